This is an optimization exercise on Yosys and OpenROAD, whose aim is small area, not a production implementation.
The RTL was checked by simulation tests, not by an equivalence proof against the original design.
The runs stand in the order in which they began. Some may have run side by side, so a run need not build on the results above it, and the first need not be the original design.
The series may have gaps, and a smaller design here may also do less where the tests do not look.

--- flow/config.mk ---
export PLATFORM = sky130hd
export DESIGN_NAME = top
export DESIGN_NICKNAME = top
export VERILOG_FILES = /design/flow/design.v
export SDC_FILE = /design/flow/constraint.sdc
export NUM_CORES = 4
export LEC_CHECK = 0
export CAP_MARGIN = 20
export CORE_MARGIN = 2
export CORE_UTILIZATION = 40
export PLACE_DENSITY = 0.6
export SLEW_MARGIN = 20
--- flow/constraint.sdc ---
create_clock -name core_clock -period 10.0 [get_ports {clk}]
set_input_delay 2.0000 -clock core_clock [delete_from_list [all_inputs] [get_ports {clk}]]
set_output_delay 2.0000 -clock core_clock [all_outputs]
set_load 0.01 [all_outputs]
--- flow/design.v ---
module clk_div_4 (
  input     wire clk,
  input     wire rst,
  output    wire clk_div_4,      
  output    wire mclk_rise,      
  output    wire mclk_fall       
);
  reg [1:0] div_cnt;
  always @(posedge clk, posedge rst) begin
    if (rst) begin
      div_cnt <= 2'b00;
    end else begin
      div_cnt <= div_cnt + 2'b01;
    end
  end
  assign clk_div_4 = div_cnt[1];
  assign mclk_rise = (div_cnt == 2'b01);
  assign mclk_fall = (div_cnt == 2'b11);
endmodule
module word_clk #( 
  parameter DIVCLK = 256
) (
  input         clk,
  input         rst,
  input         mclk_rise,
  output reg    word_clk,
  output wire   word_rise        
);
  localparam bit_width = $clog2(DIVCLK);  
  reg [bit_width :0] word_count;
  assign word_rise = mclk_rise && (word_count == DIVCLK/2-1);
  always @(posedge clk, posedge rst) begin
    if (rst) begin
      word_count <= 0;
      word_clk   <= 1'b0;
    end else if (mclk_rise) begin
      word_count <= word_count + 1'b1;
      if (word_count == DIVCLK-1) begin 
        word_count <= 0;
        word_clk <= 1'b0;
      end else if (word_count == DIVCLK/2-1) begin 
        word_clk <= 1'b1;
      end
    end
  end
endmodule
module data_adc (
  input     wire     clk,
  input     wire     rst,
  input     wire     mclk_rise,
  input     wire     data_in_i1,   
  input     wire     data_in_u1,
  input     wire     data_in_i2,   
  input     wire     data_in_u2,
  input     wire     data_in_i3,   
  input     wire     data_in_u3,
  output    reg      mdat_i1,       
  output    reg      mdat_u1,
  output    reg      mdat_i2,       
  output    reg      mdat_u2, 
  output    reg      mdat_i3,       
  output    reg      mdat_u3     
);
  always @(posedge clk, posedge rst) begin
    if(rst) begin
      mdat_i1 <= 0;
      mdat_u1 <= 0;  
      mdat_i2 <= 0;
      mdat_u2 <= 0;
      mdat_i3 <= 0;
      mdat_u3 <= 0;
    end else if (mclk_rise) begin  
      mdat_i1 <= data_in_i1;
      mdat_u1 <= data_in_u1;  
      mdat_i2 <= data_in_i2;
      mdat_u2 <= data_in_u2;
      mdat_i3 <= data_in_i3;
      mdat_u3 <= data_in_u3;  
    end
  end
endmodule
module filter_sinc3 #(
  parameter WIDTH = 16,
  parameter dec_rate = 256,
  parameter REG_BIT_WIDTH = 37                        
) (
  input                       clk,
  input                       rst,
  input                       mclk_fall,              
  input                       word_rise,              
  input                       mdata1,                 
  output reg [WIDTH - 1: 0]   DATA                    
);
   reg [REG_BIT_WIDTH - 1:0] ip_data1;
   reg [REG_BIT_WIDTH - 1:0] acc1;
   reg [REG_BIT_WIDTH - 1:0] acc2;
   reg [REG_BIT_WIDTH - 1:0] acc3;
   reg [REG_BIT_WIDTH - 1:0] acc3_d2;
   reg [REG_BIT_WIDTH - 1:0] diff1;
   reg [REG_BIT_WIDTH - 1:0] diff2;
   reg [REG_BIT_WIDTH - 1:0] diff3;
   reg [REG_BIT_WIDTH - 1:0] diff1_d;
   reg [REG_BIT_WIDTH - 1:0] diff2_d;
  always @( mdata1 ) begin
    if (mdata1 == 0) begin
	    ip_data1 = 37'd0;
	 end else begin
	    ip_data1 = 37'd1;
    end
  end
  always @( posedge clk, posedge  rst) begin
    if (rst) begin
       acc1    <= 0;
       acc2    <= 0;
       acc3    <= 0;
    end else if (mclk_fall) begin
      acc1 <= acc1 + ip_data1;
      acc2 <= acc2 + acc1;
      acc3 <= acc3 + acc2;
    end
  end
  always @( posedge clk, posedge rst ) begin
    if (rst) begin
       acc3_d2 <= 0;
       diff1   <= 0;
       diff2   <= 0;
       diff3   <= 0;
       diff1_d <= 0;
       diff2_d <= 0;
    end else if (word_rise) begin
      diff1 <= acc3 - acc3_d2;
	    diff2 <= diff1 - diff1_d;
	    diff3 <= diff2 - diff2_d;
	    acc3_d2 <= acc3; 
	    diff1_d <= diff1;
	    diff2_d <= diff2;
    end
  end
  always @ ( posedge clk, posedge rst ) begin
    if (rst) begin
      DATA <= 0;
    end else if (word_rise) begin
    case ( dec_rate )
      16'd32:   DATA <= (diff3[15:0]  == 16'h8000)  ? 16'hFFFF : {diff3[14:0], 1'b0};
      16'd64:   DATA <= (diff3[18:2]  == 17'h10000) ? 16'hFFFF : diff3[17:2];
      16'd128:  DATA <= (diff3[21:5]  == 17'h10000) ? 16'hFFFF : diff3[20:5];
      16'd256:  DATA <= (diff3[24:8]  == 17'h10000) ? 16'hFFFF : diff3[23:8];
      16'd512:  DATA <= (diff3[27:11] == 17'h10000) ? 16'hFFFF : diff3[26:11];
      16'd1024: DATA <= (diff3[30:14] == 17'h10000) ? 16'hFFFF : diff3[29:14];
      16'd2048: DATA <= (diff3[33:17] == 17'h10000) ? 16'hFFFF : diff3[32:17];
      16'd4096: DATA <= (diff3[36:20] == 17'h10000) ? 16'hFFFF : diff3[35:20];
      default:  DATA <= (diff3[24:8]  == 17'h10000) ? 16'hFFFF : diff3[23:8];
    endcase
    end
  end
endmodule
module top #(
  parameter WIDTH = 16 
  ) (
    input    clk,                
    input    rst,
    input    data_in_i1,         
    input    data_in_u1,         
    input    data_in_i2,         
    input    data_in_u2,         
    input    data_in_i3,         
    input    data_in_u3,         
    output   mclkin,             
    output   word_clk,           
    output   [WIDTH - 1 :0]  data_i1,
    output   [WIDTH - 1 :0]  data_u1,
    output   [WIDTH - 1 :0]  data_i2,
    output   [WIDTH - 1 :0]  data_u2,
    output   [WIDTH - 1 :0]  data_i3,
    output   [WIDTH - 1 :0]  data_u3
);
  wire      mdat_i1;
  wire      mdat_u1;
  wire      mdat_i2;
  wire      mdat_u2;
  wire      mdat_i3;
  wire      mdat_u3;
  wire      mclk_rise;
  wire      mclk_fall;
  wire      word_rise;
  clk_div_4 gen_mclkin (
    .clk(clk),
    .rst(rst),
    .clk_div_4(mclkin),
    .mclk_rise(mclk_rise),
    .mclk_fall(mclk_fall)
  );
  word_clk gen_word_clk (
  .clk(clk),
  .rst(rst),
  .mclk_rise(mclk_rise),
  .word_clk(word_clk),
  .word_rise(word_rise)
  );
  data_adc SIGMA_DELTA_DATA (
  .clk(clk),
  .rst(rst),
  .mclk_rise(mclk_rise),
  .data_in_i1(data_in_i1),
  .data_in_u1(data_in_u1),
  .data_in_i2(data_in_i2),
  .data_in_u2(data_in_u2),
  .data_in_i3(data_in_i3),
  .data_in_u3(data_in_u3),
  .mdat_i1(mdat_i1),
  .mdat_u1(mdat_u1),
  .mdat_i2(mdat_i2),
  .mdat_u2(mdat_u2),
  .mdat_i3(mdat_i3),
  .mdat_u3(mdat_u3)
  );
  filter_sinc3 data_filter_I1 (
  .clk(clk),
  .rst(rst),
  .mclk_fall(mclk_fall),
  .word_rise(word_rise),
  .mdata1(mdat_i1),
  .DATA(data_i1)
  );
  filter_sinc3 data_filter_U1 (
  .clk(clk),
  .rst(rst),
  .mclk_fall(mclk_fall),
  .word_rise(word_rise),
  .mdata1(mdat_u1),
  .DATA(data_u1)
  );
  filter_sinc3 data_filter_I2 (
  .clk(clk),
  .rst(rst),
  .mclk_fall(mclk_fall),
  .word_rise(word_rise),
  .mdata1(mdat_i2),
  .DATA(data_i2)
  );
  filter_sinc3 data_filter_U2 (
  .clk(clk),
  .rst(rst),
  .mclk_fall(mclk_fall),
  .word_rise(word_rise),
  .mdata1(mdat_u2),
  .DATA(data_u2)
  );
  filter_sinc3 data_filter_I3 (
  .clk(clk),
  .rst(rst),
  .mclk_fall(mclk_fall),
  .word_rise(word_rise),
  .mdata1(mdat_i3),
  .DATA(data_i3)
  );
  filter_sinc3 data_filter_U3 (
  .clk(clk),
  .rst(rst),
  .mclk_fall(mclk_fall),
  .word_rise(word_rise),
  .mdata1(mdat_u3),
  .DATA(data_u3)
  );
endmodule
--- flow/run.sh ---
#!/bin/bash
# synth_recipe.tcl (not shown) runs the flow's synth.tcl, then flattens the netlist and writes it again
# the make line also repeats each setting of config.mk as NAME=value (left out here)
make -C /OpenROAD-flow-scripts/flow DESIGN_CONFIG=/design/flow/config.mk WORK_HOME=/design/flow/orfs CLKGATE_MAP_FILE= SYNTH_SCRIPT=/design/flow/synth_recipe.tcl finish
==> run_results.csv, run 1 <==
group,metric,value,unit
global_route,overflow,0,
status,status,"finished clean",
detailed_routing,dr.pass1.iters,8,
cts,clockRootBuffer,"clkbuf_16",
detailed_routing,via_count,60300,
yosys,ys_warn_count,4,
detailed_routing,detail_route.iter0.violations,3098,
yosys,syn_area_per_cell,9.44,um^2
sta,slew_headroom,29.8,%
worst_setup_path,startpoint_type,"flip-flop",
sta,fmax,0.243,GHz
global_route,grt_max_degree,236,
cts,clock_path_buffers,3,
floorplanning,rows,167,
worst_setup_path,crit_type,"flip-flop to output port",
cts,ctsResizeCount,0,
layout,seq_area,35400,um^2
floorplanning,initial_utilization,40.2,%
detailed_routing,wirelength,163000,um
worst_setup_path,crit_path_max_incr_delay,0.80,ns
worst_setup_path,critPathBufInv,1,
floorplanning,ios,106,
sta,fin_skew,0.0423,ns
worst_hold_path,hold_path_depth,2,
worst_hold_path,min-delay-start,"data_filter_U1.diff2_d[0]",
floorplanning,dieArea,211000,um^2
yosys,synth.ff_latch_count,1416,
global_route,grt_pass1_wl,285000,um
global_route,antenna_found_initial,6,
detailed_routing,post_drt_via_cell_ratio,5.17,
floorplanning,dieHeight,460,um
placement,numPortBuffers,105,
worst_setup_path,r2r_start,"data_filter_I2.acc3[0]",
global_route,grtUsageTotal,15.6,%
layout,multiInputGateArea,44500,um^2
global_route,grt_pass1_vias,59600,
sta,worst_slew_pin_slew,1.05,ns
worst_setup_path,cp_slowest_cell,"clkdlybuf4s50_1",
worst_hold_path,worstHoldEndpoint,"data_filter_U1.diff2_d[0]",
layout,drive_gt1_share,7.08,%
yosys,synth_cell_type_count,86,
sta,grt_setup_unrepaired,"no",
worst_setup_path,rrSetupSlack,6.10,ns
cts,clock_sinks,1416,
yosys,syn_inst,8800,
run,maxCapViolCount,0,
worst_setup_path,r2r_cells,15,
sta,setup_viol,0,
yosys,async_flop_share,100,%
cts,clk-insertion-delay-late,0.82,ns
detailed_routing,drcViolationCount,0,
yosys,dominantRegCellSynth,"dfrtp_1",
worst_setup_path,end_kind,"output port",
yosys,synth_edf_count,0,
floorplanning,core,207000,um^2
cts,postCtsHoldBufs,0,
sta,fin_crit,4.12,ns
worst_setup_path,path_max_fanout,2,
sta,tns,0,ns
detailed_routing,postRouteAntennaNets,0,
floorplanning,die_w,460,um
sta,final_max_slew_viol_count,0,
sta,final.period_utilization,41.2,%
worst_setup_path,cp_cell_sequence,"clkdlybuf4s50_1",
layout,finalNetCount,9602,
worst_setup_path,critPathTopFamily,"buffers and inverters",
cts,clkTransAtPathRegs,0.06,ns
detailed_routing,wl_per_cell,14.0,um
worst_hold_path,min_path_type,"flip-flop to flip-flop",
cts,ctsHtreeMaxLevel,4,
worst_setup_path,worstReg2RegEnd,"data_filter_I2.diff1[24]",
placement,place.detailed.hpwl,116000,um
yosys,syn-cell-area,83100,um^2
sta,hold_violations,0,
yosys,synth_seq_area_share,42.6,%
layout,area_delta_synth_final,11.4,%
placement,finalWeightedCongestion,0.843,
worst_setup_path,required,8.00,ns
cts,cts_tree,"yes",
cts,post_cts_buffers,0,
worst_setup_path,arrival,2.12,ns
layout,fill_cells,19700,
cts,cts_made_buffers,162,
[area by class of cell]
cell class              count  share of cell area, %
well taps                2704                   3.65
diodes                      1                0.00270
inverters                 600                   2.44
clock buffers             235                   5.21
repair buffers            146                   1.64
multi-input cells        6515                   48.0
flip-flops and latches   1416                   38.3
clock inverters            60                  0.745
[kinds of logic (layout without fill, tap and decap cells)]
family                   Yosys count  after routing  synth area share, %
buffers and inverters            869           1041                 3.93
XOR/XNOR                         724            724                 7.63
multiplexers                     259            259                 3.50
flip-flops                      1416           1416                 42.6
AO/OA/AOI/OAI                   2421           2421                 18.0
AND/OR/NAND/NOR                 2358           2358                 12.7
other                              0              1                    0
adder cells (fa/ha/maj)          753            753                 11.6
[cell usage in the layout (no fill, tap or decap), types with 22 or more instances in the layout]
cell type        Yosys  routed
dfrtp_1           1416    1416
nand2_1           1222    1222
o21ai_0           1008    1008
ha_1               729     727
inv_1              599     598
a21oi_1            464     464
xnor2_1            459     459
nor2_1             369     369
xor2_1             265     265
mux2_2             251     251
a21o_1             244     244
clkbuf_16            0     168
nand3_1            152     152
nor3_1             118     118
clkdlybuf4s50_1      0     105
o22a_1              98      98
nor2b_1             86      86
nand4_1             85      85
nand2b_1            78      78
and3_1              76      76
o21a_1              73      73
o31ai_1             71      71
o21bai_1            68      68
a31oi_1             59      59
a211oi_1            49      49
clkbuf_8             0      37
clkinv_2             0      36
o211ai_1            35      35
or3_1               32      32
clkbuf_1           250      30
buf_4                0      27
and2_1              25      25
fa_1                24      24
a211o_1             23      23
nor4_1              23      22
[stage by stage]
step	cells	area, um^2	util, %	hold slack [ns]	setup slack [ns]
finish	11700	92600	44.8	0.466	5.88
global route	11700	92600	44.8	0.492	5.74
CTS	11700	92600	44.7	0.471	5.68
detailed placement	11400	87000	42.1	0.456	5.57
global placement	11400	87000	42.1	0.450	5.59
floorplan	8800	83100	-	0.423	-11.60
[synth_stat cells (all sizes together) (24+ instances only)]
cell / n / share of area (%)
a21o: 244 / 2.2
o22a: 98 / 1.0
o41ai: 27 / 0.31
a211oi: 50 / 0.46
and2: 25 / 0.19
xnor2: 459 / 4.8
mux2: 251 / 3.4
o21ai: 1019 / 6.1
nor2: 369 / 1.7
nand4: 85 / 0.64
nand2: 1222 / 5.5
o21bai: 68 / 0.61
a21oi: 466 / 2.8
xor2: 265 / 2.8
fa: 24 / 0.58
a21boi: 24 / 0.22
clkbuf: 250 / 1.1
ha: 729 / 11
nand3: 152 / 0.92
or3: 32 / 0.24
nand2b: 78 / 0.59
o31ai: 71 / 0.64
o21a: 73 / 0.66
o211ai: 36 / 0.33
dfrtp: 1416 / 43
nor3: 118 / 0.71
a31oi: 60 / 0.46
inv: 600 / 2.7
nor2b: 86 / 0.65
and3: 76 / 0.57
[per-layer routing]
layer	GRT usage [%]	vias to the layer above	wire length (um)
met5	0	-	0
met4	4.58	0	3920
met3	2.15	262	4670
met2	26.3	673	75900
met1	20.7	28400	78800
li1	-	31000	-
[how the worst max path moves through the flow]
stage	from	end	slack [ns]	depth (start not counted)
finish	data_filter_U2.DATA[0]	data_u2[0]	5.88	1
global route	data_filter_I2.acc3[0]	data_filter_I2.diff1[24]	5.74	15
CTS	data_filter_U2.DATA[0]	data_u2[0]	5.68	1
detailed placement	rst	data_filter_I3.DATA[3]	5.57	4
global placement	rst	data_filter_I3.DATA[5]	5.59	4
floorplan	rst	SIGMA_DELTA_DATA.mdat_i1	-11.60	1
Power of run 1 is not shown: the default activity estimate is doubtful for this run.
==> inputs of run 2 (changes only) <==
==> flow/design.v (replaced) <==
module clk_div_4 (
  input  wire       clk,
  input  wire       rst,
  output wire       clk_div_4,   
  output wire       word_clk,
  output wire [1:0] phase,       
  output wire [1:0] role,        
  output wire [7:0] p0,          
  output wire       cap,         
  output wire       word_rise,   
  output wire       clr,         
  output wire       ext,         
  output wire       pshift,      
  output wire       wzero        
);
  reg [1:0] div_cnt;
  reg [9:0] cnt;
  reg       init;                
  reg       init2;               
  always @(posedge clk, posedge rst) begin
    if (rst) begin
      div_cnt <= 2'b00;
      cnt     <= 10'd128;
      init    <= 1'b1;
      init2   <= 1'b1;
    end else begin
      div_cnt <= div_cnt + 2'b01;
      if (div_cnt == 2'b01)
        cnt <= cnt + 10'd1;
      if (div_cnt == 2'b11) begin
        init  <= 1'b0;
        init2 <= init;
      end
    end
  end
  assign clk_div_4 = div_cnt[1];
  assign word_clk  = ~cnt[7];
  assign phase     = div_cnt;
  assign role      = div_cnt - cnt[9:8];
  assign p0        = ~cnt[7:0];
  assign cap       = (div_cnt == 2'b01);
  assign word_rise = cap && (cnt[7:0] == 8'hFF);
  wire start = (role == 2'd3) && (cnt[7:0] == 8'd0);
  assign clr    = init | start;
  wire   zinit  = init2 & ~init;
  assign ext    = start | (zinit && div_cnt == 2'b00);
  assign pshift = word_rise | (zinit && div_cnt == 2'b01);
  assign wzero  = init && !div_cnt[1];
endmodule
module word_clk (
  input  wire [1:0]  role,
  input  wire [7:0]  p0,
  input  wire        wzero,
  output wire [15:0] w
);
  wire [16:0] sq = p0 * p0;
  wire [16:0] w1 = (sq - p0) >> 1;
  wire [16:0] w2 = 17'd32640 + {p0, 8'd0} + p0 - sq;
  wire [16:0] w3 = 17'd65536 - w1 - w2;
  reg [16:0] wr;
  always @(*) begin
    case (role)
      2'd1:    wr = w1;
      2'd2:    wr = w2;
      2'd3:    wr = w3;
      default: wr = 17'd0;
    endcase
  end
  assign w = wzero ? 16'd0 : wr[15:0];
endmodule
module data_adc (
  input  wire       clk,
  input  wire       cap,
  input  wire [5:0] din,
  output reg  [5:0] mdat
);
  always @(posedge clk) begin
    if (cap)
      mdat <= din;
  end
endmodule
module filter_sinc3 (
  input  wire        clk,
  input  wire        rst,
  input  wire        x,           
  input  wire [15:0] w,           
  input  wire        clr,
  input  wire        ext,
  input  wire        pshift,
  input  wire        word_rise,
  output reg  [15:0] DATA
);
  reg  [24:0] r0, r1, r2, r3;    
  reg  [15:0] pn, po;            
  wire [24:0] a = clr ? 25'd0 : r3;
  always @(posedge clk) begin
    r0 <= a + (x ? w : 16'd0);
    r1 <= r0;
    r2 <= r1;
    r3 <= r2;
    if (ext)
      pn <= r3[23:8] | {16{r3[24]}};
    if (pshift)
      po <= pn;
  end
  always @(posedge clk, posedge rst) begin
    if (rst)
      DATA <= 16'd0;
    else if (word_rise)
      DATA <= po;
  end
endmodule
module top #(
  parameter WIDTH = 16
  ) (
    input    clk,
    input    rst,
    input    data_in_i1,         
    input    data_in_u1,
    input    data_in_i2,
    input    data_in_u2,
    input    data_in_i3,
    input    data_in_u3,
    output   mclkin,             
    output   word_clk,           
    output   [WIDTH - 1 :0]  data_i1,
    output   [WIDTH - 1 :0]  data_u1,
    output   [WIDTH - 1 :0]  data_i2,
    output   [WIDTH - 1 :0]  data_u2,
    output   [WIDTH - 1 :0]  data_i3,
    output   [WIDTH - 1 :0]  data_u3
);
  wire [1:0]  phase, role;
  wire [7:0]  p0;
  wire        cap, word_rise, clr, ext, pshift, wzero;
  wire [15:0] w;
  wire [5:0]  mdat;
  clk_div_4 ctrl (
    .clk(clk), .rst(rst),
    .clk_div_4(mclkin), .word_clk(word_clk),
    .phase(phase), .role(role), .p0(p0),
    .cap(cap), .word_rise(word_rise),
    .clr(clr), .ext(ext), .pshift(pshift), .wzero(wzero)
  );
  word_clk kernel (
    .role(role), .p0(p0), .wzero(wzero), .w(w)
  );
  data_adc SIGMA_DELTA_DATA (
    .clk(clk), .cap(cap),
    .din({data_in_u3, data_in_i3, data_in_u2, data_in_i2, data_in_u1, data_in_i1}),
    .mdat(mdat)
  );
  wire [15:0] dout [0:5];
  genvar g;
  generate
    for (g = 0; g < 6; g = g + 1) begin : ch
      filter_sinc3 f (
        .clk(clk), .rst(rst),
        .x(mdat[g]), .w(w),
        .clr(clr), .ext(ext), .pshift(pshift), .word_rise(word_rise),
        .DATA(dout[g])
      );
    end
  endgenerate
  assign data_i1 = dout[0];
  assign data_u1 = dout[1];
  assign data_i2 = dout[2];
  assign data_u2 = dout[3];
  assign data_i3 = dout[4];
  assign data_u3 = dout[5];
endmodule
==> run 2 against run 1 <==
Against the previous run: synthesized cell count is 70% lower; maximum frequency down 56%; non-clock buffer count is 6 higher; wire length is 60% lower; sequential share of layout area is 15 points higher; final cell count decreased by 66%; cell area shrank 58%; register-to-register slack lost 5.5 ns; area after synthesis decreased by 60%; largest cell class is now registers.
==> run_results.csv, run 2 <==
group,metric,value,unit
yosys,synth-compound-area-share,6.79,%
worst_hold_path,min-delay-start,"ch[5].f.r2[9]",
sta,grt_setup_unrepaired,"no",
cts,postCtsHoldBufs,0,
floorplanning,core,82100,um^2
sta,tns,0,ns
worst_setup_path,r2r_cells,39,
worst_hold_path,min_path_type,"flip-flop to flip-flop",
placement,placed_area,35800,um^2
sta,setup_viol,0,
worst_setup_path,path_max_fanout,8,
layout,mostFrequentLayoutCells,"dfxtp_1, nor2_1, edfxtp_1",
detailed_routing,wirelength,65300,um
yosys,synth.most_common_cell,"dfxtp_1",
yosys,synth.ff_latch_count,908,
floorplanning,rows,105,
placement,dp.cells,3843,
global_route,grt_pass1_wl,107000,um
detailed_routing,wl_met3,2280,um
worst_setup_path,crit_type,"flip-flop to flip-flop",
worst_setup_path,rrSetupSlack,0.62,ns
detailed_routing,drcViolationCount,0,
global_route,grt_pass1_vias,19800,
worst_setup_path,cp_slowest_cell,"fa_1",
layout,drive_gt1_share,14.6,%
worst_hold_path,hold_path_depth,0,
worst_hold_path,worstHoldEndpoint,"ch[5].f.r3[9]",
yosys,synth_largest_area_cell,"dfxtp_1",
layout,final_cells,4012,
sta,hold_violations,0,
floorplanning,initial_utilization,40.4,%
worst_setup_path,startpoint_type,"flip-flop",
yosys,synth_cell_type_count,71,
cts,cts_tree,"yes",
floorplanning,dieHeight,292,um
layout,stdcell_area,38900,um^2
run,maxCapViolCount,0,
detailed_routing,via_count,19100,
worst_setup_path,worstReg2RegEnd,"ch[0].f.r0[23]",
yosys,synthMuxAreaShare,3.41,%
yosys,dominantRegCellSynth,"dfxtp_1",
sta,fin_skew,0.0488,ns
worst_setup_path,arrival,9.90,ns
sta,worst_slew_pin_slew,1.06,ns
sta,fin_ws,0.622,ns
yosys,synth_top_family_by_area,"simple AND/OR/NAND/NOR gates",
layout,final_common_cell,"dfxtp_1",
yosys,syn_area_per_cell,12.4,um^2
global_route,overflow,0,
placement,place.detailed.hpwl,45300,um
cts,cts_made_buffers,90,
sta,slew_headroom,29.3,%
global_route,grt_max_degree,59,
detailed_routing,post_drt_via_cell_ratio,4.77,
detailed_routing,dr.pass1.iters,5,
detailed_routing,met1_length,31100,um
yosys,syn-cell-area,33200,um^2
status,status,"finished clean",
yosys,synth_xor_area_share,4.89,%
cts,clock_sinks,908,
global_route,antenna_found_initial,2,
layout,diodes,0,
yosys,synth_edf_count,198,
cts,ctsHtreeMaxLevel,3,
cts,post_cts_buffers,0,
cts,clkTransAtPathRegs,0.07,ns
floorplanning,die_w,292,um
worst_setup_path,worst_path_most_repeated_cell,"ha_1",
sta,final_max_slew_viol_count,0,
yosys,synth_seq_area_share,62.5,%
detailed_routing,postRouteAntennaNets,0,
worst_setup_path,required,10.53,ns
floorplanning,ios,106,
detailed_routing,wl_per_cell,16.3,um
worst_setup_path,end_kind,"flip-flop",
layout,finalNetCount,3093,
detailed_routing,dr_wl_met2,30300,um
cts,clk-insertion-delay-late,0.65,ns
yosys,synth_common_cells,"dfxtp_1, nor2_1, edfxtp_1, ha_1, xnor2_1",
sta,final.period_utilization,93.8,%
yosys,synth_simple_gate_area_share,11.5,%
placement,numPortBuffers,105,
yosys,syn_inst,2670,
yosys,synth_top_area_share,36.2,%
sta,fin_crit,9.38,ns
worst_setup_path,crit_path_max_incr_delay,0.51,ns
layout,area_delta_synth_final,17.3,%
detailed_routing,top_layer_used,"met5",
sta,fmax,0.107,GHz
worst_setup_path,r2r_start,"ctrl.cnt[1]",
cts,clock_path_buffers,3,
placement,finalWeightedCongestion,0.856,
cts,clockRootBuffer,"clkbuf_16",
detailed_routing,detail_route.iter0.violations,891,
placement,pre_cts_ws,0.485,ns
floorplanning,dieArea,85200,um^2
yosys,ys_warn_count,5,
yosys,synth-adder-area-share,8.98,%
global_route,grtUsageTotal,15.7,%
yosys,synthTopCellsByArea,"dfxtp_1, edfxtp_1, dfrtp_1",
yosys,async_flop_share,12.1,%
-- run 2: per-stage QoR --
| stage | hold slack [ns] | utilization, % |
|---|---|---|
| detailed placement | 0.312 | 43.6 |
| CTS | 0.293 | 47.4 |
| global placement | 0.310 | 43.5 |
| global route | 0.302 | 47.4 |
| finish | 0.292 | 47.4 |
| floorplan | 0.310 | - |
-- run 2: final cells by class --
class / instances / area, um^2
fillers: 7231 / 43200
flip-flops and latches: 908 / 20700
multi-input cells: 1592 / 11900
clock buffers: 122 / 2590
repair buffers: 152 / 1420
well taps: 1070 / 1340
clock inverters: 47 / 520
inverters: 121 / 457
-- run 2: logic make-up after synthesis --
group,count (synthesis)
other,1
DFF,908
AOI/OAI and AO/OA,349
buffers and inverters,171
muxes,101
adders and majority gates,220
and+or+nand+nor,735
xor gates and xnor gates,185
-- run 2: per-layer routing --
metal  up-vias  GRT usage [%]
li1       9496              -
met4         2           5.24
met2       297           25.7
met5         -              0
met3       109           2.42
met1      9224           21.2
-- run 2: how the worst max path moves through the flow --
| stage | start | endpoint | slack, ns |
|---|---|---|---|
| floorplan | ctrl.cnt[1] | ch[4].f.r0[18] | 1.15 |
| finish | ctrl.cnt[1] | ch[0].f.r0[23] | 0.62 |
| global placement | ctrl.cnt[5] | ch[3].f.r0[24] | 0.52 |
| detailed placement | ctrl.cnt[5] | ch[2].f.r0[17] | 0.48 |
| global route | ctrl.cnt[7] | ch[0].f.r0[21] | 0.01 |
| CTS | ctrl.cnt[1] | ch[2].f.r0[17] | 0.44 |
-- run 2: critical path, delay by kind of cell, from the launching register on --
| kind | cells | cell delay, ns |
|---|---|---|
| fa+ha+maj | 10 | 3.48 |
| compound gates | 11 | 2.76 |
| simple gates | 8 | 1.32 |
| buf+inv | 7 | 0.74 |
| xor+xnor | 3 | 0.56 |
| flops | 1 | 0.37 |
-- run 2: what timing repair did --
action / 4_1_cts / 5_1_grt
hold endpoints to repair: 0 / 0
gates resized for setup: 0 / 6
setup endpoints to repair: 0 / 38
Power of run 2 is not shown: the default activity estimate is doubtful for this run.
==> inputs of run 3 (changes only) <==
--- a/flow/design.v
+++ b/flow/design.v
@@ -5,3 +5,2 @@
   output wire       word_clk,
-  output wire [1:0] phase,       
   output wire [1:0] role,        
@@ -37,3 +36,2 @@
   assign word_clk  = ~cnt[7];
-  assign phase     = div_cnt;
   assign role      = div_cnt - cnt[9:8];
@@ -42,5 +40,5 @@
   assign word_rise = cap && (cnt[7:0] == 8'hFF);
-  wire start = (role == 2'd3) && (cnt[7:0] == 8'd0);
+  wire   start  = (role == 2'd3) && (cnt[7:0] == 8'd0);
+  wire   zinit  = init2 & ~init;
   assign clr    = init | start;
-  wire   zinit  = init2 & ~init;
   assign ext    = start | (zinit && div_cnt == 2'b00);
@@ -50,2 +48,5 @@
 module word_clk (
+  input  wire        clk,
+  input  wire        rst,
+  input  wire        cap,
   input  wire [1:0]  role,
@@ -55,16 +56,42 @@
 );
-  wire [16:0] sq = p0 * p0;
-  wire [16:0] w1 = (sq - p0) >> 1;
-  wire [16:0] w2 = 17'd32640 + {p0, 8'd0} + p0 - sq;
-  wire [16:0] w3 = 17'd65536 - w1 - w2;
-  reg [16:0] wr;
+  reg  [14:0] t;
+  wire [14:0] tdec;
+  ripple_add #(15) step (.a(t), .b(~{7'd0, p0 - 8'd1}), .ci(1'b1), .s(tdec));
+  always @(posedge clk, posedge rst) begin
+    if (rst)
+      t <= 15'd8001;              
+    else if (cap)
+      t <= (p0 == 8'd0) ? 15'd32385 : tdec;
+  end
+  reg  [15:0] base, op;
+  reg         ci;
   always @(*) begin
     case (role)
-      2'd1:    wr = w1;
-      2'd2:    wr = w2;
-      2'd3:    wr = w3;
-      default: wr = 17'd0;
+      2'd1:    begin base = 16'd0;                       op = {1'b0, t};  ci = 1'b0; end
+      2'd2:    begin base = {8'h7F + p0, 8'h80};         op = ~{t, 1'b0}; ci = 1'b1; end
+      2'd3:    begin base = {8'h80 - p0, 8'h80};         op = {1'b0, t};  ci = 1'b0; end
+      default: begin base = 16'd0;                       op = 16'd0;      ci = 1'b0; end
     endcase
   end
-  assign w = wzero ? 16'd0 : wr[15:0];
+  wire [15:0] wsum;
+  ripple_add #(16) sum (.a(base), .b(op), .ci(ci), .s(wsum));
+  assign w = wzero ? 16'd0 : wsum;
+endmodule
+module ripple_add #(
+  parameter N = 16
+) (
+  input  wire [N-1:0] a,
+  input  wire [N-1:0] b,
+  input  wire         ci,
+  output wire [N-1:0] s
+);
+  wire [N:0] c;
+  assign c[0] = ci;
+  genvar i;
+  generate
+    for (i = 0; i < N; i = i + 1) begin : bit_
+      assign s[i]   = a[i] ^ b[i] ^ c[i];
+      assign c[i+1] = (a[i] & b[i]) | (a[i] & c[i]) | (b[i] & c[i]);
+    end
+  endgenerate
 endmodule
@@ -95,4 +122,7 @@
   wire [24:0] a = clr ? 25'd0 : r3;
+  wire [24:0] b = {9'd0, x ? w : 16'd0};
+  wire [24:0] s;
+  ripple_add #(25) add (.a(a), .b(b), .ci(1'b0), .s(s));
   always @(posedge clk) begin
-    r0 <= a + (x ? w : 16'd0);
+    r0 <= s;
     r1 <= r0;
@@ -132,3 +162,3 @@
 );
-  wire [1:0]  phase, role;
+  wire [1:0]  role;
   wire [7:0]  p0;
@@ -140,3 +170,3 @@
     .clk_div_4(mclkin), .word_clk(word_clk),
-    .phase(phase), .role(role), .p0(p0),
+    .role(role), .p0(p0),
     .cap(cap), .word_rise(word_rise),
@@ -145,2 +175,3 @@
   word_clk kernel (
+    .clk(clk), .rst(rst), .cap(cap),
     .role(role), .p0(p0), .wzero(wzero), .w(w)
==> run 3 against run 2 <==
Against the previous run: sequential share of layout area grew 8.7 points; first-iteration DRC count shrank 25%; still clean on timing, DRC and antenna; area after synthesis shrank 13%; global-route usage shrank 2.2 points; flip-flop and latch count grew 15; non-clock buffer count shrank 27; worst hold slack gained 0.016 ns.
==> run_results.csv, run 3 <==
group,metric,value,unit
cts,clk-insertion-delay-late,0.64,ns
detailed_routing,wirelength,48200,um
sta,fmax,0.106,GHz
floorplanning,ios,106,
worst_setup_path,required,10.52,ns
sta,fin_crit,9.46,ns
cts,clockRootBuffer,"clkbuf_16",
sta,fin_skew,0.0280,ns
placement,numPortBuffers,105,
sta,fin_hold_ws,0.308,ns
yosys,synth_largest_area_cell,"dfxtp_1",
detailed_routing,post_drt_via_cell_ratio,4.38,
layout,final_cells,3172,
sta,tns,0,ns
worst_setup_path,path_max_fanout,11,
yosys,dominantRegCellSynth,"dfxtp_1",
floorplanning,rows,98,
yosys,synth_top_area_share,41.6,%
detailed_routing,via_count,13900,
layout,mostFrequentLayoutCells,"dfxtp_1, nand2_1, edfxtp_1",
sta,hold_violations,0,
global_route,antenna_found_initial,1,
detailed_routing,detail_route.iter0.violations,670,
worst_setup_path,cp_slowest_cell,"ha_1",
layout,final_common_cell,"dfxtp_1",
cts,clock_path_buffers,3,
global_route,grt_max_degree,73,
layout,multiInputGateArea,7170,um^2
yosys,synth.ff_latch_count,923,
yosys,syn-cell-area,28900,um^2
cts,clkTransAtPathRegs,0.06,ns
global_route,grt_pass1_wl,79000,um
cts,ctsHtreeMaxLevel,3,
status,status,"finished clean",
worst_setup_path,startpoint_type,"flip-flop",
floorplanning,initial_utilization,40.4,%
placement,placed_area,30900,um^2
layout,fill_cells,6101,
yosys,syn_area_per_cell,14.5,um^2
yosys,synth.most_common_cell,"dfxtp_1",
layout,diodes,0,
floorplanning,core,71500,um^2
floorplanning,dieArea,74400,um^2
layout,area_delta_synth_final,17.8,%
sta,worst_slew_pin_slew,1.21,ns
yosys,synthTopCellsByArea,"dfxtp_1, edfxtp_1, dfrtp_1",
yosys,synth_seq_area_share,73.0,%
worst_setup_path,worst_path_most_repeated_cell,"fa_1",
worst_setup_path,end_kind,"flip-flop",
placement,place.detailed.hpwl,31000,um
detailed_routing,drcViolationCount,0,
cts,cts_made_buffers,88,
yosys,ys_warn_count,5,
detailed_routing,postRouteAntennaNets,0,
yosys,synth_edf_count,198,
yosys,synth_cell_type_count,44,
run,maxCapViolCount,0,
layout,drive_gt1_share,13.0,%
yosys,syn_inst,1999,
layout,seq_area,21100,um^2
global_route,grtUsageTotal,13.5,%
global_route,overflow,0,
cts,cts_tree,"yes",
placement,finalWeightedCongestion,0.789,
worst_hold_path,min_path_type,"flip-flop to flip-flop",
floorplanning,die_w,273,um
sta,final.period_utilization,94.6,%
layout,finalNetCount,2332,
yosys,async_flop_share,13.5,%
sta,slew_headroom,19.3,%
sta,setup_viol,0,
global_route,grt_pass1_vias,14800,
detailed_routing,wl_per_cell,15.2,um
cts,ctsResizeCount,0,
worst_setup_path,crit_type,"flip-flop to flip-flop",
floorplanning,dieHeight,273,um
layout,stdcell_area,34000,um^2
sta,final_max_slew_viol_count,0,
worst_setup_path,crit_path_max_incr_delay,0.61,ns
yosys,synth_common_cells,"dfxtp_1, nand2_1, edfxtp_1, and2_1, dfrtp_1",
worst_setup_path,arrival,9.98,ns
cts,postCtsHoldBufs,0,
cts,clock_sinks,923,
placement,dp.cells,3006,
cts,post_cts_buffers,0,
sta,grt_setup_unrepaired,"no",
detailed_routing,dr.pass1.iters,5,
run 3: changes by cell type in the layout (fill, tap and decap cells not counted), moves of 61 or more:
cell / change
ha_1: -117
nand2_1: +233
xnor2_1: -123
o21ai_0: -61
fa_1: +75
mux2_2: -96
nor2_1: -180
a21oi_1: -108
run 3: final timing paths:
path,depth (start not counted),startpoint,slack (ns),endpoint
worst min register to register,0,ch[0].f.r1[5],0.31,ch[0].f.r2[5]
worst min-delay path,0,ch[0].f.r1[5],0.31,ch[0].f.r2[5]
max in group asynchronous,3,rst,6.92,ch[3].f.DATA[3]
worst max-delay path,34,ctrl.div_cnt[0],0.54,ch[5].f.r0[24]
worst max register to register,34,ctrl.div_cnt[0],0.54,ch[5].f.r0[24]
min in group asynchronous,2,rst,1.85,ch[0].f.DATA[2]
run 3: cells by family (layout without fill, tap and decap cells):
| kind of cell | count (synthesis) | in the layout | share of synthesized area (%) |
|---|---|---|---|
| compound gates | 35 | 35 | 0.827 |
| xor+xnor | 24 | 24 | 0.844 |
| fa+ha+maj | 178 | 178 | 10.4 |
| buf+inv | 130 | 353 | 2.29 |
| flops | 923 | 923 | 73.0 |
| mux | 13 | 13 | 0.498 |
| simple gates | 696 | 696 | 12.1 |
run 3: critical path, delay by kind of cell, from the launching register on:
kind	cells	cell delay (ns)
buf+inv	4	0.27
simple gates	3	0.57
fa+ha+maj	25	7.80
flops	1	0.39
compound gates	1	0.18
xor+xnor	1	0.12
run 3: through the flow:
stage	utilization (%)	worst slack, ns
after CTS	47.6	0.538
after floorplan	-	0.882
final	47.6	0.543
after detailed placement	43.2	0.567
after global placement	43.2	0.723
after global routing	47.6	0.0744
run 3: final cells by class:
type                            instances  area share, %
Clock buffer                          127           7.74
Clock inverter                         39           1.50
Inverter                               62          0.698
Multi-Input combinational cell        946           21.1
Sequential cell                       923           62.0
Tap cell                              950           3.49
Timing Repair Buffer                  125           3.53
run 3: layer usage:
| metal | track usage [%] | part of all wire, % |
|---|---|---|
| met1 | 18.4 | 47 |
| met2 | 21.5 | 46 |
| met3 | 2.64 | 4.3 |
| met4 | 5.12 | 2.8 |
| met5 | 0 | 0 |
Power of run 3 is not shown: the default activity estimate is doubtful for this run.
==> inputs of run 4 (changes only) <==
--- a/flow/config.mk
+++ b/flow/config.mk
@@ -9,4 +9,7 @@
 export CORE_MARGIN = 2
-export CORE_UTILIZATION = 40
-export PLACE_DENSITY = 0.6
+export CORE_UTILIZATION = 60
+export CTS_BUF_LIST = sky130_fd_sc_hd__clkbuf_8
+export CTS_CLUSTER_DIAMETER = 50
+export CTS_CLUSTER_SIZE = 20
+export PLACE_DENSITY = 0.75
 export SLEW_MARGIN = 20
==> run 4 against run 3 <==
Against the previous run: still clean on timing, DRC and antenna; wire length fell by 7.3%; worst hold slack got worse by 0.0017 ns; first-iteration DRC count rose by 14%; worst setup slack lost 0.0034 ns; register-to-register slack hardly changed; global-route usage rose by 5.3 points; flip-flop and latch count unchanged; core utilization is 19 points higher; clock skew rose by 0.0044 ns; synthesized cell count did not move; non-clock buffer count fell by 3; critical endpoint is now ch[0].f.r0[24]; largest cell class unchanged.
==> run_results.csv, run 4 <==
group,metric,value,unit
sta,fin_skew,0.0324,ns
status,status,"finished clean",
placement,finalWeightedCongestion,0.828,
yosys,syn_area_per_cell,14.5,um^2
yosys,synth_common_cells,"dfxtp_1, nand2_1, edfxtp_1, and2_1, dfrtp_1",
floorplanning,die_w,223,um
global_route,grt_pass1_vias,13900,
detailed_routing,postRouteAntennaNets,0,
yosys,dominantRegCellSynth,"dfxtp_1",
detailed_routing,wirelength,44700,um
layout,fill_cells,3305,
cts,clock_sinks,923,
cts,cts_made_buffers,59,
run,maxCapViolCount,0,
cts,clkTransAtPathRegs,0.12,ns
yosys,synth-adder-area-share,10.4,%
worst_setup_path,critPathTopFamily,"adder cells",
global_route,grt_most_used_layer,"met2",
yosys,async_flop_share,13.5,%
yosys,synth_largest_area_cell,"dfxtp_1",
cts,post_cts_buffers,0,
yosys,synth_edf_count,198,
detailed_routing,dr.pass1.iters,5,
worst_setup_path,worst_path_most_repeated_cell,"fa_1",
yosys,syn-cell-area,28900,um^2
floorplanning,dieHeight,223,um
yosys,synth_xor_area_share,0.844,%
floorplanning,ios,106,
global_route,antenna_found_initial,5,
cts,postCtsHoldBufs,0,
layout,area_delta_synth_final,9.78,%
worst_setup_path,path_max_fanout,11,
global_route,use_met1,26.6,%
sta,final_max_slew_viol_count,0,
worst_setup_path,required,10.59,ns
detailed_routing,drcViolationCount,0,
yosys,synth.most_common_cell,"dfxtp_1",
worst_setup_path,critPathBufInv,4,
layout,drive_gt1_share,10.3,%
cts,ctsResizeCount,0,
sta,setup_viol,0,
global_route,overflow,0,
yosys,syn_inst,1999,
yosys,synth_top_area_share,41.6,%
detailed_routing,via_count,13600,
yosys,synth-compound-area-share,0.827,%
placement,numPortBuffers,105,
worst_setup_path,crit_type,"flip-flop to flip-flop",
sta,tns,0,ns
yosys,synth.ff_latch_count,923,
worst_setup_path,arrival,10.05,ns
worst_setup_path,cp_slowest_cell,"ha_1",
worst_setup_path,startpoint_type,"flip-flop",
yosys,synth_simple_gate_area_share,12.1,%
layout,final_common_cell,"dfxtp_1",
yosys,ys_warn_count,5,
placement,place.detailed.hpwl,28600,um
floorplanning,initial_utilization,60.7,%
yosys,synth_seq_area_share,73.0,%
cts,clock_path_buffers,3,
cts,clk-insertion-delay-late,0.70,ns
sta,slew_headroom,23.4,%
floorplanning,core,47600,um^2
detailed_routing,wl_per_cell,16.1,um
layout,finalNetCount,2300,
worst_setup_path,crit_path_max_incr_delay,0.61,ns
sta,final.period_utilization,94.6,%
sta,worst_slew_pin_slew,1.14,ns
yosys,synthTopCellsByArea,"dfxtp_1, edfxtp_1, dfrtp_1",
sta,hold_violations,0,
detailed_routing,detail_route.iter0.violations,765,
global_route,grtUsageTotal,18.8,%
yosys,synthMuxAreaShare,0.498,%
cts,cts_tree,"yes",
yosys,synth_cell_type_count,44,
cts,clockRootBuffer,"clkbuf_8",
layout,mostFrequentLayoutCells,"dfxtp_1, nand2_1, edfxtp_1",
worst_hold_path,min_path_type,"flip-flop to flip-flop",
yosys,synth_top_family_by_area,"simple AND/OR/NAND/NOR gates",
cts,ctsHtreeMaxLevel,2,
floorplanning,rows,80,
floorplanning,dieArea,49900,um^2
sta,fin_crit,9.46,ns
global_route,grt_max_degree,99,
detailed_routing,post_drt_via_cell_ratio,4.91,
global_route,grt_pass1_wl,73300,um
sta,grt_setup_unrepaired,"no",
global_route,use_met3,3.74,%
worst_setup_path,end_kind,"flip-flop",
sta,fmax,0.106,GHz
global_route,met2_usage,30.1,%
[run 4: metal layers]
metal | vias up | part of all wire [%] | wire length (um)
met5 | - | 0 | 0
met3 | 80 | 4.6 | 2060
met2 | 241 | 46 | 20700
li1 | 6585 | - | -
met1 | 6704 | 47 | 20900
met4 | 0 | 2.3 | 1020
[run 4: cells by family (layout without fill, tap and decap cells)]
| family | Yosys count | in the layout |
|---|---|---|
| AO/OA/AOI/OAI | 35 | 35 |
| XOR/XNOR | 24 | 24 |
| adder cells (fa/ha/maj) | 178 | 178 |
| buffers and inverters | 130 | 289 |
| flip-flops | 923 | 923 |
| multiplexers | 13 | 13 |
| other | 0 | 1 |
| AND/OR/NAND/NOR | 696 | 696 |
[run 4: final timing paths]
check	endpoint	slack, ns	from	cells after the start
worst max-delay path	ch[0].f.r0[24]	0.54	ctrl.div_cnt[0]	34
worst min-delay path	ch[3].f.r3[14]	0.31	ch[3].f.r2[14]	0
worst max register to register	ch[0].f.r0[24]	0.54	ctrl.div_cnt[0]	34
worst min register to register	ch[3].f.r3[14]	0.31	ch[3].f.r2[14]	0
max in group asynchronous	ch[1].f.DATA[5]	6.82	rst	3
min in group asynchronous	ch[0].f.DATA[12]	1.79	rst	2
[run 4: cell type report]
cell class / instances / area (um^2) / area share (%)
timing repair buffer: 122 / 1190 / 3.75
antenna: 1 / 2.50 / 0.00789
clock buffer: 63 / 867 / 2.73
tap: 615 / 769 / 2.43
clock inverter: 42 / 387 / 1.22
multi-input combinational: 946 / 7180 / 22.6
sequential: 923 / 21100 / 66.5
inverter: 62 / 235 / 0.741
[run 4: per-stage QoR]
step                utilization [%]  setup slack (ns)  instance area [um^2]  hold WS (ns)  std cells
floorplan                         -             0.882                 28900         0.310       1999
global placement               63.9             0.813                 30400         0.310       2667
detailed placement             63.9             0.629                 30400         0.312       2667
CTS                            66.5             0.595                 31700         0.308       2772
global route                   66.6             0.125                 31700         0.300       2774
finish                         66.6             0.539                 31700         0.306       2774
[run 4: worst reg2reg max path: cells and delay by family (launching register included)]
kind / cells / cell delay (ns)
adder cells (fa/ha/maj): 25 / 7.79
AND/OR/NAND/NOR: 3 / 0.59
flip-flops: 1 / 0.40
buffers and inverters: 4 / 0.27
AO/OA/AOI/OAI: 1 / 0.18
XOR/XNOR: 1 / 0.12
Power of run 4 is not shown: the default activity estimate is doubtful for this run.
==> inputs of run 5 (changes only) <==
--- a/flow/design.v
+++ b/flow/design.v
@@ -58,3 +58,3 @@
   wire [14:0] tdec;
-  ripple_add #(15) step (.a(t), .b(~{7'd0, p0 - 8'd1}), .ci(1'b1), .s(tdec));
+  ripple_add #(15) step (.a(t), .b(~{7'd0, p0 - 8'd1}), .ci(1'b1), .s(tdec), .co());
   always @(posedge clk, posedge rst) begin
@@ -76,3 +76,3 @@
   wire [15:0] wsum;
-  ripple_add #(16) sum (.a(base), .b(op), .ci(ci), .s(wsum));
+  ripple_add #(16) sum (.a(base), .b(op), .ci(ci), .s(wsum), .co());
   assign w = wzero ? 16'd0 : wsum;
@@ -85,3 +85,4 @@
   input  wire         ci,
-  output wire [N-1:0] s
+  output wire [N-1:0] s,
+  output wire         co
 );
@@ -89,2 +90,3 @@
   assign c[0] = ci;
+  assign co   = c[N];
   genvar i;
@@ -119,10 +121,11 @@
 );
-  reg  [24:0] r0, r1, r2, r3;    
+  reg  [23:0] r0, r1, r2, r3;    
   reg  [15:0] pn, po;            
-  wire [24:0] a = clr ? 25'd0 : r3;
-  wire [24:0] b = {9'd0, x ? w : 16'd0};
-  wire [24:0] s;
-  ripple_add #(25) add (.a(a), .b(b), .ci(1'b0), .s(s));
+  wire [23:0] a = clr ? 24'd0 : r3;
+  wire [23:0] b = {8'd0, x ? w : 16'd0};
+  wire [23:0] s;
+  wire        co;
+  ripple_add #(24) add (.a(a), .b(b), .ci(1'b0), .s(s), .co(co));
   always @(posedge clk) begin
-    r0 <= s;
+    r0 <= {s[23:8] | {16{co}}, s[7:0]};
     r1 <= r0;
@@ -131,3 +134,3 @@
     if (ext)
-      pn <= r3[23:8] | {16{r3[24]}};
+      pn <= r3[23:8];
     if (pshift)
==> run 5 against run 4 <==
Against the previous run: critical path depth is 3 higher; still clean; critical path type unchanged; area after synthesis is 2.0% lower; clock skew hardly changed; die area is 2.0% lower; worst setup slack worse by 0.24 ns.
==> run_results.csv, run 5 <==
group,metric,value,unit
global_route,grt_max_degree,104,
global_route,antenna_found_initial,0,
cts,clockRootBuffer,"clkbuf_8",
worst_setup_path,cp_slowest_cell,"or4b_4",
worst_setup_path,required,10.59,ns
sta,setup_viol,0,
worst_setup_path,arrival,10.28,ns
detailed_routing,via_count,13600,
yosys,synthTopCellsByArea,"dfxtp_1, edfxtp_1, dfrtp_1",
layout,fill_cells,3190,
worst_setup_path,rrSetupSlack,0.30,ns
worst_setup_path,worst_path_most_repeated_cell,"fa_1",
yosys,ys_warn_count,5,
layout,mostFrequentLayoutCells,"dfxtp_1, nand2_1, edfxtp_1",
worst_setup_path,r2r_cells,37,
floorplanning,dieArea,48900,um^2
yosys,dominantRegCellSynth,"dfxtp_1",
global_route,overflow,0,
detailed_routing,postRouteAntennaNets,0,
yosys,syn-cell-area,28300,um^2
yosys,synth_edf_count,198,
worst_setup_path,setup.worst_path.start,"ctrl.cnt[1]",
yosys,synth_common_cells,"dfxtp_1, nand2_1, edfxtp_1, and2_1, dfrtp_1",
detailed_routing,wirelength,46600,um
placement,place.detailed.hpwl,30200,um
global_route,grt_pass1_wl,74800,um
worst_setup_path,end_kind,"flip-flop",
yosys,synth.most_common_cell,"dfxtp_1",
yosys,synth_cell_type_count,40,
sta,final_max_slew_viol_count,0,
cts,cts_tree,"yes",
yosys,synth.ff_latch_count,899,
placement,numPortBuffers,105,
sta,final.period_utilization,97.0,%
placement,finalWeightedCongestion,0.840,
worst_hold_path,min-delay-start,"ch[4].f.r2[16]",
floorplanning,ios,106,
worst_setup_path,crit_end,"ch[1].f.r0[15]",
layout,finalNetCount,2310,
sta,fin_skew,0.0321,ns
worst_setup_path,crit_path_max_incr_delay,0.46,ns
detailed_routing,dr.pass1.iters,5,
sta,fmax,0.103,GHz
floorplanning,die_w,221,um
sta,fin_crit,9.70,ns
yosys,synth_largest_area_cell,"dfxtp_1",
yosys,syn_inst,2002,
yosys,synth_xor_area_share,0.526,%
yosys,synthMuxAreaShare,0.371,%
sta,worst_slew_pin_slew,1.22,ns
layout,drive_gt1_share,7.21,%
status,status,"finished clean",
yosys,synth_top_area_share,40.7,%
cts,ctsHtreeMaxLevel,2,
worst_setup_path,crit_type,"flip-flop to flip-flop",
cts,clock_path_buffers,3,
yosys,synth-compound-area-share,1.32,%
floorplanning,initial_utilization,60.8,%
floorplanning,rows,79,
layout,final_common_cell,"dfxtp_1",
cts,cts_made_buffers,59,
run,maxCapViolCount,0,
worst_setup_path,path_max_fanout,7,
detailed_routing,detail_route.iter0.violations,869,
floorplanning,core,46600,um^2
yosys,async_flop_share,13.9,%
cts,clock_sinks,899,
worst_setup_path,r2r_start,"ctrl.cnt[1]",
layout,area_delta_synth_final,10.8,%
detailed_routing,wl_per_cell,16.7,um
worst_setup_path,startpoint_type,"flip-flop",
global_route,grt_pass1_vias,14000,
global_route,grtUsageTotal,19.4,%
sta,fin_hold_ws,0.320,ns
cts,clkTransAtPathRegs,0.12,ns
worst_setup_path,worstReg2RegEnd,"ch[1].f.r0[15]",
sta,hold_violations,0,
yosys,synth_seq_area_share,72.8,%
sta,slew_headroom,18.6,%
detailed_routing,post_drt_via_cell_ratio,4.90,
yosys,synth_simple_gate_area_share,12.4,%
yosys,syn_area_per_cell,14.1,um^2
cts,clk-insertion-delay-late,0.71,ns
yosys,synth_top_family_by_area,"simple AND/OR/NAND/NOR gates",
yosys,synth-adder-area-share,10.4,%
floorplanning,dieHeight,221,um
worst_hold_path,min_path_type,"flip-flop to flip-flop",
detailed_routing,drcViolationCount,0,
[run 5: cell types whose count changed in the layout (fill, tap and decap cells not counted), sizes merged, moves of 11 or more]
cell / before / now
dfxtp: 600 / 576
or2: 96 / 1
o21ai: 2 / 13
nor2: 26 / 42
buf: 17 / 36
nand2b: 1 / 93
[run 5: how the worst min path moves through the flow]
stage,end,slack (ns),cells past startpoint
2_1_floorplan,ch[0].f.r1[0],0.31,0
3_3_place_gp,ch[1].f.r1[17],0.31,0
3_5_place_dp,ch[3].f.r1[9],0.31,0
4_1_cts,ch[2].f.r1[6],0.32,0
5_1_grt,ch[3].f.r3[12],0.32,0
6_report,ch[4].f.r3[16],0.32,0
[run 5: stage by stage]
stage / TNS [ns] / area, um^2 / cells / util (%) / setup slack [ns]
detailed placement: 0 / 30000 / 2666 / 64.5 / 0.0902
global placement: 0 / 30000 / 2666 / 64.5 / 0.374
floorplan: 0 / 28300 / 2002 / - / 0.487
finish: 0 / 31400 / 2786 / 67.4 / 0.304
CTS: 0 / 31200 / 2774 / 67.1 / 0.0875
global route: -0.0374 / 31400 / 2784 / 67.4 / -0.0112
[run 5: final cells by class]
| type | instances | area [um^2] | area share [%] |
|---|---|---|---|
| sequential | 899 | 20600 | 65.7 |
| multi-input combinational | 964 | 7150 | 22.8 |
| timing repair buffer | 142 | 1390 | 4.42 |
| clock buffer | 62 | 853 | 2.72 |
| tap | 607 | 759 | 2.42 |
| clock inverter | 46 | 355 | 1.13 |
| inverter | 64 | 243 | 0.774 |
| antenna | 2 | 5.00 | 0.0160 |
[run 5: logic make-up after synthesis]
| family | count (synthesis) |
|---|---|
| flops | 899 |
| mux | 10 |
| compound gates | 57 |
| buf+inv | 139 |
| simple gates | 708 |
| fa+ha+maj | 172 |
| xor+xnor | 17 |
[run 5: what timing repair did]
| item | 4_1_cts | 5_1_grt |
|---|---|---|
| hold buffers | 0 | 0 |
| resized for setup | 0 | 21 |
| setup endpoints to repair | 0 | 60 |
| setup buffers | 0 | 6 |
[run 5: routing by layer]
metal | wire, um | GRT usage (%)
met3 | 1900 | 3.47
met1 | 22400 | 28.3
met5 | 0 | 0
met2 | 21000 | 29.6
met4 | 1340 | 6.82
[run 5: critical path: cells and delay by family (launching register included)]
family / cells / cell delay, ns
buffers and inverters: 7 / 0.70
flip-flops: 1 / 0.42
AO/OA/AOI/OAI: 1 / 0.24
AND/OR/NAND/NOR: 5 / 1.18
adder cells (fa/ha/maj): 24 / 7.03
Power of run 5 is not shown: the default activity estimate is doubtful for this run.
==> inputs of run 6 (changes only) <==
==> flow/flow/run.sh (new file) <==
#!/bin/bash
# Standard layout with three changes: port buffers use the smallest buffer,
# the clock tree uses clkbuf_8 with clusters of up to 20 sinks, and CTS adds
# no dummy loads.  Each tool's output goes to the ORFS logs under orfs/logs/;
# this script's own output goes to flow.log.
set -euo pipefail
export BUFFER_PORTS_ARGS="-buffer_cell sky130_fd_sc_hd__buf_1"
export CTS_ARGS="-sink_clustering_enable -repair_clock_nets -dont_use_dummy_load -buf_list sky130_fd_sc_hd__clkbuf_8 -sink_clustering_size 20 -sink_clustering_max_diameter 50"
bash standard.sh > flow.log 2>&1
==> flow/standard.sh (new file) <==
#!/bin/bash
# synth_recipe.tcl (not shown) runs the flow's synth.tcl, then flattens the netlist and writes it again
# the make line also repeats each setting of config.mk as NAME=value (left out here)
make -C /OpenROAD-flow-scripts/flow DESIGN_CONFIG=/design/flow/config.mk WORK_HOME=/design/flow/orfs CLKGATE_MAP_FILE= SYNTH_SCRIPT=/design/flow/synth_recipe.tcl "${@:-finish}"
--- a/flow/config.mk
+++ b/flow/config.mk
@@ -10,5 +10,2 @@
 export CORE_UTILIZATION = 60
-export CTS_BUF_LIST = sky130_fd_sc_hd__clkbuf_8
-export CTS_CLUSTER_DIAMETER = 50
-export CTS_CLUSTER_SIZE = 20
 export PLACE_DENSITY = 0.75
removed: flow/run.sh
==> run 6 against run 5 <==
Against the previous run: flip-flop and latch count did not move; worst hold slack got worse by 0.041 ns; non-clock buffer count fell by 7; core utilization fell by 2.6 points; cell area fell by 3.8%; critical path type unchanged; critical endpoint is now ch[3].f.r0[9]; largest cell class unchanged.
==> run_results.csv, run 6 <==
group,metric,value,unit
yosys,syn-cell-area,28300,um^2
detailed_routing,post_drt_via_cell_ratio,4.97,
status,status,"finished clean",
worst_setup_path,arrival,10.15,ns
yosys,ys_warn_count,5,
worst_setup_path,path_max_fanout,15,
cts,clkTransAtPathRegs,0.11,ns
cts,clk-insertion-delay-late,0.67,ns
global_route,grtUsageTotal,19.4,%
layout,area_delta_synth_final,6.60,%
yosys,synth_largest_area_cell,"dfxtp_1",
placement,pre_cts_ws,0.190,ns
layout,fill_cells,3321,
detailed_routing,via_count,13500,
layout,drive_gt1_share,5.38,%
layout,seq_area,20600,um^2
sta,fmax,0.104,GHz
layout,finalNetCount,2301,
yosys,dominantRegCellSynth,"dfxtp_1",
cts,cts_tree,"yes",
placement,placed_area,29400,um^2
sta,fin_hold_ws,0.280,ns
cts,cts_made_buffers,57,
floorplanning,initial_utilization,60.8,%
cts,postCtsHoldBufs,0,
yosys,synth_common_cells,"dfxtp_1, nand2_1, edfxtp_1, and2_1, dfrtp_1",
worst_setup_path,required,10.57,ns
floorplanning,dieHeight,221,um
detailed_routing,wirelength,45800,um
yosys,synthTopCellsByArea,"dfxtp_1, edfxtp_1, dfrtp_1",
worst_setup_path,cp_slowest_cell,"or4b_4",
yosys,syn_area_per_cell,14.1,um^2
sta,grt_setup_unrepaired,"no",
worst_setup_path,end_kind,"flip-flop",
sta,tns,0,ns
worst_setup_path,crit_type,"flip-flop to flip-flop",
run,maxCapViolCount,0,
yosys,synth_top_area_share,40.7,%
layout,diodes,0,
floorplanning,ios,106,
sta,slew_headroom,25.1,%
floorplanning,die_w,221,um
yosys,synth_cell_type_count,40,
sta,hold_violations,0,
global_route,grt_max_degree,65,
layout,multiInputGateArea,7130,um^2
global_route,overflow,0,
detailed_routing,dr.pass1.iters,5,
sta,fin_crit,9.58,ns
sta,fin_ws,0.421,ns
sta,worst_slew_pin_slew,1.12,ns
placement,place.detailed.hpwl,30100,um
worst_setup_path,worst_path_most_repeated_cell,"fa_1",
layout,stdcell_area,30200,um^2
yosys,synth_edf_count,198,
worst_setup_path,crit_path_max_incr_delay,0.46,ns
cts,clock_sinks,899,
worst_hold_path,min-delay-start,"ch[5].f.r1[1]",
global_route,antenna_found_initial,0,
floorplanning,dieArea,48900,um^2
cts,ctsHtreeMaxLevel,2,
detailed_routing,wl_per_cell,16.8,um
yosys,synth_seq_area_share,72.8,%
cts,clockRootBuffer,"clkbuf_8",
placement,finalWeightedCongestion,0.840,
detailed_routing,postRouteAntennaNets,0,
yosys,async_flop_share,13.9,%
yosys,synth.most_common_cell,"dfxtp_1",
sta,fin_skew,0.0825,ns
detailed_routing,detail_route.iter0.violations,764,
placement,numPortBuffers,105,
worst_setup_path,r2r_start,"ctrl.cnt[1]",
floorplanning,core,46600,um^2
detailed_routing,drcViolationCount,0,
yosys,synth.ff_latch_count,899,
worst_hold_path,min_path_type,"flip-flop to flip-flop",
global_route,grt_pass1_vias,13900,
global_route,grt_pass1_wl,74800,um
yosys,syn_inst,2002,
worst_setup_path,startpoint_type,"flip-flop",
cts,clock_path_buffers,3,
layout,mostFrequentLayoutCells,"dfxtp_1, nand2_1, edfxtp_1",
layout,final_common_cell,"dfxtp_1",
worst_setup_path,setup.worst_path.start,"ctrl.cnt[1]",
sta,setup_viol,0,
sta,final.period_utilization,95.8,%
sta,final_max_slew_viol_count,0,
floorplanning,rows,79,
[run 6: logic make-up (layout without fill, tap and decap cells)]
kind of cell / Yosys count / count (layout) / synth area share [%]
AOI/OAI and AO/OA: 57 / 57 / 1.32
xor gates and xnor gates: 17 / 17 / 0.526
adders and majority gates: 172 / 172 / 10.4
buffers and inverters: 139 / 256 / 2.14
DFF: 899 / 899 / 72.8
muxes: 10 / 10 / 0.371
and+or+nand+nor: 708 / 708 / 12.4
[run 6: routing by layer]
layer	share of wire, %	wire (um)	up-vias	track usage [%]
met1	47	21700	6643	28.6
met2	46	21000	261	30.3
li1	-	-	6570	-
met3	4.5	2060	70	2.84
met4	2.3	1060	0	5.91
met5	0	0	-	0
[run 6: timing repair]
| item | CTS | global route |
|---|---|---|
| endpoints found under the setup margin | 0 | 45 |
| gates resized for setup | 0 | 5 |
| hold endpoints to repair | 0 | 0 |
| setup buffers | 0 | 3 |
[run 6: final cells by class]
type / instances / area share (%)
Tap cell: 607 / 2.52
Multi-Input combinational cell: 964 / 23.6
Inverter: 64 / 0.804
Timing Repair Buffer: 135 / 2.13
Clock buffer: 57 / 2.60
Sequential cell: 899 / 68.3
[run 6: worst max-delay path, delay by kind of cell, from the launching register on]
kind,cells,cell delay (ns)
buffers and inverters,7,0.76
and+or+nand+nor,5,1.10
adders and majority gates,24,7.03
DFF,1,0.43
AOI/OAI and AO/OA,1,0.21
[run 6: path summary, 6_finish.rpt]
path | end | slack [ns] | cells past startpoint
setup / recovery | ch[3].f.r0[9] | 0.42 | 37
hold / removal | ch[5].f.r2[1] | 0.28 | 0
setup reg to reg | ch[3].f.r0[9] | 0.42 | 37
hold reg to reg | ch[5].f.r2[1] | 0.28 | 0
max in group asynchronous | ch[1].f.DATA[5] | 7.15 | 3
min in group asynchronous | ch[0].f.DATA[3] | 1.48 | 2
[run 6: through the flow]
step           cells  util [%]
3_3_place_gp    2665      63.0
2_1_floorplan   2002         -
4_1_cts         2723      64.7
6_report        2726      64.8
3_5_place_dp    2666      63.1
5_1_grt         2726      64.8
Power of run 6 is not shown: the default activity estimate is doubtful for this run.
==> inputs of run 7 (changes only) <==
--- a/flow/config.mk
+++ b/flow/config.mk
@@ -9,4 +9,4 @@
 export CORE_MARGIN = 2
-export CORE_UTILIZATION = 60
-export PLACE_DENSITY = 0.75
+export CORE_UTILIZATION = 75
+export PLACE_DENSITY = 0.88
 export SLEW_MARGIN = 20
==> run 7 against run 6 <==
Against the previous run: via count is 4.3% higher; non-clock buffer count grew 4; critical path depth fell by 1; first-iteration DRC count up 30%; worst setup slack lost 0.20 ns; cell area decreased by 0.19%; synthesized cell count is the same; die area decreased by 20%; final cell count down 3.5%; maximum frequency down 2.1%; highest routed layer unchanged.
==> run_results.csv, run 7 <==
group,metric,value,unit
detailed_routing,post_drt_via_cell_ratio,5.37,
detailed_routing,wirelength,49100,um
worst_setup_path,path_max_fanout,15,
yosys,synth_edf_count,198,
worst_setup_path,setup.worst_path.start,"ctrl.cnt[1]",
worst_setup_path,cp_slowest_cell,"or4b_4",
yosys,synth-compound-area-share,1.32,%
global_route,grt_max_degree,104,
yosys,synth_common_cells,"dfxtp_1, nand2_1, edfxtp_1, and2_1, dfrtp_1",
worst_setup_path,crit_type,"flip-flop to flip-flop",
worst_setup_path,r2r_cells,36,
worst_setup_path,end_kind,"flip-flop",
yosys,synth.ff_latch_count,899,
global_route,antenna_found_initial,3,
yosys,async_flop_share,13.9,%
worst_setup_path,startpoint_type,"flip-flop",
yosys,synth_top_area_share,40.7,%
sta,final.period_utilization,97.8,%
yosys,synth_simple_gate_area_share,12.4,%
yosys,dominantRegCellSynth,"dfxtp_1",
run,maxCapViolCount,0,
placement,dp.cells,2568,
floorplanning,dieArea,39300,um^2
sta,hold_violations,0,
worst_setup_path,arrival,10.34,ns
yosys,synthMuxAreaShare,0.371,%
layout,mostFrequentLayoutCells,"dfxtp_1, nand2_1, edfxtp_1",
yosys,synth_cell_type_count,40,
global_route,grtUsageTotal,25.7,%
worst_setup_path,crit_path_max_incr_delay,0.47,ns
worst_setup_path,rrSetupSlack,0.22,ns
yosys,syn_inst,2002,
cts,clock_path_buffers,3,
worst_setup_path,worstReg2RegEnd,"ch[5].f.r0[16]",
yosys,synth_largest_area_cell,"dfxtp_1",
yosys,synthTopCellsByArea,"dfxtp_1, edfxtp_1, dfrtp_1",
layout,area_delta_synth_final,6.40,%
sta,fin_skew,0.0458,ns
floorplanning,core,37400,um^2
sta,fin_crit,9.78,ns
yosys,synth_xor_area_share,0.526,%
yosys,syn_area_per_cell,14.1,um^2
yosys,synth_top_family_by_area,"simple AND/OR/NAND/NOR gates",
global_route,overflow,0,
sta,worst_slew_pin_slew,1.22,ns
detailed_routing,detail_route.iter0.violations,994,
worst_setup_path,worst_path_most_repeated_cell,"fa_1",
yosys,syn-cell-area,28300,um^2
sta,final_max_slew_viol_count,0,
floorplanning,ios,106,
cts,clk-insertion-delay-late,0.66,ns
cts,clock_sinks,899,
yosys,synth-adder-area-share,10.4,%
worst_setup_path,critPathTopFamily,"adder cells",
status,status,"finished clean",
yosys,synth_seq_area_share,72.8,%
worst_hold_path,min-delay-start,"ch[2].f.r0[0]",
sta,setup_viol,0,
floorplanning,dieHeight,198,um
layout,finalNetCount,2301,
cts,clockRootBuffer,"clkbuf_8",
placement,finalWeightedCongestion,0.844,
floorplanning,rows,71,
cts,clkTransAtPathRegs,0.11,ns
yosys,ys_warn_count,5,
detailed_routing,wl_per_cell,18.7,um
sta,slew_headroom,18.5,%
worst_hold_path,min_path_type,"flip-flop to flip-flop",
cts,cts_tree,"yes",
detailed_routing,drcViolationCount,0,
floorplanning,initial_utilization,75.7,%
worst_setup_path,cp.depth,36,
layout,drive_gt1_share,6.04,%
layout,final_cells,2631,
worst_setup_path,r2r_start,"ctrl.cnt[1]",
placement,numPortBuffers,105,
worst_setup_path,required,10.56,ns
cts,postCtsHoldBufs,0,
global_route,grt_pass1_vias,14300,
worst_setup_path,crit_end,"ch[5].f.r0[16]",
layout,final_common_cell,"dfxtp_1",
cts,cts_made_buffers,53,
worst_setup_path,critPathBufInv,6,
floorplanning,die_w,198,um
detailed_routing,postRouteAntennaNets,0,
sta,fmax,0.102,GHz
cts,ctsHtreeMaxLevel,2,
detailed_routing,via_count,14100,
global_route,grt_pass1_wl,76400,um
yosys,synth.most_common_cell,"dfxtp_1",
placement,place.detailed.hpwl,30900,um
detailed_routing,dr.pass1.iters,8,
==> run 7: cell counts after synthesis <==
Identical to the previous run, type by type.
==> run 7: per-stage QoR <==
stage | cell area, um^2 | hold slack, ns | worst slack, ns | TNS (ns) | util (%)
after floorplan | 28300 | 0.310 | 0.487 | 0 | -
after global placement | 29200 | 0.310 | 0.467 | 0 | 78.1
after detailed placement | 29200 | 0.312 | 0.150 | 0 | 78.1
after CTS | 30000 | 0.291 | 0.137 | 0 | 80.1
after global routing | 30100 | 0.299 | -0.0980 | -1.33 | 80.5
final | 30100 | 0.295 | 0.217 | 0 | 80.5
==> run 7: how the worst min path moves through the flow <==
stage	to	slack, ns	cells past startpoint
after detailed placement	ch[1].f.r3[6]	0.31	0
after global routing	ch[1].f.r2[1]	0.30	0
final	ch[2].f.r1[0]	0.30	0
after global placement	ch[5].f.r1[12]	0.31	0
after floorplan	ch[0].f.r1[0]	0.31	0
after CTS	ch[2].f.r1[0]	0.29	0
==> run 7: what timing repair did <==
item | in CTS | in global routing
buffers inserted | 2 | 3
endpoints found under the setup margin | 15 | 90
resized for setup | 0 | 26
pin swaps | 1 | 2
cloned | 0 | 3
==> run 7: kinds of logic (layout without fill, tap and decap cells) <==
family,Yosys count,in the layout
flip-flops,899,899
AND/OR/NAND/NOR,708,708
adder cells (fa/ha/maj),172,172
buffers and inverters,139,256
AO/OA/AOI/OAI,57,57
XOR/XNOR,17,17
multiplexers,10,10
other,0,1
==> run 7: final cells by class <==
cell class	instances	area, um^2
antenna	1	2.50
clock buffer	53	729
fill	1912	7280
multi-input combinational	964	7180
tap	511	639
timing repair buffer	139	706
sequential	899	20600
inverter	64	243
==> run 7: metal layers <==
layer  GRT usage [%]  share of wire, %  up-vias
met4            9.36               3.4        0
met1            35.7                43     6975
met2            41.7                49      444
met5               0                 0        -
met3            4.41               5.3      130
li1                -                 -     6571
Power of run 7 is not shown: the default activity estimate is doubtful for this run.
==> inputs of run 8 (changes only) <==
--- a/flow/design.v
+++ b/flow/design.v
@@ -6,3 +6,4 @@
   output wire [1:0] role,        
-  output wire [7:0] p0,          
+  output wire [7:0] m,           
+  output wire [7:0] m1,          
   output wire       cap,         
@@ -16,2 +17,3 @@
   reg [9:0] cnt;
+  wire [9:0] cnt1 = cnt + 10'd1;
   reg       init;                
@@ -27,3 +29,3 @@
       if (div_cnt == 2'b01)
-        cnt <= cnt + 10'd1;
+        cnt <= cnt1;
       if (div_cnt == 2'b11) begin
@@ -37,3 +39,4 @@
   assign role      = div_cnt - cnt[9:8];
-  assign p0        = ~cnt[7:0];
+  assign m         = cnt[7:0];
+  assign m1        = cnt1[7:0];
   assign cap       = (div_cnt == 2'b01);
@@ -52,5 +55,6 @@
   input  wire [1:0]  role,
-  input  wire [7:0]  p0,
+  input  wire [7:0]  m,           
+  input  wire [7:0]  m1,          
   input  wire        wzero,
-  output wire [15:0] w
+  output wire [15:0] nw           
 );
@@ -58,3 +62,3 @@
   wire [14:0] tdec;
-  ripple_add #(15) step (.a(t), .b(~{7'd0, p0 - 8'd1}), .ci(1'b1), .s(tdec), .co());
+  ripple_add #(15) step (.a(t), .b({7'h7F, m1}), .ci(1'b1), .s(tdec), .co());
   always @(posedge clk, posedge rst) begin
@@ -63,4 +67,6 @@
     else if (cap)
-      t <= (p0 == 8'd0) ? 15'd32385 : tdec;
-  end
+      t <= (m == 8'hFF) ? 15'd32385 : tdec;
+  end
+  wire [7:0] hb = m + 8'h81;
+  wire [1:0] r  = wzero ? 2'd0 : role;
   reg  [15:0] base, op;
@@ -68,12 +74,10 @@
   always @(*) begin
-    case (role)
-      2'd1:    begin base = 16'd0;                       op = {1'b0, t};  ci = 1'b0; end
-      2'd2:    begin base = {8'h7F + p0, 8'h80};         op = ~{t, 1'b0}; ci = 1'b1; end
-      2'd3:    begin base = {8'h80 - p0, 8'h80};         op = {1'b0, t};  ci = 1'b0; end
-      default: begin base = 16'd0;                       op = 16'd0;      ci = 1'b0; end
+    case (r)
+      2'd1:    begin base = 16'd0;          op = {1'b0, t};  ci = 1'b0; end
+      2'd2:    begin base = {~hb, 8'h80};   op = ~{t, 1'b0}; ci = 1'b1; end
+      2'd3:    begin base = {hb, 8'h80};    op = {1'b0, t};  ci = 1'b0; end
+      default: begin base = 16'd0;          op = 16'd0;      ci = 1'b0; end
     endcase
   end
-  wire [15:0] wsum;
-  ripple_add #(16) sum (.a(base), .b(op), .ci(ci), .s(wsum), .co());
-  assign w = wzero ? 16'd0 : wsum;
+  ripple_add #(16) sum (.a(~base), .b(~op), .ci(~ci), .s(nw), .co());
 endmodule
@@ -103,3 +107,3 @@
   input  wire [5:0] din,
-  output reg  [5:0] mdat
+  output reg  [5:0] nmdat
 );
@@ -107,3 +111,3 @@
     if (cap)
-      mdat <= din;
+      nmdat <= ~din;
   end
@@ -113,4 +117,4 @@
   input  wire        rst,
-  input  wire        x,           
-  input  wire [15:0] w,           
+  input  wire        nx,          
+  input  wire [15:0] nw,          
   input  wire        clr,
@@ -124,3 +128,3 @@
   wire [23:0] a = clr ? 24'd0 : r3;
-  wire [23:0] b = {8'd0, x ? w : 16'd0};
+  wire [23:0] b = {8'd0, ~({16{nx}} | nw)};
   wire [23:0] s;
@@ -166,6 +170,6 @@
   wire [1:0]  role;
-  wire [7:0]  p0;
+  wire [7:0]  m, m1;
   wire        cap, word_rise, clr, ext, pshift, wzero;
-  wire [15:0] w;
-  wire [5:0]  mdat;
+  wire [15:0] nw;
+  wire [5:0]  nmdat;
   clk_div_4 ctrl (
@@ -173,3 +177,3 @@
     .clk_div_4(mclkin), .word_clk(word_clk),
-    .role(role), .p0(p0),
+    .role(role), .m(m), .m1(m1),
     .cap(cap), .word_rise(word_rise),
@@ -179,3 +183,3 @@
     .clk(clk), .rst(rst), .cap(cap),
-    .role(role), .p0(p0), .wzero(wzero), .w(w)
+    .role(role), .m(m), .m1(m1), .wzero(wzero), .nw(nw)
   );
@@ -184,3 +188,3 @@
     .din({data_in_u3, data_in_i3, data_in_u2, data_in_i2, data_in_u1, data_in_i1}),
-    .mdat(mdat)
+    .nmdat(nmdat)
   );
@@ -192,3 +196,3 @@
         .clk(clk), .rst(rst),
-        .x(mdat[g]), .w(w),
+        .nx(nmdat[g]), .nw(nw),
         .clr(clr), .ext(ext), .pshift(pshift), .word_rise(word_rise),
--- a/flow/config.mk
+++ b/flow/config.mk
@@ -9,4 +9,4 @@
 export CORE_MARGIN = 2
-export CORE_UTILIZATION = 75
-export PLACE_DENSITY = 0.88
+export CORE_UTILIZATION = 60
+export PLACE_DENSITY = 0.75
 export SLEW_MARGIN = 20
==> run 8 against run 7 <==
Against the previous run: worst hold slack gained 0.0020 ns; critical endpoint is now ch[0].f.r0[11]; flip-flop and latch count is the same; clock skew grew 0.049 ns; largest cell class unchanged; non-clock buffer count shrank 8; global-route usage shrank 7.4 points; cell area shrank 0.14%; final cell count shrank 5.5%; worst setup slack gained 0.19 ns; clock-buffer cell count grew 5; critical path depth is the same; sequential share of layout area grew 0.090 points.
==> run_results.csv, run 8 <==
group,metric,value,unit
cts,ctsHtreeMaxLevel,2,
worst_setup_path,startpoint_type,"flip-flop",
floorplanning,die_w,220,um
placement,place.detailed.hpwl,27500,um
layout,finalNetCount,2061,
yosys,synth_cell_type_count,47,
detailed_routing,detail_route.iter0.violations,602,
global_route,grt_pass1_wl,68700,um
global_route,grt_pass1_vias,13000,
worst_setup_path,worst_path_most_repeated_cell,"fa_1",
sta,hold_violations,0,
yosys,syn-cell-area,28100,um^2
cts,clock_sinks,899,
floorplanning,initial_utilization,60.6,%
cts,clock_path_buffers,3,
detailed_routing,dr.pass1.iters,4,
worst_setup_path,r2r_start,"ctrl.div_cnt[0]",
detailed_routing,postRouteAntennaNets,0,
worst_setup_path,cp_slowest_cell,"fa_1",
worst_setup_path,path_max_fanout,15,
sta,final.period_utilization,95.9,%
yosys,synth.most_common_cell,"dfxtp_1",
global_route,overflow,0,
detailed_routing,wl_per_cell,16.9,um
sta,slew_headroom,43.2,%
yosys,synth_seq_area_share,73.4,%
layout,final_common_cell,"dfxtp_1",
sta,final_max_slew_viol_count,0,
cts,clkTransAtPathRegs,0.11,ns
layout,final_util,64.9,%
worst_hold_path,min-delay-start,"ch[5].f.r2[0]",
yosys,syn_inst,1741,
cts,cts_tree,"yes",
yosys,ys_warn_count,5,
layout,final_cells,2486,
detailed_routing,wirelength,42000,um
cts,clk-insertion-delay-late,0.69,ns
cts,postCtsHoldBufs,0,
floorplanning,dieArea,48500,um^2
sta,fin_crit,9.59,ns
status,status,"finished clean",
layout,fill_cells,3295,
global_route,grt_max_degree,72,
worst_setup_path,r2r_cells,36,
worst_setup_path,required,10.54,ns
sta,setup_viol,0,
global_route,grtUsageTotal,18.4,%
floorplanning,ios,106,
detailed_routing,via_count,12300,
yosys,synth_edf_count,198,
yosys,synth_top_area_share,41.1,%
yosys,synth.ff_latch_count,899,
sta,fmax,0.104,GHz
global_route,antenna_found_initial,1,
sta,fin_skew,0.0947,ns
yosys,synth_largest_area_cell,"dfxtp_1",
yosys,dominantRegCellSynth,"dfxtp_1",
detailed_routing,drcViolationCount,0,
layout,area_delta_synth_final,7.13,%
floorplanning,core,46400,um^2
worst_setup_path,rrSetupSlack,0.41,ns
worst_setup_path,setup.worst_path.start,"ctrl.div_cnt[0]",
cts,cts_made_buffers,58,
yosys,synthTopCellsByArea,"dfxtp_1, edfxtp_1, dfrtp_1",
floorplanning,rows,79,
worst_setup_path,crit_path_max_incr_delay,0.42,ns
placement,finalWeightedCongestion,0.817,
layout,drive_gt1_share,15.5,%
worst_setup_path,crit_type,"flip-flop to flip-flop",
yosys,synth_common_cells,"dfxtp_1, edfxtp_1, and2_1, dfrtp_1, fa_1",
worst_hold_path,worstHoldEndpoint,"ch[5].f.r3[0]",
placement,dp.cells,2426,
placement,numPortBuffers,105,
worst_setup_path,arrival,10.13,ns
layout,mostFrequentLayoutCells,"dfxtp_1, edfxtp_1, and2_1",
layout,multiInputGateArea,7060,um^2
worst_setup_path,worstReg2RegEnd,"ch[0].f.r0[11]",
layout,seq_area,20600,um^2
run,maxCapViolCount,0,
layout,diodes,0,
floorplanning,dieHeight,220,um
detailed_routing,post_drt_via_cell_ratio,4.96,
worst_hold_path,min_path_type,"flip-flop to flip-flop",
yosys,syn_area_per_cell,16.1,um^2
worst_hold_path,hold_path_depth,0,
worst_setup_path,end_kind,"flip-flop",
sta,worst_slew_pin_slew,0.852,ns
yosys,async_flop_share,13.9,%
cts,clockRootBuffer,"clkbuf_8",
-- run 8: cell types whose count changed after synthesis, moves of 10 or more --
| cell | delta |
|---|---|
| clkbuf_1 | -23 |
| or2_1 | +10 |
| nor2_1 | -18 |
| and3_1 | -29 |
| mux2_2 | +63 |
| and2_1 | -48 |
| nand2b_1 | -80 |
| nor2b_1 | +71 |
| or2_2 | +79 |
| mux2_4 | +30 |
| nand2_1 | -289 |
| a21oi_1 | -10 |
-- run 8: through the flow --
step	TNS, ns	cell area, um^2	hold WS (ns)	setup slack [ns]
final	0	30100	0.297	0.411
after global routing	-0.00901	30100	0.299	-0.00901
after CTS	0	30000	0.290	0.0478
after detailed placement	-1.42	29200	0.312	-0.102
after global placement	0	29200	0.310	0.124
after floorplan	0	28100	0.310	0.392
-- run 8: how the worst max path moves through the flow --
stage / to / slack (ns) / cells past startpoint
global route: ch[3].f.r0[19] / -0.009 / 36
global placement: ch[3].f.r0[16] / 0.12 / 36
detailed placement: ch[1].f.r0[15] / -0.10 / 36
floorplan: ch[0].f.r0[13] / 0.39 / 37
finish: ch[0].f.r0[11] / 0.41 / 36
CTS: ch[1].f.r0[10] / 0.05 / 36
-- run 8: routing by layer --
| layer | global-route usage (%) | wire length, um | share of wire [%] |
|---|---|---|---|
| met4 | 5.84 | 1070 | 2.5 |
| met1 | 26.3 | 19700 | 47 |
| met2 | 28.9 | 19300 | 46 |
| met5 | 0 | 0 | 0 |
| met3 | 3.27 | 1880 | 4.5 |
-- run 8: critical path: cells and delay by family, from the launching register on --
family	cells	cell delay, ns
and+or+nand+nor	4	0.75
buffers and inverters	5	0.49
AOI/OAI and AO/OA	1	0.10
adders and majority gates	24	7.29
xor gates and xnor gates	1	0.20
DFF	1	0.40
muxes	1	0.28
-- run 8: final cells by class --
class / count / share of cell area [%]
Multi-Input combinational cell: 728 / 23.5
Tap cell: 607 / 2.52
Inverter: 63 / 0.794
Timing Repair Buffer: 131 / 2.01
Clock buffer: 58 / 2.65
Sequential cell: 899 / 68.5
-- run 8: what timing repair did --
| action | CTS | global route |
|---|---|---|
| gates resized for setup | 0 | 18 |
| endpoints found under the setup margin | 0 | 90 |
| buffers inserted | 0 | 2 |
-- run 8: kinds of logic (layout without fill, tap and decap cells) --
logic type      Yosys count  in the layout  synth area share, %
compound gates           46             46                 1.08
xor+xnor                 24             24                0.749
fa+ha+maj               172            172                 10.5
buf+inv                 114            252                 1.76
flops                   899            899                 73.4
mux                      98             98                 4.33
simple gates            388            388                 8.19
Power of run 8 is not shown: the default activity estimate is doubtful for this run.
==> inputs of run 9 (changes only) <==
--- a/flow/flow/run.sh
+++ b/flow/flow/run.sh
@@ -7,3 +7,3 @@
 export BUFFER_PORTS_ARGS="-buffer_cell sky130_fd_sc_hd__buf_1"
-export CTS_ARGS="-sink_clustering_enable -repair_clock_nets -dont_use_dummy_load -buf_list sky130_fd_sc_hd__clkbuf_8 -sink_clustering_size 20 -sink_clustering_max_diameter 50"
+export CTS_ARGS="-sink_clustering_enable -repair_clock_nets -dont_use_dummy_load -buf_list sky130_fd_sc_hd__clkbuf_4 -sink_clustering_size 12 -sink_clustering_max_diameter 40"
 bash standard.sh > flow.log 2>&1
==> run 9 against run 8 <==
Against the previous run: worst setup slack better by 0.012 ns; worst hold slack worse by 0.024 ns; via count up 2.4%; clock-buffer cell count up 43; final cell count up 1.9%; wire length up 0.66%; global-route usage up 0.32 points; critical path type unchanged.
==> run_results.csv, run 9 <==
group,metric,value,unit
yosys,synth.most_common_cell,"dfxtp_1",
cts,ctsHtreeMaxLevel,3,
yosys,synth.ff_latch_count,899,
worst_setup_path,rrSetupSlack,0.42,ns
sta,fin_skew,0.0888,ns
layout,mostFrequentLayoutCells,"dfxtp_1, edfxtp_1, and2_1",
detailed_routing,via_count,12600,
cts,clkTransAtPathRegs,0.11,ns
sta,fmax,0.104,GHz
layout,fill_cells,3318,
worst_setup_path,crit_type,"flip-flop to flip-flop",
cts,clock_sinks,899,
sta,final_max_slew_viol_count,0,
detailed_routing,wl_per_cell,16.7,um
worst_setup_path,startpoint_type,"flip-flop",
floorplanning,rows,79,
sta,hold_violations,0,
global_route,grt_pass1_vias,13400,
sta,fin_hold_ws,0.274,ns
floorplanning,dieArea,48500,um^2
detailed_routing,met1_length,19600,um
yosys,syn-cell-area,28100,um^2
detailed_routing,detail_route.iter0.violations,511,
yosys,async_flop_share,13.9,%
layout,area_delta_synth_final,7.04,%
yosys,synth_seq_area_share,73.4,%
yosys,synth-adder-area-share,10.5,%
yosys,synth_largest_area_cell,"dfxtp_1",
global_route,overflow,0,
layout,final_cells,2534,
yosys,dominantRegCellSynth,"dfxtp_1",
global_route,grt_pass1_wl,69500,um
yosys,synth_cell_type_count,47,
yosys,synth_top_family_by_area,"adder cells",
sta,slew_headroom,43.1,%
yosys,synth_common_cells,"dfxtp_1, edfxtp_1, and2_1, dfrtp_1, fa_1",
cts,cts_tree,"yes",
worst_hold_path,min_path_type,"flip-flop to flip-flop",
yosys,synthMuxAreaShare,4.33,%
floorplanning,initial_utilization,60.6,%
yosys,synthTopCellsByArea,"dfxtp_1, edfxtp_1, dfrtp_1",
detailed_routing,wl_met3,1860,um
global_route,grt_max_degree,72,
yosys,syn_area_per_cell,16.1,um^2
sta,fin_crit,9.58,ns
worst_setup_path,path_max_fanout,15,
detailed_routing,drcViolationCount,0,
status,status,"finished clean",
worst_setup_path,worst_path_most_repeated_cell,"fa_1",
run,maxCapViolCount,0,
sta,setup_viol,0,
placement,dp.cells,2426,
yosys,ys_warn_count,5,
floorplanning,ios,106,
yosys,synth-compound-area-share,1.08,%
cts,postCtsHoldBufs,0,
yosys,synth_xor_area_share,0.749,%
cts,clock_path_buffers,3,
worst_setup_path,end_kind,"flip-flop",
floorplanning,dieHeight,220,um
sta,grt_setup_unrepaired,"no",
worst_setup_path,crit_path_max_incr_delay,0.41,ns
yosys,syn_inst,1741,
detailed_routing,dr.pass1.iters,5,
worst_setup_path,arrival,10.24,ns
worst_setup_path,required,10.66,ns
placement,place.detailed.hpwl,27500,um
placement,numPortBuffers,105,
detailed_routing,dr_wl_met2,19700,um
global_route,grtUsageTotal,18.7,%
detailed_routing,top_layer_used,"met4",
layout,drive_gt1_share,17.5,%
yosys,synth_edf_count,198,
layout,finalNetCount,2104,
worst_setup_path,cp_slowest_cell,"dfrtp_1",
global_route,antenna_found_initial,3,
placement,finalWeightedCongestion,0.817,
cts,cts_made_buffers,101,
cts,clockRootBuffer,"clkbuf_4",
yosys,synth_simple_gate_area_share,8.19,%
floorplanning,core,46400,um^2
floorplanning,die_w,220,um
yosys,synth_top_area_share,41.1,%
detailed_routing,post_drt_via_cell_ratio,4.98,
sta,final.period_utilization,95.8,%
detailed_routing,wirelength,42200,um
detailed_routing,postRouteAntennaNets,0,
layout,final_common_cell,"dfxtp_1",
sta,worst_slew_pin_slew,0.854,ns
cts,clk-insertion-delay-late,0.86,ns
-- run 9: repair_timing --
item	in CTS	in global routing
cloned	0	0
setup buffers	0	2
pin swaps	0	1
resized for setup	1	19
setup endpoints to repair	3	82
-- run 9: per-layer routing --
metal	vias to the layer above	global-route usage, %
met5	-	0
met4	0	6.60
met3	94	4.56
met2	224	28.9
met1	6294	26.1
li1	6011	-
-- run 9: through the flow --
stage | worst slack [ns] | setup TNS [ns] | utilization [%] | instance area [um^2]
3_3_place_gp | 0.124 | 0 | 63.0 | 29200
4_1_cts | 0.0756 | 0 | 64.6 | 30000
2_1_floorplan | 0.392 | 0 | - | 28100
6_report | 0.423 | 0 | 64.8 | 30100
5_1_grt | 0.00813 | 0 | 64.8 | 30100
3_5_place_dp | -0.102 | -1.42 | 63.0 | 29200
-- run 9: final timing paths --
path | from | end | depth (start not counted)
max | ctrl.div_cnt[0] | ch[0].f.r0[11] | 36
min | ch[1].f.r1[1] | ch[1].f.r2[1] | 0
max reg2reg | ctrl.div_cnt[0] | ch[0].f.r0[11] | 36
min reg2reg | ch[1].f.r1[1] | ch[1].f.r2[1] | 0
max in group asynchronous | rst | ctrl.cnt[4] | 3
min in group asynchronous | rst | ch[3].f.DATA[8] | 2
-- run 9: cells by family after synthesis --
group | Yosys count
AND/OR/NAND/NOR | 388
multiplexers | 98
adder cells (fa/ha/maj) | 172
flip-flops | 899
XOR/XNOR | 24
buffers and inverters | 114
AO/OA/AOI/OAI | 46
-- run 9: critical path: cells and delay by family, from the launching register on --
kind / cells / cell delay (ns)
XOR/XNOR: 1 / 0.20
AND/OR/NAND/NOR: 4 / 0.76
AO/OA/AOI/OAI: 1 / 0.10
multiplexers: 1 / 0.28
adder cells (fa/ha/maj): 24 / 7.21
buffers and inverters: 5 / 0.46
flip-flops: 1 / 0.41
-- run 9: area by class of cell --
cell class | instances | area, um^2 | area share [%]
Sequential cell | 899 | 20600 | 68.6
Multi-Input combinational cell | 728 | 7060 | 23.5
Tap cell | 607 | 759 | 2.53
Clock buffer | 101 | 758 | 2.52
Timing Repair Buffer | 131 | 606 | 2.01
Inverter | 63 | 239 | 0.795
Antenna cell | 5 | 12.5 | 0.0416
Power of run 9 is not shown: the default activity estimate is doubtful for this run.
==> inputs of run 10 (changes only) <==
--- a/flow/flow/run.sh
+++ b/flow/flow/run.sh
@@ -7,3 +7,3 @@
 export BUFFER_PORTS_ARGS="-buffer_cell sky130_fd_sc_hd__buf_1"
-export CTS_ARGS="-sink_clustering_enable -repair_clock_nets -dont_use_dummy_load -buf_list sky130_fd_sc_hd__clkbuf_4 -sink_clustering_size 12 -sink_clustering_max_diameter 40"
+export CTS_ARGS="-sink_clustering_enable -repair_clock_nets -dont_use_dummy_load -buf_list sky130_fd_sc_hd__clkbuf_16 -sink_clustering_size 32 -sink_clustering_max_diameter 60"
 bash standard.sh > flow.log 2>&1
==> run 10 against run 9 <==
Against the previous run: clock-buffer cell count down 58; worst hold slack better by 0.017 ns; via count down 2.9%; critical path type unchanged; critical endpoint is now ch[0].f.r0[10].
==> run_results.csv, run 10 <==
group,metric,value,unit
placement,numPortBuffers,105,
status,status,"finished clean",
detailed_routing,wl_per_cell,17.0,um
worst_setup_path,arrival,10.07,ns
placement,pre_cts_ws,-0.102,ns
global_route,grt_pass1_vias,12900,
yosys,syn_inst,1741,
yosys,async_flop_share,13.9,%
cts,clk-insertion-delay-late,0.61,ns
cts,cts_made_buffers,43,
sta,fin_crit,9.60,ns
yosys,syn-cell-area,28100,um^2
cts,postCtsHoldBufs,0,
yosys,dominantRegCellSynth,"dfxtp_1",
global_route,antenna_found_initial,1,
sta,final.period_utilization,96.0,%
layout,mostFrequentLayoutCells,"dfxtp_1, edfxtp_1, and2_1",
cts,clock_path_buffers,3,
yosys,synthTopCellsByArea,"dfxtp_1, edfxtp_1, dfrtp_1",
floorplanning,core,46400,um^2
cts,clkTransAtPathRegs,0.10,ns
layout,stdcell_area,30400,um^2
sta,hold_violations,0,
detailed_routing,detail_route.iter0.violations,594,
cts,clock_sinks,899,
yosys,synth.most_common_cell,"dfxtp_1",
floorplanning,dieArea,48500,um^2
yosys,synth_cell_type_count,47,
global_route,grtUsageTotal,18.5,%
detailed_routing,via_count,12300,
worst_setup_path,required,10.46,ns
sta,slew_headroom,41.9,%
global_route,overflow,0,
worst_hold_path,min_path_type,"flip-flop to flip-flop",
layout,final_common_cell,"dfxtp_1",
worst_setup_path,startpoint_type,"flip-flop",
cts,ctsHtreeMaxLevel,2,
layout,fill_cells,3247,
worst_setup_path,cp_slowest_cell,"fa_1",
yosys,syn_area_per_cell,16.1,um^2
worst_setup_path,critPathBufInv,5,
yosys,synth_largest_area_cell,"dfxtp_1",
layout,diodes,0,
worst_setup_path,worst_path_most_repeated_cell,"fa_1",
detailed_routing,post_drt_via_cell_ratio,4.96,
cts,clockRootBuffer,"clkbuf_16",
worst_setup_path,crit_path_max_incr_delay,0.42,ns
placement,finalWeightedCongestion,0.817,
detailed_routing,wirelength,42100,um
yosys,synth.ff_latch_count,899,
floorplanning,rows,79,
yosys,synth_common_cells,"dfxtp_1, edfxtp_1, and2_1, dfrtp_1, fa_1",
yosys,synth_seq_area_share,73.4,%
cts,cts_tree,"yes",
worst_setup_path,crit_type,"flip-flop to flip-flop",
yosys,synth_top_area_share,41.1,%
worst_setup_path,end_kind,"flip-flop",
layout,finalNetCount,2047,
sta,setup_viol,0,
global_route,grt_max_degree,72,
detailed_routing,drcViolationCount,0,
detailed_routing,dr.pass1.iters,4,
layout,area_delta_synth_final,8.17,%
global_route,grt_pass1_wl,69200,um
floorplanning,ios,106,
run,maxCapViolCount,0,
sta,fin_ws,0.398,ns
detailed_routing,postRouteAntennaNets,0,
sta,fin_skew,0.0774,ns
layout,drive_gt1_share,15.0,%
floorplanning,initial_utilization,60.6,%
worst_setup_path,rrSetupSlack,0.40,ns
sta,final_max_slew_viol_count,0,
yosys,synth_edf_count,198,
yosys,ys_warn_count,5,
placement,place.detailed.hpwl,27500,um
worst_setup_path,critPathTopFamily,"adder cells",
floorplanning,die_w,220,um
floorplanning,dieHeight,220,um
worst_setup_path,path_max_fanout,15,
sta,fmax,0.104,GHz
sta,fin_hold_ws,0.291,ns
sta,worst_slew_pin_slew,0.871,ns
placement,placed_area,29200,um^2
==> run 10: cell counts after synthesis <==
No cell type changed its count.
==> run 10: metrics by stage <==
| stage | instances | TNS, ns | utilization, % |
|---|---|---|---|
| 6_report | 2472 | 0 | 65.5 |
| 5_1_grt | 2472 | -0.00527 | 65.5 |
| 4_1_cts | 2469 | 0 | 65.3 |
| 3_5_place_dp | 2426 | -1.42 | 63.0 |
| 3_3_place_gp | 2426 | 0 | 63.0 |
| 2_1_floorplan | 1741 | 0 | - |
==> run 10: layout make-up <==
type	instances	area, um^2	area share, %
timing repair buffer	132	613	2.02
multi-input combinational	728	7070	23.3
clock buffer	43	1080	3.54
tap	607	759	2.50
sequential	899	20600	67.9
inverter	63	239	0.787
==> run 10: per-layer routing <==
metal	GRT usage [%]	vias up	routed length, um
met1	26.3	6172	19700
met3	3.20	58	1720
li1	-	5860	-
met5	0	-	0
met4	5.57	0	1010
met2	29.5	169	19700
==> run 10: path summary, 6_finish.rpt <==
path	start	endpoint	depth (start not counted)
worst max-delay path	ctrl.div_cnt[0]	ch[0].f.r0[10]	36
worst min-delay path	ch[1].f.r0[9]	ch[1].f.r1[9]	0
worst max register to register	ctrl.div_cnt[0]	ch[0].f.r0[10]	36
worst min register to register	ch[1].f.r0[9]	ch[1].f.r1[9]	0
max in group asynchronous	rst	ctrl.cnt[4]	3
min in group asynchronous	rst	ch[3].f.DATA[8]	2
==> run 10: cells by family (layout without fill, tap and decap cells) <==
group / Yosys count / count (layout) / share of synthesized area (%)
DFF: 899 / 899 / 73.4
xor gates and xnor gates: 24 / 24 / 0.749
AOI/OAI and AO/OA: 46 / 46 / 1.08
buffers and inverters: 114 / 238 / 1.76
adders and majority gates: 172 / 172 / 10.5
and+or+nand+nor: 388 / 388 / 8.19
muxes: 98 / 98 / 4.33
==> run 10: what timing repair did <==
action | 4_1_cts | 5_1_grt
setup buffers | 0 | 3
gates resized for setup | 0 | 21
setup endpoints to repair | 0 | 91
==> run 10: worst register-to-register path: cells and delay by family, from the launching register on <==
kind | cells | cell delay (ns)
flip-flops | 1 | 0.41
adder cells (fa/ha/maj) | 24 | 7.28
AND/OR/NAND/NOR | 4 | 0.75
buffers and inverters | 5 | 0.46
multiplexers | 1 | 0.28
XOR/XNOR | 1 | 0.20
AO/OA/AOI/OAI | 1 | 0.11
Power of run 10 is not shown: the default activity estimate is doubtful for this run.
==> inputs of run 11 (changes only) <==
--- a/flow/design.v
+++ b/flow/design.v
@@ -62,3 +62,13 @@
   wire [14:0] tdec;
-  ripple_add #(15) step (.a(t), .b({7'h7F, m1}), .ci(1'b1), .s(tdec), .co());
+  wire [14:0] sa = t;
+  wire [14:0] sb = {7'h7F, m1};
+  wire [15:0] sc;
+  assign sc[0] = 1'b1;
+  genvar i;
+  generate
+    for (i = 0; i < 15; i = i + 1) begin : step
+      assign tdec[i]  = sa[i] ^ sb[i] ^ sc[i];
+      assign sc[i+1]  = (sa[i] & sb[i]) | (sa[i] & sc[i]) | (sb[i] & sc[i]);
+    end
+  endgenerate
   always @(posedge clk, posedge rst) begin
@@ -81,21 +91,10 @@
   end
-  ripple_add #(16) sum (.a(~base), .b(~op), .ci(~ci), .s(nw), .co());
-endmodule
-module ripple_add #(
-  parameter N = 16
-) (
-  input  wire [N-1:0] a,
-  input  wire [N-1:0] b,
-  input  wire         ci,
-  output wire [N-1:0] s,
-  output wire         co
-);
-  wire [N:0] c;
-  assign c[0] = ci;
-  assign co   = c[N];
-  genvar i;
-  generate
-    for (i = 0; i < N; i = i + 1) begin : bit_
-      assign s[i]   = a[i] ^ b[i] ^ c[i];
-      assign c[i+1] = (a[i] & b[i]) | (a[i] & c[i]) | (b[i] & c[i]);
+  wire [15:0] wa = ~base;
+  wire [15:0] wb = ~op;
+  wire [16:0] wc;
+  assign wc[0] = ~ci;
+  generate
+    for (i = 0; i < 16; i = i + 1) begin : sum
+      assign nw[i]    = wa[i] ^ wb[i] ^ wc[i];
+      assign wc[i+1]  = (wa[i] & wb[i]) | (wa[i] & wc[i]) | (wb[i] & wc[i]);
     end
@@ -130,4 +129,12 @@
   wire [23:0] s;
-  wire        co;
-  ripple_add #(24) add (.a(a), .b(b), .ci(1'b0), .s(s), .co(co));
+  wire [24:0] c;
+  assign c[0] = 1'b0;
+  genvar i;
+  generate
+    for (i = 0; i < 24; i = i + 1) begin : add
+      assign s[i]   = a[i] ^ b[i] ^ c[i];
+      assign c[i+1] = (a[i] & b[i]) | (a[i] & c[i]) | (b[i] & c[i]);
+    end
+  endgenerate
+  wire        co = c[24];
   always @(posedge clk) begin
--- a/flow/flow/run.sh
+++ b/flow/flow/run.sh
@@ -7,3 +7,3 @@
 export BUFFER_PORTS_ARGS="-buffer_cell sky130_fd_sc_hd__buf_1"
-export CTS_ARGS="-sink_clustering_enable -repair_clock_nets -dont_use_dummy_load -buf_list sky130_fd_sc_hd__clkbuf_16 -sink_clustering_size 32 -sink_clustering_max_diameter 60"
+export CTS_ARGS="-sink_clustering_enable -repair_clock_nets -dont_use_dummy_load -buf_list sky130_fd_sc_hd__clkbuf_4 -sink_clustering_size 10 -sink_clustering_max_diameter 40"
 bash standard.sh > flow.log 2>&1
==> run 11 against run 10 <==
Against the previous run: still clean; clock skew rose by 0.067 ns; critical path depth decreased by 1; maximum frequency is 0.57% lower; first-iteration DRC count is 8.6% lower; critical path type unchanged; largest cell class unchanged; highest routed layer unchanged.
==> run_results.csv, run 11 <==
group,metric,value,unit
status,status,"finished clean",
floorplanning,rows,79,
floorplanning,die_w,220,um
worst_setup_path,end_kind,"flip-flop",
detailed_routing,postRouteAntennaNets,0,
detailed_routing,detail_route.iter0.violations,543,
floorplanning,initial_utilization,60.4,%
layout,drive_gt1_share,17.4,%
sta,final.period_utilization,96.6,%
worst_setup_path,crit_path_max_incr_delay,0.50,ns
yosys,syn_area_per_cell,15.9,um^2
yosys,synth_largest_area_cell,"dfxtp_1",
detailed_routing,drcViolationCount,0,
detailed_routing,post_drt_via_cell_ratio,4.93,
sta,final_max_slew_viol_count,0,
worst_hold_path,worstHoldEndpoint,"ch[1].f.r3[1]",
cts,clockRootBuffer,"clkbuf_4",
yosys,synth_common_cells,"dfxtp_1, edfxtp_1, and2_1, dfrtp_1, fa_1",
worst_setup_path,required,10.70,ns
global_route,grtUsageTotal,18.6,%
worst_hold_path,hold_path_depth,0,
sta,hold_violations,0,
sta,fmax,0.104,GHz
worst_setup_path,path_max_fanout,15,
yosys,syn-cell-area,28000,um^2
placement,finalWeightedCongestion,0.812,
floorplanning,core,46300,um^2
cts,clock_path_buffers,3,
run,maxCapViolCount,0,
cts,clk-insertion-delay-late,0.87,ns
sta,grt_setup_unrepaired,"no",
layout,final_common_cell,"dfxtp_1",
detailed_routing,wl_per_cell,16.5,um
worst_setup_path,r2r_start,"ctrl.div_cnt[0]",
yosys,synth_cell_type_count,44,
worst_setup_path,startpoint_type,"flip-flop",
sta,slew_headroom,27.6,%
worst_setup_path,arrival,10.36,ns
placement,place.detailed.hpwl,27100,um
cts,clock_sinks,899,
worst_setup_path,rrSetupSlack,0.34,ns
worst_setup_path,worstReg2RegEnd,"ch[2].f.r0[19]",
global_route,grt_pass1_vias,13100,
sta,fin_skew,0.145,ns
yosys,synth.most_common_cell,"dfxtp_1",
yosys,syn_inst,1759,
sta,fin_crit,9.66,ns
worst_setup_path,crit_type,"flip-flop to flip-flop",
cts,cts_tree,"yes",
yosys,synth.ff_latch_count,899,
yosys,synthTopCellsByArea,"dfxtp_1, edfxtp_1, dfrtp_1",
yosys,synth_top_area_share,41.2,%
layout,finalNetCount,2114,
yosys,synth_edf_count,198,
global_route,antenna_found_initial,3,
floorplanning,dieHeight,220,um
worst_hold_path,min_path_type,"flip-flop to flip-flop",
worst_setup_path,worst_path_most_repeated_cell,"fa_1",
worst_setup_path,r2r_cells,35,
global_route,grt_max_degree,77,
cts,clkTransAtPathRegs,0.10,ns
placement,numPortBuffers,105,
yosys,async_flop_share,13.9,%
floorplanning,dieArea,48300,um^2
layout,mostFrequentLayoutCells,"dfxtp_1, edfxtp_1, and2_1",
yosys,synth_seq_area_share,73.7,%
worst_setup_path,critPathTopFamily,"adder cells",
yosys,ys_warn_count,5,
global_route,overflow,0,
detailed_routing,via_count,12500,
layout,final_cells,2541,
sta,setup_viol,0,
worst_setup_path,cp_slowest_cell,"or4b_4",
yosys,dominantRegCellSynth,"dfxtp_1",
detailed_routing,dr.pass1.iters,5,
cts,ctsHtreeMaxLevel,3,
layout,area_delta_synth_final,6.86,%
worst_setup_path,critPathBufInv,5,
placement,dp.cells,2433,
floorplanning,ios,106,
cts,cts_made_buffers,105,
detailed_routing,wirelength,42000,um
global_route,grt_pass1_wl,68700,um
worst_hold_path,min-delay-start,"ch[1].f.r2[1]",
sta,worst_slew_pin_slew,1.09,ns
-- run 11: how the worst max path moves through the flow --
stage                          from              to  slack [ns]  depth (start not counted)
finish              ctrl.div_cnt[0]  ch[2].f.r0[19]        0.34                         35
floorplan           ctrl.div_cnt[0]  ch[0].f.r0[13]        0.61                         38
global route        ctrl.div_cnt[0]  ch[2].f.r0[18]       0.001                         35
global placement    ctrl.div_cnt[0]  ch[2].f.r0[19]        0.14                         36
CTS                 ctrl.div_cnt[0]  ch[4].f.r0[13]        0.04                         36
detailed placement  ctrl.div_cnt[0]  ch[4].f.r0[21]      -0.009                         36
-- run 11: cell type report --
cell class                 count  area (um^2)
multi-input combinational    739         6930
antenna                        2         5.00
fill                        3310        16400
tap                          607          759
inverter                      69          264
timing repair buffer         120          514
clock buffer                 105          788
sequential                   899        20600
-- run 11: layer usage --
metal,part of all wire (%),GRT usage (%),up-vias,wire length [um]
li1,-,-,6070,-
met1,47,26.1,6149,19800
met2,46,28.5,246,19200
met3,4.8,4.17,70,2000
met4,2.6,7.40,0,1090
met5,0,0,-,0
-- run 11: what timing repair did --
| action | CTS | global route |
|---|---|---|
| pin swaps | 0 | 2 |
| hold buffers | 0 | 0 |
| endpoints found under the setup margin | 9 | 85 |
| endpoints found under the hold margin | 0 | 0 |
| gates resized for setup | 2 | 18 |
| setup buffers | 0 | 1 |
-- run 11: through the flow --
stage                     hold WS [ns]  setup slack, ns  TNS (ns)  area [um^2]  utilization, %
after floorplan                  0.310            0.611         0        28000               -
after global placement           0.310            0.140         0        29000            62.7
after detailed placement         0.312         -0.00935   -0.0234        29000            62.7
after CTS                        0.228           0.0396         0        29800            64.4
after global routing             0.226         0.000953         0        29900            64.6
final                            0.244            0.344         0        29900            64.6
-- run 11: cells by family after synthesis --
| kind of cell | after synthesis | synth area share (%) |
|---|---|---|
| AND/OR/NAND/NOR | 401 | 8.31 |
| XOR/XNOR | 20 | 0.680 |
| AO/OA/AOI/OAI | 48 | 1.02 |
| adder cells (fa/ha/maj) | 172 | 10.5 |
| flip-flops | 899 | 73.7 |
| buffers and inverters | 121 | 1.79 |
| multiplexers | 98 | 3.95 |
Power of run 11 is not shown: the default activity estimate is doubtful for this run.
==> inputs of run 12 (changes only) <==
--- a/flow/flow/run.sh
+++ b/flow/flow/run.sh
@@ -7,3 +7,3 @@
 export BUFFER_PORTS_ARGS="-buffer_cell sky130_fd_sc_hd__buf_1"
-export CTS_ARGS="-sink_clustering_enable -repair_clock_nets -dont_use_dummy_load -buf_list sky130_fd_sc_hd__clkbuf_4 -sink_clustering_size 10 -sink_clustering_max_diameter 40"
+export CTS_ARGS="-sink_clustering_enable -repair_clock_nets -dont_use_dummy_load -buf_list sky130_fd_sc_hd__clkbuf_8 -sink_clustering_size 20 -sink_clustering_max_diameter 50"
 bash standard.sh > flow.log 2>&1
==> run 12 against run 11 <==
Against the previous run: still clean on timing, DRC and antenna; flip-flop and latch count is the same; global-route usage shrank 0.42 points; maximum frequency grew 0.28%; synthesized cell count is the same; cell area is essentially flat; first-iteration DRC count grew 15%; clock-buffer cell count shrank 49; wire length shrank 0.99%; die area is the same; area after synthesis is the same; register-to-register slack gained 0.03 ns; largest cell class unchanged.
==> run_results.csv, run 12 <==
group,metric,value,unit
sta,fin_hold_ws,0.289,ns
placement,place.detailed.hpwl,27100,um
sta,setup_viol,0,
floorplanning,die_w,220,um
sta,final_max_slew_viol_count,0,
placement,pre_cts_ws,-0.00935,ns
worst_setup_path,r2r_start,"ctrl.div_cnt[0]",
yosys,synth_cell_type_count,44,
worst_hold_path,worstHoldEndpoint,"ch[1].f.r2[20]",
cts,postCtsHoldBufs,0,
sta,grt_setup_unrepaired,"no",
cts,clock_path_buffers,3,
yosys,synth_top_area_share,41.2,%
worst_setup_path,arrival,10.15,ns
layout,drive_gt1_share,15.1,%
worst_setup_path,worst_path_most_repeated_cell,"fa_1",
yosys,synth_largest_area_cell,"dfxtp_1",
layout,mostFrequentLayoutCells,"dfxtp_1, edfxtp_1, and2_1",
sta,fin_crit,9.63,ns
global_route,overflow,0,
floorplanning,dieHeight,220,um
floorplanning,core,46300,um^2
yosys,synth.ff_latch_count,899,
worst_hold_path,min_path_type,"flip-flop to flip-flop",
sta,fmax,0.104,GHz
cts,clkTransAtPathRegs,0.08,ns
sta,fin_skew,0.0804,ns
worst_setup_path,worstReg2RegEnd,"ch[1].f.r0[20]",
worst_setup_path,rrSetupSlack,0.37,ns
worst_setup_path,r2r_cells,35,
worst_setup_path,crit_path_max_incr_delay,0.53,ns
worst_setup_path,crit_type,"flip-flop to flip-flop",
layout,finalNetCount,2065,
yosys,async_flop_share,13.9,%
layout,fill_cells,3277,
yosys,syn-cell-area,28000,um^2
sta,fin_ws,0.371,ns
cts,clockRootBuffer,"clkbuf_8",
worst_setup_path,startpoint_type,"flip-flop",
global_route,grt_pass1_vias,12700,
worst_hold_path,min-delay-start,"ch[1].f.r1[20]",
detailed_routing,via_count,12300,
worst_setup_path,end_kind,"flip-flop",
global_route,grtUsageTotal,18.2,%
layout,multiInputGateArea,6930,um^2
cts,cts_made_buffers,56,
yosys,synthTopCellsByArea,"dfxtp_1, edfxtp_1, dfrtp_1",
cts,clock_sinks,899,
yosys,syn_area_per_cell,15.9,um^2
sta,slew_headroom,27.7,%
yosys,synth_edf_count,198,
detailed_routing,postRouteAntennaNets,0,
sta,hold_violations,0,
global_route,grt_pass1_wl,67500,um
worst_hold_path,hold_path_depth,0,
run,maxCapViolCount,0,
floorplanning,ios,106,
layout,seq_area,20600,um^2
floorplanning,initial_utilization,60.4,%
placement,numPortBuffers,105,
detailed_routing,post_drt_via_cell_ratio,4.93,
yosys,synth_seq_area_share,73.7,%
yosys,dominantRegCellSynth,"dfxtp_1",
worst_setup_path,cp_slowest_cell,"or4b_1",
global_route,grt_max_degree,77,
yosys,synth_common_cells,"dfxtp_1, edfxtp_1, and2_1, dfrtp_1, fa_1",
status,status,"finished clean",
yosys,synth.most_common_cell,"dfxtp_1",
sta,worst_slew_pin_slew,1.09,ns
detailed_routing,wirelength,41600,um
sta,final.period_utilization,96.3,%
layout,final_common_cell,"dfxtp_1",
worst_setup_path,path_max_fanout,15,
placement,finalWeightedCongestion,0.812,
detailed_routing,drcViolationCount,0,
cts,clk-insertion-delay-late,0.69,ns
layout,area_delta_synth_final,6.78,%
floorplanning,dieArea,48300,um^2
global_route,antenna_found_initial,1,
worst_setup_path,setup.worst_path.start,"ctrl.div_cnt[0]",
yosys,syn_inst,1759,
detailed_routing,dr.pass1.iters,5,
cts,cts_tree,"yes",
detailed_routing,wl_per_cell,16.7,um
detailed_routing,detail_route.iter0.violations,626,
floorplanning,rows,79,
yosys,ys_warn_count,5,
worst_setup_path,required,10.52,ns
cts,ctsHtreeMaxLevel,2,
## run 12: worst max-delay path by stage
stage,end,cells after the start,slack [ns]
after floorplan,ch[0].f.r0[13],38,0.61
after global placement,ch[2].f.r0[19],36,0.14
after detailed placement,ch[4].f.r0[21],36,-0.009
after CTS,ch[4].f.r0[13],36,0.02
after global routing,ch[4].f.r0[8],35,0.003
final,ch[1].f.r0[20],35,0.37
## run 12: cell families after synthesis
kind of cell | Yosys count | synth area share, %
flops | 899 | 73.7
simple gates | 401 | 8.31
fa+ha+maj | 172 | 10.5
buf+inv | 121 | 1.79
mux | 98 | 3.95
compound gates | 48 | 1.02
xor+xnor | 20 | 0.680
## run 12: critical path, delay by kind of cell, from the launching register on
| kind | cells | cell delay [ns] |
|---|---|---|
| simple gates | 6 | 1.58 |
| buf+inv | 5 | 0.32 |
| fa+ha+maj | 24 | 7.19 |
| flops | 1 | 0.41 |
## run 12: through the flow
step	utilization, %	cells	TNS [ns]	cell area, um^2
after floorplan	-	1759	0	28000
after global placement	62.7	2433	0	29000
after detailed placement	62.7	2433	-0.0234	29000
after CTS	64.4	2489	0	29800
after global routing	64.5	2490	0	29900
final	64.5	2491	0	29900
## run 12: repair_timing
item / 4_1_cts / 5_1_grt
pin swaps: 0 / 1
resized for setup: 1 / 18
hold endpoints to repair: 0 / 0
setup buffers: 0 / 1
endpoints found under the setup margin: 9 / 90
## run 12: layer usage
layer / track usage, % / part of all wire (%)
met4: 4.99 / 2.3
met2: 28.4 / 46
met5: 0 / 0
met3: 3.56 / 3.9
met1: 26.3 / 48
## run 12: final cells by class
class,instances,share of cell area (%)
timing repair buffer,120,1.72
multi-input combinational,739,23.2
inverter,69,0.884
clock buffer,56,2.58
antenna,1,0.00838
sequential,899,69.1
tap,607,2.54
Power of run 12 is not shown: the default activity estimate is doubtful for this run.
==> inputs of run 13 (changes only) <==
--- a/flow/config.mk
+++ b/flow/config.mk
@@ -10,2 +10,3 @@
 export CORE_UTILIZATION = 60
+export GPL_TIMING_DRIVEN = 0
 export PLACE_DENSITY = 0.75
==> run 13 against run 12 <==
Against the previous run: non-clock buffer count is 44 higher; clock skew is 0.046 ns higher; global-route usage is 1.8 points higher; critical path depth is 2 higher; core utilization is 0.97 points higher; critical endpoint is now ch[5].f.r0[18].
==> run_results.csv, run 13 <==
group,metric,value,unit
worst_setup_path,path_max_fanout,10,
detailed_routing,dr.pass1.iters,5,
detailed_routing,via_count,12500,
layout,stdcell_area,30300,um^2
placement,finalWeightedCongestion,0.830,
cts,cts_made_buffers,56,
floorplanning,die_w,220,um
global_route,grtUsageTotal,19.9,%
detailed_routing,wl_per_cell,18.0,um
detailed_routing,detail_route.iter0.violations,687,
yosys,synth_cell_type_count,44,
sta,final.period_utilization,97.3,%
detailed_routing,postRouteAntennaNets,0,
worst_setup_path,worst_path_most_repeated_cell,"fa_1",
yosys,dominantRegCellSynth,"dfxtp_1",
detailed_routing,drcViolationCount,0,
yosys,syn_inst,1759,
yosys,syn-cell-area,28000,um^2
worst_setup_path,end_kind,"flip-flop",
layout,area_delta_synth_final,8.38,%
yosys,synth_top_area_share,41.2,%
layout,diodes,0,
detailed_routing,post_drt_via_cell_ratio,4.95,
cts,clockRootBuffer,"clkbuf_8",
yosys,synthTopCellsByArea,"dfxtp_1, edfxtp_1, dfrtp_1",
global_route,grt_max_degree,76,
worst_setup_path,arrival,10.32,ns
global_route,antenna_found_initial,3,
yosys,synth_seq_area_share,73.7,%
sta,fmax,0.103,GHz
yosys,ys_warn_count,5,
layout,finalNetCount,2109,
worst_setup_path,required,10.59,ns
placement,placed_area,29300,um^2
yosys,synth.most_common_cell,"dfxtp_1",
layout,mostFrequentLayoutCells,"dfxtp_1, edfxtp_1, and2_1",
cts,ctsHtreeMaxLevel,2,
cts,clk-insertion-delay-late,0.70,ns
worst_setup_path,crit_type,"flip-flop to flip-flop",
floorplanning,core,46300,um^2
status,status,"finished clean",
worst_setup_path,startpoint_type,"flip-flop",
global_route,overflow,0,
sta,worst_slew_pin_slew,1.00,ns
placement,numPortBuffers,105,
placement,place.detailed.hpwl,30600,um
yosys,async_flop_share,13.9,%
floorplanning,ios,106,
cts,clock_path_buffers,3,
worst_setup_path,cp_slowest_cell,"or4b_4",
sta,setup_viol,0,
sta,fin_crit,9.73,ns
yosys,synth_edf_count,198,
sta,fin_skew,0.127,ns
sta,slew_headroom,33.0,%
global_route,grt_pass1_wl,72600,um
floorplanning,dieHeight,220,um
yosys,syn_area_per_cell,15.9,um^2
sta,final_max_slew_viol_count,0,
yosys,synth.ff_latch_count,899,
yosys,synth_largest_area_cell,"dfxtp_1",
worst_setup_path,crit_path_max_incr_delay,0.50,ns
cts,cts_tree,"yes",
yosys,synth_common_cells,"dfxtp_1, edfxtp_1, and2_1, dfrtp_1, fa_1",
layout,drive_gt1_share,17.7,%
floorplanning,rows,79,
floorplanning,dieArea,48300,um^2
cts,clock_sinks,899,
worst_hold_path,min_path_type,"flip-flop to flip-flop",
global_route,grt_pass1_vias,13100,
detailed_routing,wirelength,45600,um
run,maxCapViolCount,0,
floorplanning,initial_utilization,60.4,%
sta,hold_violations,0,
cts,clkTransAtPathRegs,0.11,ns
layout,final_common_cell,"dfxtp_1",
## run 13: cell counts after synthesis
Identical to the previous run, type by type.
## run 13: stage by stage
step	hold WS, ns	cells	setup TNS [ns]	util [%]	setup WS [ns]
2_1_floorplan	0.310	1759	0	-	0.611
4_1_cts	0.260	2534	0	65.3	0.00549
3_5_place_dp	0.312	2477	-58.68	63.3	-0.916
3_3_place_gp	0.310	2471	-41.99	62.9	-0.709
6_report	0.260	2534	0	65.5	0.268
5_1_grt	0.250	2534	-0.00336	65.5	-0.00330
## run 13: final timing paths
path	cells past startpoint	to	startpoint	slack, ns
max in group asynchronous	3	ctrl.cnt[7]	rst	7.77
max reg2reg	37	ch[5].f.r0[18]	ctrl.cnt[8]	0.27
min reg2reg	0	ch[2].f.r3[5]	ch[2].f.r2[5]	0.26
min in group asynchronous	2	ch[1].f.DATA[5]	rst	1.33
max	37	ch[5].f.r0[18]	ctrl.cnt[8]	0.27
min	0	ch[2].f.r3[5]	ch[2].f.r2[5]	0.26
## run 13: critical path, delay by kind of cell (launching register included)
| kind | cells | cell delay [ns] |
|---|---|---|
| flops | 1 | 0.43 |
| simple gates | 6 | 1.38 |
| buf+inv | 7 | 0.74 |
| fa+ha+maj | 24 | 7.05 |
## run 13: final cells by class
type / count / area, um^2
timing repair buffer: 114 / 558
inverter: 69 / 267
tap: 607 / 759
fill: 3214 / 16000
multi-input combinational: 739 / 7030
clock buffer: 56 / 771
buffer: 50 / 298
sequential: 899 / 20600
## run 13: routing by layer
metal | up-vias | track usage [%] | wire, um
met3 | 61 | 3.75 | 2080
met1 | 6269 | 28.3 | 21000
met5 | - | 0 | 0
met4 | 0 | 5.57 | 1090
li1 | 6012 | - | -
met2 | 204 | 31.9 | 21400
## run 13: logic make-up after synthesis
family,count (synthesis),synth area share (%)
AOI/OAI and AO/OA,48,1.02
xor gates and xnor gates,20,0.680
adders and majority gates,172,10.5
buffers and inverters,121,1.79
DFF,899,73.7
muxes,98,3.95
and+or+nand+nor,401,8.31
## run 13: timing repair
action | 4_1_cts | 5_1_grt
endpoints found under the setup margin | 96 | 88
hold buffers | 0 | 0
gates resized for setup | 52 | 27
buffers inserted | 2 | 1
pin swaps | 4 | 3
Power of run 13 is not shown: the default activity estimate is doubtful for this run.
==> inputs of run 14 (changes only) <==
--- a/flow/config.mk
+++ b/flow/config.mk
@@ -9,5 +9,4 @@
 export CORE_MARGIN = 2
-export CORE_UTILIZATION = 60
-export GPL_TIMING_DRIVEN = 0
-export PLACE_DENSITY = 0.75
+export CORE_UTILIZATION = 65
+export PLACE_DENSITY = 0.7
 export SLEW_MARGIN = 20
==> run 14 against run 13 <==
Against the previous run: clock skew decreased by 0.068 ns; register-to-register slack improved by 0.09 ns; critical endpoint is now ch[1].f.r0[8]; still clean; non-clock buffer count decreased by 37; cell area decreased by 1.6%; flip-flop and latch count unchanged; first-iteration DRC count decreased by 14%; global-route usage increased by 0.33 points; highest routed layer is now met5.
==> run_results.csv, run 14 <==
group,metric,value,unit
status,status,"finished clean",
cts,clock_path_buffers,3,
detailed_routing,via_count,12300,
sta,fmax,0.104,GHz
global_route,antenna_found_initial,4,
yosys,syn_area_per_cell,15.9,um^2
cts,ctsHtreeMaxLevel,2,
detailed_routing,dr.pass1.iters,4,
sta,setup_viol,0,
floorplanning,die_w,211,um
worst_setup_path,cp_slowest_cell,"or4b_4",
yosys,synth.ff_latch_count,899,
cts,clockRootBuffer,"clkbuf_8",
worst_setup_path,worst_path_most_repeated_cell,"fa_1",
floorplanning,rows,75,
floorplanning,ios,106,
cts,cts_tree,"yes",
yosys,synth_cell_type_count,44,
global_route,grtUsageTotal,20.3,%
detailed_routing,detail_route.iter0.violations,590,
layout,finalNetCount,2072,
floorplanning,initial_utilization,66.2,%
sta,final.period_utilization,96.4,%
yosys,synth_top_area_share,41.2,%
detailed_routing,wl_per_cell,17.4,um
layout,stdcell_area,29800,um^2
worst_setup_path,setup.worst_path.start,"ctrl.cnt[8]",
worst_setup_path,startpoint_type,"flip-flop",
sta,worst_slew_pin_slew,1.02,ns
global_route,overflow,0,
yosys,synth_edf_count,198,
floorplanning,dieArea,44700,um^2
worst_setup_path,end_kind,"flip-flop",
yosys,synth.most_common_cell,"dfxtp_1",
cts,cts_made_buffers,56,
worst_setup_path,crit_type,"flip-flop to flip-flop",
layout,fill_cells,2884,
yosys,syn-cell-area,28000,um^2
yosys,synth_seq_area_share,73.7,%
floorplanning,dieHeight,211,um
placement,place.detailed.hpwl,26900,um
sta,slew_headroom,31.8,%
layout,drive_gt1_share,15.3,%
worst_setup_path,r2r_start,"ctrl.cnt[8]",
yosys,ys_warn_count,5,
global_route,grt_pass1_wl,69700,um
layout,final_util,70.6,%
cts,clock_sinks,899,
cts,clk-insertion-delay-late,0.68,ns
global_route,grt_pass1_vias,12900,
sta,fin_crit,9.64,ns
placement,placed_area,29000,um^2
placement,numPortBuffers,105,
sta,fin_skew,0.0584,ns
global_route,grt_max_degree,112,
detailed_routing,post_drt_via_cell_ratio,5.07,
placement,finalWeightedCongestion,0.814,
detailed_routing,postRouteAntennaNets,0,
yosys,dominantRegCellSynth,"dfxtp_1",
worst_setup_path,arrival,10.19,ns
detailed_routing,wirelength,42200,um
layout,final_common_cell,"dfxtp_1",
worst_setup_path,required,10.55,ns
run,maxCapViolCount,0,
sta,tns,0,ns
yosys,async_flop_share,13.9,%
worst_hold_path,min_path_type,"flip-flop to flip-flop",
yosys,synthTopCellsByArea,"dfxtp_1, edfxtp_1, dfrtp_1",
layout,mostFrequentLayoutCells,"dfxtp_1, edfxtp_1, and2_1",
detailed_routing,drcViolationCount,0,
floorplanning,core,42200,um^2
sta,hold_violations,0,
yosys,synth_largest_area_cell,"dfxtp_1",
worst_setup_path,path_max_fanout,15,
layout,area_delta_synth_final,6.69,%
cts,clkTransAtPathRegs,0.11,ns
worst_setup_path,crit_path_max_incr_delay,0.50,ns
yosys,syn_inst,1759,
worst_hold_path,min-delay-start,"ch[5].f.r2[5]",
yosys,synth_common_cells,"dfxtp_1, edfxtp_1, and2_1, dfrtp_1, fa_1",
sta,final_max_slew_viol_count,0,
## run 14: per-layer routing
| metal | routed length (um) | vias up | track usage (%) |
|---|---|---|---|
| met3 | 1970 | 82 | 3.43 |
| met1 | 19600 | 6120 | 29.4 |
| met2 | 19300 | 186 | 31.5 |
| met4 | 1320 | 4 | 7.14 |
| li1 | - | 5936 | - |
| met5 | 32 | - | 0 |
## run 14: cells by family (layout without fill, tap and decap cells)
group	count (synthesis)	after routing	synth area share [%]
AND/OR/NAND/NOR	401	401	8.31
flip-flops	899	899	73.7
XOR/XNOR	20	20	0.680
multiplexers	98	98	3.95
AO/OA/AOI/OAI	48	48	1.02
buffers and inverters	121	252	1.79
adder cells (fa/ha/maj)	172	172	10.5
other	0	2	0
## run 14: path summary, 6_finish.rpt
check | cells after the start | slack (ns) | endpoint
setup reg to reg | 34 | 0.36 | ch[1].f.r0[8]
setup / recovery | 34 | 0.36 | ch[1].f.r0[8]
hold / removal | 0 | 0.30 | ch[5].f.r3[5]
min in group asynchronous | 2 | 1.48 | ch[1].f.DATA[12]
max in group asynchronous | 3 | 7.09 | ctrl.cnt[5]
hold reg to reg | 0 | 0.30 | ch[5].f.r3[5]
## run 14: area by class of cell
class / instances / area (um^2) / share of cell area, %
diodes: 2 / 5.00 / 0.0168
clock buffers: 56 / 771 / 2.58
inverters: 69 / 262 / 0.877
multi-input cells: 739 / 6940 / 23.3
flip-flops and latches: 899 / 20600 / 69.1
well taps: 539 / 674 / 2.26
repair buffers: 127 / 559 / 1.87
## run 14: critical path, delay by kind of cell, from the launching register on
family / cells / cell delay [ns]
buffers and inverters: 4 / 0.25
flip-flops: 1 / 0.42
adder cells (fa/ha/maj): 24 / 7.31
AND/OR/NAND/NOR: 6 / 1.52
## run 14: timing repair
| action | in CTS | in global routing |
|---|---|---|
| setup buffers | 0 | 2 |
| setup endpoints to repair | 15 | 90 |
| gates resized for setup | 1 | 15 |
| hold buffers | 0 | 0 |
| pin swaps | 0 | 2 |
## run 14: stage by stage
stage               instances  setup slack (ns)  hold WS, ns
floorplan                1759             0.611        0.310
detailed placement       2371           -0.0490        0.312
finish                   2431             0.359        0.301
global placement         2371             0.165        0.310
CTS                      2427            0.0140        0.293
global route             2429          -0.00782        0.302
Power of run 14 is not shown: the default activity estimate is doubtful for this run.
==> inputs of run 15 (changes only) <==
--- a/flow/design.v
+++ b/flow/design.v
@@ -12,3 +12,3 @@
   output wire       ext,         
-  output wire       pshift,      
+  output wire       lo_wr,       
   output wire       wzero        
@@ -20,2 +20,3 @@
   reg       init2;               
+  reg       init3;               
   always @(posedge clk, posedge rst) begin
@@ -26,2 +27,3 @@
       init2   <= 1'b1;
+      init3   <= 1'b1;
     end else begin
@@ -33,2 +35,3 @@
         init2 <= init;
+        init3 <= init2;
       end
@@ -44,6 +47,6 @@
   wire   start  = (role == 2'd3) && (cnt[7:0] == 8'd0);
-  wire   zinit  = init2 & ~init;
+  wire   zinit  = init3 & ~init;
   assign clr    = init | start;
   assign ext    = start | (zinit && div_cnt == 2'b00);
-  assign pshift = word_rise | (zinit && div_cnt == 2'b01);
+  assign lo_wr  = start;
   assign wzero  = init && !div_cnt[1];
@@ -118,5 +121,5 @@
   input  wire [15:0] nw,          
-  input  wire        clr,
-  input  wire        ext,
-  input  wire        pshift,
+  input  wire        clr,         
+  input  wire        ext,         
+  input  wire        lo_wr,       
   input  wire        word_rise,
@@ -125,3 +128,4 @@
   reg  [23:0] r0, r1, r2, r3;    
-  reg  [15:0] pn, po;            
+  reg  [7:0]  pn;                
+  reg  [15:0] po;                
   wire [23:0] a = clr ? 24'd0 : r3;
@@ -143,7 +147,7 @@
     r2 <= r1;
-    r3 <= r2;
-    if (ext)
-      pn <= r3[23:8];
-    if (pshift)
-      po <= pn;
+    r3 <= {r2[23:8], lo_wr ? r3[15:8] : r2[7:0]};
+    if (ext) begin
+      pn <= r3[23:16];
+      po <= {pn, r3[7:0]};
+    end
   end
@@ -178,3 +182,3 @@
   wire [7:0]  m, m1;
-  wire        cap, word_rise, clr, ext, pshift, wzero;
+  wire        cap, word_rise, clr, ext, lo_wr, wzero;
   wire [15:0] nw;
@@ -186,3 +190,3 @@
     .cap(cap), .word_rise(word_rise),
-    .clr(clr), .ext(ext), .pshift(pshift), .wzero(wzero)
+    .clr(clr), .ext(ext), .lo_wr(lo_wr), .wzero(wzero)
   );
@@ -204,3 +208,3 @@
         .nx(nmdat[g]), .nw(nw),
-        .clr(clr), .ext(ext), .pshift(pshift), .word_rise(word_rise),
+        .clr(clr), .ext(ext), .lo_wr(lo_wr), .word_rise(word_rise),
         .DATA(dout[g])
--- a/flow/config.mk
+++ b/flow/config.mk
@@ -9,4 +9,4 @@
 export CORE_MARGIN = 2
-export CORE_UTILIZATION = 65
-export PLACE_DENSITY = 0.7
+export CORE_UTILIZATION = 60
+export PLACE_DENSITY = 0.75
 export SLEW_MARGIN = 20
==> run 15 against run 14 <==
Against the previous run: global-route usage down 0.088 points; clock-buffer cell count down 1; largest cell class unchanged; wire length up 6.1%; final cell count up 5.6%; maximum frequency about the same; still clean; flip-flop and latch count down 47.
==> run_results.csv, run 15 <==
group,metric,value,unit
status,status,"finished clean",
worst_hold_path,min-delay-start,"ch[2].f.r1[20]",
yosys,synth_simple_gate_area_share,10.4,%
sta,slew_headroom,39.2,%
layout,finalNetCount,2157,
worst_setup_path,worst_path_most_repeated_cell,"fa_1",
yosys,synth-compound-area-share,0.849,%
worst_setup_path,end_kind,"flip-flop",
cts,clock_sinks,852,
yosys,synth_edf_count,150,
detailed_routing,postRouteAntennaNets,0,
layout,area_delta_synth_final,7.03,%
detailed_routing,via_count,12800,
placement,finalWeightedCongestion,0.813,
worst_setup_path,critPathBufInv,4,
worst_setup_path,setup.worst_path.start,"ctrl.div_cnt[0]",
yosys,synth_top_family_by_area,"adder cells",
sta,fin_crit,9.65,ns
yosys,syn_area_per_cell,14.7,um^2
placement,place.detailed.hpwl,28700,um
global_route,grtUsageTotal,20.2,%
worst_setup_path,critPathTopFamily,"adder cells",
layout,drive_gt1_share,15.0,%
global_route,grt_pass1_vias,13700,
yosys,synth.ff_latch_count,852,
detailed_routing,dr.pass1.iters,5,
cts,post_cts_buffers,0,
placement,numPortBuffers,105,
worst_setup_path,arrival,10.21,ns
worst_setup_path,crit_path_max_incr_delay,0.43,ns
yosys,synth_common_cells,"dfxtp_1, nand2_1, edfxtp_1, and2_1, dfrtp_1",
worst_hold_path,min_path_type,"flip-flop to flip-flop",
sta,setup_viol,0,
sta,final.period_utilization,96.5,%
cts,postCtsHoldBufs,0,
yosys,synth_largest_area_cell,"dfxtp_1",
floorplanning,ios,106,
worst_setup_path,required,10.56,ns
yosys,syn-cell-area,27100,um^2
detailed_routing,wirelength,44800,um
yosys,syn_inst,1849,
sta,fmax,0.104,GHz
cts,clk-insertion-delay-late,0.68,ns
layout,fill_cells,3241,
sta,grt_setup_unrepaired,"no",
floorplanning,rows,77,
layout,mostFrequentLayoutCells,"dfxtp_1, nand2_1, edfxtp_1",
global_route,grt_max_degree,65,
yosys,synth.most_common_cell,"dfxtp_1",
detailed_routing,wl_per_cell,17.5,um
floorplanning,dieArea,46900,um^2
sta,worst_slew_pin_slew,0.910,ns
layout,final_common_cell,"dfxtp_1",
yosys,async_flop_share,14.8,%
sta,tns,0,ns
floorplanning,die_w,217,um
cts,cts_made_buffers,55,
cts,ctsHtreeMaxLevel,2,
global_route,antenna_found_initial,0,
floorplanning,initial_utilization,61.1,%
yosys,synth-adder-area-share,10.8,%
run,maxCapViolCount,0,
cts,clkTransAtPathRegs,0.11,ns
detailed_routing,post_drt_via_cell_ratio,4.98,
global_route,grt_pass1_wl,73100,um
detailed_routing,detail_route.iter0.violations,646,
yosys,synth_top_area_share,42.5,%
worst_setup_path,r2r_start,"ctrl.div_cnt[0]",
cts,cts_tree,"yes",
worst_setup_path,crit_type,"flip-flop to flip-flop",
yosys,synth_seq_area_share,70.8,%
cts,clockRootBuffer,"clkbuf_8",
floorplanning,dieHeight,217,um
sta,final_max_slew_viol_count,0,
worst_setup_path,path_max_fanout,15,
yosys,synthTopCellsByArea,"dfxtp_1, edfxtp_1, dfrtp_1",
yosys,synthMuxAreaShare,4.38,%
sta,fin_skew,0.0826,ns
yosys,synth_xor_area_share,0.830,%
floorplanning,core,44400,um^2
worst_setup_path,cp_slowest_cell,"fa_1",
yosys,dominantRegCellSynth,"dfxtp_1",
cts,ctsResizeCount,0,
yosys,ys_warn_count,5,
global_route,overflow,0,
detailed_routing,drcViolationCount,0,
worst_setup_path,startpoint_type,"flip-flop",
yosys,synth_cell_type_count,46,
cts,clock_path_buffers,3,
sta,hold_violations,0,
run 15: changes by cell type in the layout (fill, tap and decap cells not counted), moves of 7 or more:
cell,before,now
nand3_1,15,4
or2_1,10,0
nor2_1,33,40
o21ai_0,25,13
mux2_2,98,91
nor3_1,8,1
nand2_1,36,181
or2_2,80,90
edfxtp_1,198,150
mux2i_1,0,7
run 15: cell type report:
class                           count  area, um^2  share of cell area [%]
Sequential cell                   852       19200                    66.1
Multi-Input combinational cell    874        7500                    25.8
Clock buffer                       55         757                    2.61
Tap cell                          592         741                    2.55
Timing Repair Buffer              131         597                    2.06
Inverter                           63         241                   0.832
Antenna cell                        1        2.50                 0.00862
run 15: final timing paths:
| path | cells after the start | slack, ns | endpoint |
|---|---|---|---|
| worst max-delay path | 35 | 0.35 | ch[1].f.r0[14] |
| worst min-delay path | 0 | 0.26 | ch[2].f.r2[20] |
| worst max register to register | 35 | 0.35 | ch[1].f.r0[14] |
| worst min register to register | 0 | 0.26 | ch[2].f.r2[20] |
| max in group asynchronous | 3 | 7.20 | ctrl.cnt[3] |
| min in group asynchronous | 2 | 1.40 | ch[5].f.DATA[2] |
run 15: kinds of logic (layout without fill, tap and decap cells):
kind of cell             after synthesis  count (layout)
AO/OA/AOI/OAI                         36              36
flip-flops                           852             852
multiplexers                         105             105
AND/OR/NAND/NOR                      537             537
adder cells (fa/ha/maj)              172             172
buffers and inverters                123             249
other                                  0               1
XOR/XNOR                              24              24
run 15: through the flow:
stage	instances	instance area, um^2	hold WS (ns)	util, %	setup WS, ns
finish	2568	29000	0.258	65.4	0.351
global route	2567	29000	0.255	65.4	0.0128
CTS	2567	29000	0.256	65.2	0.0651
detailed placement	2512	28200	0.312	63.5	0.0698
global placement	2512	28200	0.310	63.5	0.217
floorplan	1849	27100	0.310	-	0.388
run 15: per-layer routing:
metal	GRT usage, %	up-vias	part of all wire [%]
met1	26.7	6345	44
met2	33.7	227	48
met5	0	-	0
li1	-	6131	-
met3	4.29	74	4.6
met4	6.23	0	2.8
Power of run 15 is not shown: the default activity estimate is doubtful for this run.
==> inputs of run 16 (changes only) <==
--- a/flow/flow/run.sh
+++ b/flow/flow/run.sh
@@ -7,3 +7,3 @@
 export BUFFER_PORTS_ARGS="-buffer_cell sky130_fd_sc_hd__buf_1"
-export CTS_ARGS="-sink_clustering_enable -repair_clock_nets -dont_use_dummy_load -buf_list sky130_fd_sc_hd__clkbuf_8 -sink_clustering_size 20 -sink_clustering_max_diameter 50"
+export CTS_ARGS="-sink_clustering_enable -repair_clock_nets -dont_use_dummy_load -buf_list sky130_fd_sc_hd__clkbuf_4 -sink_clustering_size 10 -sink_clustering_max_diameter 40"
 bash standard.sh > flow.log 2>&1
==> run 16 against run 15 <==
Against the previous run: non-clock buffer count is the same; first-iteration DRC count is 6.7% higher; synthesized cell count stayed put; sequential share of layout area decreased by 0.083 points; flip-flop and latch count did not move; wire length increased by 0.26%; die area unchanged; clock skew grew 0.028 ns; maximum frequency shrank 0.15%; worst hold slack got worse by 0.013 ns; register-to-register slack hardly changed.
==> run_results.csv, run 16 <==
group,metric,value,unit
worst_setup_path,crit_path_max_incr_delay,0.43,ns
global_route,antenna_found_initial,2,
yosys,synth_common_cells,"dfxtp_1, nand2_1, edfxtp_1, and2_1, dfrtp_1",
sta,tns,0,ns
yosys,synth.most_common_cell,"dfxtp_1",
sta,hold_violations,0,
layout,fill_cells,3267,
floorplanning,ios,106,
cts,ctsHtreeMaxLevel,3,
worst_setup_path,end_kind,"flip-flop",
yosys,synth_cell_type_count,46,
layout,area_delta_synth_final,7.16,%
worst_setup_path,startpoint_type,"flip-flop",
yosys,async_flop_share,14.8,%
cts,postCtsHoldBufs,0,
yosys,synthTopCellsByArea,"dfxtp_1, edfxtp_1, dfrtp_1",
worst_setup_path,cp_slowest_cell,"dfrtp_1",
yosys,ys_warn_count,5,
cts,clkTransAtPathRegs,0.11,ns
global_route,grt_pass1_vias,14200,
layout,stdcell_area,29100,um^2
detailed_routing,wirelength,44900,um
placement,numPortBuffers,105,
cts,clk-insertion-delay-late,0.88,ns
floorplanning,initial_utilization,61.1,%
yosys,syn_area_per_cell,14.7,um^2
global_route,grt_pass1_wl,74300,um
yosys,synth_edf_count,150,
floorplanning,dieArea,46900,um^2
layout,drive_gt1_share,17.1,%
layout,mostFrequentLayoutCells,"dfxtp_1, nand2_1, edfxtp_1",
sta,fin_skew,0.111,ns
detailed_routing,post_drt_via_cell_ratio,4.97,
yosys,synth_seq_area_share,70.8,%
placement,finalWeightedCongestion,0.813,
sta,final.period_utilization,96.6,%
detailed_routing,top_layer_used,"met4",
worst_hold_path,hold_path_depth,0,
worst_setup_path,r2r_start,"ctrl.div_cnt[0]",
global_route,overflow,0,
detailed_routing,wl_met3,2400,um
detailed_routing,met1_length,19700,um
detailed_routing,dr_wl_met2,21400,um
floorplanning,die_w,217,um
floorplanning,core,44400,um^2
sta,setup_viol,0,
floorplanning,rows,77,
floorplanning,dieHeight,217,um
worst_setup_path,path_max_fanout,15,
worst_setup_path,crit_type,"flip-flop to flip-flop",
detailed_routing,wl_per_cell,17.2,um
detailed_routing,dr.pass1.iters,5,
sta,worst_slew_pin_slew,0.949,ns
sta,fin_hold_ws,0.245,ns
worst_setup_path,required,10.76,ns
yosys,synth_largest_area_cell,"dfxtp_1",
detailed_routing,drcViolationCount,0,
worst_setup_path,rrSetupSlack,0.34,ns
yosys,syn_inst,1849,
yosys,synth_top_area_share,42.5,%
cts,post_cts_buffers,0,
sta,final_max_slew_viol_count,0,
worst_setup_path,arrival,10.43,ns
yosys,syn-cell-area,27100,um^2
worst_hold_path,worstHoldEndpoint,"ch[1].f.r3[9]",
run,maxCapViolCount,0,
worst_hold_path,min-delay-start,"ch[1].f.r2[9]",
worst_setup_path,worst_path_most_repeated_cell,"fa_1",
layout,finalNetCount,2206,
global_route,grt_max_degree,65,
global_route,grtUsageTotal,20.6,%
sta,fin_crit,9.66,ns
sta,grt_setup_unrepaired,"no",
status,status,"finished clean",
sta,slew_headroom,36.5,%
detailed_routing,via_count,13000,
detailed_routing,detail_route.iter0.violations,689,
layout,final_common_cell,"dfxtp_1",
cts,cts_made_buffers,104,
detailed_routing,postRouteAntennaNets,0,
cts,cts_tree,"yes",
cts,clock_path_buffers,3,
yosys,synth.ff_latch_count,852,
worst_setup_path,r2r_cells,35,
cts,clockRootBuffer,"clkbuf_4",
yosys,dominantRegCellSynth,"dfxtp_1",
worst_setup_path,worstReg2RegEnd,"ch[4].f.r0[10]",
worst_hold_path,min_path_type,"flip-flop to flip-flop",
sta,fmax,0.103,GHz
cts,clock_sinks,852,
placement,place.detailed.hpwl,28700,um
placement,placed_area,28200,um^2
run 16: cell type report:
cell class | count | area, um^2 | area share (%)
sequential | 852 | 19200 | 66.0
multi-input combinational | 874 | 7510 | 25.8
clock buffer | 104 | 781 | 2.69
tap | 592 | 741 | 2.55
timing repair buffer | 131 | 597 | 2.05
inverter | 63 | 241 | 0.831
antenna | 2 | 5.00 | 0.0172
run 16: timing repair:
item / in CTS / in global routing
setup endpoints to repair: 0 / 90
endpoints found under the hold margin: 0 / 0
resized for setup: 0 / 20
run 16: worst max-delay path: cells and delay by family (launching register included):
kind	cells	cell delay, ns
AOI/OAI and AO/OA	1	0.14
xor gates and xnor gates	1	0.17
adders and majority gates	24	7.35
buffers and inverters	4	0.38
DFF	1	0.43
muxes	1	0.28
and+or+nand+nor	4	0.87
run 16: how the worst max path moves through the flow:
stage | from | slack, ns | endpoint | depth (start not counted)
global placement | ctrl.div_cnt[0] | 0.22 | ch[3].f.r0[20] | 36
CTS | ctrl.div_cnt[0] | 0.06 | ch[1].f.r0[14] | 35
finish | ctrl.div_cnt[0] | 0.34 | ch[4].f.r0[10] | 35
detailed placement | ctrl.div_cnt[0] | 0.07 | ch[3].f.r0[22] | 36
floorplan | ctrl.div_cnt[0] | 0.39 | ch[4].f.r0[13] | 37
global route | ctrl.div_cnt[0] | 0.005 | ch[2].f.r0[20] | 35
run 16: kinds of logic (layout without fill, tap and decap cells):
family / count (synthesis) / after routing / share of synthesized area [%]
DFF: 852 / 852 / 70.8
adders and majority gates: 172 / 172 / 10.8
other: 0 / 2 / 0
xor gates and xnor gates: 24 / 24 / 0.830
AOI/OAI and AO/OA: 36 / 36 / 0.849
muxes: 105 / 105 / 4.38
and+or+nand+nor: 537 / 537 / 10.4
buffers and inverters: 123 / 298 / 1.89
run 16: per-layer routing:
layer | up-vias | GRT usage [%]
met5 | - | 0
li1 | 6260 | -
met1 | 6365 | 26.7
met2 | 283 | 33.7
met4 | 0 | 8.56
met3 | 114 | 4.58
run 16: stage by stage:
| step | util, % | setup slack [ns] | instances |
|---|---|---|---|
| floorplan | - | 0.388 | 1849 |
| global placement | 63.5 | 0.217 | 2512 |
| detailed placement | 63.5 | 0.0698 | 2512 |
| CTS | 65.3 | 0.0554 | 2616 |
| global route | 65.5 | 0.00543 | 2618 |
| finish | 65.5 | 0.336 | 2618 |
Power of run 16 is not shown: the default activity estimate is doubtful for this run.
==> inputs of run 17 (changes only) <==
--- a/flow/flow/run.sh
+++ b/flow/flow/run.sh
@@ -7,3 +7,3 @@
 export BUFFER_PORTS_ARGS="-buffer_cell sky130_fd_sc_hd__buf_1"
-export CTS_ARGS="-sink_clustering_enable -repair_clock_nets -dont_use_dummy_load -buf_list sky130_fd_sc_hd__clkbuf_4 -sink_clustering_size 10 -sink_clustering_max_diameter 40"
+export CTS_ARGS="-sink_clustering_enable -repair_clock_nets -dont_use_dummy_load -buf_list sky130_fd_sc_hd__clkbuf_8 -sink_clustering_size 20 -sink_clustering_max_diameter 50"
 bash standard.sh > flow.log 2>&1
--- a/flow/config.mk
+++ b/flow/config.mk
@@ -9,4 +9,4 @@
 export CORE_MARGIN = 2
-export CORE_UTILIZATION = 60
-export PLACE_DENSITY = 0.75
+export CORE_UTILIZATION = 55
+export PLACE_DENSITY = 0.7
 export SLEW_MARGIN = 20
==> run 17 against run 16 <==
Against the previous run: largest cell class unchanged; area after synthesis is the same; first-iteration DRC count fell by 21%; final cell count increased by 1.0%; highest routed layer is now met5; critical path type unchanged; cell area increased by 0.34%; clock skew decreased by 0.033 ns; core utilization fell by 5.7 points; register-to-register slack gained 0.08 ns.
==> run_results.csv, run 17 <==
group,metric,value,unit
cts,cts_tree,"yes",
run,maxCapViolCount,0,
yosys,synth_edf_count,150,
sta,fmax,0.104,GHz
sta,slew_headroom,37.1,%
yosys,synth_common_cells,"dfxtp_1, nand2_1, edfxtp_1, and2_1, dfrtp_1",
layout,stdcell_area,29200,um^2
floorplanning,core,48800,um^2
worst_setup_path,worstReg2RegEnd,"ch[1].f.r0[8]",
layout,diodes,0,
floorplanning,dieArea,51100,um^2
yosys,synth_cell_type_count,46,
worst_hold_path,min-delay-start,"ch[5].f.r1[20]",
global_route,overflow,0,
worst_setup_path,critPathBufInv,4,
placement,placed_area,28300,um^2
detailed_routing,detail_route.iter0.violations,542,
yosys,ys_warn_count,5,
worst_setup_path,required,10.55,ns
global_route,grtUsageTotal,18.4,%
worst_hold_path,min_path_type,"flip-flop to flip-flop",
floorplanning,die_w,226,um
worst_setup_path,rrSetupSlack,0.41,ns
cts,clock_sinks,852,
yosys,syn_inst,1849,
sta,worst_slew_pin_slew,0.944,ns
sta,final.period_utilization,95.9,%
detailed_routing,wirelength,44700,um
detailed_routing,wl_per_cell,16.9,um
global_route,antenna_found_initial,1,
worst_setup_path,crit_type,"flip-flop to flip-flop",
detailed_routing,via_count,12800,
cts,clockRootBuffer,"clkbuf_8",
cts,clkTransAtPathRegs,0.11,ns
placement,place.detailed.hpwl,29200,um
placement,finalWeightedCongestion,0.815,
cts,clock_path_buffers,3,
sta,fin_skew,0.0777,ns
sta,setup_viol,0,
worst_setup_path,crit_path_max_incr_delay,0.42,ns
layout,drive_gt1_share,15.2,%
floorplanning,rows,81,
yosys,syn_area_per_cell,14.7,um^2
yosys,synth.most_common_cell,"dfxtp_1",
layout,final_util,59.7,%
worst_setup_path,critPathTopFamily,"adder cells",
global_route,grt_max_degree,71,
worst_hold_path,hold_path_depth,0,
worst_hold_path,worstHoldEndpoint,"ch[5].f.r2[20]",
detailed_routing,dr.pass1.iters,4,
detailed_routing,postRouteAntennaNets,0,
detailed_routing,drcViolationCount,0,
yosys,synth_seq_area_share,70.8,%
yosys,dominantRegCellSynth,"dfxtp_1",
sta,fin_crit,9.59,ns
global_route,grt_pass1_wl,71400,um
worst_setup_path,setup.worst_path.start,"ctrl.div_cnt[0]",
status,status,"finished clean",
worst_setup_path,cp_slowest_cell,"fa_1",
cts,ctsHtreeMaxLevel,2,
yosys,synthTopCellsByArea,"dfxtp_1, edfxtp_1, dfrtp_1",
worst_setup_path,r2r_cells,35,
layout,area_delta_synth_final,7.52,%
sta,tns,0,ns
yosys,async_flop_share,14.8,%
worst_setup_path,worst_path_most_repeated_cell,"fa_1",
sta,final_max_slew_viol_count,0,
sta,hold_violations,0,
yosys,synth.ff_latch_count,852,
detailed_routing,post_drt_via_cell_ratio,4.82,
yosys,syn-cell-area,27100,um^2
floorplanning,initial_utilization,55.5,%
layout,mostFrequentLayoutCells,"dfxtp_1, nand2_1, edfxtp_1",
sta,grt_setup_unrepaired,"no",
global_route,grt_pass1_vias,13300,
layout,multiInputGateArea,7490,um^2
layout,finalNetCount,2163,
yosys,synth_largest_area_cell,"dfxtp_1",
worst_setup_path,startpoint_type,"flip-flop",
floorplanning,dieHeight,226,um
worst_setup_path,r2r_start,"ctrl.div_cnt[0]",
layout,seq_area,19200,um^2
worst_setup_path,end_kind,"flip-flop",
cts,cts_made_buffers,58,
placement,numPortBuffers,105,
worst_setup_path,path_max_fanout,15,
layout,final_common_cell,"dfxtp_1",
layout,fill_cells,3843,
cts,clk-insertion-delay-late,0.70,ns
worst_setup_path,arrival,10.14,ns
yosys,synth_top_area_share,42.5,%
floorplanning,ios,106,
-- run 17: cell counts after synthesis --
Identical to the previous run, type by type.
-- run 17: repair_timing --
item,4_1_cts,5_1_grt
endpoints found under the setup margin,0,90
resized for setup,0,14
hold buffers,0,0
hold endpoints to repair,0,0
buffers inserted,0,2
-- run 17: per-layer routing --
layer	global-route usage, %	share of wire (%)	up-vias
met5	0	0.027	-
met4	6.18	3.1	2
met3	4.32	4.7	94
met2	29.9	47	191
met1	24.4	45	6337
li1	-	-	6131
-- run 17: final cells by class --
class                   instances  share of cell area [%]
flip-flops and latches        852                    65.8
multi-input cells             874                    25.7
well taps                     664                    2.85
clock buffers                  58                    2.74
repair buffers                134                    2.10
inverters                      63                   0.828
-- run 17: kinds of logic after synthesis --
logic type	count (synthesis)	synth area share [%]
flip-flops	852	70.8
multiplexers	105	4.38
adder cells (fa/ha/maj)	172	10.8
AND/OR/NAND/NOR	537	10.4
XOR/XNOR	24	0.830
AO/OA/AOI/OAI	36	0.849
buffers and inverters	123	1.89
-- run 17: how the worst max path moves through the flow --
stage	end	cells after the start	slack, ns
floorplan	ch[4].f.r0[13]	37	0.39
global placement	ch[3].f.r0[19]	35	0.32
detailed placement	ch[1].f.r0[17]	35	0.15
CTS	ch[1].f.r0[8]	35	0.13
global route	ch[2].f.r0[13]	35	0.03
finish	ch[1].f.r0[8]	35	0.41
-- run 17: metrics by stage --
step / std cells / setup slack (ns) / hold WS (ns)
5_1_grt: 2645 / 0.0327 / 0.269
3_5_place_dp: 2585 / 0.154 / 0.312
3_3_place_gp: 2585 / 0.320 / 0.309
4_1_cts: 2643 / 0.131 / 0.277
6_report: 2645 / 0.414 / 0.285
2_1_floorplan: 1849 / 0.388 / 0.310
-- run 17: worst register-to-register path, delay by kind of cell, from the launching register on --
family,cells,cell delay [ns]
adder cells (fa/ha/maj),24,7.42
AND/OR/NAND/NOR,4,0.81
flip-flops,1,0.40
buffers and inverters,4,0.36
multiplexers,1,0.24
XOR/XNOR,1,0.16
AO/OA/AOI/OAI,1,0.10
Power of run 17 is not shown: the default activity estimate is doubtful for this run.
==> inputs of run 18 (changes only) <==
==> flow/flow/run.sh (replaced) <==
#!/bin/bash
# Standard layout with these changes: after the standard synthesis, its
# combinational logic is mapped again for area (flow/resynth.tcl; registers
# and adder cells are kept as they are); port buffers use the smallest
# buffer; the clock tree uses clkbuf_8 with clusters of up to 20 sinks and
# no dummy loads.  Each tool's output goes to a log file in this folder
# (synth.log, resynth.log, flow.log) and to ORFS's own logs under orfs/logs/.
set -euo pipefail
export BUFFER_PORTS_ARGS="-buffer_cell sky130_fd_sc_hd__buf_1"
export CTS_ARGS="-sink_clustering_enable -repair_clock_nets -dont_use_dummy_load -buf_list sky130_fd_sc_hd__clkbuf_8 -sink_clustering_size 20 -sink_clustering_max_diameter 50"

R=orfs/results/$FLOW_PLATFORM/top/base
bash standard.sh synth > synth.log 2>&1
cp $R/1_2_yosys.v $R/1_2_yosys_standard.v

PLAT=$FLOW_HOME/platforms/$FLOW_PLATFORM
export LIB=$PLAT/lib/sky130_fd_sc_hd__tt_025C_1v80.lib
export DONT_USE_ARGS="$(sed -n '/DONT_USE_CELLS += /,/^#/p' $PLAT/config.mk | grep -o 'sky130_fd_sc_hd__[A-Za-z0-9_]*' | sed 's/^/-dont_use /' | tr '\n' ' ')"
export STD_NETLIST=$R/1_2_yosys_standard.v
export OUT_NETLIST=$R/1_2_yosys.v
export ABC_SCRIPT=$PWD/flow/area.abc
yosys -c flow/resynth.tcl > resynth.log 2>&1
rm -f $R/1_synth.odb $R/1_synth.sdc
bash standard.sh > flow.log 2>&1
==> flow/flow/area.abc (new file) <==
&get -n
&st
&syn2
&dch -f
&nf -a -R 1000
&put
==> flow/flow/resynth.tcl (new file) <==
# Re-map the combinational logic of the standard synthesis for area.  The
# registers, full/half adders and tie cells stay the cell instances the
# standard synthesis made, with their names; every other cell is read as its
# liberty function and mapped again by ABC with an area-oriented script.
yosys read_liberty -ignore_miss_func $::env(LIB)
yosys read_verilog $::env(STD_NETLIST)
yosys hierarchy -top $::env(FLOW_TOP)
yosys setattr -mod -set keep_hierarchy 1 sky130_fd_sc_hd__df* sky130_fd_sc_hd__edf* sky130_fd_sc_hd__fa_* sky130_fd_sc_hd__ha_* sky130_fd_sc_hd__conb_*
yosys flatten
yosys opt_clean
yosys techmap
yosys opt -fast
yosys abc -liberty $::env(LIB) {*}$::env(DONT_USE_ARGS) -script $::env(ABC_SCRIPT)
yosys opt_clean -purge
yosys select $::env(FLOW_TOP)
yosys write_verilog -noattr -nohex -nodec -selected $::env(OUT_NETLIST)
--- a/flow/config.mk
+++ b/flow/config.mk
@@ -9,4 +9,4 @@
 export CORE_MARGIN = 2
-export CORE_UTILIZATION = 55
-export PLACE_DENSITY = 0.7
+export CORE_UTILIZATION = 60
+export PLACE_DENSITY = 0.75
 export SLEW_MARGIN = 20
==> run 18 against run 17 <==
Against the previous run: die area shrank 9.5%; cell area grew 0.95%; clock skew is 0.011 ns higher; wire length about the same; first-iteration DRC count rose by 45%; global-route usage grew 1.6 points; sequential share of layout area is 0.62 points lower; core utilization is 7.0 points higher; synthesized cell count is 8.1% lower; via count decreased by 0.80%; flip-flop and latch count stayed put; area after synthesis shrank 1.5%.
==> run_results.csv, run 18 <==
group,metric,value,unit
worst_setup_path,worst_path_most_repeated_cell,"fa_2",
sta,final.period_utilization,94.9,%
status,status,"finished clean",
global_route,overflow,0,
floorplanning,dieHeight,215,um
worst_setup_path,crit_type,"flip-flop to flip-flop",
worst_setup_path,critPathBufInv,6,
layout,area_delta_synth_final,10.2,%
cts,ctsHtreeMaxLevel,2,
placement,placed_area,28700,um^2
floorplanning,initial_utilization,60.6,%
placement,finalWeightedCongestion,0.812,
placement,dp.cells,2412,
global_route,grt_pass1_vias,13300,
layout,final_common_cell,"dfxtp_1",
cts,clkTransAtPathRegs,0.11,ns
worst_hold_path,min_path_type,"flip-flop to flip-flop",
yosys,syn-cell-area,26700,um^2
layout,final_util,66.7,%
layout,drive_gt1_share,13.1,%
layout,final_cells,2466,
detailed_routing,postRouteAntennaNets,0,
worst_setup_path,required,10.54,ns
placement,numPortBuffers,105,
cts,clk-insertion-delay-late,0.70,ns
yosys,syn_area_per_cell,15.7,um^2
worst_setup_path,startpoint_type,"flip-flop",
worst_setup_path,cp_slowest_cell,"ha_1",
worst_setup_path,path_max_fanout,15,
sta,final_max_slew_viol_count,0,
sta,setup_viol,0,
floorplanning,rows,77,
layout,fill_cells,3172,
floorplanning,core,44100,um^2
floorplanning,die_w,215,um
sta,fmax,0.105,GHz
detailed_routing,post_drt_via_cell_ratio,5.13,
cts,postCtsHoldBufs,0,
detailed_routing,drcViolationCount,0,
global_route,antenna_found_initial,0,
detailed_routing,dr.pass1.iters,4,
layout,diodes,0,
cts,cts_tree,"yes",
cts,clock_path_buffers,3,
run,maxCapViolCount,0,
yosys,ys_warn_count,5,
sta,fin_crit,9.49,ns
sta,worst_slew_pin_slew,1.01,ns
floorplanning,ios,106,
detailed_routing,via_count,12700,
placement,place.detailed.hpwl,29100,um
layout,stdcell_area,29400,um^2
floorplanning,dieArea,46200,um^2
yosys,syn_inst,1699,
worst_setup_path,end_kind,"flip-flop",
worst_setup_path,critPathTopFamily,"adder cells",
global_route,grt_pass1_wl,71800,um
cts,clockRootBuffer,"clkbuf_8",
global_route,grtUsageTotal,20.0,%
worst_setup_path,rrSetupSlack,0.51,ns
cts,cts_made_buffers,54,
detailed_routing,wl_per_cell,18.1,um
sta,hold_violations,0,
worst_setup_path,crit_path_max_incr_delay,0.44,ns
detailed_routing,detail_route.iter0.violations,784,
layout,mostFrequentLayoutCells,"dfxtp_1, edfxtp_1, mux2_1",
worst_setup_path,arrival,10.04,ns
cts,clock_sinks,852,
sta,grt_setup_unrepaired,"no",
global_route,grt_max_degree,130,
detailed_routing,wirelength,44700,um
sta,fin_skew,0.0888,ns
layout,finalNetCount,2056,
sta,slew_headroom,32.6,%
run 18: metal layers:
layer	GRT usage, %	share of wire (%)	up-vias
li1	-	-	5974
met1	28.9	47	6386
met2	31.3	46	213
met3	3.26	3.9	80
met4	6.51	2.7	0
met5	0	0	-
run 18: worst register-to-register path, delay by kind of cell, from the launching register on:
kind | cells | cell delay [ns]
buffers and inverters | 6 | 0.63
AO/OA/AOI/OAI | 1 | 0.12
adder cells (fa/ha/maj) | 24 | 7.32
AND/OR/NAND/NOR | 4 | 0.62
XOR/XNOR | 2 | 0.33
flip-flops | 1 | 0.39
run 18: what timing repair did:
item	CTS	global route
gates resized for setup	0	1
endpoints found under the setup margin	0	6
setup buffers	0	0
run 18: worst paths after layout:
check | end | start | cells past startpoint
min in group asynchronous | ch[5].f.DATA[2] | rst | 2
max reg2reg | ch[0].f.r0[11] | ctrl.div_cnt[0] | 37
max in group asynchronous | ctrl.cnt[2] | rst | 3
min reg2reg | ch[3].f.r1[2] | ch[3].f.r0[2] | 0
max | ch[0].f.r0[11] | ctrl.div_cnt[0] | 37
min | ch[3].f.r1[2] | ch[3].f.r0[2] | 0
run 18: area by class of cell:
class | instances | area [um^2] | area share, %
well taps | 592 | 741 | 2.52
clock buffers | 54 | 743 | 2.52
inverters | 71 | 295 | 1.00
repair buffers | 121 | 539 | 1.83
flip-flops and latches | 852 | 19200 | 65.2
multi-input cells | 776 | 7930 | 26.9
run 18: metrics by stage:
stage	hold slack, ns	TNS [ns]	setup WS [ns]
global route	0.256	0	0.0949
finish	0.263	0	0.506
floorplan	0.310	-1186.15	-6.75
detailed placement	0.312	0	0.319
global placement	0.310	0	0.540
CTS	0.261	0	0.388
Power of run 18 is not shown: the default activity estimate is doubtful for this run.
==> inputs of run 19 (changes only) <==
==> flow/run.sh (new file) <==
#!/bin/bash
# synth_recipe.tcl (not shown) runs the flow's synth.tcl, then flattens the netlist and writes it again
# the make line also repeats each setting of config.mk as NAME=value (left out here)
make -C /OpenROAD-flow-scripts/flow DESIGN_CONFIG=/design/flow/config.mk WORK_HOME=/design/flow/orfs CLKGATE_MAP_FILE= SYNTH_SCRIPT=/design/flow/synth_recipe.tcl finish
--- a/flow/config.mk
+++ b/flow/config.mk
@@ -10,2 +10,5 @@
 export CORE_UTILIZATION = 60
+export CTS_BUF_LIST = sky130_fd_sc_hd__clkbuf_8
+export CTS_CLUSTER_DIAMETER = 50
+export CTS_CLUSTER_SIZE = 20
 export PLACE_DENSITY = 0.75
removed: flow/flow/run.sh
removed: flow/flow/area.abc
removed: flow/flow/resynth.tcl
removed: flow/standard.sh
==> run 19 against run 18 <==
Against the previous run: core utilization increased by 1.3 points; clock skew decreased by 0.052 ns; critical path depth decreased by 1; worst setup slack got worse by 0.11 ns; global-route usage increased by 0.13 points; critical path type unchanged; die area increased by 1.5%; worst hold slack improved by 0.059 ns; maximum frequency decreased by 1.1%; final cell count increased by 6.3%; synthesized cell count increased by 8.8%.
==> run_results.csv, run 19 <==
group,metric,value,unit
yosys,synth-compound-area-share,0.849,%
worst_setup_path,crit_type,"flip-flop to flip-flop",
floorplanning,die_w,217,um
placement,placed_area,28900,um^2
yosys,ys_warn_count,5,
worst_setup_path,end_kind,"flip-flop",
yosys,synth-adder-area-share,10.8,%
floorplanning,rows,77,
placement,finalWeightedCongestion,0.837,
layout,diodes,0,
detailed_routing,via_count,12800,
yosys,synth_seq_area_share,70.8,%
layout,mostFrequentLayoutCells,"dfxtp_1, nand2_1, edfxtp_1",
sta,fin_skew,0.0365,ns
worst_setup_path,required,10.58,ns
layout,stdcell_area,30200,um^2
yosys,synth_common_cells,"dfxtp_1, nand2_1, edfxtp_1, and2_1, dfrtp_1",
worst_setup_path,critPathTopFamily,"adder cells",
cts,clock_sinks,852,
sta,final.period_utilization,96.0,%
global_route,grtUsageTotal,20.1,%
yosys,synth_xor_area_share,0.830,%
layout,area_delta_synth_final,11.4,%
sta,grt_setup_unrepaired,"yes",
cts,clkTransAtPathRegs,0.11,ns
yosys,syn_area_per_cell,14.7,um^2
yosys,synth.most_common_cell,"dfxtp_1",
yosys,dominantRegCellSynth,"dfxtp_1",
yosys,synthMuxAreaShare,4.38,%
layout,final_common_cell,"dfxtp_1",
detailed_routing,wl_per_cell,17.1,um
yosys,synth_largest_area_cell,"dfxtp_1",
sta,setup_viol,0,
cts,clk-insertion-delay-late,0.70,ns
global_route,overflow,0,
yosys,synth_simple_gate_area_share,10.4,%
detailed_routing,drcViolationCount,0,
worst_setup_path,cp_slowest_cell,"dfrtp_1",
cts,cts_made_buffers,56,
worst_setup_path,setup.worst_path.start,"ctrl.div_cnt[0]",
yosys,async_flop_share,14.8,%
global_route,grt_pass1_wl,73200,um
cts,clock_path_buffers,3,
layout,finalNetCount,2162,
yosys,syn-cell-area,27100,um^2
worst_setup_path,r2r_start,"ctrl.div_cnt[0]",
worst_setup_path,worst_path_most_repeated_cell,"fa_1",
cts,postCtsHoldBufs,0,
worst_hold_path,min-delay-start,"ch[2].f.r1[12]",
yosys,synth_cell_type_count,46,
sta,hold_violations,0,
global_route,grt_pass1_vias,13600,
layout,final_util,68.0,%
global_route,antenna_found_initial,0,
detailed_routing,wirelength,44900,um
floorplanning,dieHeight,217,um
cts,cts_tree,"yes",
worst_setup_path,path_max_fanout,15,
yosys,syn_inst,1849,
worst_setup_path,arrival,10.18,ns
yosys,synth.ff_latch_count,852,
detailed_routing,detail_route.iter0.violations,687,
sta,fmax,0.104,GHz
placement,numPortBuffers,105,
worst_setup_path,startpoint_type,"flip-flop",
sta,fin_crit,9.60,ns
yosys,synth_top_area_share,42.5,%
detailed_routing,dr.pass1.iters,5,
yosys,synth_top_family_by_area,"adder cells",
detailed_routing,post_drt_via_cell_ratio,4.89,
floorplanning,initial_utilization,61.1,%
sta,slew_headroom,32.1,%
floorplanning,ios,106,
sta,final_max_slew_viol_count,0,
yosys,synthTopCellsByArea,"dfxtp_1, edfxtp_1, dfrtp_1",
detailed_routing,postRouteAntennaNets,0,
worst_hold_path,min_path_type,"flip-flop to flip-flop",
cts,clockRootBuffer,"clkbuf_8",
status,status,"finished clean",
layout,drive_gt1_share,16.2,%
run,maxCapViolCount,0,
layout,fill_cells,3074,
sta,worst_slew_pin_slew,1.02,ns
yosys,synth_edf_count,150,
placement,place.detailed.hpwl,28800,um
worst_setup_path,critPathBufInv,5,
worst_setup_path,crit_path_max_incr_delay,0.41,ns
floorplanning,core,44400,um^2
cts,ctsHtreeMaxLevel,2,
global_route,grt_max_degree,78,
floorplanning,dieArea,46900,um^2
[run 19: layer usage]
layer,share of wire (%),GRT usage [%],vias to the layer above
li1,-,-,6183
met1,45,27.4,6326
met2,48,33.0,221
met3,4.0,3.85,89
met4,3.2,6.48,0
met5,0,0,-
[run 19: kinds of logic (layout without fill, tap and decap cells)]
logic type,after synthesis,after routing
multiplexers,105,105
AND/OR/NAND/NOR,537,537
XOR/XNOR,24,24
flip-flops,852,852
buffers and inverters,123,303
adder cells (fa/ha/maj),172,172
AO/OA/AOI/OAI,36,36
[run 19: cell type report]
type | instances | area [um^2] | share of cell area (%)
sequential | 852 | 19200 | 63.5
multi-input combinational | 874 | 7510 | 24.8
timing repair buffer | 135 | 1330 | 4.39
clock buffer | 61 | 840 | 2.78
tap | 592 | 741 | 2.45
clock inverter | 44 | 367 | 1.21
inverter | 63 | 241 | 0.799
[run 19: through the flow]
stage | setup slack, ns | instances | hold WS [ns] | TNS [ns]
after floorplan | 0.388 | 1849 | 0.310 | 0
after global placement | 0.257 | 2510 | 0.309 | 0
final | 0.399 | 2621 | 0.322 | 0
after detailed placement | 0.133 | 2510 | 0.312 | 0
after global routing | -0.0180 | 2621 | 0.327 | -0.203
after CTS | 0.0640 | 2615 | 0.323 | 0
[run 19: what timing repair did]
item                                    4_1_cts  5_1_grt
resized for setup                             0       20
buffers inserted                              0        4
endpoints found under the hold margin         0        0
endpoints found under the setup margin        0       90
[run 19: final timing paths]
check,slack (ns),cells past startpoint,endpoint
min in group asynchronous,1.77,2,ch[5].f.DATA[12]
min reg2reg,0.32,0,ch[2].f.r2[12]
min,0.32,0,ch[2].f.r2[12]
max reg2reg,0.40,36,ch[4].f.r0[8]
max in group asynchronous,6.98,3,kernel.t[7]
max,0.40,36,ch[4].f.r0[8]
Power of run 19 is not shown: the default activity estimate is doubtful for this run.
==> inputs of run 20 (changes only) <==
==> flow/flow/run.sh (new file) <==
#!/bin/bash
# Standard layout with three changes: port buffers use the smallest buffer,
# the clock tree uses clkbuf_8 with clusters of up to 20 sinks, and CTS adds
# no dummy loads.  Each tool's output goes to the ORFS logs under orfs/logs/;
# this script's own output goes to flow.log.
set -euo pipefail
export BUFFER_PORTS_ARGS="-buffer_cell sky130_fd_sc_hd__buf_1"
export CTS_ARGS="-sink_clustering_enable -repair_clock_nets -dont_use_dummy_load -buf_list sky130_fd_sc_hd__clkbuf_8 -sink_clustering_size 26 -sink_clustering_max_diameter 40"
bash standard.sh > flow.log 2>&1
==> flow/standard.sh (new file) <==
#!/bin/bash
# synth_recipe.tcl (not shown) runs the flow's synth.tcl, then flattens the netlist and writes it again
# the make line also repeats each setting of config.mk as NAME=value (left out here)
make -C /OpenROAD-flow-scripts/flow DESIGN_CONFIG=/design/flow/config.mk WORK_HOME=/design/flow/orfs CLKGATE_MAP_FILE= SYNTH_SCRIPT=/design/flow/synth_recipe.tcl "${@:-finish}"
--- a/flow/config.mk
+++ b/flow/config.mk
@@ -10,5 +10,2 @@
 export CORE_UTILIZATION = 60
-export CTS_BUF_LIST = sky130_fd_sc_hd__clkbuf_8
-export CTS_CLUSTER_DIAMETER = 50
-export CTS_CLUSTER_SIZE = 20
 export PLACE_DENSITY = 0.75
removed: flow/run.sh
==> run 20 against run 19 <==
Against the previous run: synthesized cell count stayed put; final cell count shrank 0.92%; via count is 0.70% higher; first-iteration DRC count shrank 0.29%; largest cell class unchanged.
==> run_results.csv, run 20 <==
group,metric,value,unit
yosys,synth_top_area_share,42.5,%
floorplanning,core,44400,um^2
yosys,syn-cell-area,27100,um^2
worst_hold_path,worstHoldEndpoint,"ch[2].f.r3[14]",
global_route,grt_pass1_wl,74000,um
placement,place.detailed.hpwl,28700,um
detailed_routing,postRouteAntennaNets,0,
worst_setup_path,arrival,10.15,ns
status,status,"finished clean",
detailed_routing,via_count,12900,
worst_hold_path,min_path_type,"flip-flop to flip-flop",
yosys,dominantRegCellSynth,"dfxtp_1",
layout,final_common_cell,"dfxtp_1",
detailed_routing,post_drt_via_cell_ratio,4.97,
layout,drive_gt1_share,16.4,%
cts,ctsResizeCount,0,
global_route,grt_max_degree,65,
floorplanning,ios,106,
placement,pre_cts_ws,0.0698,ns
layout,area_delta_synth_final,8.56,%
detailed_routing,dr.pass1.iters,5,
detailed_routing,wirelength,45000,um
cts,clockRootBuffer,"clkbuf_8",
floorplanning,dieHeight,217,um
global_route,grt_pass1_vias,14100,
floorplanning,die_w,217,um
global_route,grtUsageTotal,20.5,%
worst_setup_path,r2r_cells,35,
worst_setup_path,worst_path_most_repeated_cell,"fa_1",
yosys,synth_common_cells,"dfxtp_1, nand2_1, edfxtp_1, and2_1, dfrtp_1",
placement,placed_area,28200,um^2
yosys,async_flop_share,14.8,%
yosys,synth_cell_type_count,46,
sta,fin_ws,0.372,ns
cts,clock_path_buffers,3,
cts,postCtsHoldBufs,0,
global_route,antenna_found_initial,1,
cts,clk-insertion-delay-late,0.68,ns
detailed_routing,wl_per_cell,17.3,um
layout,finalNetCount,2187,
detailed_routing,drcViolationCount,0,
yosys,synth_edf_count,150,
yosys,syn_inst,1849,
worst_setup_path,end_kind,"flip-flop",
layout,final_util,66.3,%
yosys,synth_seq_area_share,70.8,%
worst_hold_path,hold_path_depth,0,
yosys,synth_largest_area_cell,"dfxtp_1",
cts,clock_sinks,852,
sta,setup_viol,0,
sta,fin_skew,0.0942,ns
yosys,synth.ff_latch_count,852,
worst_setup_path,crit_type,"flip-flop to flip-flop",
worst_setup_path,path_max_fanout,15,
worst_setup_path,crit_path_max_incr_delay,0.42,ns
run,maxCapViolCount,0,
worst_setup_path,worstReg2RegEnd,"ch[1].f.r0[14]",
worst_setup_path,cp_slowest_cell,"dfrtp_1",
sta,worst_slew_pin_slew,0.942,ns
yosys,syn_area_per_cell,14.7,um^2
worst_setup_path,required,10.52,ns
layout,stdcell_area,29500,um^2
layout,fill_cells,3188,
placement,finalWeightedCongestion,0.813,
placement,numPortBuffers,105,
detailed_routing,detail_route.iter0.violations,685,
cts,ctsHtreeMaxLevel,3,
sta,fin_crit,9.63,ns
floorplanning,dieArea,46900,um^2
sta,final_max_slew_viol_count,0,
layout,mostFrequentLayoutCells,"dfxtp_1, nand2_1, edfxtp_1",
sta,fmax,0.104,GHz
worst_setup_path,startpoint_type,"flip-flop",
yosys,ys_warn_count,5,
cts,cts_tree,"yes",
yosys,synthTopCellsByArea,"dfxtp_1, edfxtp_1, dfrtp_1",
sta,slew_headroom,37.0,%
cts,clkTransAtPathRegs,0.11,ns
sta,final.period_utilization,96.3,%
worst_hold_path,min-delay-start,"ch[2].f.r2[14]",
global_route,overflow,0,
worst_setup_path,rrSetupSlack,0.37,ns
cts,cts_made_buffers,85,
cts,post_cts_buffers,0,
layout,diodes,0,
sta,hold_violations,0,
floorplanning,initial_utilization,61.1,%
sta,tns,0,ns
worst_setup_path,r2r_start,"ctrl.div_cnt[0]",
yosys,synth.most_common_cell,"dfxtp_1",
floorplanning,rows,77,
## run 20: cell types whose count changed in the layout (fill, tap and decap cells not counted), moves of 3 or more
cell / delta
buf_1: +105
bufinv_16: -3
clkbuf_8: +24
clkdlybuf4s50_1: -105
clkinv_2: -3
fa_1: +3
fa_2: -3
inv_1: -24
inv_12: -3
inv_6: -4
## run 20: worst max path at each step
stage | startpoint | slack, ns | end | cells past startpoint
after floorplan | ctrl.div_cnt[0] | 0.39 | ch[4].f.r0[13] | 37
after global placement | ctrl.div_cnt[0] | 0.22 | ch[3].f.r0[20] | 36
after detailed placement | ctrl.div_cnt[0] | 0.07 | ch[3].f.r0[22] | 36
after CTS | ctrl.div_cnt[0] | 0.08 | ch[1].f.r0[14] | 35
after global routing | ctrl.div_cnt[0] | -0.03 | ch[3].f.r0[22] | 36
final | ctrl.div_cnt[0] | 0.37 | ch[1].f.r0[14] | 35
## run 20: stage by stage
stage / std cells / hold WS [ns]
3_5_place_dp: 2512 / 0.312
6_report: 2597 / 0.282
4_1_cts: 2597 / 0.273
3_3_place_gp: 2512 / 0.310
2_1_floorplan: 1849 / 0.310
5_1_grt: 2597 / 0.268
## run 20: kinds of logic after synthesis
group                      Yosys count  synth area share [%]
DFF                                852                  70.8
and+or+nand+nor                    537                  10.4
adders and majority gates          172                  10.8
buffers and inverters              123                  1.89
muxes                              105                  4.38
AOI/OAI and AO/OA                   36                 0.849
xor gates and xnor gates            24                 0.830
## run 20: layout make-up
class | count | area [um^2] | area share (%)
well taps | 592 | 741 | 2.51
clock buffers | 85 | 1170 | 3.97
multi-input cells | 874 | 7510 | 25.5
inverters | 63 | 241 | 0.820
flip-flops and latches | 852 | 19200 | 65.2
repair buffers | 131 | 593 | 2.01
## run 20: layer usage
metal	vias up	global-route usage (%)	routed length, um	share of wire [%]
met5	-	0	0	0
met2	251	33.7	21600	48
li1	6184	-	-	-
met1	6376	26.8	19900	44
met3	98	4.01	2110	4.7
met4	0	8.33	1460	3.3
## run 20: critical path, delay by kind of cell, from the launching register on
kind	cells	cell delay, ns
AND/OR/NAND/NOR	4	0.79
AO/OA/AOI/OAI	1	0.14
buffers and inverters	4	0.36
flip-flops	1	0.42
adder cells (fa/ha/maj)	24	7.35
multiplexers	1	0.28
XOR/XNOR	1	0.17
Power of run 20 is not shown: the default activity estimate is doubtful for this run.
==> inputs of run 21 (changes only) <==
--- a/flow/flow/run.sh
+++ b/flow/flow/run.sh
@@ -7,3 +7,3 @@
 export BUFFER_PORTS_ARGS="-buffer_cell sky130_fd_sc_hd__buf_1"
-export CTS_ARGS="-sink_clustering_enable -repair_clock_nets -dont_use_dummy_load -buf_list sky130_fd_sc_hd__clkbuf_8 -sink_clustering_size 26 -sink_clustering_max_diameter 40"
+export CTS_ARGS="-sink_clustering_enable -repair_clock_nets -dont_use_dummy_load -buf_list sky130_fd_sc_hd__clkbuf_8 -sink_clustering_size 20 -sink_clustering_max_diameter 100"
 bash standard.sh > flow.log 2>&1
==> run 21 against run 20 <==
Against the previous run: global-route usage shrank 0.38 points; sequential share of layout area grew 1.1 points; core utilization shrank 1.1 points; clock-buffer cell count shrank 37; final cell count shrank 1.4%; register-to-register slack is essentially flat; worst setup slack gained 0.012 ns; flip-flop and latch count is the same; cell area shrank 1.7%; critical path depth is the same; first-iteration DRC count grew 0.29%; largest cell class unchanged; synthesized cell count is the same; critical endpoint is now ch[1].f.r0[22].
==> run_results.csv, run 21 <==
group,metric,value,unit
status,status,"finished clean",
placement,numPortBuffers,105,
yosys,synth.most_common_cell,"dfxtp_1",
worst_setup_path,arrival,10.15,ns
yosys,ys_warn_count,5,
cts,postCtsHoldBufs,0,
yosys,synthTopCellsByArea,"dfxtp_1, edfxtp_1, dfrtp_1",
worst_setup_path,worst_path_most_repeated_cell,"fa_1",
cts,cts_tree,"yes",
global_route,overflow,0,
floorplanning,dieHeight,217,um
cts,ctsHtreeMaxLevel,2,
layout,fill_cells,3245,
sta,final_max_slew_viol_count,0,
worst_setup_path,required,10.53,ns
yosys,async_flop_share,14.8,%
worst_hold_path,min_path_type,"flip-flop to flip-flop",
cts,clkTransAtPathRegs,0.12,ns
placement,finalWeightedCongestion,0.813,
yosys,synth_top_area_share,42.5,%
floorplanning,ios,106,
yosys,dominantRegCellSynth,"dfxtp_1",
global_route,grt_max_degree,65,
layout,mostFrequentLayoutCells,"dfxtp_1, nand2_1, edfxtp_1",
floorplanning,die_w,217,um
sta,fmax,0.104,GHz
placement,dp.cells,2512,
yosys,syn-cell-area,27100,um^2
yosys,syn_area_per_cell,14.7,um^2
floorplanning,initial_utilization,61.1,%
detailed_routing,detail_route.iter0.violations,687,
worst_setup_path,crit_type,"flip-flop to flip-flop",
detailed_routing,via_count,12700,
global_route,grt_pass1_vias,13600,
yosys,synth_cell_type_count,46,
detailed_routing,dr.pass1.iters,4,
layout,diodes,0,
layout,final_common_cell,"dfxtp_1",
layout,final_cells,2561,
layout,seq_area,19200,um^2
yosys,synth_seq_area_share,70.8,%
detailed_routing,postRouteAntennaNets,0,
global_route,grt_pass1_wl,72800,um
yosys,synth_edf_count,150,
layout,multiInputGateArea,7510,um^2
layout,area_delta_synth_final,6.74,%
cts,clockRootBuffer,"clkbuf_8",
global_route,grtUsageTotal,20.1,%
worst_setup_path,crit_path_max_incr_delay,0.43,ns
sta,grt_setup_unrepaired,"no",
placement,place.detailed.hpwl,28700,um
layout,finalNetCount,2151,
sta,worst_slew_pin_slew,0.916,ns
global_route,antenna_found_initial,0,
sta,hold_violations,0,
sta,tns,0,ns
cts,clock_sinks,852,
cts,cts_made_buffers,48,
floorplanning,rows,77,
floorplanning,core,44400,um^2
worst_setup_path,path_max_fanout,15,
run,maxCapViolCount,0,
detailed_routing,wirelength,44500,um
worst_setup_path,startpoint_type,"flip-flop",
detailed_routing,wl_per_cell,17.4,um
sta,fin_skew,0.0507,ns
worst_setup_path,end_kind,"flip-flop",
yosys,synth_common_cells,"dfxtp_1, nand2_1, edfxtp_1, and2_1, dfrtp_1",
cts,clk-insertion-delay-late,0.67,ns
sta,setup_viol,0,
floorplanning,dieArea,46900,um^2
detailed_routing,post_drt_via_cell_ratio,4.96,
cts,clock_path_buffers,3,
yosys,synth.ff_latch_count,852,
yosys,syn_inst,1849,
layout,drive_gt1_share,14.9,%
sta,final.period_utilization,96.2,%
worst_setup_path,rrSetupSlack,0.38,ns
yosys,synth_largest_area_cell,"dfxtp_1",
sta,slew_headroom,38.7,%
worst_setup_path,cp_slowest_cell,"dfrtp_1",
sta,fin_crit,9.62,ns
detailed_routing,drcViolationCount,0,
[run 21: worst paths after layout]
| path | end | depth (start not counted) | from |
|---|---|---|---|
| setup / recovery | ch[1].f.r0[22] | 35 | ctrl.div_cnt[0] |
| hold / removal | ch[5].f.r1[9] | 0 | ch[5].f.r0[9] |
| setup reg to reg | ch[1].f.r0[22] | 35 | ctrl.div_cnt[0] |
| hold reg to reg | ch[5].f.r1[9] | 0 | ch[5].f.r0[9] |
| max in group asynchronous | kernel.t[7] | 3 | rst |
| min in group asynchronous | ch[5].f.DATA[13] | 2 | rst |
[run 21: what timing repair did]
action | 4_1_cts | 5_1_grt
setup buffers | 0 | 1
resized for setup | 0 | 22
setup endpoints to repair | 0 | 90
[run 21: cell families after synthesis]
family	Yosys count	share of synthesized area, %
XOR/XNOR	24	0.830
adder cells (fa/ha/maj)	172	10.8
AO/OA/AOI/OAI	36	0.849
AND/OR/NAND/NOR	537	10.4
multiplexers	105	4.38
flip-flops	852	70.8
buffers and inverters	123	1.89
[run 21: metal layers]
layer,global-route usage (%),vias to the layer above,wire length [um]
met3,3.94,84,1980
met2,33.2,226,21200
met4,6.71,0,1400
li1,-,6107,-
met5,0,-,0
met1,26.8,6277,20000
[run 21: layout make-up]
| cell class | count | area share, % |
|---|---|---|
| Multi-Input combinational cell | 874 | 25.9 |
| Inverter | 63 | 0.834 |
| Tap cell | 592 | 2.56 |
| Clock buffer | 48 | 2.28 |
| Sequential cell | 852 | 66.3 |
| Timing Repair Buffer | 132 | 2.09 |
[run 21: metrics by stage]
| stage | hold slack, ns | utilization (%) | instance area [um^2] | setup slack (ns) |
|---|---|---|---|---|
| after floorplan | 0.310 | - | 27100 | 0.388 |
| after global routing | 0.315 | 65.2 | 29000 | 0.0270 |
| after detailed placement | 0.312 | 63.5 | 28200 | 0.0698 |
| final | 0.306 | 65.2 | 29000 | 0.385 |
| after CTS | 0.311 | 65.0 | 28900 | 0.0388 |
| after global placement | 0.310 | 63.5 | 28200 | 0.217 |
[run 21: critical path: cells and delay by family (launching register included)]
family	cells	cell delay (ns)
adder cells (fa/ha/maj)	24	7.35
buffers and inverters	4	0.32
AND/OR/NAND/NOR	4	0.78
XOR/XNOR	1	0.17
AO/OA/AOI/OAI	1	0.14
multiplexers	1	0.28
flip-flops	1	0.43
Power of run 21 is not shown: the default activity estimate is doubtful for this run.
==> inputs of run 22 (changes only) <==
--- a/flow/flow/run.sh
+++ b/flow/flow/run.sh
@@ -7,3 +7,3 @@
 export BUFFER_PORTS_ARGS="-buffer_cell sky130_fd_sc_hd__buf_1"
-export CTS_ARGS="-sink_clustering_enable -repair_clock_nets -dont_use_dummy_load -buf_list sky130_fd_sc_hd__clkbuf_8 -sink_clustering_size 20 -sink_clustering_max_diameter 100"
+export CTS_ARGS="-sink_clustering_enable -repair_clock_nets -dont_use_dummy_load -buf_list sky130_fd_sc_hd__clkbuf_8 -sink_clustering_size 20 -sink_clustering_max_diameter 70"
 bash standard.sh > flow.log 2>&1
==> run 22 against run 21 <==
Against the previous run: worst hold slack better by 0.0038 ns; largest cell class unchanged; maximum frequency fell by 0.11%; sequential share of layout area about the same; die area unchanged; synthesized cell count stayed put; non-clock buffer count down 1; highest routed layer unchanged; via count decreased by 0.39%.
==> run_results.csv, run 22 <==
group,metric,value,unit
yosys,async_flop_share,14.8,%
floorplanning,dieArea,46900,um^2
worst_setup_path,critPathBufInv,4,
worst_setup_path,critPathTopFamily,"adder cells",
worst_hold_path,worstHoldEndpoint,"ch[2].f.r2[13]",
worst_setup_path,rrSetupSlack,0.37,ns
yosys,syn_area_per_cell,14.7,um^2
floorplanning,initial_utilization,61.1,%
detailed_routing,via_count,12600,
cts,clockRootBuffer,"clkbuf_8",
global_route,grt_pass1_vias,13600,
cts,clk-insertion-delay-late,0.67,ns
worst_setup_path,crit_type,"flip-flop to flip-flop",
worst_setup_path,worstReg2RegEnd,"ch[1].f.r0[14]",
cts,clock_path_buffers,3,
yosys,synth.ff_latch_count,852,
detailed_routing,postRouteAntennaNets,0,
global_route,grt_pass1_wl,72700,um
global_route,grt_max_degree,65,
detailed_routing,wl_per_cell,17.4,um
sta,tns,0,ns
worst_setup_path,end_kind,"flip-flop",
yosys,syn-cell-area,27100,um^2
sta,hold_violations,0,
detailed_routing,dr.pass1.iters,5,
floorplanning,die_w,217,um
layout,fill_cells,3244,
cts,ctsHtreeMaxLevel,2,
layout,drive_gt1_share,14.8,%
placement,finalWeightedCongestion,0.813,
yosys,synthMuxAreaShare,4.38,%
layout,finalNetCount,2151,
worst_setup_path,crit_path_max_incr_delay,0.42,ns
yosys,ys_warn_count,5,
global_route,grtUsageTotal,20.0,%
sta,final.period_utilization,96.3,%
cts,cts_tree,"yes",
detailed_routing,wirelength,44600,um
sta,setup_viol,0,
yosys,synth-adder-area-share,10.8,%
sta,grt_setup_unrepaired,"no",
yosys,synth_largest_area_cell,"dfxtp_1",
worst_setup_path,cp_slowest_cell,"dfrtp_1",
worst_hold_path,min-delay-start,"ch[2].f.r1[13]",
placement,place.detailed.hpwl,28700,um
sta,slew_headroom,37.2,%
floorplanning,rows,77,
sta,final_max_slew_viol_count,0,
layout,final_common_cell,"dfxtp_1",
yosys,synthTopCellsByArea,"dfxtp_1, edfxtp_1, dfrtp_1",
worst_hold_path,hold_path_depth,0,
yosys,synth.most_common_cell,"dfxtp_1",
yosys,syn_inst,1849,
yosys,dominantRegCellSynth,"dfxtp_1",
global_route,antenna_found_initial,1,
cts,clkTransAtPathRegs,0.11,ns
global_route,overflow,0,
sta,fmax,0.104,GHz
yosys,synth_seq_area_share,70.8,%
worst_setup_path,required,10.56,ns
worst_setup_path,path_max_fanout,15,
detailed_routing,drcViolationCount,0,
status,status,"finished clean",
worst_setup_path,startpoint_type,"flip-flop",
yosys,synth_xor_area_share,0.830,%
run,maxCapViolCount,0,
placement,numPortBuffers,105,
cts,ctsResizeCount,0,
cts,postCtsHoldBufs,0,
yosys,synth-compound-area-share,0.849,%
worst_setup_path,r2r_cells,35,
sta,fin_skew,0.0722,ns
sta,worst_slew_pin_slew,0.939,ns
worst_setup_path,worst_path_most_repeated_cell,"fa_1",
detailed_routing,post_drt_via_cell_ratio,4.94,
yosys,synth_common_cells,"dfxtp_1, nand2_1, edfxtp_1, and2_1, dfrtp_1",
yosys,synth_top_family_by_area,"adder cells",
layout,area_delta_synth_final,6.72,%
sta,fin_crit,9.63,ns
yosys,synth_edf_count,150,
cts,post_cts_buffers,0,
yosys,synth_simple_gate_area_share,10.4,%
worst_setup_path,r2r_start,"ctrl.div_cnt[0]",
cts,cts_made_buffers,49,
floorplanning,ios,106,
worst_setup_path,arrival,10.18,ns
yosys,synth_cell_type_count,46,
layout,mostFrequentLayoutCells,"dfxtp_1, nand2_1, edfxtp_1",
floorplanning,dieHeight,217,um
cts,clock_sinks,852,
floorplanning,core,44400,um^2
worst_hold_path,min_path_type,"flip-flop to flip-flop",
detailed_routing,detail_route.iter0.violations,700,
yosys,synth_top_area_share,42.5,%
-- run 22: layout make-up --
cell class,instances,area [um^2],share of cell area [%]
Sequential cell,852,19200,66.3
Clock buffer,49,674,2.33
Antenna cell,1,2.50,0.00864
Multi-Input combinational cell,874,7500,25.9
Tap cell,592,741,2.56
Inverter,63,241,0.834
Timing Repair Buffer,131,597,2.06
-- run 22: logic make-up after synthesis --
family                   count (synthesis)
buffers and inverters                  123
adder cells (fa/ha/maj)                172
multiplexers                           105
XOR/XNOR                                24
AND/OR/NAND/NOR                        537
AO/OA/AOI/OAI                           36
flip-flops                             852
-- run 22: worst max-delay path by stage --
stage	from	endpoint	cells past startpoint
2_1_floorplan	ctrl.div_cnt[0]	ch[4].f.r0[13]	37
3_3_place_gp	ctrl.div_cnt[0]	ch[3].f.r0[20]	36
3_5_place_dp	ctrl.div_cnt[0]	ch[3].f.r0[22]	36
4_1_cts	ctrl.div_cnt[0]	ch[1].f.r0[17]	35
5_1_grt	ctrl.div_cnt[0]	ch[1].f.r0[9]	35
6_report	ctrl.div_cnt[0]	ch[1].f.r0[14]	35
-- run 22: layer usage --
metal  vias to the layer above  wire (um)  global-route usage (%)
li1                       6110          -                       -
met3                        70       1980                    4.10
met1                      6268      20200                    26.8
met5                         -          0                       0
met4                         0       1140                    5.73
met2                       197      21200                    33.5
-- run 22: stage by stage --
step           setup slack (ns)  instances  utilization [%]  hold WS [ns]  area (um^2)
6_report                  0.374       2562             65.2         0.310        29000
5_1_grt                  0.0122       2562             65.2         0.315        29000
4_1_cts                   0.104       2561             65.0         0.303        28900
3_5_place_dp             0.0698       2512             63.5         0.312        28200
3_3_place_gp              0.217       2512             63.5         0.310        28200
2_1_floorplan             0.388       1849                -         0.310        27100
Power of run 22 is not shown: the default activity estimate is doubtful for this run.
==> inputs of run 23 (changes only) <==
--- a/flow/flow/run.sh
+++ b/flow/flow/run.sh
@@ -7,3 +7,3 @@
 export BUFFER_PORTS_ARGS="-buffer_cell sky130_fd_sc_hd__buf_1"
-export CTS_ARGS="-sink_clustering_enable -repair_clock_nets -dont_use_dummy_load -buf_list sky130_fd_sc_hd__clkbuf_8 -sink_clustering_size 20 -sink_clustering_max_diameter 70"
+export CTS_ARGS="-sink_clustering_enable -repair_clock_nets -dont_use_dummy_load -buf_list sky130_fd_sc_hd__clkbuf_16 -sink_clustering_size 36 -sink_clustering_max_diameter 45"
 bash standard.sh > flow.log 2>&1
==> run 23 against run 22 <==
Against the previous run: synthesized cell count stayed put; core utilization is 2.3 points higher; global-route usage is 0.58 points higher; clock skew is 0.0081 ns lower; maximum frequency is 0.27% higher; final cell count is 0.66% higher; die area stayed put; register-to-register slack better by 0.03 ns; sequential share of layout area is 2.3 points lower; via count is 1.6% higher; cell area is 3.5% higher.
==> run_results.csv, run 23 <==
group,metric,value,unit
status,status,"finished clean",
worst_setup_path,required,10.45,ns
yosys,async_flop_share,14.8,%
sta,fin_skew,0.0641,ns
detailed_routing,dr_wl_met2,22000,um
detailed_routing,wl_met3,2220,um
yosys,synth_seq_area_share,70.8,%
sta,fmax,0.104,GHz
worst_setup_path,cp_slowest_cell,"dfrtp_1",
layout,drive_gt1_share,15.6,%
worst_setup_path,arrival,10.05,ns
worst_hold_path,min-delay-start,"ch[2].f.r1[18]",
yosys,synth_largest_area_cell,"dfxtp_1",
sta,worst_slew_pin_slew,0.958,ns
cts,cts_tree,"yes",
worst_setup_path,crit_path_max_incr_delay,0.41,ns
global_route,grt_pass1_wl,74500,um
worst_hold_path,hold_path_depth,0,
worst_setup_path,startpoint_type,"flip-flop",
global_route,antenna_found_initial,0,
detailed_routing,detail_route.iter0.violations,612,
placement,numPortBuffers,105,
yosys,synth_top_area_share,42.5,%
floorplanning,rows,77,
worst_setup_path,crit_type,"flip-flop to flip-flop",
layout,diodes,0,
detailed_routing,wl_per_cell,17.6,um
detailed_routing,wirelength,45400,um
global_route,grtUsageTotal,20.6,%
detailed_routing,drcViolationCount,0,
cts,ctsResizeCount,0,
detailed_routing,post_drt_via_cell_ratio,4.98,
sta,slew_headroom,35.9,%
floorplanning,core,44400,um^2
layout,finalNetCount,2169,
placement,place.detailed.hpwl,28700,um
detailed_routing,via_count,12900,
sta,fin_crit,9.60,ns
yosys,syn_area_per_cell,14.7,um^2
layout,final_common_cell,"dfxtp_1",
detailed_routing,dr.pass1.iters,5,
cts,post_cts_buffers,0,
sta,tns,0,ns
yosys,ys_warn_count,5,
worst_setup_path,path_max_fanout,15,
worst_hold_path,worstHoldEndpoint,"ch[2].f.r2[18]",
cts,clock_sinks,852,
detailed_routing,met1_length,20000,um
yosys,dominantRegCellSynth,"dfxtp_1",
layout,mostFrequentLayoutCells,"dfxtp_1, nand2_1, edfxtp_1",
placement,finalWeightedCongestion,0.813,
sta,final.period_utilization,96.0,%
cts,clockRootBuffer,"clkbuf_16",
detailed_routing,postRouteAntennaNets,0,
sta,fin_ws,0.400,ns
floorplanning,ios,106,
cts,clock_path_buffers,3,
floorplanning,dieArea,46900,um^2
global_route,grt_pass1_vias,14000,
worst_setup_path,r2r_cells,35,
yosys,synthTopCellsByArea,"dfxtp_1, edfxtp_1, dfrtp_1",
floorplanning,initial_utilization,61.1,%
floorplanning,die_w,217,um
cts,ctsHtreeMaxLevel,3,
yosys,synth_common_cells,"dfxtp_1, nand2_1, edfxtp_1, and2_1, dfrtp_1",
cts,cts_made_buffers,67,
sta,final_max_slew_viol_count,0,
worst_setup_path,r2r_start,"ctrl.div_cnt[0]",
worst_setup_path,worstReg2RegEnd,"ch[1].f.r0[15]",
worst_setup_path,rrSetupSlack,0.40,ns
yosys,synth.ff_latch_count,852,
cts,clkTransAtPathRegs,0.10,ns
sta,setup_viol,0,
placement,dp.cells,2512,
yosys,syn-cell-area,27100,um^2
placement,pre_cts_ws,0.0698,ns
detailed_routing,top_layer_used,"met4",
worst_hold_path,min_path_type,"flip-flop to flip-flop",
sta,grt_setup_unrepaired,"no",
layout,area_delta_synth_final,10.5,%
sta,hold_violations,0,
worst_setup_path,worst_path_most_repeated_cell,"fa_1",
layout,final_cells,2579,
yosys,synth_edf_count,150,
yosys,syn_inst,1849,
global_route,grt_max_degree,65,
layout,fill_cells,3100,
run,maxCapViolCount,0,
cts,postCtsHoldBufs,0,
yosys,synth_cell_type_count,46,
floorplanning,dieHeight,217,um
cts,clk-insertion-delay-late,0.60,ns
global_route,overflow,0,
worst_setup_path,end_kind,"flip-flop",
yosys,synth.most_common_cell,"dfxtp_1",
==> run 23: cell type report <==
| type | count | area, um^2 | area share, % |
|---|---|---|---|
| flip-flops and latches | 852 | 19200 | 64.1 |
| inverters | 63 | 241 | 0.806 |
| well taps | 592 | 741 | 2.47 |
| multi-input cells | 874 | 7510 | 25.1 |
| repair buffers | 131 | 597 | 1.99 |
| clock buffers | 67 | 1680 | 5.59 |
==> run 23: worst max path at each step <==
| stage | start | endpoint | slack, ns | cells past startpoint |
|---|---|---|---|---|
| 2_1_floorplan | ctrl.div_cnt[0] | ch[4].f.r0[13] | 0.39 | 37 |
| 3_3_place_gp | ctrl.div_cnt[0] | ch[3].f.r0[20] | 0.22 | 36 |
| 3_5_place_dp | ctrl.div_cnt[0] | ch[3].f.r0[22] | 0.07 | 36 |
| 4_1_cts | ctrl.div_cnt[0] | ch[1].f.r0[15] | 0.08 | 35 |
| 5_1_grt | ctrl.div_cnt[0] | ch[5].f.r0[9] | 0.005 | 35 |
| 6_report | ctrl.div_cnt[0] | ch[1].f.r0[15] | 0.40 | 35 |
==> run 23: through the flow <==
step / hold WS (ns) / util, % / cell area (um^2)
after detailed placement: 0.312 / 63.5 / 28200
after floorplan: 0.310 / - / 27100
final: 0.289 / 67.5 / 30000
after CTS: 0.294 / 67.3 / 29900
after global routing: 0.293 / 67.5 / 30000
after global placement: 0.310 / 63.5 / 28200
==> run 23: cell families (layout without fill, tap and decap cells) <==
kind of cell    after synthesis  in the layout  synth area share (%)
fa+ha+maj                   172            172                  10.8
flops                       852            852                  70.8
mux                         105            105                  4.38
buf+inv                     123            261                  1.89
xor+xnor                     24             24                 0.830
compound gates               36             36                 0.849
simple gates                537            537                  10.4
==> run 23: metal layers <==
| metal | vias up | global-route usage (%) |
|---|---|---|
| met5 | - | 0 |
| met4 | 0 | 7.03 |
| met3 | 82 | 4.03 |
| met2 | 244 | 34.4 |
| met1 | 6371 | 27.2 |
| li1 | 6156 | - |
==> run 23: worst max-delay path, delay by kind of cell, from the launching register on <==
kind                     cells  cell delay, ns
adder cells (fa/ha/maj)     24            7.33
multiplexers                 1            0.28
XOR/XNOR                     1            0.17
AND/OR/NAND/NOR              4            0.78
flip-flops                   1            0.41
buffers and inverters        4            0.36
AO/OA/AOI/OAI                1            0.14
Power of run 23 is not shown: the default activity estimate is doubtful for this run.

## separate check: timing with driven ports
The results above use ideal ports. As a check the final layouts listed here were re-extracted and re-timed, cells and wires unchanged. Step 1, drivers: a clkbuf_16 drives clk and a buf_2 each remaining input, both assumed. Step 2 moves the port delays by t, midway between the first and last clock arrival at a register: inputs arrive t later, outputs are due t later. That takes back most of the time a late clock gives input paths. Slacks: ideal / step 1 / step 2; pairs: ideal / step 1.
run	shift t [ns]	setup WS [ns]	clock arrival spread, ns	worst slew at a driven data input, ns
run 1	0.891	5.879 / 5.785 / 5.770	0.043 / 0.043	0.11
run 2	0.691	0.622 / 0.622 / 0.622	0.049 / 0.049	0.03
run 3	0.687	0.543 / 0.543 / 0.543	0.029 / 0.028	0.03
run 4	0.734	0.539 / 0.539 / 0.539	0.033 / 0.032	0.04
run 5	0.744	0.304 / 0.304 / 0.304	0.037 / 0.037	0.03
run 6	0.686	0.421 / 0.421 / 0.421	0.083 / 0.083	0.03
run 7	0.692	0.217 / 0.217 / 0.217	0.047 / 0.048	0.03
run 8	0.696	0.411 / 0.411 / 0.411	0.094 / 0.095	0.03
run 9	0.868	0.423 / 0.423 / 0.423	0.092 / 0.092	0.03
run 10	0.622	0.398 / 0.398 / 0.398	0.086 / 0.086	0.03
run 11	0.852	0.344 / 0.344 / 0.344	0.145 / 0.144	0.04
run 12	0.694	0.371 / 0.371 / 0.371	0.096 / 0.096	0.04
run 13	0.686	0.268 / 0.268 / 0.268	0.127 / 0.127	0.03
run 14	0.700	0.359 / 0.359 / 0.359	0.058 / 0.059	0.03
run 15	0.690	0.351 / 0.351 / 0.351	0.089 / 0.089	0.05
run 16	0.879	0.336 / 0.336 / 0.336	0.117 / 0.117	0.05
run 17	0.713	0.414 / 0.414 / 0.414	0.078 / 0.078	0.03
run 18	0.700	0.506 / 0.506 / 0.506	0.089 / 0.089	0.03
run 19	0.732	0.399 / 0.399 / 0.399	0.041 / 0.041	0.04
run 20	0.686	0.372 / 0.372 / 0.372	0.094 / 0.094	0.05
run 21	0.699	0.385 / 0.385 / 0.385	0.051 / 0.051	0.05
run 22	0.683	0.374 / 0.374 / 0.374	0.073 / 0.073	0.05
run 23	0.623	0.400 / 0.400 / 0.400	0.064 / 0.065	0.05
After both steps every run listed still meets setup and hold. The setup slack of run 1, which loses most, moves by -0.094 ns with the drivers and by -0.109 ns with both steps. Setup slack includes reset recovery checks.
